Context: an optimization exercise on an open-source flow, tuned for small area. The choices shown serve that exercise and are no tape-out recipe.
In this exercise RTL edits were held to simulation tests only and were not proved equivalent to the original.
Runs are listed by start time; runs that overlapped did not see each other's results, and the first one shown may already differ from the original design.
Some runs may be left out. An edit can pass the tests and still lose a function that they never use.
Power figures rest on the tool's default switching activity, not on a simulated workload.

==> design/flow/design.v <==
`timescale 1ns / 1ps
module bin2dec(clk,bin,dec0,dec1,dec2);
input clk;
input [7:0] bin;
output reg [3:0] dec0;
output reg [3:0] dec1;
output reg [3:0] dec2;
reg [3:0] i;
always @(posedge clk)
begin
	for(i=0;i<=9;i=i+1)
	begin
		if(100*i<=bin) dec2=i;
	end
	for(i=0;i<=9;i=i+1)
	begin
		if(10*i<=bin-dec2*100) dec1=i;
	end
	dec0=bin-dec1*10-dec2*100;
end
endmodule
`timescale 1ns / 1ps
module doRaMi(note,clk,rst,wave);
input [4:0] note;
input clk;
input rst;
output reg wave;
reg [15:0]count;
always @(posedge clk)
if(rst)
begin
	count<=0;
	wave<=0;
end
else
begin
	case (note)
		0:wave<=0;
		1: 
		begin
			if(count>=47800)
			begin
				count<=0;
				wave<=~wave;
			end
			else count<=count+1;
		end
		2: 
		begin
			if(count>=45125)
			begin
				count<=0;
				wave<=~wave;
			end
			else count<=count+1;
		end
		3: 
		begin
			if(count>=42588)
			begin
				count<=0;
				wave<=~wave;
			end
			else count<=count+1;
		end
		4: 
		begin
			if(count>=40191)
			begin
				count<=0;
				wave<=~wave;
			end
			else count<=count+1;
		end
		5: 
		begin
			if(count>=37935)
			begin
				count<=0;
				wave<=~wave;
			end
			else count<=count+1;
		end
		6: 
		begin
			if(count>=35815)
			begin
				count<=0;
				wave<=~wave;
			end
			else count<=count+1;
		end
		7: 
		begin
			if(count>=33828)
			begin
				count<=0;
				wave<=~wave;
			end
			else count<=count+1;
		end
		8: 
		begin
			if(count>=31886)
			begin
				count<=0;
				wave<=~wave;
			end
			else count<=count+1;
		end
		9: 
		begin
			if(count>=30119)
			begin
				count<=0;
				wave<=~wave;
			end
			else count<=count+1;
		end
		10: 
		begin
			if(count>=28408)
			begin
				count<=0;
				wave<=~wave;
			end
			else count<=count+1;
		end
		11: 
		begin
			if(count>=26823)
			begin
				count<=0;
				wave<=~wave;
			end
			else count<=count+1;
		end
		12: 
		begin
			if(count>=25328)
			begin
				count<=0;
				wave<=~wave;
			end
			else count<=count+1;
		end
		13: 
		begin
			if(count>=23899)
			begin
				count<=0;
				wave<=~wave;
			end
			else count<=count+1;
		end
		14: 
		begin
			if(count>=22562)
			begin
				count<=0;
				wave<=~wave;
			end
			else count<=count+1;
		end
		15: 
		begin
			if(count>=21294)
			begin
				count<=0;
				wave<=~wave;
			end
			else count<=count+1;
		end
		16: 
		begin
			if(count>=18967)
			begin
				count<=0;
				wave<=~wave;
			end
			else count<=count+1;
		end
		17: 
		begin
			if(count>=17908)
			begin
				count<=0;
				wave<=~wave;
			end
			else count<=count+1;
		end
		18: 
		begin
			if(count>=12664)
			begin
				count<=0;
				wave<=~wave;
			end
			else count<=count+1;
		end
		19: 
		begin
			if(count>=9484)
			begin
				count<=0;
				wave<=~wave;
			end
			else count<=count+1;
		end
		default:wave<=0;
	endcase
end
endmodule
`timescale 1ns / 1ps
module sound(tick,clk,rst,hit,fault,lose,squareWave);
input tick,clk,rst,hit,fault,lose;
output squareWave;
reg [1:0] play;
reg [6:0]notelength;
reg [4:0]note;
doRaMi U(note,clk,rst,squareWave);
always @(posedge clk)
if(rst)
	begin
	play<=0;
	notelength<=0;
	note<=0;
	end 
else if(tick)
begin
	if(hit)
	begin
		notelength<=0;
		play<=1;
	end
	if(fault)
	begin
		notelength<=0;
		play<=2;
	end
	if(lose)
	begin
		notelength<=0;
		play<=3;
	end
	if(play==1)
	begin
		if(notelength<9) note<=18;
		else if(notelength<49) note<=19;
		else
		begin
			note<=0;
			play<=0;
		end
		notelength<=notelength+1;
	end
	if(play==2)
	begin
		if(notelength<19) note<=1;
		else
		begin
			note<=0;
			play<=0;
		end
		notelength<=notelength+1;
	end
	if(play==3)
	begin
		if(notelength<15) note<=12;
		else if(notelength==15) note<=0;
		else if(notelength<31) note<=17;
		else if(notelength<47) note<=0;
		else if(notelength<63) note<=17;
		else if(notelength==63) note<=0;
		else if(notelength<79) note<=17;
		else if(notelength==79) note<=0;
		else if(notelength<95) note<=16;
		else if(notelength==95) note<=0;
		else if(notelength<111) note<=15;
		else if(notelength==111) note<=0;
		else if(notelength<127) note<=13;
		else
		begin
			note<=0;
			play<=0;
		end
		notelength<=notelength+1;
	end
end
endmodule
`timescale 1ns / 1ps
module bgm(situation,mission,clk,rst,tick,wave);
input [1:0] situation;
input [2:0] mission;
input clk,rst,tick;
output wave;
reg [2:0] count;
reg [3:0] note;
reg [6:0] i;
reg [3:0] j;
doRaMi U({1'b0,note},clk,rst,wave);
always @(posedge clk)
if(rst)
	begin
	note<=0;
	i=0;
	j=0;
	count<=0;
	end
else if(tick)
begin
	if((count>=3&&mission==0)||(count>=2&&mission==1)||(count>=1&&mission==2))
	begin
		count<=0;
		if(situation==0)
		begin 
			if(i<85)
			begin
				j=j+1;
				if(j>getLength(i))
				begin
					j=0;
					i=i+1;
					note<=0;
				end
				else note<=getNote(i);
			end
			else i=0;
		end
		else if(situation==3) note<=0;
		else
		begin
			i=0;
			j=0;
			note<=0;
		end
	end
	else count<=count+1;
end
function [3:0] getNote;
	input [6:0]i;
	case(i)
		0:getNote=7;
		1:getNote=2;
		2:getNote=7;
		3:getNote=7;
		4:getNote=9;
		5:getNote=10;
		6:getNote=10;
		7:getNote=7;
		8:getNote=7;
		9:getNote=7;
		10:getNote=10;
		11:getNote=9;
		12:getNote=5;
		13:getNote=5;
		14:getNote=5;
		15:getNote=9;
		16:getNote=9;
		17:getNote=7;
		18:getNote=7;
		19:getNote=7;
		20:getNote=2;
		21:getNote=7;
		22:getNote=7;
		23:getNote=9;
		24:getNote=10;
		25:getNote=10;
		26:getNote=7;
		27:getNote=7;
		28:getNote=7;
		29:getNote=10;
		30:getNote=14;
		31:getNote=14;
		32:getNote=14;
		33:getNote=12;
		34:getNote=10;
		35:getNote=10;
		36:getNote=9;
		37:getNote=9;
		38:getNote=10;
		39:getNote=7;
		40:getNote=7;
		41:getNote=7;
		42:getNote=7;
		43:getNote=10;
		44:getNote=14;
		45:getNote=14;
		46:getNote=12;
		47:getNote=10;
		48:getNote=9;
		49:getNote=5;
		50:getNote=5;
		51:getNote=5;
		52:getNote=9;
		53:getNote=12;
		54:getNote=12;
		55:getNote=12;
		56:getNote=12;
		57:getNote=10;
		58:getNote=9;
		59:getNote=10;
		60:getNote=7;
		61:getNote=7;
		62:getNote=7;
		63:getNote=0;
		64:getNote=7;
		65:getNote=14;
		66:getNote=14;
		67:getNote=12;
		68:getNote=10;
		69:getNote=9;
		70:getNote=5;
		71:getNote=5;
		72:getNote=5;
		73:getNote=9;
		74:getNote=12;
		75:getNote=12;
		76:getNote=12;
		77:getNote=12;
		78:getNote=10;
		79:getNote=9;
		80:getNote=10;
		81:getNote=7;
		82:getNote=7;
		83:getNote=7;
		84:getNote=0;
		default:getNote=0;
	endcase
endfunction
function [3:0] getLength;
	input [6:0]i;
	case(i)
		0:getLength=4;
		1:getLength=9;
		2:getLength=9;
		3:getLength=14;
		4:getLength=4;
		5:getLength=4;
		6:getLength=4;
		7:getLength=9;
		8:getLength=9;
		9:getLength=4;
		10:getLength=4;
		11:getLength=9;
		12:getLength=9;
		13:getLength=9;
		14:getLength=9;
		15:getLength=4;
		16:getLength=4;
		17:getLength=9;
		18:getLength=14;
		19:getLength=4;
		20:getLength=9;
		21:getLength=9;
		22:getLength=14;
		23:getLength=4;
		24:getLength=4;
		25:getLength=4;
		26:getLength=9;
		27:getLength=9;
		28:getLength=4;
		29:getLength=4;
		30:getLength=4;
		31:getLength=4;
		32:getLength=4;
		33:getLength=4;
		34:getLength=4;
		35:getLength=4;
		36:getLength=4;
		37:getLength=4;
		38:getLength=9;
		39:getLength=4;
		40:getLength=4;
		41:getLength=9;
		42:getLength=4;
		43:getLength=4;
		44:getLength=9;
		45:getLength=9;
		46:getLength=9;
		47:getLength=9;
		48:getLength=9;
		49:getLength=9;
		50:getLength=9;
		51:getLength=4;
		52:getLength=4;
		53:getLength=4;
		54:getLength=4;
		55:getLength=4;
		56:getLength=4;
		57:getLength=9;
		58:getLength=9;
		59:getLength=9;
		60:getLength=4;
		61:getLength=4;
		62:getLength=9;
		63:getLength=4;
		64:getLength=4;
		65:getLength=9;
		66:getLength=9;
		67:getLength=9;
		68:getLength=9;
		69:getLength=9;
		70:getLength=9;
		71:getLength=9;
		72:getLength=4;
		73:getLength=4;
		74:getLength=4;
		75:getLength=4;
		76:getLength=4;
		77:getLength=4;
		78:getLength=9;
		79:getLength=9;
		80:getLength=9;
		81:getLength=4;
		82:getLength=4;
		83:getLength=9;
		84:getLength=9;
		default:getLength=0;
	endcase
endfunction
endmodule
`timescale 1ns / 1ps
module game(clk,rst,reset,start,pause,btn,soundWave,BGM,mouseout,score2,score1,score0,countdownout,lifeout,mission,score_max0,score_max1,score_max2);
output soundWave,BGM;
input clk,rst,reset,start,pause;
input [7:0] btn;
output [7:0]mouseout;
output [4:0]lifeout;
output [5:0]countdownout;
parameter MAX_LIFE=5,MAX_TIME=40;
parameter TICK_HALF=500;  
reg clk100;
reg [17:0]clk100_count;
wire tick;
reg [7:0] old_btn;
reg old_pause;
reg hit;
reg [9:0] i,j;
reg [30:0]randNum;
reg [4:0]seed;
reg [8:0] appearCount;
reg [6:0] TimeCount;
reg [5:0] disappearCount;
reg [7:0]score; 
reg [4:0]lifebuff;
reg [5:0]countdown; 
reg [2:0]life; 
reg [7:0]score_max; 
reg [4:0]onebitlife;
reg [2:0]mouse[7:0];
reg [7:0]onebitmouse;
output reg [1:0]mission; 
reg [1:0]situation; 
reg hitSound,faultSound,loseSound;
output [3:0]score0,score1,score2;
output [3:0]score_max0,score_max1,score_max2;
bin2dec U3(clk,score_max,score_max0,score_max1,score_max2);
sound U4(tick,clk,rst,hitSound,faultSound,loseSound,soundWave);
bgm U5(situation,{1'b0,mission},clk,rst,tick,BGM);
bin2dec U6(clk,score,score0,score1,score2);
assign tick = (clk100_count==TICK_HALF-1) && !clk100;
always @(posedge clk)
begin
	if(rst)
	begin
		seed<=0;
		clk100_count<=0;
		clk100<=0;
	end
	else
	begin
		if(seed>=25)
			seed<=0;
		else seed<=seed+1;
		if(clk100_count==TICK_HALF-1)
		begin
			clk100_count<=0;
			clk100<=~clk100;
		end
		else clk100_count<=clk100_count+1;
	end
end
always @(posedge clk)
if(rst)
begin
	score_max<=0;
	score<=0;
	countdown<=MAX_TIME;
	life<=MAX_LIFE;
	mission<=0;
	lifebuff<=0;
	appearCount<=0;
	TimeCount<=0;
	disappearCount<=0;
	randNum=0;
	situation<=2;
	hit<=0;
	hitSound<=0;
	faultSound<=0;
	loseSound<=0;
	for(i=0;i<8;i=i+1) mouse[i]<=0;
	old_btn<=0;
	old_pause<=0;
end
else if(tick)
begin
	if(score>score_max) score_max<=score;
	hitSound<=0;
	faultSound<=0;
	loseSound<=0;
	if(situation==0)
	begin
		if((appearCount>=299&&mission==0)||(appearCount>=249&&mission==1)||(appearCount>=149&&mission==2)||(hit&&appearCount==49))
			begin
				hit<=0;
				appearCount<=0;
				if(mission==0)
					begin
						randNum=65539*randNum;
						mouse[randNum>>28]<=5;
					end
				else
					begin
						randNum=65539*randNum;
						mouse[randNum>>28]<=4;
					end
			end
		else appearCount<=appearCount+1'b1;
		if(disappearCount>=49)
			begin
				disappearCount<=0;
				for(i=0;i<8;i=i+1)
				begin
					if(mouse[i]>0) mouse[i]<=mouse[i]-1;
				end
			end
		else disappearCount<=disappearCount+1'b1;
		if(TimeCount==99)
			begin
				TimeCount<=0;
				if(countdown>0) countdown<=countdown-1;
				else situation<=1; 
			end
		else TimeCount<=TimeCount+1'b1;
		for(i=0;i<8;i=i+1)
		begin
			if(!old_btn[i]&&btn[i])
			begin
				if(mouse[i])
				begin
					mouse[i]<=0;
					score<=score+1;
					lifebuff<=lifebuff+1;
					hit<=1;
					appearCount<=0;
					disappearCount<=0;
					hitSound<=1;
				end
				else
				begin
					life<=life-1;
					lifebuff<=0;
					faultSound<=1;
				end
			end
		end
		if(life<MAX_LIFE&&lifebuff==10)
		begin
			life<=life+1;
			lifebuff<=0;
		end
		if((score>=20&&mission==0)||(score>=50&&mission==1))
			begin
				mission<=mission+1;
				countdown<=MAX_TIME;
			end
		if(life==0)
		begin
			situation<=1; 
			loseSound<=1;
		end
	end
	if(reset)
	begin
		score<=0;
		lifebuff<=0;
		countdown<=MAX_TIME;
		life<=MAX_LIFE;
		mission<=0;
		appearCount<=0;
		TimeCount<=0;
		situation<=2;
		disappearCount<=0;
		for(i=0;i<8;i=i+1) mouse[i]<=0;
		hit<=0;
	end
	if(!old_pause&&pause&&situation==0)situation<=3;
	else if(!old_pause&&pause&&situation==3) situation<=0;
	if(start&&situation==3) situation<=0;
	else if(start&&situation!=0)
	begin
		score<=0;
		countdown<=MAX_TIME;
		life<=MAX_LIFE;
		mission<=0;
		appearCount<=0;
		TimeCount<=0;
		disappearCount<=0;
		for(i=0;i<8;i=i+1) mouse[i]<=0;
		situation<=0;
		randNum=65539*seed;
		for(i=0;i<20;i=i+1) randNum=65539*randNum;
		hit<=1;
	end
	old_btn<=btn;
	old_pause<=pause;
end
always@(posedge clk)
if(rst)
begin
	onebitmouse=0;
	onebitlife=5'b11111;
end
else
begin
for(j=0;j<=7;j=j+1)
if (mouse[j]==0) onebitmouse[j]=0;
	else onebitmouse[j]=1;
case (life)
	0: onebitlife=5'b00000;
	1: onebitlife=5'b10000;
	2: onebitlife=5'b11000;
	3: onebitlife=5'b11100;
	4: onebitlife=5'b11110;
	5: onebitlife=5'b11111;
endcase
end
assign mouseout[7:0] = onebitmouse[7:0];
assign lifeout[4:0] = onebitlife[4:0];
assign countdownout[5:0] =countdown[5:0];
endmodule
`timescale 1ns / 1ps
module VGA_Display(ck,rst,HS,VS,outRed,outGreen,outBlue,mouse,score2,score1,score0,
                   countdown,life,score_max2,score_max1,score_max0,mission);
input ck,rst;
output reg HS,VS;
output reg outRed,outGreen,outBlue;
input [7:0] mouse;
input [3:0] score2,score1,score0;
input [5:0] countdown;
input [4:0] life;
input [3:0] score_max2,score_max1,score_max0;
input [1:0] mission;
localparam PAL=640;   
localparam LAF=480;   
localparam PLD=800;   
localparam LFD=521;   
localparam HPW=96;    
localparam HFP=16;    
localparam VPW=2;     
localparam VFP=10;    
reg ck25MHz;
reg [9:0] intHcnt;  
reg [9:0] intVcnt;  
function integer fmod;
	input integer a;
	input integer b;
	integer k;
	begin
		fmod=0;
		for(k=0;k<=16;k=k+1)
			if((a-b*k)>=b) fmod=k+1;
	end
endfunction
function pic_mouse;
	input integer r;
	input integer c;
	reg [15:0] row;
	begin
		case(r)
			0: row=16'b0000000000000000;
			1: row=16'b0000011111100000;
			2: row=16'b0000111111110000;
			3: row=16'b0001111111111000;
			4: row=16'b0001101111011000;
			5: row=16'b0001101111011000;
			6: row=16'b0001101111011000;
			7: row=16'b0001111111111000;
			8: row=16'b0001111001111000;
			9: row=16'b0001111111111000;
			10: row=16'b0001100110011000;
			11: row=16'b0001100110011000;
			12: row=16'b0001110000111000;
			13: row=16'b0111111111111110;
			14: row=16'b0111111111111110;
			15: row=16'b0000000000000000;
			default: row=16'b0;
		endcase
		if(c>=0 && c<=15) pic_mouse=row[15-c];
		else pic_mouse=1'b0;
	end
endfunction
function pic_heart;
	input integer r;
	input integer c;
	input broken;
	reg [12:0] row;
	begin
		if(!broken)
			case(r)
				0: row=13'b0001000001000;
				1: row=13'b0111100011110;
				2: row=13'b1111110111111;
				3: row=13'b1111111111111;
				4: row=13'b1111111111111;
				5: row=13'b1111111111111;
				6: row=13'b1111111111111;
				7: row=13'b0111111111110;
				8: row=13'b0011111111100;
				9: row=13'b0001111111000;
				10: row=13'b0000111110000;
				11: row=13'b0000011100000;
				12: row=13'b0000001000000;
				default: row=13'b0;
			endcase
		else
			case(r)
				0: row=13'b0001000001000;
				1: row=13'b0111100011110;
				2: row=13'b1111100111111;
				3: row=13'b1111001111111;
				4: row=13'b1110000011111;
				5: row=13'b1111000000111;
				6: row=13'b1111110000111;
				7: row=13'b0111110001110;
				8: row=13'b0011110011100;
				9: row=13'b0001100111000;
				10: row=13'b0000100110000;
				11: row=13'b0000001100000;
				12: row=13'b0000001000000;
				default: row=13'b0;
			endcase
		if(c>=0 && c<=12) pic_heart=row[12-c];
		else pic_heart=1'b0;
	end
endfunction
function pic_num;
	input [3:0] num;
	input integer r;
	input integer c;
	reg [29:0] p;
	reg [4:0] row;
	begin
		case(num)
			0: p={5'b01110,5'b10001,5'b10001,5'b10001,5'b10001,5'b01110};
			1: p={5'b00100,5'b01100,5'b00100,5'b00100,5'b00100,5'b01110};
			2: p={5'b01110,5'b10001,5'b00010,5'b00100,5'b01000,5'b11111};
			3: p={5'b11111,5'b00001,5'b00110,5'b00001,5'b00001,5'b01110};
			4: p={5'b00010,5'b00110,5'b01010,5'b10010,5'b11111,5'b00010};
			5: p={5'b11111,5'b10000,5'b11110,5'b00001,5'b00001,5'b01110};
			6: p={5'b01110,5'b10000,5'b11110,5'b10001,5'b10001,5'b01110};
			7: p={5'b11111,5'b00001,5'b00010,5'b00100,5'b00100,5'b00100};
			8: p={5'b01110,5'b10001,5'b01110,5'b10001,5'b10001,5'b01110};
			9: p={5'b01110,5'b10001,5'b10001,5'b01111,5'b00001,5'b01110};
			default: p=30'b0;
		endcase
		case(r)
			0: row=p[29:25];
			1: row=p[24:20];
			2: row=p[19:15];
			3: row=p[14:10];
			4: row=p[9:5];
			5: row=p[4:0];
			default: row=5'b0;
		endcase
		if(c>=0 && c<=4) pic_num=row[4-c];
		else pic_num=1'b0;
	end
endfunction
function [2:0] draw_mouse;
	input integer x;
	input integer y;
	input integer h;
	input integer v;
	input up;
	begin
		if(!up)
		begin
			if(h>=x+10 && h<x+150 && v>=y+130 && v<y+150) draw_mouse=3'b111;
			else draw_mouse=3'b000;
		end
		else
		begin
			if(h>=x+10 && h<x+150 && v>=y+130 && v<y+150) draw_mouse=3'b111;
			else if(h>=x+70 && h<x+90 && v>=y+80 && v<y+90) draw_mouse=3'b101;
			else if(h>=x+70 && h<x+90 && v>=y+100 && v<y+120) draw_mouse=3'b111;
			else if(pic_mouse(fmod(v-y,10),fmod(h-x,10))) draw_mouse=3'b011;
			else draw_mouse=3'b000;
		end
	end
endfunction
function [2:0] draw_heart;
	input integer x;
	input integer y;
	input integer h;
	input integer v;
	input alive;
	begin
		if(!alive)
			draw_heart = pic_heart(fmod(v-y,4),fmod(h-x,4),1'b1) ? 3'b111 : 3'b000;
		else
			draw_heart = pic_heart(fmod(v-y,4),fmod(h-x,4),1'b0) ? 3'b100 : 3'b000;
	end
endfunction
function [2:0] draw_num;
	input integer x;
	input integer y;
	input integer h;
	input integer v;
	input [3:0] num;
	begin
		draw_num = pic_num(num,fmod(v-y,10),fmod(h-x,10)) ? 3'b111 : 3'b000;
	end
endfunction
always @(posedge ck)
	if(rst) ck25MHz<=1'b0;
	else ck25MHz<=~ck25MHz;
always @(posedge ck)
	if(rst)
	begin
		intHcnt<=0;
		intVcnt<=0;
		HS<=1'b1;
		VS<=1'b1;
	end
	else if(!ck25MHz)
	begin
		if(intHcnt==PLD-1)
		begin
			intHcnt<=0;
			if(intVcnt==LFD-1) intVcnt<=0;
			else intVcnt<=intVcnt+1'b1;
		end
		else intHcnt<=intHcnt+1'b1;
		if(intHcnt==PAL-1+HFP) HS<=1'b0;
		else if(intHcnt==PAL-1+HFP+HPW) HS<=1'b1;
		if(intVcnt==LAF-1+VFP) VS<=1'b0;
		else if(intVcnt==LAF-1+VFP+VPW) VS<=1'b1;
	end
integer h,v,inttime,x,y,ti,tj;
reg [2:0] rgb,t;
always @*
begin
	h=intHcnt;
	v=intVcnt;
	inttime=countdown;
	x=0;
	y=0;
	t=3'b000;
	rgb=3'b000;
	if(h<PAL && v<LAF)
	begin
		if(v<320)
		begin
			for(ti=0;ti<4;ti=ti+1)
				for(tj=0;tj<2;tj=tj+1)
				begin
					x=ti*160;
					y=tj*160;
					if(h>=x && h<x+160 && v>=y && v<y+160)
						rgb=draw_mouse(x,y,h,v,mouse[7-ti-4*tj]);
				end
		end
		else if(h>=10 && h<=10+inttime*7 && v>=420 && v<=460) rgb=3'b010;
		else if(h>=340 && h<=390 && v>=330 && v<=390) rgb=draw_num(340,330,h,v,score2);
		else if(h>=410 && h<=460 && v>=330 && v<=390) rgb=draw_num(410,330,h,v,score1);
		else if(h>=480 && h<=530 && v>=330 && v<=390) rgb=draw_num(480,330,h,v,score0);
		else if(h>=340 && h<=390 && v>=410 && v<=470)
		begin
			t=draw_num(340,410,h,v,score_max2);
			rgb={t[2],2'b00};
		end
		else if(h>=410 && h<=460 && v>=410 && v<=470)
		begin
			t=draw_num(410,410,h,v,score_max1);
			rgb={t[2],2'b00};
		end
		else if(h>=480 && h<=530 && v>=410 && v<=470)
		begin
			t=draw_num(480,410,h,v,score_max0);
			rgb={t[2],2'b00};
		end
		else if(h>=560 && h<=620 && v>=430 && v<=460) rgb=3'b011;
		else if(h>=560 && h<=620 && v>=390 && v<=420)
			rgb = (mission==2'b01 || mission==2'b10) ? 3'b010 : 3'b000;
		else if(h>=560 && h<=620 && v>=350 && v<=380)
			rgb = (mission==2'b10) ? 3'b110 : 3'b000;
		else if(h>=14 && h<=14+52 && v>=336 && v<=336+52) rgb=draw_heart(14,336,h,v,life[4]);
		else if(h>=74 && h<=74+52 && v>=336 && v<=336+52) rgb=draw_heart(74,336,h,v,life[3]);
		else if(h>=134 && h<=134+52 && v>=336 && v<=336+52) rgb=draw_heart(134,336,h,v,life[2]);
		else if(h>=194 && h<=194+52 && v>=336 && v<=336+52) rgb=draw_heart(194,336,h,v,life[1]);
		else if(h>=254 && h<=254+52 && v>=336 && v<=336+52) rgb=draw_heart(254,336,h,v,life[0]);
		else rgb=3'b000;
	end
	outRed=rgb[2];
	outGreen=rgb[1];
	outBlue=rgb[0];
end
endmodule
`timescale 1ns / 1ps
module HitTheMouse(
	input        mclk,       
	input        rst,        
	input  [7:0] btn,        
	output [7:0] led,        
	input  [3:0] fpgabtn,    
	output       OutBlue,
	output       OutGreen,
	output       OutRed,
	output       HS,
	output       VS,
	output       soundwave,  
	output       bgm         
);
wire [7:0] mainmouse;
wire [3:0] score2,score1,score0;
wire [4:0] life;
wire [5:0] countdown;
wire [3:0] score_max2,score_max1,score_max0;
wire [1:0] mission;
VGA_Display VGAshow(
	.ck(mclk),
	.rst(rst),
	.HS(HS),
	.VS(VS),
	.outRed(OutRed),
	.outGreen(OutGreen),
	.outBlue(OutBlue),
	.mouse(mainmouse),
	.score2(score2),
	.score1(score1),
	.score0(score0),
	.countdown(countdown),
	.life(life),
	.score_max2(score_max2),
	.score_max1(score_max1),
	.score_max0(score_max0),
	.mission(mission)
);
assign led = mainmouse;
game verilogmodelGE(
	.clk(mclk),
	.rst(rst),
	.reset(fpgabtn[0]),
	.start(fpgabtn[2]),
	.pause(fpgabtn[1]),
	.btn(btn),
	.soundWave(soundwave),
	.BGM(bgm),
	.mouseout(mainmouse),
	.score2(score2),
	.score1(score1),
	.score0(score0),
	.countdownout(countdown),
	.lifeout(life),
	.mission(mission),
	.score_max0(score_max0),
	.score_max1(score_max1),
	.score_max2(score_max2)
);
endmodule
==> design/flow/run.sh <==
#!/bin/bash
# synth_recipe.tcl (not shown) runs the flow's synth.tcl, then flattens the netlist and writes it again
# the make line also repeats each setting of config.mk as NAME=value (left out here)
make -C /OpenROAD-flow-scripts/flow DESIGN_CONFIG=/design/flow/config.mk WORK_HOME=/design/flow/orfs CLKGATE_MAP_FILE= SYNTH_SCRIPT=/design/flow/synth_recipe.tcl finish
==> design/flow/config.mk <==
export PLATFORM = sky130hd
export DESIGN_NAME = HitTheMouse
export DESIGN_NICKNAME = HitTheMouse
export VERILOG_FILES = /design/flow/design.v
export SDC_FILE = /design/flow/constraint.sdc
export NUM_CORES = 8
export LEC_CHECK = 0
export CAP_MARGIN = 20
export CORE_MARGIN = 2
export CORE_UTILIZATION = 40
export SLEW_MARGIN = 20
==> design/flow/constraint.sdc <==
create_clock -name core_clock -period 60.0 [get_ports {mclk}]
set_input_delay 12.0000 -clock core_clock [delete_from_list [all_inputs] [get_ports {mclk}]]
set_output_delay 12.0000 -clock core_clock [all_outputs]
set_load 0.01 [all_outputs]
==> results by group, run 1 <==
Logic synthesis
  – Sequential fraction of the synthesis area: 4.93%
  – Synth async-reset ratio: 0%
  – Syn_area_per_cell: 7.63 um^2
  – Number of synthesized flops with an enable pin: 0
  – Synth warnings: 6
  – Yosys reg bits: 377
  – Synth Flop Type: dfxtp_1
  – Synth unique cells: 142
  – Area leader, netlist: ha_1
  – Synth top area cells: ha_1 (33%), dfxtp_1 (4.9%), nand2_1 (4.9%), xnor2_1 (4.6%), inv_1 (4.4%)
  – Mapped Area: 0.153 mm^2
  – Yosys top cell area share: 33.1%
  – Top cells by count, synth: ha_1 (4044), nand2_1 (1992), inv_1 (1783)
  – Cells after Synth: 20.1k
  – Most common cell in the netlist: ha_1

Die
  – Placement row count: 227
  – Die Footprint: 0.387 mm^2
  – Die Wd: 622 um
  – Core Region: 0.381 mm^2
  – Ports: 29
  – Initial Utilization: 40.1%
  – Die Y-Extent: 622 um

Detailed routing
  – Final wirelength: 573000 um
  – Via count: 153k
  – DR iter-0 viols: 16.0k
  – TritonRoute pass-1 iters: 9
  – Post-route antenna net violation count: 0
  – WL/cell: 23.1 um
  – DR vias/cell: 6.20
  – # DRC: 0

Clock network
  – Worst-Skew Late Latency: 0.62 ns
  – Root Driver: clkbuf_16
  – Clock transition at path regs: 0.06 ns
  – H-tree depth: 2
  – CTS tree: built
  – Hold_buf cts: 0
  – TritonCTS sink count: 377
  – Longest Clk Path Bufs: 3
  – Number of CTS-inserted buffers: 47

Timing
  – Post-layout min period: 56.31 ns
  – Pins Over Slew Limit: 0
  – Worst Tran Pin Value: 1.27 ns
  – Final TNS setup: 0 ns
  – Clock Skews: 0.0199 ns
  – Unrepaired setup endpoints after global routing: no
  – Max-Slew Margin vs Limit: 14.4%
  – Period utilization: 93.9%
  – Fmax: 17.8 MHz
  – Final-report hold violation count: 0
  – Final Setup Violations: 0

Place
  – DP HPWL: 444000 um
  – Gpl congestion: 1.06
  – Number of I/O port buffers: 27

Cells and area
  – Fill cell total of the finished layout: 39.4k
  – Storage cell area: 0.00758 mm^2
  – Proportion of layout cells with a drive suffix above 1: 5.14%
  – Area grow syn2layout: 5.21%
  – Footprint of the multi-input gates: 0.135 mm^2
  – Final-stage net count: 24.0k

Global route
  – M2 GR Usage: 44.1%
  – Vias in the first global route: 143k
  – M1 GR Usage: 37.4%
  – Grt ovf: 0
  – Initial antenna violation count: 24
  – Total track usage: 28.3%
  – First-pass GRT wire length: 870000 um
  – Largest net degree at the start of global routing: 84
  – GRT Max-Usage Layer: met2
  – Met3 GRT Util: 4.70%

Min path
  – Hold crit path type: reg2reg

Critical path
  – WP data required: 60.47 ns
  – Setup Crit Path Kind: reg2reg
  – Worst Path Arrival: 56.78 ns
  – Crit Path Max Fanout: 21
  – Critical Path End Type: flip-flop
  – CP dominant cell by count: ha_1
  – Setup crit start kind: flip-flop
  – Slowest-stage cell, CP: a2111oi_1
  – Critical Path Max Stage Delay: 0.61 ns

Outcome
  – Status: no timing/DRC/antenna violations

Run
  – Max cap viols: 0
timing repair:
action | CTS | global route
gates resized for setup | 0 | 3
buffers inserted | 0 | 0
endpoints found under the setup margin | 0 | 1
final timing paths:
kind / start / depth (start not counted) / end / slack [ns]
min: verilogmodelGE.old_btn[2]$_SDFFE_PP0P_ / 2 / verilogmodelGE.old_btn[2]$_SDFFE_PP0P_ / 0.45
min reg2reg: verilogmodelGE.old_btn[2]$_SDFFE_PP0P_ / 2 / verilogmodelGE.old_btn[2]$_SDFFE_PP0P_ / 0.45
max: verilogmodelGE.seed[0]$_SDFF_PP0_ / 227 / verilogmodelGE.randNum[30]$_SDFFE_PP0P_ / 3.69
max reg2reg: verilogmodelGE.seed[0]$_SDFF_PP0_ / 227 / verilogmodelGE.randNum[30]$_SDFFE_PP0P_ / 3.69
critical path: cells and delay by family (launching register included):
family	cells	cell delay, ns
fa+ha+maj	98	32.66
flops	1	0.31
buf+inv	28	2.11
simple gates	32	4.89
xor+xnor	27	7.01
compound gates	42	9.15
layout make-up:
type,count,area share (%)
clock inverter,19,0.189
timing repair buffer,437,2.09
sequential,377,4.71
tap,5038,3.92
antenna,18,0.0280
inverter,1844,4.32
multi-input combinational,17000,83.9
clock buffer,66,0.838
layout by cell type, fill, tap and decap left out, types with 73 or more instances in the layout:
cell,instances
o21bai_1,84
ha_1,4036
xnor2_1,783
nand3_1,744
and3_1,191
xor2_1,166
a2111oi_0,85
nor4b_1,181
inv_1,1776
nand4b_1,146
a31oi_1,211
or3_1,199
or4_1,81
a21o_1,195
or2_2,84
o211ai_1,172
and2_1,150
nand2b_1,251
nor2_1,1164
nor2b_1,172
mux2i_1,111
a211oi_1,193
o31a_1,73
dfxtp_1,362
o31ai_1,170
o22ai_1,100
o2111ai_1,109
a21boi_0,73
nand2_1,1992
a21oi_1,984
nor3_1,488
o21a_1,151
nand4_1,351
o21ai_0,930
buf_4,409
nor4_1,246
o41ai_1,83
fa_1,285
routing by layer:
layer | wire [um] | share of wire [%]
met1 | 243000 | 43
met2 | 242000 | 42
met3 | 51300 | 9.0
met4 | 35400 | 6.2
met5 | 93 | 0.016
cells by family after synthesis:
group / Yosys count / synth area share [%]
AO/OA/AOI/OAI: 4551 / 20.2
XOR/XNOR: 1033 / 6.49
adder cells (fa/ha/maj): 4334 / 36.8
buffers and inverters: 2718 / 6.99
flip-flops: 377 / 4.93
multiplexers: 160 / 1.13
other: 1 / 0.00245
AND/OR/NAND/NOR: 6882 / 23.4
metrics by stage:
step / area, um^2 / utilization [%] / hold WS (ns) / std cells / setup slack [ns]
after CTS: 161000 / 42.2 / 0.447 / 24700 / 3.01
after floorplan: 153000 / - / 0.426 / 20100 / 9.32
after detailed placement: 159000 / 41.7 / 0.440 / 24700 / 3.21
final: 161000 / 42.2 / 0.447 / 24800 / 3.69
after global placement: 159000 / 41.7 / 0.432 / 24700 / 3.46
after global routing: 161000 / 42.2 / 0.482 / 24700 / 0.0299
Power of run 1 is not shown: default switching activity piles up to over one toggle a cycle in this logic, so the estimate is an artifact.
==> inputs of run 2 (changes only) <==
==> design/flow/design.v (replaced) <==
`timescale 1ns / 1ps
module HitTheMouse(
	input        mclk,       
	input        rst,        
	input  [7:0] btn,        
	output [7:0] led,        
	input  [3:0] fpgabtn,    
	output       OutBlue,
	output       OutGreen,
	output       OutRed,
	output       HS,
	output       VS,
	output       soundwave,  
	output       bgm         
);
reg       p;
reg [3:0] hr;
reg [6:0] hq;
reg [3:0] vr;
reg [5:0] vq;
reg [2:0] lm5;
wire hend = (hq==7'd79) && (hr==4'd9);
wire vend = (vq==6'd52) && (vr==4'd0);
always @(posedge mclk)
	if(rst) begin
		p<=1'b0; hr<=4'd0; hq<=7'd0; vr<=4'd0; vq<=6'd0; lm5<=3'd0;
	end else begin
		p<=~p;
		if(!p) begin
			if(hr==4'd9) begin
				hr<=4'd0;
				hq<=hend ? 7'd0 : hq+1'b1;
			end else hr<=hr+1'b1;
			if(hend) begin
				lm5<=(lm5==3'd4) ? 3'd0 : lm5+1'b1;
				if(vend) begin
					vr<=4'd0; vq<=6'd0;
				end else if(vr==4'd9) begin
					vr<=4'd0; vq<=vq+1'b1;
				end else vr<=vr+1'b1;
			end
		end
	end
wire th = (hr==4'd0) &&
          ((lm5==3'd0 && (hq==7'd25 || hq==7'd75)) ||
           (lm5==3'd1 &&  hq==7'd45) ||
           (lm5==3'd2 && (hq==7'd15 || hq==7'd65)) ||
           (lm5==3'd3 &&  hq==7'd35) ||
           (lm5==3'd4 && (hq==7'd5  || hq==7'd55)));
wire tick  = th & p;
wire tick1 = th & ~p;
assign HS = !(((hq>7'd65) || (hq==7'd65 && hr>=4'd6)) && ((hq<7'd75) || (hq==7'd75 && hr<=4'd1)));
wire h0 = (hq==7'd0) && (hr==4'd0);
assign VS = !((vq==6'd48 && vr==4'd9 && !h0) || (vq==6'd49 && vr==4'd0) || (vq==6'd49 && vr==4'd1 && h0));
wire [7:0] up;
wire [1:0] sc2, mx2;
wire [3:0] sc1, sc0, mx1, mx0;
wire [2:0] life;
wire [5:0] cd;
wire [1:0] mission, sit;
wire hs, fs, ls;
game u_game(.clk(mclk), .rst(rst), .tick(tick), .tick1(tick1), .btn(btn),
	.reset(fpgabtn[0]), .pause(fpgabtn[1]), .start(fpgabtn[2]),
	.up(up), .sc2(sc2), .sc1(sc1), .sc0(sc0), .mx2(mx2), .mx1(mx1), .mx0(mx0),
	.life(life), .cd(cd), .mission(mission), .sit(sit), .hs(hs), .fs(fs), .ls(ls));
assign led = up;
sfx u_sfx(.clk(mclk), .rst(rst), .tick(tick), .hs(hs), .fs(fs), .ls(ls), .wave(soundwave));
music u_music(.clk(mclk), .rst(rst), .tick(tick), .sit(sit), .mission(mission), .wave(bgm));
vga u_vga(.hq(hq), .hr(hr), .vq(vq), .vr(vr), .up(up), .sc2(sc2), .sc1(sc1), .sc0(sc0),
	.mx2(mx2), .mx1(mx1), .mx0(mx0), .cd(cd), .life(life), .mission(mission),
	.rgb({OutRed, OutGreen, OutBlue}));
endmodule
module game(
	input            clk, rst, tick, tick1,
	input      [7:0] btn,
	input            reset, pause, start,
	output reg [7:0] up,
	output reg [1:0] sc2, mx2,
	output reg [3:0] sc1, sc0, mx1, mx0,
	output reg [2:0] life,
	output reg [5:0] cd,
	output reg [1:0] mission, sit,
	output reg       hs, fs, ls
);
reg [3:0] sd;
always @(posedge clk)
	if(rst) sd<=4'd2;
	else if(tick) sd<=(sd>=4'd7) ? sd-4'd7 : sd+4'd6;
reg [7:0]  old_btn;
reg        old_pause;
reg        hit;
reg [29:0] ry;           
reg [8:0]  ac;           
reg [6:0]  tc;           
reg [5:0]  dc;           
reg [4:0]  lb;           
reg [23:0] mouse;        
reg        clr_p, linc_p;
wire play = (sit==2'd0);
wire [7:0] rise = btn & ~old_btn;
wire [7:0] mup;
genvar gi;
generate for(gi=0;gi<8;gi=gi+1) begin: g_mup
	assign mup[gi] = |mouse[3*gi+2:3*gi];
end endgenerate
wire [7:0] hitv  = rise & mup;
wire anyhit  = |hitv;
wire anymiss = |(rise & ~mup);
reg lasthit;
integer k;
always @* begin
	lasthit=1'b0;
	for(k=0;k<8;k=k+1)
		if(rise[k]) lasthit=mup[k];
end
wire ge20 = (sc2!=2'd0) || (sc1>=4'd2);
wire ge50 = (sc2!=2'd0) || (sc1>=4'd5);
wire spawn = (ac==9'd299 && mission==2'd0) || (ac>=9'd249 && mission==2'd1) ||
             (ac>=9'd149 && mission==2'd2) || (hit && ac==9'd49);
wire [29:0] ry_n = ry + {ry[28:0],1'b0} + {ry[13:0],16'd0} + 30'd32769;
wire [2:0] idx = ry_n[29:27];
wire dis = (dc==6'd49);
wire tcw = (tc==7'd99);
wire mup_g = (ge20 && mission==2'd0) || (ge50 && mission==2'd1);
wire newgame = start && sit!=2'd3 && sit!=2'd0;
wire clr = reset || newgame;
wire linc = play && life<3'd5 && lb==5'd10;
wire pedge = !old_pause && pause;
wire [3:0] sd_prev = sd;
wire [3:0] ryinit_i = sd_prev;
wire [29:0] ryinit =
	({30{ryinit_i==4'd0}} & 30'h1930a959) |
	({30{ryinit_i==4'd1}} & 30'hb91fc0c) |
	({30{ryinit_i==4'd2}} & 30'h3df34ebf) |
	({30{ryinit_i==4'd3}} & 30'h3054a172) |
	({30{ryinit_i==4'd4}} & 30'h22b5f425) |
	({30{ryinit_i==4'd5}} & 30'h151746d8) |
	({30{ryinit_i==4'd6}} & 30'h778998b) |
	({30{ryinit_i==4'd7}} & 30'h39d9ec3e) |
	({30{ryinit_i==4'd8}} & 30'h2c3b3ef1) |
	({30{ryinit_i==4'd9}} & 30'h1e9c91a4) |
	({30{ryinit_i==4'd10}} & 30'h10fde457) |
	({30{ryinit_i==4'd11}} & 30'h35f370a) |
	({30{ryinit_i==4'd12}} & 30'h35c089bd);
reg [2:0] nm;
integer i;
always @(posedge clk)
if(rst) begin
	old_btn<=8'd0; old_pause<=1'b0; hit<=1'b0; ry<=30'd0;
	ac<=9'd0; tc<=7'd0; dc<=6'd0; lb<=5'd0; cd<=6'd40;
	mission<=2'd0; sit<=2'd2; hs<=1'b0; fs<=1'b0; ls<=1'b0;
	mouse<=24'd0;
end else if(tick) begin
	hs<=play && anyhit;
	fs<=play && anymiss;
	ls<=play && life==3'd0;
	if(play) begin
		if(spawn) begin
			hit<=1'b0;
			ac<=9'd0;
			ry<=ry_n;
		end else ac<=ac+1'b1;
		if(dis) dc<=6'd0; else dc<=dc+1'b1;
		if(tcw) begin
			tc<=7'd0;
			if(cd!=6'd0) cd<=cd-1'b1;
		end else tc<=tc+1'b1;
		if(|rise) lb<=lasthit ? lb+1'b1 : 5'd0;
		if(anyhit) begin
			hit<=1'b1; ac<=9'd0; dc<=6'd0;
		end
		if(linc) lb<=5'd0;
		if(mup_g) begin
			mission<=mission+1'b1;
			cd<=6'd40;
		end
	end
	for(i=0;i<8;i=i+1) begin
		nm=mouse[3*i+:3];
		if(play && spawn && idx==i) nm=(mission==2'd0) ? 3'd5 : 3'd4;
		if(play && dis && mouse[3*i+:3]!=3'd0) nm=mouse[3*i+:3]-1'b1;
		if(play && hitv[i]) nm=3'd0;
		if(clr) nm=3'd0;
		mouse[3*i+:3]<=nm;
	end
	if(reset) begin
		lb<=5'd0; cd<=6'd40; mission<=2'd0; ac<=9'd0; tc<=7'd0; dc<=6'd0; hit<=1'b0;
	end
	if(newgame) begin
		cd<=6'd40; mission<=2'd0; ac<=9'd0; tc<=7'd0; dc<=6'd0;
		ry<=ryinit;
		hit<=1'b1;
	end
	if(start && sit!=2'd0) sit<=2'd0;
	else if(pedge && sit==2'd0) sit<=2'd3;
	else if(pedge && sit==2'd3) sit<=2'd0;
	else if(reset) sit<=2'd2;
	else if(play && ((tcw && cd==6'd0) || life==3'd0)) sit<=2'd1;
	old_btn<=btn;
	old_pause<=pause;
end
always @(posedge clk)
	if(rst) begin
		clr_p<=1'b0; linc_p<=1'b0;
	end else begin
		clr_p<=tick && clr;
		linc_p<=tick && linc;
	end
always @(posedge clk)
if(rst) begin
	sc2<=2'd0; sc1<=4'd0; sc0<=4'd0;
	mx2<=2'd0; mx1<=4'd0; mx0<=4'd0;
	life<=3'd5;
	up<=8'd0;
end else begin
	up<=mup;
	if(tick1 && {sc2,sc1,sc0}>{mx2,mx1,mx0}) begin
		mx2<=sc2; mx1<=sc1; mx0<=sc0;
	end
	if(clr_p) begin
		sc2<=2'd0; sc1<=4'd0; sc0<=4'd0;
	end else if(tick1 && hs) begin
		if(sc0==4'd9) begin
			sc0<=4'd0;
			if(sc1==4'd9) begin
				sc1<=4'd0;
				sc2<=sc2+1'b1;
			end else sc1<=sc1+1'b1;
		end else sc0<=sc0+1'b1;
	end
	if(clr_p) life<=3'd5;
	else if(linc_p) life<=life+1'b1;
	else if(tick1 && fs) life<=life-1'b1;
end
endmodule
module tone(
	input         clk, rst,
	input         silent,
	input  [15:0] thr,
	output reg    wave
);
reg [15:0] cnt;
always @(posedge clk)
if(rst) begin
	cnt<=16'd0; wave<=1'b0;
end else if(silent) wave<=1'b0;
else if(cnt>=thr) begin
	cnt<=16'd0; wave<=~wave;
end else cnt<=cnt+1'b1;
endmodule
module sfx(
	input  clk, rst, tick, hs, fs, ls,
	output wave
);
reg [1:0] play, lastplay;
reg [6:0] nl;
always @(posedge clk)
if(rst) begin
	play<=2'd0; lastplay<=2'd0; nl<=7'd0;
end else if(tick) begin
	lastplay<=play;
	if(play!=2'd0) nl<=nl+1'b1;
	else if(hs|fs|ls) nl<=7'd0;
	if((play==2'd1 && nl>=7'd49) || (play==2'd2 && nl>=7'd19) || (play==2'd3 && nl==7'd127))
		play<=2'd0;
	else if(ls) play<=2'd3;
	else if(fs) play<=2'd2;
	else if(hs) play<=2'd1;
end
wire [6:0] onl = nl-1'b1;
reg [3:0] scode;
always @* begin
	scode=4'd0;
	case(lastplay)
		2'd1: if(onl<7'd9) scode=4'd7; else if(onl<7'd49) scode=4'd8;
		2'd2: if(onl<7'd19) scode=4'd1;
		2'd3: begin
			if(onl<7'd15) scode=4'd2;
			else if(onl==7'd15) scode=4'd0;
			else if(onl<7'd31) scode=4'd6;
			else if(onl<7'd47) scode=4'd0;
			else if(onl<7'd63) scode=4'd6;
			else if(onl==7'd63) scode=4'd0;
			else if(onl<7'd79) scode=4'd6;
			else if(onl==7'd79) scode=4'd0;
			else if(onl<7'd95) scode=4'd5;
			else if(onl==7'd95) scode=4'd0;
			else if(onl<7'd111) scode=4'd4;
			else if(onl==7'd111) scode=4'd0;
			else if(onl<7'd127) scode=4'd3;
		end
		default: scode=4'd0;
	endcase
end
wire [3:0] sthr_i = scode;
wire [15:0] sthr =
	({16{sthr_i==4'd1}} & 16'hbab8) |
	({16{sthr_i==4'd2}} & 16'h62f0) |
	({16{sthr_i==4'd3}} & 16'h5d5b) |
	({16{sthr_i==4'd4}} & 16'h532e) |
	({16{sthr_i==4'd5}} & 16'h4a17) |
	({16{sthr_i==4'd6}} & 16'h45f4) |
	({16{sthr_i==4'd7}} & 16'h3178) |
	({16{sthr_i==4'd8}} & 16'h250c);
tone u_tone(.clk(clk), .rst(rst), .silent(scode==4'd0), .thr(sthr), .wave(wave));
endmodule
module music(
	input       clk, rst, tick,
	input [1:0] sit, mission,
	output      wave
);
reg [1:0] bc;
reg [6:0] bi;
reg [3:0] bj;
reg       muted;
wire [6:0] song_i = bi;
wire [4:0] song =
	({5{song_i==7'd0}} & 5'h3) |
	({5{song_i==7'd1}} & 5'h9) |
	({5{song_i==7'd2}} & 5'hb) |
	({5{song_i==7'd3}} & 5'h13) |
	({5{song_i==7'd4}} & 5'h4) |
	({5{song_i==7'd5}} & 5'h5) |
	({5{song_i==7'd6}} & 5'h5) |
	({5{song_i==7'd7}} & 5'hb) |
	({5{song_i==7'd8}} & 5'hb) |
	({5{song_i==7'd9}} & 5'h3) |
	({5{song_i==7'd10}} & 5'h5) |
	({5{song_i==7'd11}} & 5'hc) |
	({5{song_i==7'd12}} & 5'ha) |
	({5{song_i==7'd13}} & 5'ha) |
	({5{song_i==7'd14}} & 5'ha) |
	({5{song_i==7'd15}} & 5'h4) |
	({5{song_i==7'd16}} & 5'h4) |
	({5{song_i==7'd17}} & 5'hb) |
	({5{song_i==7'd18}} & 5'h13) |
	({5{song_i==7'd19}} & 5'h3) |
	({5{song_i==7'd20}} & 5'h9) |
	({5{song_i==7'd21}} & 5'hb) |
	({5{song_i==7'd22}} & 5'h13) |
	({5{song_i==7'd23}} & 5'h4) |
	({5{song_i==7'd24}} & 5'h5) |
	({5{song_i==7'd25}} & 5'h5) |
	({5{song_i==7'd26}} & 5'hb) |
	({5{song_i==7'd27}} & 5'hb) |
	({5{song_i==7'd28}} & 5'h3) |
	({5{song_i==7'd29}} & 5'h5) |
	({5{song_i==7'd30}} & 5'h7) |
	({5{song_i==7'd31}} & 5'h7) |
	({5{song_i==7'd32}} & 5'h7) |
	({5{song_i==7'd33}} & 5'h6) |
	({5{song_i==7'd34}} & 5'h5) |
	({5{song_i==7'd35}} & 5'h5) |
	({5{song_i==7'd36}} & 5'h4) |
	({5{song_i==7'd37}} & 5'h4) |
	({5{song_i==7'd38}} & 5'hd) |
	({5{song_i==7'd39}} & 5'h3) |
	({5{song_i==7'd40}} & 5'h3) |
	({5{song_i==7'd41}} & 5'hb) |
	({5{song_i==7'd42}} & 5'h3) |
	({5{song_i==7'd43}} & 5'h5) |
	({5{song_i==7'd44}} & 5'hf) |
	({5{song_i==7'd45}} & 5'hf) |
	({5{song_i==7'd46}} & 5'he) |
	({5{song_i==7'd47}} & 5'hd) |
	({5{song_i==7'd48}} & 5'hc) |
	({5{song_i==7'd49}} & 5'ha) |
	({5{song_i==7'd50}} & 5'ha) |
	({5{song_i==7'd51}} & 5'h2) |
	({5{song_i==7'd52}} & 5'h4) |
	({5{song_i==7'd53}} & 5'h6) |
	({5{song_i==7'd54}} & 5'h6) |
	({5{song_i==7'd55}} & 5'h6) |
	({5{song_i==7'd56}} & 5'h6) |
	({5{song_i==7'd57}} & 5'hd) |
	({5{song_i==7'd58}} & 5'hc) |
	({5{song_i==7'd59}} & 5'hd) |
	({5{song_i==7'd60}} & 5'h3) |
	({5{song_i==7'd61}} & 5'h3) |
	({5{song_i==7'd62}} & 5'hb) |
	({5{song_i==7'd64}} & 5'h3) |
	({5{song_i==7'd65}} & 5'hf) |
	({5{song_i==7'd66}} & 5'hf) |
	({5{song_i==7'd67}} & 5'he) |
	({5{song_i==7'd68}} & 5'hd) |
	({5{song_i==7'd69}} & 5'hc) |
	({5{song_i==7'd70}} & 5'ha) |
	({5{song_i==7'd71}} & 5'ha) |
	({5{song_i==7'd72}} & 5'h2) |
	({5{song_i==7'd73}} & 5'h4) |
	({5{song_i==7'd74}} & 5'h6) |
	({5{song_i==7'd75}} & 5'h6) |
	({5{song_i==7'd76}} & 5'h6) |
	({5{song_i==7'd77}} & 5'h6) |
	({5{song_i==7'd78}} & 5'hd) |
	({5{song_i==7'd79}} & 5'hc) |
	({5{song_i==7'd80}} & 5'hd) |
	({5{song_i==7'd81}} & 5'h3) |
	({5{song_i==7'd82}} & 5'h3) |
	({5{song_i==7'd83}} & 5'hb) |
	({5{song_i==7'd84}} & 5'h8);
wire [1:0] blen = song[4:3];
wire adv = (blen==2'd0) ? (bj>=4'd4) : (blen==2'd1) ? (bj>=4'd9) : (bj>=4'd14);
wire beat = (bc>=2'd3 && mission==2'd0) || (bc>=2'd2 && mission==2'd1) || (bc>=2'd1 && mission==2'd2);
always @(posedge clk)
if(rst) begin
	bc<=2'd0; bi<=7'd0; bj<=4'd0; muted<=1'b0;
end else if(tick) begin
	if(beat) begin
		bc<=2'd0;
		if(sit==2'd0) begin
			if(bi<7'd85) begin
				muted<=1'b0;
				if(adv) begin
					bj<=4'd0; bi<=bi+1'b1;
				end else bj<=bj+1'b1;
			end else bi<=7'd0;
		end else if(sit==2'd3) muted<=1'b1;
		else begin
			bi<=7'd0; bj<=4'd0;
		end
	end else bc<=bc+1'b1;
end
wire [2:0] bcode = song[2:0];
wire [2:0] bthr_i = bcode;
wire [15:0] bthr =
	({16{bthr_i==3'd1}} & 16'hb045) |
	({16{bthr_i==3'd2}} & 16'h942f) |
	({16{bthr_i==3'd3}} & 16'h8424) |
	({16{bthr_i==3'd4}} & 16'h75a7) |
	({16{bthr_i==3'd5}} & 16'h6ef8) |
	({16{bthr_i==3'd6}} & 16'h62f0) |
	({16{bthr_i==3'd7}} & 16'h5822);
tone u_tone(.clk(clk), .rst(rst), .silent(bj==4'd0 || muted || bcode==3'd0), .thr(bthr), .wave(wave));
endmodule
module vga(
	input  [6:0] hq,
	input  [3:0] hr,
	input  [5:0] vq,
	input  [3:0] vr,
	input  [7:0] up,
	input  [1:0] sc2, mx2,
	input  [3:0] sc1, sc0, mx1, mx0,
	input  [5:0] cd,
	input  [2:0] life,
	input  [1:0] mission,
	output [2:0] rgb
);
wire act = !hq[6] && (vq<6'd48);
wire [3:0] C = hq[3:0];
wire [3:0] R = vq[3:0];
wire mu = up[~{vq[4],hq[5:4]}];
wire [3:0] mrow_i = R;
wire [15:0] mrow =
	({16{mrow_i==4'd1}} & 16'h7e0) |
	({16{mrow_i==4'd2}} & 16'hff0) |
	({16{mrow_i==4'd3}} & 16'h1ff8) |
	({16{mrow_i==4'd4}} & 16'h1bd8) |
	({16{mrow_i==4'd5}} & 16'h1bd8) |
	({16{mrow_i==4'd6}} & 16'h1bd8) |
	({16{mrow_i==4'd7}} & 16'h1ff8) |
	({16{mrow_i==4'd8}} & 16'h1e78) |
	({16{mrow_i==4'd9}} & 16'h1ff8) |
	({16{mrow_i==4'd10}} & 16'h1998) |
	({16{mrow_i==4'd11}} & 16'h1998) |
	({16{mrow_i==4'd12}} & 16'h1c38) |
	({16{mrow_i==4'd13}} & 16'h7ffe) |
	({16{mrow_i==4'd14}} & 16'h7ffe);
wire hole  = (C!=4'd0) && (C!=4'd15) && (R==4'd13 || R==4'd14);
wire mid   = (C==4'd7 || C==4'd8);
wire [2:0] mrgb = hole ? 3'b111 :
                  !mu ? 3'b000 :
                  (mid && R==4'd8) ? 3'b101 :
                  (mid && (R==4'd10 || R==4'd11)) ? 3'b111 :
                  mrow[C] ? 3'b011 : 3'b000;
wire [5:0] bar_i = cd;
wire [8:0] bar =
	({9{bar_i==6'd0}} & 9'h10) |
	({9{bar_i==6'd1}} & 9'h17) |
	({9{bar_i==6'd2}} & 9'h24) |
	({9{bar_i==6'd3}} & 9'h31) |
	({9{bar_i==6'd4}} & 9'h38) |
	({9{bar_i==6'd5}} & 9'h45) |
	({9{bar_i==6'd6}} & 9'h52) |
	({9{bar_i==6'd7}} & 9'h59) |
	({9{bar_i==6'd8}} & 9'h66) |
	({9{bar_i==6'd9}} & 9'h73) |
	({9{bar_i==6'd10}} & 9'h80) |
	({9{bar_i==6'd11}} & 9'h87) |
	({9{bar_i==6'd12}} & 9'h94) |
	({9{bar_i==6'd13}} & 9'ha1) |
	({9{bar_i==6'd14}} & 9'ha8) |
	({9{bar_i==6'd15}} & 9'hb5) |
	({9{bar_i==6'd16}} & 9'hc2) |
	({9{bar_i==6'd17}} & 9'hc9) |
	({9{bar_i==6'd18}} & 9'hd6) |
	({9{bar_i==6'd19}} & 9'he3) |
	({9{bar_i==6'd20}} & 9'hf0) |
	({9{bar_i==6'd21}} & 9'hf7) |
	({9{bar_i==6'd22}} & 9'h104) |
	({9{bar_i==6'd23}} & 9'h111) |
	({9{bar_i==6'd24}} & 9'h118) |
	({9{bar_i==6'd25}} & 9'h125) |
	({9{bar_i==6'd26}} & 9'h132) |
	({9{bar_i==6'd27}} & 9'h139) |
	({9{bar_i==6'd28}} & 9'h146) |
	({9{bar_i==6'd29}} & 9'h153) |
	({9{bar_i==6'd30}} & 9'h160) |
	({9{bar_i==6'd31}} & 9'h167) |
	({9{bar_i==6'd32}} & 9'h174) |
	({9{bar_i==6'd33}} & 9'h181) |
	({9{bar_i==6'd34}} & 9'h188) |
	({9{bar_i==6'd35}} & 9'h195) |
	({9{bar_i==6'd36}} & 9'h1a2) |
	({9{bar_i==6'd37}} & 9'h1a9) |
	({9{bar_i==6'd38}} & 9'h1b6) |
	({9{bar_i==6'd39}} & 9'h1c3) |
	({9{bar_i==6'd40}} & 9'h1d0) |
	({9{bar_i==6'd41}} & 9'h1d0) |
	({9{bar_i==6'd42}} & 9'h1d0) |
	({9{bar_i==6'd43}} & 9'h1d0) |
	({9{bar_i==6'd44}} & 9'h1d0) |
	({9{bar_i==6'd45}} & 9'h1d0) |
	({9{bar_i==6'd46}} & 9'h1d0) |
	({9{bar_i==6'd47}} & 9'h1d0) |
	({9{bar_i==6'd48}} & 9'h1d0) |
	({9{bar_i==6'd49}} & 9'h1d0) |
	({9{bar_i==6'd50}} & 9'h1d0) |
	({9{bar_i==6'd51}} & 9'h1d0) |
	({9{bar_i==6'd52}} & 9'h1d0) |
	({9{bar_i==6'd53}} & 9'h1d0) |
	({9{bar_i==6'd54}} & 9'h1d0) |
	({9{bar_i==6'd55}} & 9'h1d0) |
	({9{bar_i==6'd56}} & 9'h1d0) |
	({9{bar_i==6'd57}} & 9'h1d0) |
	({9{bar_i==6'd58}} & 9'h1d0) |
	({9{bar_i==6'd59}} & 9'h1d0) |
	({9{bar_i==6'd60}} & 9'h1d0) |
	({9{bar_i==6'd61}} & 9'h1d0) |
	({9{bar_i==6'd62}} & 9'h1d0) |
	({9{bar_i==6'd63}} & 9'h1d0);
wire [4:0] bq = bar[8:4];
wire [3:0] brm = bar[3:0];
wire vbar = (vq>=6'd42 && vq<=6'd45) || (vq==6'd46 && vr==4'd0);
wire hbar = (hq!=7'd0) && ((hq<{2'b00,bq}) || (hq=={2'b00,bq} && hr<=brm));
wire srow = (vq>=6'd33 && vq<=6'd38);
wire brow = (vq>=6'd41 && vq<=6'd46);
wire g2 = (hq>=7'd34 && hq<=7'd38);
wire g1 = (hq>=7'd41 && hq<=7'd45);
wire g0 = (hq>=7'd48 && hq<=7'd52);
wire [2:0] dr = vq[2:0]-3'd1;
wire [2:0] dc = g2 ? hq[2:0]-3'd2 : g1 ? hq[2:0]-3'd1 : hq[2:0];
wire [3:0] digit = srow ? (g2 ? {2'b00,sc2} : g1 ? sc1 : sc0) : (g2 ? {2'b00,mx2} : g1 ? mx1 : mx0);
wire [3:0] font_i = digit;
wire [29:0] font =
	({30{font_i==4'd0}} & 30'h1d18c62e) |
	({30{font_i==4'd1}} & 30'h1c4210c4) |
	({30{font_i==4'd2}} & 30'h3e22222e) |
	({30{font_i==4'd3}} & 30'h1d08321f) |
	({30{font_i==4'd4}} & 30'h11f4a988) |
	({30{font_i==4'd5}} & 30'h1d083c3f) |
	({30{font_i==4'd6}} & 30'h1d18bc2e) |
	({30{font_i==4'd7}} & 30'h842221f) |
	({30{font_i==4'd8}} & 30'h1d18ba2e) |
	({30{font_i==4'd9}} & 30'h1d0f462e);
wire [4:0] frow = (dr==3'd0) ? font[4:0] : (dr==3'd1) ? font[9:5] : (dr==3'd2) ? font[14:10] :
                  (dr==3'd3) ? font[19:15] : (dr==3'd4) ? font[24:20] : font[29:25];
wire dpix = (srow | brow) && (g2 | g1 | g0) && frow[dc];
wire hlev = (hq>=7'd56 && hq<=7'd61) || (hq==7'd62 && hr==4'd0);
wire lv1 = (vq>=6'd43 && vq<=6'd45) || (vq==6'd46 && vr==4'd0);
wire lv2 = (vq>=6'd39 && vq<=6'd41) || (vq==6'd42 && vr==4'd0);
wire lv3 = (vq>=6'd35 && vq<=6'd37) || (vq==6'd38 && vr==4'd0);
wire [6:0] hh_i = hq;
wire [5:0] hh =
	({6{hh_i==7'd0}} & 6'h3f) |
	({6{hh_i==7'd2}} & 6'h1) |
	({6{hh_i==7'd3}} & 6'h2) |
	({6{hh_i==7'd4}} & 6'h3) |
	({6{hh_i==7'd5}} & 6'h4) |
	({6{hh_i==7'd6}} & 6'h5) |
	({6{hh_i==7'd7}} & 6'h8) |
	({6{hh_i==7'd8}} & 6'h9) |
	({6{hh_i==7'd9}} & 6'ha) |
	({6{hh_i==7'd10}} & 6'hb) |
	({6{hh_i==7'd11}} & 6'hc) |
	({6{hh_i==7'd12}} & 6'hd) |
	({6{hh_i==7'd13}} & 6'h10) |
	({6{hh_i==7'd14}} & 6'h11) |
	({6{hh_i==7'd15}} & 6'h12) |
	({6{hh_i==7'd16}} & 6'h13) |
	({6{hh_i==7'd17}} & 6'h14) |
	({6{hh_i==7'd18}} & 6'h15) |
	({6{hh_i==7'd19}} & 6'h18) |
	({6{hh_i==7'd20}} & 6'h19) |
	({6{hh_i==7'd21}} & 6'h1a) |
	({6{hh_i==7'd22}} & 6'h1b) |
	({6{hh_i==7'd23}} & 6'h1c) |
	({6{hh_i==7'd24}} & 6'h1d) |
	({6{hh_i==7'd25}} & 6'h20) |
	({6{hh_i==7'd26}} & 6'h21) |
	({6{hh_i==7'd27}} & 6'h22) |
	({6{hh_i==7'd28}} & 6'h23) |
	({6{hh_i==7'd29}} & 6'h24) |
	({6{hh_i==7'd30}} & 6'h25) |
	({6{hh_i==7'd31}} & 6'h3f) |
	({6{hh_i==7'd32}} & 6'h3f) |
	({6{hh_i==7'd33}} & 6'h3f) |
	({6{hh_i==7'd34}} & 6'h3f) |
	({6{hh_i==7'd35}} & 6'h3f) |
	({6{hh_i==7'd36}} & 6'h3f) |
	({6{hh_i==7'd37}} & 6'h3f) |
	({6{hh_i==7'd38}} & 6'h3f) |
	({6{hh_i==7'd39}} & 6'h3f) |
	({6{hh_i==7'd40}} & 6'h3f) |
	({6{hh_i==7'd41}} & 6'h3f) |
	({6{hh_i==7'd42}} & 6'h3f) |
	({6{hh_i==7'd43}} & 6'h3f) |
	({6{hh_i==7'd44}} & 6'h3f) |
	({6{hh_i==7'd45}} & 6'h3f) |
	({6{hh_i==7'd46}} & 6'h3f) |
	({6{hh_i==7'd47}} & 6'h3f) |
	({6{hh_i==7'd48}} & 6'h3f) |
	({6{hh_i==7'd49}} & 6'h3f) |
	({6{hh_i==7'd50}} & 6'h3f) |
	({6{hh_i==7'd51}} & 6'h3f) |
	({6{hh_i==7'd52}} & 6'h3f) |
	({6{hh_i==7'd53}} & 6'h3f) |
	({6{hh_i==7'd54}} & 6'h3f) |
	({6{hh_i==7'd55}} & 6'h3f) |
	({6{hh_i==7'd56}} & 6'h3f) |
	({6{hh_i==7'd57}} & 6'h3f) |
	({6{hh_i==7'd58}} & 6'h3f) |
	({6{hh_i==7'd59}} & 6'h3f) |
	({6{hh_i==7'd60}} & 6'h3f) |
	({6{hh_i==7'd61}} & 6'h3f) |
	({6{hh_i==7'd62}} & 6'h3f) |
	({6{hh_i==7'd63}} & 6'h3f) |
	({6{hh_i==7'd64}} & 6'h3f) |
	({6{hh_i==7'd65}} & 6'h3f) |
	({6{hh_i==7'd66}} & 6'h3f) |
	({6{hh_i==7'd67}} & 6'h3f) |
	({6{hh_i==7'd68}} & 6'h3f) |
	({6{hh_i==7'd69}} & 6'h3f) |
	({6{hh_i==7'd70}} & 6'h3f) |
	({6{hh_i==7'd71}} & 6'h3f) |
	({6{hh_i==7'd72}} & 6'h3f) |
	({6{hh_i==7'd73}} & 6'h3f) |
	({6{hh_i==7'd74}} & 6'h3f) |
	({6{hh_i==7'd75}} & 6'h3f) |
	({6{hh_i==7'd76}} & 6'h3f) |
	({6{hh_i==7'd77}} & 6'h3f) |
	({6{hh_i==7'd78}} & 6'h3f) |
	({6{hh_i==7'd79}} & 6'h3f) |
	({6{hh_i==7'd80}} & 6'h3f) |
	({6{hh_i==7'd81}} & 6'h3f) |
	({6{hh_i==7'd82}} & 6'h3f) |
	({6{hh_i==7'd83}} & 6'h3f) |
	({6{hh_i==7'd84}} & 6'h3f) |
	({6{hh_i==7'd85}} & 6'h3f) |
	({6{hh_i==7'd86}} & 6'h3f) |
	({6{hh_i==7'd87}} & 6'h3f) |
	({6{hh_i==7'd88}} & 6'h3f) |
	({6{hh_i==7'd89}} & 6'h3f) |
	({6{hh_i==7'd90}} & 6'h3f) |
	({6{hh_i==7'd91}} & 6'h3f) |
	({6{hh_i==7'd92}} & 6'h3f) |
	({6{hh_i==7'd93}} & 6'h3f) |
	({6{hh_i==7'd94}} & 6'h3f) |
	({6{hh_i==7'd95}} & 6'h3f) |
	({6{hh_i==7'd96}} & 6'h3f) |
	({6{hh_i==7'd97}} & 6'h3f) |
	({6{hh_i==7'd98}} & 6'h3f) |
	({6{hh_i==7'd99}} & 6'h3f) |
	({6{hh_i==7'd100}} & 6'h3f) |
	({6{hh_i==7'd101}} & 6'h3f) |
	({6{hh_i==7'd102}} & 6'h3f) |
	({6{hh_i==7'd103}} & 6'h3f) |
	({6{hh_i==7'd104}} & 6'h3f) |
	({6{hh_i==7'd105}} & 6'h3f) |
	({6{hh_i==7'd106}} & 6'h3f) |
	({6{hh_i==7'd107}} & 6'h3f) |
	({6{hh_i==7'd108}} & 6'h3f) |
	({6{hh_i==7'd109}} & 6'h3f) |
	({6{hh_i==7'd110}} & 6'h3f) |
	({6{hh_i==7'd111}} & 6'h3f) |
	({6{hh_i==7'd112}} & 6'h3f) |
	({6{hh_i==7'd113}} & 6'h3f) |
	({6{hh_i==7'd114}} & 6'h3f) |
	({6{hh_i==7'd115}} & 6'h3f) |
	({6{hh_i==7'd116}} & 6'h3f) |
	({6{hh_i==7'd117}} & 6'h3f) |
	({6{hh_i==7'd118}} & 6'h3f) |
	({6{hh_i==7'd119}} & 6'h3f) |
	({6{hh_i==7'd120}} & 6'h3f) |
	({6{hh_i==7'd121}} & 6'h3f) |
	({6{hh_i==7'd122}} & 6'h3f) |
	({6{hh_i==7'd123}} & 6'h3f) |
	({6{hh_i==7'd124}} & 6'h3f) |
	({6{hh_i==7'd125}} & 6'h3f) |
	({6{hh_i==7'd126}} & 6'h3f) |
	({6{hh_i==7'd127}} & 6'h3f);
wire [2:0] hi = hh[5:3];
wire [2:0] hj = hh[2:0];
wire [6:0] hc_i = {hj,hr};
wire [4:0] hc =
	({5{hc_i==7'd4}} & 5'h10) |
	({5{hc_i==7'd5}} & 5'h10) |
	({5{hc_i==7'd6}} & 5'h10) |
	({5{hc_i==7'd7}} & 5'h10) |
	({5{hc_i==7'd8}} & 5'h11) |
	({5{hc_i==7'd9}} & 5'h11) |
	({5{hc_i==7'd16}} & 5'h11) |
	({5{hc_i==7'd17}} & 5'h11) |
	({5{hc_i==7'd18}} & 5'h12) |
	({5{hc_i==7'd19}} & 5'h12) |
	({5{hc_i==7'd20}} & 5'h12) |
	({5{hc_i==7'd21}} & 5'h12) |
	({5{hc_i==7'd22}} & 5'h13) |
	({5{hc_i==7'd23}} & 5'h13) |
	({5{hc_i==7'd24}} & 5'h13) |
	({5{hc_i==7'd25}} & 5'h13) |
	({5{hc_i==7'd32}} & 5'h14) |
	({5{hc_i==7'd33}} & 5'h14) |
	({5{hc_i==7'd34}} & 5'h14) |
	({5{hc_i==7'd35}} & 5'h14) |
	({5{hc_i==7'd36}} & 5'h15) |
	({5{hc_i==7'd37}} & 5'h15) |
	({5{hc_i==7'd38}} & 5'h15) |
	({5{hc_i==7'd39}} & 5'h15) |
	({5{hc_i==7'd40}} & 5'h16) |
	({5{hc_i==7'd41}} & 5'h16) |
	({5{hc_i==7'd48}} & 5'h16) |
	({5{hc_i==7'd49}} & 5'h16) |
	({5{hc_i==7'd50}} & 5'h17) |
	({5{hc_i==7'd51}} & 5'h17) |
	({5{hc_i==7'd52}} & 5'h17) |
	({5{hc_i==7'd53}} & 5'h17) |
	({5{hc_i==7'd54}} & 5'h18) |
	({5{hc_i==7'd55}} & 5'h18) |
	({5{hc_i==7'd56}} & 5'h18) |
	({5{hc_i==7'd57}} & 5'h18) |
	({5{hc_i==7'd64}} & 5'h19) |
	({5{hc_i==7'd65}} & 5'h19) |
	({5{hc_i==7'd66}} & 5'h19) |
	({5{hc_i==7'd67}} & 5'h19) |
	({5{hc_i==7'd68}} & 5'h1a) |
	({5{hc_i==7'd69}} & 5'h1a) |
	({5{hc_i==7'd70}} & 5'h1a) |
	({5{hc_i==7'd71}} & 5'h1a) |
	({5{hc_i==7'd72}} & 5'h1b) |
	({5{hc_i==7'd73}} & 5'h1b) |
	({5{hc_i==7'd80}} & 5'h1b) |
	({5{hc_i==7'd81}} & 5'h1b) |
	({5{hc_i==7'd82}} & 5'h1c) |
	({5{hc_i==7'd83}} & 5'h1c) |
	({5{hc_i==7'd84}} & 5'h1c) |
	({5{hc_i==7'd85}} & 5'h1c);
wire [9:0] hv_i = {vq,vr};
wire [4:0] hv =
	({5{hv_i==10'd534}} & 5'h10) |
	({5{hv_i==10'd535}} & 5'h10) |
	({5{hv_i==10'd536}} & 5'h10) |
	({5{hv_i==10'd537}} & 5'h10) |
	({5{hv_i==10'd544}} & 5'h11) |
	({5{hv_i==10'd545}} & 5'h11) |
	({5{hv_i==10'd546}} & 5'h11) |
	({5{hv_i==10'd547}} & 5'h11) |
	({5{hv_i==10'd548}} & 5'h12) |
	({5{hv_i==10'd549}} & 5'h12) |
	({5{hv_i==10'd550}} & 5'h12) |
	({5{hv_i==10'd551}} & 5'h12) |
	({5{hv_i==10'd552}} & 5'h13) |
	({5{hv_i==10'd553}} & 5'h13) |
	({5{hv_i==10'd560}} & 5'h13) |
	({5{hv_i==10'd561}} & 5'h13) |
	({5{hv_i==10'd562}} & 5'h14) |
	({5{hv_i==10'd563}} & 5'h14) |
	({5{hv_i==10'd564}} & 5'h14) |
	({5{hv_i==10'd565}} & 5'h14) |
	({5{hv_i==10'd566}} & 5'h15) |
	({5{hv_i==10'd567}} & 5'h15) |
	({5{hv_i==10'd568}} & 5'h15) |
	({5{hv_i==10'd569}} & 5'h15) |
	({5{hv_i==10'd576}} & 5'h16) |
	({5{hv_i==10'd577}} & 5'h16) |
	({5{hv_i==10'd578}} & 5'h16) |
	({5{hv_i==10'd579}} & 5'h16) |
	({5{hv_i==10'd580}} & 5'h17) |
	({5{hv_i==10'd581}} & 5'h17) |
	({5{hv_i==10'd582}} & 5'h17) |
	({5{hv_i==10'd583}} & 5'h17) |
	({5{hv_i==10'd584}} & 5'h18) |
	({5{hv_i==10'd585}} & 5'h18) |
	({5{hv_i==10'd592}} & 5'h18) |
	({5{hv_i==10'd593}} & 5'h18) |
	({5{hv_i==10'd594}} & 5'h19) |
	({5{hv_i==10'd595}} & 5'h19) |
	({5{hv_i==10'd596}} & 5'h19) |
	({5{hv_i==10'd597}} & 5'h19) |
	({5{hv_i==10'd598}} & 5'h1a) |
	({5{hv_i==10'd599}} & 5'h1a) |
	({5{hv_i==10'd600}} & 5'h1a) |
	({5{hv_i==10'd601}} & 5'h1a) |
	({5{hv_i==10'd608}} & 5'h1b) |
	({5{hv_i==10'd609}} & 5'h1b) |
	({5{hv_i==10'd610}} & 5'h1b) |
	({5{hv_i==10'd611}} & 5'h1b) |
	({5{hv_i==10'd612}} & 5'h1c) |
	({5{hv_i==10'd613}} & 5'h1c) |
	({5{hv_i==10'd614}} & 5'h1c) |
	({5{hv_i==10'd615}} & 5'h1c);
wire [3:0] hrow = hv[3:0];
wire [3:0] hcol = hc[3:0];
wire [3:0] hrowa_i = hrow;
wire [12:0] hrowa =
	({13{hrowa_i==4'd0}} & 13'h208) |
	({13{hrowa_i==4'd1}} & 13'hf1e) |
	({13{hrowa_i==4'd2}} & 13'h1fbf) |
	({13{hrowa_i==4'd3}} & 13'h1fff) |
	({13{hrowa_i==4'd4}} & 13'h1fff) |
	({13{hrowa_i==4'd5}} & 13'h1fff) |
	({13{hrowa_i==4'd6}} & 13'h1fff) |
	({13{hrowa_i==4'd7}} & 13'hffe) |
	({13{hrowa_i==4'd8}} & 13'h7fc) |
	({13{hrowa_i==4'd9}} & 13'h3f8) |
	({13{hrowa_i==4'd10}} & 13'h1f0) |
	({13{hrowa_i==4'd11}} & 13'he0) |
	({13{hrowa_i==4'd12}} & 13'h40);
wire [3:0] hrowb_i = hrow;
wire [12:0] hrowb =
	({13{hrowb_i==4'd0}} & 13'h208) |
	({13{hrowb_i==4'd1}} & 13'hf1e) |
	({13{hrowb_i==4'd2}} & 13'h1f9f) |
	({13{hrowb_i==4'd3}} & 13'h1fcf) |
	({13{hrowb_i==4'd4}} & 13'h1f07) |
	({13{hrowb_i==4'd5}} & 13'h1c0f) |
	({13{hrowb_i==4'd6}} & 13'h1c3f) |
	({13{hrowb_i==4'd7}} & 13'he3e) |
	({13{hrowb_i==4'd8}} & 13'h73c) |
	({13{hrowb_i==4'd9}} & 13'h398) |
	({13{hrowb_i==4'd10}} & 13'h190) |
	({13{hrowb_i==4'd11}} & 13'hc0) |
	({13{hrowb_i==4'd12}} & 13'h40);
wire alive = (life<=3'd5) && (life>hi);
wire hpix = hv[4] && hc[4] && (alive ? hrowa[hcol] : hrowb[hcol]);
wire [2:0] lower = (vbar && hbar) ? 3'b010 :
                   dpix ? (srow ? 3'b111 : 3'b100) :
                   (hlev && lv1) ? 3'b011 :
                   (hlev && lv2 && (mission==2'd1 || mission==2'd2)) ? 3'b010 :
                   (hlev && lv3 && mission==2'd2) ? 3'b110 :
                   hpix ? (alive ? 3'b100 : 3'b111) : 3'b000;
assign rgb = !act ? 3'b000 : !vq[5] ? mrgb : lower;
endmodule
==> results by group, run 2 <==
Outcome
  – Status: no timing/DRC/antenna violations

Logic synthesis
  – Syn_area_per_cell: 7.25 um^2
  – Top cells by count, synth: nor2_1 (361), nand2_1 (272), a21oi_1 (240)
  – Mapped Area: 0.0209 mm^2
  – Yosys top cell area share: 21.5%
  – Area leader, netlist: dfxtp_1
  – Adder-cell share of the synthesized area: 11.7%
  – Synth top area cells: dfxtp_1 (22%), ha_1 (10%), nor2_1 (6.5%), a21oi_1 (5.7%), nand2_1 (4.9%)
  – Largest family of logic cells by synthesized area: simple AND/OR/NAND/NOR gates
  – Compound-Gate Fraction of Synth Area: 26.9%
  – Number of synthesized flops with an enable pin: 0
  – Synth unique cells: 109
  – Simple-gate share of the synthesized area: 26.9%
  – Sequential fraction of the synthesis area: 21.5%
  – Cells after Synth: 2885
  – Yosys reg bits: 225
  – Synth warnings: 5
  – Synth async-reset ratio: 0%
  – Xor-xnor portion of the synthesized cell area: 5.11%
  – Mux contribution to synthesized area: 2.23%
  – Most common cell in the netlist: nor2_1
  – Synth Flop Type: dfxtp_1

Critical path
  – WP data required: 48.00 ns
  – Critical Path Max Stage Delay: 0.79 ns
  – Reg2Reg Setup Slack: 53.96 ns
  – Worst Path Arrival: 6.97 ns
  – Buf+Inv Stages, Crit Path: 2
  – FF-to-FF path depth: 22
  – Worst R2R End: u_sfx.u_tone.cnt[1]$_SDFFE_PP0N_
  – Setup crit start kind: flip-flop
  – Critical Path End Type: primary output
  – Setup Crit Path Kind: reg2out
  – Cell Chain, Critical Path: inv_1 -> ha_1 -> or3_1 -> nor3_1 -> o221a_2 -> o21a_1 -> o21ai_0 -> nor4_1 -> ha_1 -> a32oi_1 -> o21ai_1 -> maj3_1 -> a21oi_1 -> a2111oi_0 -> nor4_2 -> nand3_1 -> a311oi_1 -> clkdlybuf4s50_1
  – Reg2reg start: u_sfx.nl[0]$_SDFFE_PP0P_
  – Slowest-stage cell, CP: dfxtp_1
  – CP dominant cell by count: ha_1
  – CP top delay family: compound AO/OA/AOI/OAI gates
  – Crit Path Max Fanout: 19

Run
  – Max cap viols: 0

Cells and area
  – Final core utilization: 43.9%
  – Antenna Diode Count: 0
  – Final-stage net count: 2988
  – Commonest cells after routing, fill and taps aside: nor2_1 (360), nand2_1 (271), a21oi_1 (239)
  – Area grow syn2layout: 8.02%
  – Most flop-heavy register: u_game.ry
  – Proportion of layout cells with a drive suffix above 1: 5.41%
  – Number of flip-flops in the largest register: 30
  – Final design area excluding fillers: 0.0226 mm^2
  – Most common cell after layout, fill and taps aside: nor2_1
  – Top flop regs: u_game.ry x30, u_game.mouse x24

Place
  – Gpl congestion: 0.925
  – DP HPWL: 42600 um
  – Number of I/O port buffers: 27
  – Dpl cell area: 0.0215 mm^2

Power
  – Combinational share of power: 3.1%
  – Switching part of the total: 23.3%
  – Internal Power: 0.271 mW
  – Worst VDD drop: 0.0252 mV
  – Register share of total power: 42.4%
  – Static leakage: 8.55 nW
  – Clock share of power: 54.5%
  – Power Density: 15.7 mW/mm^2
  – P_sw: 0.0825 mW

Die
  – Die Footprint: 0.0542 mm^2
  – Die Y-Extent: 233 um
  – Placement row count: 83
  – Initial Utilization: 40.6%
  – Die Wd: 233 um
  – Ports: 29
  – Core Region: 0.0515 mm^2

Global route
  – First-pass GRT wire length: 99800 um
  – Vias in the first global route: 19.6k
  – Total track usage: 21.8%
  – Grt ovf: 0
  – Initial antenna violation count: 0
  – Largest net degree at the start of global routing: 67

Clock network
  – H-tree depth: 1
  – Clock transition at path regs: 0.06 ns
  – Root Driver: clkbuf_16
  – Hold_buf cts: 0
  – TritonCTS sink count: 225
  – Setup bufs post-CTS: 0
  – Worst-Skew Late Latency: 0.59 ns
  – Longest Clk Path Bufs: 3
  – CTS tree: built
  – Number of CTS-inserted buffers: 29
  – Post-CTS sizing: 0

Detailed routing
  – Final wirelength: 60300 um
  – TritonRoute pass-1 iters: 6
  – Post-route antenna net violation count: 0
  – DR iter-0 viols: 1994
  – WL/cell: 17.3 um
  – DR vias/cell: 5.99
  – # DRC: 0
  – Via count: 20.9k

Timing
  – Fmax: 52.7 MHz
  – Pins Over Slew Limit: 0
  – Final TNS setup: 0 ns
  – Final-report hold violation count: 0
  – Unrepaired setup endpoints after global routing: no
  – Post-layout min period: 18.97 ns
  – Clock Skews: 0.0243 ns
  – Hold_ws: 0.452 ns
  – Max-Slew Margin vs Limit: 25.5%
  – Worst Tran Pin Value: 1.10 ns
  – Final Setup Violations: 0
  – Period utilization: 31.6%

Min path
  – HP Start: u_game.old_pause$_SDFFE_PP0P_
  – Hold crit path type: reg2reg
  – Hold Crit Depth: 2
  – Hold Path Sink: u_game.old_pause$_SDFFE_PP0P_
==> run 2: worst max-delay path by stage <==
| stage | endpoint | from | slack, ns | cells after the start |
|---|---|---|---|---|
| after floorplan | OutRed | hq[0]$_SDFFE_PP0P_ | 43.39 | 21 |
| after CTS | OutRed | hq[0]$_SDFFE_PP0P_ | 41.11 | 19 |
| after detailed placement | OutRed | hq[1]$_SDFFE_PP0P_ | 41.72 | 19 |
| after global routing | OutGreen | hq[1]$_SDFFE_PP0P_ | 40.54 | 18 |
| after global placement | OutRed | hq[0]$_SDFFE_PP0P_ | 41.75 | 19 |
| final | OutGreen | hq[0]$_SDFFE_PP0P_ | 41.03 | 18 |
==> run 2: tightest hold or removal path, delay by kind of cell, from the launching register on <==
family	cells	cell delay, ns
simple gates	1	0.05
flops	1	0.30
compound gates	1	0.05
==> run 2: layout make-up <==
| cell class | instances | area (um^2) |
|---|---|---|
| Clock buffer | 34 | 774 |
| Clock inverter | 20 | 284 |
| Fill cell | 5318 | 28900 |
| Inverter | 124 | 465 |
| Multi-Input combinational cell | 2362 | 15300 |
| Sequential cell | 225 | 4500 |
| Tap cell | 680 | 851 |
| Timing Repair Buffer | 46 | 430 |
==> run 2: kinds of logic after synthesis <==
family                   Yosys count
AND/OR/NAND/NOR                 1156
AO/OA/AOI/OAI                    857
buffers and inverters            298
flip-flops                       225
adder cells (fa/ha/maj)          187
XOR/XNOR                         122
multiplexers                      40
==> run 2: through the flow <==
step	setup slack (ns)	cells	power, mW
floorplan	43.39	2885	0.160
global placement	41.75	3436	0.164
detailed placement	41.72	3436	0.164
CTS	41.11	3490	0.358
global route	40.54	3491	0.365
finish	41.03	3491	0.354
==> run 2: power by group through the flow <==
stage               clock network [mW]  registers [mW]  logic (mW)
floorplan                            0           0.153     0.00713
global placement                     0           0.153      0.0108
detailed placement                   0           0.153      0.0109
CTS                              0.197           0.150      0.0110
global route                     0.203           0.150      0.0121
finish                           0.193           0.150      0.0111
==> run 2: routing by layer <==
layer | wire length (um) | share of wire [%] | global-route usage, %
met3 | 3480 | 5.8 | 2.88
met1 | 28100 | 46 | 29.6
met2 | 27600 | 46 | 36.4
met4 | 1190 | 2.0 | 5.04
met5 | 0 | 0 | 0
--- run 3: outline of the changes from run 2 ---
design/flow/design.v: 853 -> 5043 lines; modules unchanged: 0
  HitTheMouse: edited, 71 -> 5043 lines, shown in part
  removed: game, tone, sfx, music, vga
  code outside the modules changed too, not shown
==> module HitTheMouse as of run 3, first 112 of 5043 lines <==
module HitTheMouse(mclk, rst, btn, led, fpgabtn, OutBlue, OutGreen, OutRed, HS, VS, soundwave, bgm);
  input mclk;
  wire mclk;
  input rst;
  wire rst;
  input [7:0] btn;
  wire [7:0] btn;
  output [7:0] led;
  reg [7:0] led;
  input [3:0] fpgabtn;
  wire [3:0] fpgabtn;
  output OutBlue;
  wire OutBlue;
  output OutGreen;
  wire OutGreen;
  output OutRed;
  wire OutRed;
  output HS;
  wire HS;
  output VS;
  wire VS;
  output soundwave;
  reg soundwave;
  output bgm;
  reg bgm;
  wire _0000_;
  wire _0001_;
  wire _0002_;
  wire _0003_;
  wire _0004_;
  wire _0005_;
  wire _0006_;
  wire _0007_;
  wire _0008_;
  wire _0009_;
  wire _0010_;
  wire _0011_;
  wire _0012_;
  wire _0013_;
  wire _0014_;
  wire _0015_;
  wire _0016_;
  wire _0017_;
  wire _0018_;
  wire _0019_;
  wire _0020_;
  wire _0021_;
  wire _0022_;
  wire _0023_;
  wire _0024_;
  wire _0025_;
  wire _0026_;
  wire _0027_;
  wire _0028_;
  wire _0029_;
  wire _0030_;
  wire _0031_;
  wire _0032_;
  wire _0033_;
  wire _0034_;
  wire _0035_;
  wire _0036_;
  wire _0037_;
  wire _0038_;
  wire _0039_;
  wire _0040_;
  wire _0041_;
  wire _0042_;
  wire _0043_;
  wire _0044_;
  wire _0045_;
  wire _0046_;
  wire _0047_;
  wire _0048_;
  wire _0049_;
  wire _0050_;
  wire _0051_;
  wire _0052_;
  wire _0053_;
  wire _0054_;
  wire _0055_;
  wire _0056_;
  wire _0057_;
  wire _0058_;
  wire _0059_;
  wire _0060_;
  wire _0061_;
  wire _0062_;
  wire _0063_;
  wire _0064_;
  wire _0065_;
  wire _0066_;
  wire _0067_;
  wire _0068_;
  wire _0069_;
  wire _0070_;
  wire _0071_;
  wire _0072_;
  wire _0073_;
  wire _0074_;
  wire _0075_;
  wire _0076_;
  wire _0077_;
  wire _0078_;
  wire _0079_;
  wire _0080_;
  wire _0081_;
  wire _0082_;
  wire _0083_;
  wire _0084_;
  wire _0085_;
  wire _0086_;
--- a/design/flow/config.mk
+++ b/design/flow/config.mk
@@ -5,7 +5,8 @@
 export SDC_FILE = /design/flow/constraint.sdc
 export NUM_CORES = 8
 export LEC_CHECK = 0
+export ABC_AREA = 1
 export CAP_MARGIN = 20
 export CORE_MARGIN = 2
-export CORE_UTILIZATION = 40
+export CORE_UTILIZATION = 60
 export SLEW_MARGIN = 20
==> results by group, run 3 <==
Timing
  – Final-report hold violation count: 0
  – Period utilization: 27.7%
  – Worst Tran Pin Value: 0.903 ns
  – Clock Skews: 0.0142 ns
  – Final Setup Violations: 0
  – Max-Slew Margin vs Limit: 39.8%
  – Pins Over Slew Limit: 0
  – Post-layout min period: 16.62 ns
  – Fmax: 60.2 MHz
  – Unrepaired setup endpoints after global routing: no
  – Final TNS setup: 0 ns

Cells and area
  – Top flop regs: u_game_mouse x24, u_music_u_tone_cnt x16, u_sfx_u_tone_cnt x16
  – Proportion of layout cells with a drive suffix above 1: 6.30%
  – Final design area excluding fillers: 0.0157 mm^2
  – Fill cell total of the finished layout: 2120
  – Most common cell after layout, fill and taps aside: nand2_1
  – Storage cell area: 0.00498 mm^2
  – Most flop-heavy register: u_game_mouse
  – Final core utilization: 67.3%
  – Commonest cells after routing, fill and taps aside: nand2_1 (362), inv_1 (321), nor2_1 (266)
  – Area grow syn2layout: 10.9%
  – Final-stage net count: 2135
  – Number of flip-flops in the largest register: 24
  – Antenna Diode Count: 0
  – Footprint of the multi-input gates: 0.00769 mm^2

Logic synthesis
  – Syn_area_per_cell: 7.06 um^2
  – Synth async-reset ratio: 0%
  – Sequential fraction of the synthesis area: 35.3%
  – Mapped Area: 0.0141 mm^2
  – Area leader, netlist: dfxtp_1
  – Most common cell in the netlist: nand2_1
  – Synth unique cells: 71
  – Yosys top cell area share: 31.5%
  – Synth warnings: 1
  – Synth top area cells: dfxtp_1 (31%), nand2_1 (9.6%), inv_1 (8.6%), ha_1 (8.0%), nor2_1 (7.1%)
  – Top cells by count, synth: nand2_1 (362), inv_1 (322), nor2_1 (266)
  – Synth Flop Type: dfxtp_1
  – Number of synthesized flops with an enable pin: 18
  – Cells after Synth: 1999
  – Yosys reg bits: 240

Clock network
  – CTS tree: built
  – Worst-Skew Late Latency: 0.55 ns
  – H-tree depth: 1
  – Hold_buf cts: 0
  – Clock transition at path regs: 0.06 ns
  – Post-CTS sizing: 0
  – Number of CTS-inserted buffers: 27
  – Setup bufs post-CTS: 0
  – Longest Clk Path Bufs: 3
  – TritonCTS sink count: 240
  – Root Driver: clkbuf_16

Die
  – Die Footprint: 0.0248 mm^2
  – Die Wd: 157 um
  – Die Y-Extent: 157 um
  – Placement row count: 56
  – Core Region: 0.0233 mm^2
  – Initial Utilization: 60.7%
  – Ports: 29

Critical path
  – Reg2Reg Setup Slack: 53.48 ns
  – Worst Path Arrival: 4.62 ns
  – Setup Crit Path Kind: reg2out
  – Crit Path Max Fanout: 14
  – Critical Path End Type: primary output
  – Reg2reg start: u_music_bi[3]$_DFF_P_
  – Setup crit start kind: flip-flop
  – WP data required: 48.00 ns
  – FF-to-FF path depth: 34
  – Worst Setup EP: OutBlue
  – Worst R2R End: u_music_u_tone_cnt[14]$_DFF_P_
  – Worst Setup SP: hq[3]$_DFF_P_

Global route
  – Vias in the first global route: 12.4k
  – Largest net degree at the start of global routing: 52
  – Grt ovf: 0
  – First-pass GRT wire length: 59300 um
  – Met3 GRT Util: 5.04%
  – M1 GR Usage: 38.9%
  – Initial antenna violation count: 0
  – GRT Max-Usage Layer: met2
  – M2 GR Usage: 48.5%
  – Total track usage: 29.2%

Place
  – Dpl cell area: 0.0147 mm^2
  – Gpl congestion: 0.945
  – DP HPWL: 26800 um
  – Number of I/O port buffers: 27

Detailed routing
  – DR iter-0 viols: 1117
  – Via count: 13.2k
  – Post-route antenna net violation count: 0
  – Final wirelength: 35900 um
  – DR vias/cell: 5.60
  – TritonRoute pass-1 iters: 6
  – # DRC: 0
  – WL/cell: 15.2 um

Min path
  – Hold crit path type: reg2reg

Power
  – Worst VDD drop: 0.0247 mV
  – Power Density: 23.1 mW/mm^2
  – Static leakage: 7.05 nW

Run
  – Max cap viols: 0

Outcome
  – Status: no timing/DRC/antenna violations
[run 3: cell count changes after synthesis, sizes merged, moves of 38 or more]
cell and change:
a211oi -38, a21oi -129, clkbuf -110, ha -81, inv +214, nand2 +108
nand2b -53, nor2 -71, nor2b -51, nor3 -70, o21ai -43, xnor2 -59
xor2 -49
[run 3: through the flow]
stage	setup WS (ns)	cells	power [mW]	hold slack [ns]
5_1_grt	42.83	2366	0.372	0.334
2_1_floorplan	45.27	1999	0.176	0.310
3_5_place_dp	44.03	2318	0.181	0.313
6_report	43.38	2366	0.361	0.326
3_3_place_gp	44.07	2318	0.181	0.311
4_1_cts	43.45	2366	0.364	0.327
[run 3: per-layer routing]
layer	vias up	wire length [um]
met5	-	0
met4	0	763
met3	62	2480
met2	389	16500
met1	6100	16100
li1	6690	-
[run 3: worst min path at each step]
stage,startpoint,to,slack [ns],cells after the start
after floorplan,u_game_rg_reg_12_$_DFF_P_,u_game_rg_reg_11_$_DFF_P_,0.31,0
after global placement,u_game_rg_reg_12_$_DFF_P_,u_game_rg_reg_11_$_DFF_P_,0.31,0
after detailed placement,u_game_rg_reg_21_$_DFF_P_,u_game_rg_reg_20_$_DFF_P_,0.31,0
after CTS,u_game_rg_reg_14_$_DFF_P_,u_game_rg_reg_13_$_DFF_P_,0.33,0
after global routing,u_game_rg_reg_21_$_DFF_P_,u_game_rg_reg_20_$_DFF_P_,0.33,0
final,u_game_rg_reg_15_$_DFF_P_,u_game_rg_reg_14_$_DFF_P_,0.33,0
[run 3: cell families (layout without fill, tap and decap cells)]
kind of cell | after synthesis | in the layout | synth area share, %
AOI/OAI and AO/OA | 400 | 400 | 17.3
adders and majority gates | 93 | 93 | 8.40
buffers and inverters | 371 | 419 | 10.2
xor gates and xnor gates | 14 | 14 | 0.869
DFF | 240 | 240 | 35.3
and+or+nand+nor | 881 | 881 | 27.9
[run 3: where the power goes]
group	internal, mW	switching [mW]
combinational	0.00439	0.00843
sequential	0.163	0.00194
clock	0.115	0.0686
[run 3: final cells by class]
cell class,count,area share (%)
inverters,341,8.19
multi-input cells,1388,49.1
clock inverters,10,1.13
repair buffers,30,1.87
clock buffers,38,5.32
well taps,319,2.55
flip-flops and latches,240,31.8
[run 3: critical path, stage by stage, from the launching register on]
cell and delay, ns:
dfxtp_1 0.67, clkinv_1 0.40, ha_1 0.37, inv_1 0.15, o211ai_1 0.12, o21ai_1 0.22, inv_1 0.10, o21ai_1 0.24
nand3_1 0.10, nand2_1 0.16, inv_1 0.09, nand3_1 0.09, nand2_1 0.06, o21ai_0 0.14, nand2_1 0.06, o21ai_0 0.07
nand2_1 0.11, nand3_1 0.09, nand2_1 0.06, nand2_1 0.07, nand3_1 0.08, nand2_1 0.07, nand2_1 0.06, clkdlybuf4s50_1 0.48
==> inputs of run 4 (changes only) <==
--- a/design/flow/config.mk
+++ b/design/flow/config.mk
@@ -8,5 +8,8 @@
 export ABC_AREA = 1
 export CAP_MARGIN = 20
 export CORE_MARGIN = 2
-export CORE_UTILIZATION = 60
+export CORE_UTILIZATION = 70
+export CTS_BUF_LIST = sky130_fd_sc_hd__clkbuf_16 sky130_fd_sc_hd__clkbuf_8 sky130_fd_sc_hd__clkbuf_4
+export CTS_CLUSTER_DIAMETER = 100
+export CTS_CLUSTER_SIZE = 30
 export SLEW_MARGIN = 20
==> results by group, run 4 <==
Timing
  – Worst Tran Pin Value: 0.898 ns
  – Pins Over Slew Limit: 0
  – Post-layout min period: 16.55 ns
  – Final TNS setup: 0 ns
  – Max-Slew Margin vs Limit: 39.3%
  – Period utilization: 27.6%
  – Unrepaired setup endpoints after global routing: no
  – Final Setup Violations: 0
  – Final-report hold violation count: 0
  – Final worst slack: 43.45 ns
  – Clock Skews: 0.0175 ns
  – Fmax: 60.4 MHz

Critical path
  – CP dominant cell by count: nand2_1
  – Setup crit start kind: flip-flop
  – Worst Setup EP: OutBlue
  – Reg2reg start: u_music_bi[3]$_DFF_P_
  – Critical Path Max Stage Delay: 0.52 ns
  – Worst R2R End: u_music_u_tone_cnt[14]$_DFF_P_
  – Worst Setup SP: u_vga_hv_i_reg_9_$_DFF_P_
  – Critical Path End Type: primary output
  – Crit Path Max Fanout: 13
  – WP data required: 48.00 ns
  – Reg2Reg Setup Slack: 53.46 ns
  – Setup Crit Path Kind: reg2out
  – Slowest-stage cell, CP: dfxtp_1
  – FF-to-FF path depth: 35
  – Worst Path Arrival: 4.55 ns

Outcome
  – Status: no timing/DRC/antenna violations

Logic synthesis
  – Top cells by count, synth: nand2_1 (362), inv_1 (322), nor2_1 (266)
  – Cells after Synth: 1999
  – Synth Flop Type: dfxtp_1
  – Synth async-reset ratio: 0%
  – Yosys reg bits: 240
  – Sequential fraction of the synthesis area: 35.3%
  – Most common cell in the netlist: nand2_1
  – Number of synthesized flops with an enable pin: 18
  – Mapped Area: 0.0141 mm^2
  – Area leader, netlist: dfxtp_1
  – Syn_area_per_cell: 7.06 um^2
  – Yosys top cell area share: 31.5%
  – Synth top area cells: dfxtp_1 (31%), nand2_1 (9.6%), inv_1 (8.6%), ha_1 (8.0%), nor2_1 (7.1%)
  – Synth unique cells: 71
  – Synth warnings: 1

Cells and area
  – Number of flip-flops in the largest register: 24
  – Commonest cells after routing, fill and taps aside: nand2_1 (362), inv_1 (321), nor2_1 (266)
  – Final std cells w/o fill: 2284
  – Top flop regs: u_game_mouse x24, u_music_u_tone_cnt x16, u_sfx_u_tone_cnt x16
  – Area grow syn2layout: 6.09%
  – Final-stage net count: 2120
  – Most common cell after layout, fill and taps aside: nand2_1
  – Most flop-heavy register: u_game_mouse
  – Antenna Diode Count: 0
  – Proportion of layout cells with a drive suffix above 1: 5.25%

Die
  – Initial Utilization: 71.8%
  – Die Footprint: 0.0213 mm^2
  – Placement row count: 51
  – Die Y-Extent: 146 um
  – Die Wd: 146 um
  – Ports: 29
  – Core Region: 0.0197 mm^2

Detailed routing
  – Post-route antenna net violation count: 0
  – DR iter-0 viols: 1333
  – Final wirelength: 35200 um
  – Via count: 13.5k
  – WL/cell: 15.4 um
  – TritonRoute pass-1 iters: 6
  – # DRC: 0
  – DR vias/cell: 5.89

Min path
  – Hold crit path type: reg2reg

Global route
  – Initial antenna violation count: 0
  – Total track usage: 32.8%
  – Largest net degree at the start of global routing: 53
  – First-pass GRT wire length: 59500 um
  – Vias in the first global route: 12.7k
  – Grt ovf: 0

Clock network
  – CTS tree: built
  – Setup bufs post-CTS: 0
  – H-tree depth: 1
  – Post-CTS sizing: 0
  – Hold_buf cts: 0
  – Worst-Skew Late Latency: 0.49 ns
  – Number of CTS-inserted buffers: 12
  – Longest Clk Path Bufs: 3
  – TritonCTS sink count: 240
  – Clock transition at path regs: 0.10 ns
  – Root Driver: clkbuf_16

Place
  – Placed insts: 2264
  – Number of I/O port buffers: 27
  – DP HPWL: 26900 um
  – Setup WS pre-CTS: 44.03 ns
  – Gpl congestion: 0.961

Power
  – Worst VDD drop: 0.0290 mV
  – Static leakage: 6.76 nW
  – Power Density: 18.3 mW/mm^2

Run
  – Max cap viols: 0
## run 4: how the worst min path moves through the flow
stage,cells past startpoint,to,slack [ns],from
floorplan,0,u_game_rg_reg_11_$_DFF_P_,0.31,u_game_rg_reg_12_$_DFF_P_
global placement,0,u_game_rg_reg_12_$_DFF_P_,0.31,u_game_rg_reg_13_$_DFF_P_
detailed placement,0,u_game_rg_reg_20_$_DFF_P_,0.31,u_game_rg_reg_21_$_DFF_P_
CTS,0,u_game_rg_reg_12_$_DFF_P_,0.34,u_game_rg_reg_13_$_DFF_P_
global route,0,u_game_rg_reg_23_$_DFF_P_,0.34,u_game_rg_reg_24_$_DFF_P_
finish,0,u_game_rg_reg_12_$_DFF_P_,0.34,u_game_rg_reg_13_$_DFF_P_
## run 4: metrics by stage
step	hold slack [ns]	util (%)	power (mW)	cell area (um^2)
6_report	0.337	76.2	0.274	15000
5_1_grt	0.344	76.2	0.283	15000
4_1_cts	0.341	76.2	0.275	15000
3_5_place_dp	0.315	74.2	0.181	14600
3_3_place_gp	0.312	74.2	0.181	14600
2_1_floorplan	0.310	-	0.176	14100
## run 4: cell families after synthesis
kind of cell	Yosys count	synth area share, %
flops	240	35.3
fa+ha+maj	93	8.40
simple gates	881	27.9
buf+inv	371	10.2
compound gates	400	17.3
xor+xnor	14	0.869
## run 4: worst max-delay path: cells and delay by family (launching register included)
kind            cells  cell delay (ns)
buf+inv             4             0.90
fa+ha+maj           1             0.27
compound gates      4             0.61
simple gates       20             1.77
flops               1             0.52
## run 4: final cells by class
cell class / instances / area (um^2)
Tap cell: 265 / 332
Sequential cell: 240 / 4980
Inverter: 341 / 1280
Fill cell: 1576 / 4680
Multi-Input combinational cell: 1388 / 7690
Clock inverter: 3 / 36.3
Clock buffer: 17 / 355
Timing Repair Buffer: 30 / 293
## run 4: report_power, final
part           switching (mW)  total [mW]  leakage [nW]  internal (mW)
registers             0.00192       0.165          1.97          0.163
clock network          0.0526      0.0959         0.196         0.0433
logic                 0.00840      0.0129          4.60        0.00447
total                  0.0630       0.274          6.76          0.211
## run 4: metal layers
layer,track usage (%),share of wire [%],vias to the layer above
li1,-,-,6658
met2,56.8,48,597
met4,9.42,2.7,0
met5,0,0,-
met1,43.4,42,6116
met3,3.97,7.8,86
==> inputs of run 5 (changes only) <==
==> design/flow/flow/run.sh (new file) <==
#!/bin/bash
# Own layout flow: the standard synthesis; then the logic between its registers is
# mapped again for area (ABC: deepsyn, then the area-oriented mapper amap), keeping every
# register as the standard synthesis made it; then the standard layout steps.
set -euo pipefail
R=orfs/results/${FLOW_PLATFORM}/HitTheMouse/base
bash standard.sh synth > synth.log 2>&1
cp $R/1_2_yosys.v $R/1_2_yosys_standard.v
export REMAP_LIB=${FLOW_HOME}/platforms/${FLOW_PLATFORM}/lib/sky130_fd_sc_hd__tt_025C_1v80.lib
export REMAP_MAPLIB=$PWD/remap.lib
export REMAP_SCRIPT=$PWD/flow/remap.abc
export REMAP_IN=$PWD/$R/1_2_yosys_standard.v
export REMAP_OUT=$PWD/$R/1_2_yosys.v
python3 flow/filterlib.py $REMAP_LIB $REMAP_MAPLIB > filterlib.log 2>&1
${FLOW_HOME}/../tools/install/yosys/bin/yosys -c flow/remap.tcl > remap.log 2>&1
bash standard.sh BUFFER_PORTS_ARGS="-buffer_cell sky130_fd_sc_hd__buf_1" finish > layout.log 2>&1
==> design/flow/flow/filterlib.py (new file) <==
# Writes a copy of a Liberty file that keeps only plain logic cells, for the remapping step:
# usage: python3 filterlib.py IN.lib OUT.lib
import re, sys
KEEP = re.compile(r'sky130_fd_sc_hd__(a\d|o\d|and\d|or\d|nand\d|nor\d|xor\d|xnor\d|inv_|mux2|mux4|maj3|buf_1$)')
DROP = re.compile(r'lpflow|probe|clk|dly')
src = open(sys.argv[1]).read()
out = []
pos = 0
kept = dropped = 0
for m in re.finditer(r'\n\s*cell\s*\(\s*"?([\w]+)"?\s*\)\s*\{', src):
    if m.start() < pos:
        continue
    # find the end of this cell group
    depth = 0
    i = m.end() - 1
    while True:
        c = src[i]
        if c == '{':
            depth += 1
        elif c == '}':
            depth -= 1
            if depth == 0:
                break
        i += 1
    name = m.group(1)
    out.append(src[pos:m.start()])
    if KEEP.match(name) and not DROP.search(name):
        out.append(src[m.start():i + 1])
        kept += 1
    else:
        dropped += 1
    pos = i + 1
out.append(src[pos:])
open(sys.argv[2], 'w').write(''.join(out))
print('kept %d cells, dropped %d' % (kept, dropped))
==> design/flow/flow/remap.abc (new file) <==
strash
&get -n
&deepsyn -T 120 -S 1
&put
dch
amap
==> design/flow/flow/remap.tcl (new file) <==
# Maps the logic between the registers of the standard synthesis again, for area.
# The registers (their cells, instance names and output nets) are kept as they are.
# Environment: REMAP_IN, REMAP_OUT (netlists), REMAP_LIB (the platform's Liberty file),
# REMAP_MAPLIB (the cells to map to), REMAP_SCRIPT (ABC script), FLOW_TOP.
set f [open $::env(REMAP_IN)]
set text [read $f]
close $f
# sequential cell types used in the netlist
set seq {}
foreach {m t} [regexp -all -inline {(sky130_fd_sc_hd__(?:e?s?df|dl|sedf)[a-z0-9_]*)\s} $text] {
  if {[lsearch $seq $t] < 0} { lappend seq $t }
}
puts "sequential cells: $seq"
yosys read_liberty -ignore_miss_func -ignore_miss_dir $::env(REMAP_LIB)
yosys read_verilog $::env(REMAP_IN)
yosys hierarchy -top $::env(FLOW_TOP)
set sel {}
foreach t $seq {
  yosys setattr -mod -set blackbox 1 $t
  lappend sel t:$t %d
}
# hidden names for the cells that are flattened, so that nets keep their original names
yosys rename -hide t:sky130_fd_sc_hd__* {*}$sel
yosys flatten
yosys hierarchy -top $::env(FLOW_TOP)
# the platform's cells as black boxes, so that the mapped cells have known ports
yosys read_liberty -lib -ignore_redef -ignore_miss_func -ignore_miss_dir $::env(REMAP_LIB)
yosys opt_clean
yosys stat
yosys abc -liberty $::env(REMAP_MAPLIB) -script $::env(REMAP_SCRIPT)
yosys setundef -zero
yosys splitnets
yosys opt_clean -purge
yosys hilomap -singleton -hicell sky130_fd_sc_hd__conb_1 HI -locell sky130_fd_sc_hd__conb_1 LO
yosys insbuf -buf sky130_fd_sc_hd__buf_4 A X
yosys opt_clean -purge
yosys check -assert
yosys stat -liberty $::env(REMAP_LIB)
yosys write_verilog -noattr -noexpr -nohex -nodec $::env(REMAP_OUT)
==> design/flow/standard.sh (new file) <==
#!/bin/bash
# synth_recipe.tcl (not shown) runs the flow's synth.tcl, then flattens the netlist and writes it again
# the make line also repeats each setting of config.mk as NAME=value (left out here)
make -C /OpenROAD-flow-scripts/flow DESIGN_CONFIG=/design/flow/config.mk WORK_HOME=/design/flow/orfs CLKGATE_MAP_FILE= SYNTH_SCRIPT=/design/flow/synth_recipe.tcl "${@:-finish}"
removed: design/flow/run.sh
==> results by group, run 5 <==
Outcome
  – Status: no timing/DRC/antenna violations

Clock network
  – Hold_buf cts: 0
  – Longest Clk Path Bufs: 3
  – CTS tree: built
  – Post-CTS sizing: 0
  – Root Driver: clkbuf_16
  – Clock transition at path regs: 0.11 ns
  – TritonCTS sink count: 240
  – Setup bufs post-CTS: 0
  – H-tree depth: 1
  – Worst-Skew Late Latency: 0.49 ns
  – Number of CTS-inserted buffers: 12

Detailed routing
  – # DRC: 0
  – Post-route antenna net violation count: 0
  – Final wirelength: 34700 um
  – WL/cell: 17.0 um
  – DR vias/cell: 6.44
  – TritonRoute pass-1 iters: 7
  – DR iter-0 viols: 1406
  – Via count: 13.1k

Die
  – Die Wd: 138 um
  – Core Region: 0.0174 mm^2
  – Die Footprint: 0.0190 mm^2
  – Die Y-Extent: 138 um
  – Initial Utilization: 72.1%
  – Placement row count: 48
  – Ports: 29

Logic synthesis
  – Cells after Synth: 1761
  – Syn_area_per_cell: 7.10 um^2
  – Mapped Area: 0.0125 mm^2
  – Synth warnings: 1

Cells and area
  – Final std cells w/o fill: 2039
  – Final-stage net count: 1822
  – Area grow syn2layout: 6.51%
  – Most common cell after layout, fill and taps aside: nor2_1
  – Proportion of layout cells with a drive suffix above 1: 1.54%
  – Storage cell area: 0.00498 mm^2
  – Top flop regs: u_game_mouse x24, u_music_u_tone_cnt x16, u_sfx_u_tone_cnt x16
  – Most flop-heavy register: u_game_mouse
  – Final design area excluding fillers: 0.0133 mm^2
  – Antenna Diode Count: 0
  – Commonest cells after routing, fill and taps aside: nor2_1 (412), inv_1 (270), dfxtp_1 (222)
  – Number of flip-flops in the largest register: 24
  – Footprint of the multi-input gates: 0.00651 mm^2
  – Final core utilization: 76.8%
  – Fill cell total of the finished layout: 1333

Timing
  – Period utilization: 29.2%
  – Post-layout min period: 17.55 ns
  – Final-report hold violation count: 0
  – Pins Over Slew Limit: 0
  – Unrepaired setup endpoints after global routing: no
  – Final worst slack: 42.45 ns
  – Clock Skews: 0.0214 ns
  – Fmax: 57.0 MHz
  – Worst Tran Pin Value: 0.965 ns
  – Hold_ws: 0.336 ns
  – Final Setup Violations: 0
  – Final TNS setup: 0 ns
  – Max-Slew Margin vs Limit: 35.0%

Global route
  – Largest net degree at the start of global routing: 37
  – Total track usage: 36.5%
  – First-pass GRT wire length: 56400 um
  – Initial antenna violation count: 1
  – Vias in the first global route: 12.1k
  – Grt ovf: 0

Place
  – Gpl congestion: 0.977
  – DP HPWL: 25600 um
  – Placed insts: 2019
  – Dpl cell area: 0.0129 mm^2
  – Setup WS pre-CTS: 43.08 ns
  – Number of I/O port buffers: 27

Critical path
  – Critical Path Max Stage Delay: 0.59 ns
  – Setup crit start kind: flip-flop
  – WP data required: 48.00 ns
  – Cell Chain, Critical Path: inv_1 -> nor2_1 -> nand2_1 -> o22ai_1 -> nor2_1 -> o21ai_0 -> nor2_1 -> o311ai_0 -> inv_1 -> a21oi_1 -> nor2_1 -> nor2_1 -> o21ai_0 -> a21oi_1 -> a31oi_1 -> nor4_1 -> nor3_1 -> o21ai_0 -> nand2_1 -> o21a_1 -> o22ai_1 -> nor2_1 -> o21ai_0 -> buf_1
  – Critical Path End Type: primary output
  – Slowest-stage cell, CP: o311ai_0
  – Worst Setup SP: u_vga_hv_i_reg_9_$_DFF_P_
  – CP dominant cell by count: nor2_1
  – Crit Path Max Fanout: 8
  – Worst Path Arrival: 5.55 ns
  – Setup Crit Path Kind: reg2out
  – Reg2reg start: u_music_bi[3]$_DFF_P_
  – Reg2Reg Setup Slack: 53.11 ns

Power
  – Worst VDD drop: 0.0312 mV
  – Power Density: 20.9 mW/mm^2
  – Static leakage: 4.89 nW
  – Design Power: 0.278 mW

Run
  – Max cap viols: 0

Min path
  – HP Start: u_game_rg_reg_13_$_DFF_P_
  – Hold crit path type: reg2reg
==> run 5: report_power, final <==
part,leakage (nW),switching (mW),internal [mW]
clock network,0.192,0.0527,0.0426
registers,1.97,0.00204,0.164
logic,2.73,0.0114,0.00546
==> run 5: worst paths after layout <==
| check | endpoint | cells after the start |
|---|---|---|
| max | OutBlue | 24 |
| min | u_game_rg_reg_12_$_DFF_P_ | 0 |
| max reg2reg | u_music_u_tone_cnt[14]$_DFF_P_ | 35 |
| min reg2reg | u_game_rg_reg_12_$_DFF_P_ | 0 |
==> run 5: per-layer routing <==
metal,global-route usage (%),wire length (um),vias up
li1,-,-,6303
met1,47.8,14300,5992
met2,60.2,15700,688
met3,4.71,3120,141
met4,16.9,1580,0
met5,0,0,-
==> run 5: layout make-up <==
| cell class | instances | area share [%] |
|---|---|---|
| clock buffers | 16 | 2.61 |
| clock inverters | 4 | 0.263 |
| inverters | 270 | 7.61 |
| multi-input cells | 1251 | 48.9 |
| flip-flops and latches | 240 | 37.4 |
| well taps | 225 | 2.11 |
| repair buffers | 33 | 1.11 |
==> run 5: worst max-delay path: cells and delay by family, from the launching register on <==
kind,cells,cell delay (ns)
buffers and inverters,3,0.49
AO/OA/AOI/OAI,11,2.52
AND/OR/NAND/NOR,10,1.61
flip-flops,1,0.41
==> inputs of run 6 (changes only) <==
==> design/flow/design.v (replaced) <==
`timescale 1ns / 1ps
module HitTheMouse(
	input        mclk,       
	input        rst,        
	input  [7:0] btn,        
	output [7:0] led,        
	input  [3:0] fpgabtn,    
	output       OutBlue,
	output       OutGreen,
	output       OutRed,
	output       HS,
	output       VS,
	output       soundwave,  
	output       bgm         
);
reg       p;
reg [3:0] hr;
reg [6:0] hq;
reg [3:0] vr;
reg [5:0] vq;
reg [2:0] lm5;
wire hend = (hq==7'd79) && (hr==4'd9);
wire vend = (vq==6'd52) && (vr==4'd0);
always @(posedge mclk)
	if(rst) begin
		p<=1'b0; hr<=4'd0; hq<=7'd0; vr<=4'd0; vq<=6'd0; lm5<=3'd0;
	end else begin
		p<=~p;
		if(!p) begin
			if(hr==4'd9) begin
				hr<=4'd0;
				hq<=hend ? 7'd0 : hq+1'b1;
			end else hr<=hr+1'b1;
			if(hend) begin
				lm5<=(lm5==3'd4) ? 3'd0 : lm5+1'b1;
				if(vend) begin
					vr<=4'd0; vq<=6'd0;
				end else if(vr==4'd9) begin
					vr<=4'd0; vq<=vq+1'b1;
				end else vr<=vr+1'b1;
			end
		end
	end
wire th = (hr==4'd0) &&
          ((lm5==3'd0 && (hq==7'd25 || hq==7'd75)) ||
           (lm5==3'd1 &&  hq==7'd45) ||
           (lm5==3'd2 && (hq==7'd15 || hq==7'd65)) ||
           (lm5==3'd3 &&  hq==7'd35) ||
           (lm5==3'd4 && (hq==7'd5  || hq==7'd55)));
wire tick  = th & p;
wire tick1 = th & ~p;
assign HS = !(((hq>7'd65) || (hq==7'd65 && hr>=4'd6)) && ((hq<7'd75) || (hq==7'd75 && hr<=4'd1)));
wire h0 = (hq==7'd0) && (hr==4'd0);
assign VS = !((vq==6'd48 && vr==4'd9 && !h0) || (vq==6'd49 && vr==4'd0) || (vq==6'd49 && vr==4'd1 && h0));
wire [7:0] up;
wire [1:0] sc2, mx2;
wire [3:0] sc1, sc0, mx1, mx0;
wire [2:0] life;
wire [4:0] bq;
wire [3:0] brm;
wire [1:0] mission, sit;
wire hs, fs, ls;
game u_game(.clk(mclk), .rst(rst), .tick(tick), .tick1(tick1), .p(p), .btn(btn),
	.reset(fpgabtn[0]), .pause(fpgabtn[1]), .start(fpgabtn[2]),
	.up(up), .sc2(sc2), .sc1(sc1), .sc0(sc0), .mx2(mx2), .mx1(mx1), .mx0(mx0),
	.life(life), .bq(bq), .brm(brm), .mission(mission), .sit(sit), .hs(hs), .fs(fs), .ls(ls));
assign led = up;
sfx u_sfx(.clk(mclk), .rst(rst), .tick(tick), .hs(hs), .fs(fs), .ls(ls), .wave(soundwave));
music u_music(.clk(mclk), .rst(rst), .tick(tick), .sit(sit), .mission(mission), .wave(bgm));
vga u_vga(.hq(hq), .hr(hr), .vq(vq), .vr(vr), .up(up), .sc2(sc2), .sc1(sc1), .sc0(sc0),
	.mx2(mx2), .mx1(mx1), .mx0(mx0), .bq(bq), .brm(brm), .life(life), .mission(mission),
	.rgb({OutRed, OutGreen, OutBlue}));
endmodule
module game(
	input            clk, rst, tick, tick1,
	input            p,
	input      [7:0] btn,
	input            reset, pause, start,
	output reg [7:0] up,
	output reg [1:0] sc2, mx2,
	output reg [3:0] sc1, sc0, mx1, mx0,
	output reg [2:0] life,
	output reg [4:0] bq,      
	output reg [3:0] brm,
	output reg [1:0] mission, sit,
	output reg       hs, fs, ls
);
reg [3:0] sd;
always @(posedge clk)
	if(rst) sd<=4'd2;
	else if(tick) sd<=(sd>=4'd7) ? sd-4'd7 : sd+4'd6;
reg [3:0] ph;
always @(posedge clk)
	if(rst) ph<=4'd0;
	else if(p) ph<=ph+1'b1;
wire [4:0] phase = {ph,p};
wire last = (phase==5'd31);
reg [31:0] rg;
reg        rq, act, ld, init;
reg        d1, c1, e1, r1, c2;
wire [3:0] sdp = (sd>=4'd6) ? sd-4'd6 : sd+4'd7;
wire a = rg[0];
wire w = a ^ d1 ^ c1;                          
wire xr = rg[16] ^ e1 ^ r1;                    
wire u = ph[3] & xr;                           
wire y = w ^ u ^ c2;                           
wire sbit = (phase==5'd0) | ((phase>=5'd1 && phase<=5'd4) & sdp[phase[1:0]-2'd1]);
always @(posedge clk) begin
	rg<={ (act ? (ld ? sbit : y) : a), rg[31:1] };
	d1<=!last & a;
	c1<=!last & ((a&d1)|(a&c1)|(d1&c1));
	e1<=(phase!=5'd15) & xr;
	r1<=(phase!=5'd15) & ((xr&e1)|(xr&r1)|(e1&r1));
	c2<=!last & ((w&u)|(w&c2)|(u&c2));
end
reg [7:0]  old_btn;
reg        old_pause;
reg        hit;
reg [8:0]  ac;           
reg [6:0]  tc;           
reg [5:0]  dc;           
reg [4:0]  lb;           
reg [23:0] mouse;        
reg        clr_p, linc_p;
wire play = (sit==2'd0);
wire [7:0] rise = btn & ~old_btn;
wire [7:0] mup;
genvar gi;
generate for(gi=0;gi<8;gi=gi+1) begin: g_mup
	assign mup[gi] = |mouse[3*gi+2:3*gi];
end endgenerate
wire [7:0] hitv  = rise & up;       
wire anyhit  = |hitv;
wire anymiss = |(rise & ~up);
reg lasthit;
integer k;
always @* begin
	lasthit=1'b0;
	for(k=0;k<8;k=k+1)
		if(rise[k]) lasthit=up[k];
end
wire ge20 = (sc2!=2'd0) || (sc1>=4'd2);
wire ge50 = (sc2!=2'd0) || (sc1>=4'd5);
wire spawn = (ac==9'd299 && mission==2'd0) || (ac>=9'd249 && mission==2'd1) ||
             (ac>=9'd149 && mission==2'd2) || (hit && ac==9'd49);
wire [2:0] idx = (ph[3:2]==2'd0) ? rg[27:25] : (ph[3:2]==2'd1) ? rg[19:17] :
                 (ph[3:2]==2'd2) ? rg[11:9] : rg[3:1];
wire dis = (dc==6'd49);
wire tcw = (tc==7'd99);
wire cd0 = (bq==5'd1) && (brm==4'd0);    
wire mup_g = (ge20 && mission==2'd0) || (ge50 && mission==2'd1);
wire newgame = start && sit!=2'd3 && sit!=2'd0;
wire clr = reset || newgame;
wire linc = play && life<3'd5 && lb==5'd10;
wire pedge = !old_pause && pause;
always @(posedge clk) begin
	if(last) begin
		act<=rq;
		rq<=1'b0;
		if(act) ld<=1'b0;
	end
	if(tick) begin
		if(newgame) begin
			rq<=1'b1; ld<=1'b1; init<=1'b1;
		end else if(play && (spawn || (init && tc<7'd22))) begin
			rq<=1'b1;
			if(tc==7'd21) init<=1'b0;
		end
	end
end
reg [2:0] nm;
integer i;
always @(posedge clk) begin
	if(tick) begin
		if(play) begin
			if(spawn) begin
				hit<=1'b0;
				ac<=9'd0;
			end else ac<=ac+1'b1;
			if(dis) dc<=6'd0; else dc<=dc+1'b1;
			if(tcw) tc<=7'd0;
			else tc<=tc+1'b1;
			if(anyhit) begin
				hit<=1'b1; ac<=9'd0; dc<=6'd0;
			end
		end
		if(reset) begin
			ac<=9'd0; tc<=7'd0; dc<=6'd0; hit<=1'b0;
		end
		if(newgame) begin
			ac<=9'd0; tc<=7'd0; dc<=6'd0;
			hit<=1'b1;
		end
		old_btn<=btn;
		old_pause<=pause;
	end
	clr_p<=tick && clr;
	linc_p<=tick && linc;
	up<=mup;
end
always @(posedge clk)
if(rst) begin
	lb<=5'd0; bq<=5'd29; brm<=4'd0;
	mission<=2'd0; sit<=2'd2; hs<=1'b0; fs<=1'b0; ls<=1'b0;
	mouse<=24'd0;
end else if(tick) begin
	hs<=play && anyhit;
	fs<=play && anymiss;
	ls<=play && life==3'd0;
	if(play) begin
		if(tcw && !cd0) begin
			if(brm>=4'd7) brm<=brm-4'd7;
			else begin
				brm<=brm+4'd3; bq<=bq-1'b1;
			end
		end
		if(|rise) lb<=lasthit ? lb+1'b1 : 5'd0;
		if(linc) lb<=5'd0;
		if(mup_g) begin
			mission<=mission+1'b1;
			bq<=5'd29; brm<=4'd0;
		end
	end
	for(i=0;i<8;i=i+1) begin
		nm=mouse[3*i+:3];
		if(play && spawn && idx==i) nm=(mission==2'd0) ? 3'b101 : 3'b011;
		if(play && dis && up[i]) nm={mouse[3*i+:2], mouse[3*i]&~(mouse[3*i+1]&mouse[3*i+2])};
		if(play && hitv[i]) nm=3'd0;
		if(clr) nm=3'd0;
		mouse[3*i+:3]<=nm;
	end
	if(reset) begin
		lb<=5'd0; bq<=5'd29; brm<=4'd0; mission<=2'd0;
	end
	if(newgame) begin
		bq<=5'd29; brm<=4'd0; mission<=2'd0;
	end
	if(start && sit!=2'd0) sit<=2'd0;
	else if(pedge && sit==2'd0) sit<=2'd3;
	else if(pedge && sit==2'd3) sit<=2'd0;
	else if(reset) sit<=2'd2;
	else if(play && ((tcw && cd0) || life==3'd0)) sit<=2'd1;
end
always @(posedge clk)
if(rst) begin
	sc2<=2'd0; sc1<=4'd0; sc0<=4'd0;
	mx2<=2'd0; mx1<=4'd0; mx0<=4'd0;
	life<=3'd5;
end else begin
	if(tick1 && {sc2,sc1,sc0}>{mx2,mx1,mx0}) begin
		mx2<=sc2; mx1<=sc1; mx0<=sc0;
	end
	if(clr_p) begin
		sc2<=2'd0; sc1<=4'd0; sc0<=4'd0;
	end else if(tick1 && hs) begin
		if(sc0==4'd9) begin
			sc0<=4'd0;
			if(sc1==4'd9) begin
				sc1<=4'd0;
				sc2<=sc2+1'b1;
			end else sc1<=sc1+1'b1;
		end else sc0<=sc0+1'b1;
	end
	if(clr_p) life<=3'd5;
	else if(linc_p) life<=life+1'b1;
	else if(tick1 && fs) life<=life-1'b1;
end
endmodule
module tone(
	input         clk, rst,
	input         silent,
	input  [15:0] thr,
	output reg    wave
);
reg [15:0] cnt;
always @(posedge clk)
if(rst) begin
	cnt<=16'd0; wave<=1'b0;
end else if(silent) wave<=1'b0;
else if(cnt>=thr) begin
	cnt<=16'd0; wave<=~wave;
end else cnt<=cnt+1'b1;
endmodule
module sfx(
	input  clk, rst, tick, hs, fs, ls,
	output wave
);
reg [1:0] play, lastplay;
reg [6:0] nl;
always @(posedge clk)
	if(tick) begin
		if(play!=2'd0) nl<=nl+1'b1;
		else if(hs|fs|ls) nl<=7'd0;
	end
always @(posedge clk)
if(rst) begin
	play<=2'd0; lastplay<=2'd0;
end else if(tick) begin
	lastplay<=play;
	if((play==2'd1 && nl>=7'd49) || (play==2'd2 && nl>=7'd19) || (play==2'd3 && nl==7'd127))
		play<=2'd0;
	else if(ls) play<=2'd3;
	else if(fs) play<=2'd2;
	else if(hs) play<=2'd1;
end
wire [6:0] onl = nl-1'b1;
reg [3:0] scode;
always @* begin
	scode=4'd0;
	case(lastplay)
		2'd1: if(onl<7'd9) scode=4'd7; else if(onl<7'd49) scode=4'd8;
		2'd2: if(onl<7'd19) scode=4'd1;
		2'd3: begin
			if(onl<7'd15) scode=4'd2;
			else if(onl==7'd15) scode=4'd0;
			else if(onl<7'd31) scode=4'd6;
			else if(onl<7'd47) scode=4'd0;
			else if(onl<7'd63) scode=4'd6;
			else if(onl==7'd63) scode=4'd0;
			else if(onl<7'd79) scode=4'd6;
			else if(onl==7'd79) scode=4'd0;
			else if(onl<7'd95) scode=4'd5;
			else if(onl==7'd95) scode=4'd0;
			else if(onl<7'd111) scode=4'd4;
			else if(onl==7'd111) scode=4'd0;
			else if(onl<7'd127) scode=4'd3;
		end
		default: scode=4'd0;
	endcase
end
wire [3:0] sthr_i = scode;
wire [15:0] sthr =
	({16{sthr_i==4'd1}} & 16'hbab8) |
	({16{sthr_i==4'd2}} & 16'h62f0) |
	({16{sthr_i==4'd3}} & 16'h5d5b) |
	({16{sthr_i==4'd4}} & 16'h532e) |
	({16{sthr_i==4'd5}} & 16'h4a17) |
	({16{sthr_i==4'd6}} & 16'h45f4) |
	({16{sthr_i==4'd7}} & 16'h3178) |
	({16{sthr_i==4'd8}} & 16'h250c);
tone u_tone(.clk(clk), .rst(rst), .silent(scode==4'd0), .thr(sthr), .wave(wave));
endmodule
module music(
	input       clk, rst, tick,
	input [1:0] sit, mission,
	output      wave
);
reg [1:0] bc;
reg [6:0] bi;
reg [3:0] bj;
reg       muted;
wire [6:0] song_i = bi;
wire [4:0] song =
	({5{song_i==7'd0}} & 5'h3) |
	({5{song_i==7'd1}} & 5'h9) |
	({5{song_i==7'd2}} & 5'hb) |
	({5{song_i==7'd3}} & 5'h13) |
	({5{song_i==7'd4}} & 5'h4) |
	({5{song_i==7'd5}} & 5'h5) |
	({5{song_i==7'd6}} & 5'h5) |
	({5{song_i==7'd7}} & 5'hb) |
	({5{song_i==7'd8}} & 5'hb) |
	({5{song_i==7'd9}} & 5'h3) |
	({5{song_i==7'd10}} & 5'h5) |
	({5{song_i==7'd11}} & 5'hc) |
	({5{song_i==7'd12}} & 5'ha) |
	({5{song_i==7'd13}} & 5'ha) |
	({5{song_i==7'd14}} & 5'ha) |
	({5{song_i==7'd15}} & 5'h4) |
	({5{song_i==7'd16}} & 5'h4) |
	({5{song_i==7'd17}} & 5'hb) |
	({5{song_i==7'd18}} & 5'h13) |
	({5{song_i==7'd19}} & 5'h3) |
	({5{song_i==7'd20}} & 5'h9) |
	({5{song_i==7'd21}} & 5'hb) |
	({5{song_i==7'd22}} & 5'h13) |
	({5{song_i==7'd23}} & 5'h4) |
	({5{song_i==7'd24}} & 5'h5) |
	({5{song_i==7'd25}} & 5'h5) |
	({5{song_i==7'd26}} & 5'hb) |
	({5{song_i==7'd27}} & 5'hb) |
	({5{song_i==7'd28}} & 5'h3) |
	({5{song_i==7'd29}} & 5'h5) |
	({5{song_i==7'd30}} & 5'h7) |
	({5{song_i==7'd31}} & 5'h7) |
	({5{song_i==7'd32}} & 5'h7) |
	({5{song_i==7'd33}} & 5'h6) |
	({5{song_i==7'd34}} & 5'h5) |
	({5{song_i==7'd35}} & 5'h5) |
	({5{song_i==7'd36}} & 5'h4) |
	({5{song_i==7'd37}} & 5'h4) |
	({5{song_i==7'd38}} & 5'hd) |
	({5{song_i==7'd39}} & 5'h3) |
	({5{song_i==7'd40}} & 5'h3) |
	({5{song_i==7'd41}} & 5'hb) |
	({5{song_i==7'd42}} & 5'h3) |
	({5{song_i==7'd43}} & 5'h5) |
	({5{song_i==7'd44}} & 5'hf) |
	({5{song_i==7'd45}} & 5'hf) |
	({5{song_i==7'd46}} & 5'he) |
	({5{song_i==7'd47}} & 5'hd) |
	({5{song_i==7'd48}} & 5'hc) |
	({5{song_i==7'd49}} & 5'ha) |
	({5{song_i==7'd50}} & 5'ha) |
	({5{song_i==7'd51}} & 5'h2) |
	({5{song_i==7'd52}} & 5'h4) |
	({5{song_i==7'd53}} & 5'h6) |
	({5{song_i==7'd54}} & 5'h6) |
	({5{song_i==7'd55}} & 5'h6) |
	({5{song_i==7'd56}} & 5'h6) |
	({5{song_i==7'd57}} & 5'hd) |
	({5{song_i==7'd58}} & 5'hc) |
	({5{song_i==7'd59}} & 5'hd) |
	({5{song_i==7'd60}} & 5'h3) |
	({5{song_i==7'd61}} & 5'h3) |
	({5{song_i==7'd62}} & 5'hb) |
	({5{song_i==7'd64}} & 5'h3) |
	({5{song_i==7'd65}} & 5'hf) |
	({5{song_i==7'd66}} & 5'hf) |
	({5{song_i==7'd67}} & 5'he) |
	({5{song_i==7'd68}} & 5'hd) |
	({5{song_i==7'd69}} & 5'hc) |
	({5{song_i==7'd70}} & 5'ha) |
	({5{song_i==7'd71}} & 5'ha) |
	({5{song_i==7'd72}} & 5'h2) |
	({5{song_i==7'd73}} & 5'h4) |
	({5{song_i==7'd74}} & 5'h6) |
	({5{song_i==7'd75}} & 5'h6) |
	({5{song_i==7'd76}} & 5'h6) |
	({5{song_i==7'd77}} & 5'h6) |
	({5{song_i==7'd78}} & 5'hd) |
	({5{song_i==7'd79}} & 5'hc) |
	({5{song_i==7'd80}} & 5'hd) |
	({5{song_i==7'd81}} & 5'h3) |
	({5{song_i==7'd82}} & 5'h3) |
	({5{song_i==7'd83}} & 5'hb) |
	({5{song_i==7'd84}} & 5'h8);
wire [1:0] blen = song[4:3];
wire adv = (blen==2'd0) ? (bj>=4'd4) : (blen==2'd1) ? (bj>=4'd9) : (bj>=4'd14);
wire beat = (bc>=2'd3 && mission==2'd0) || (bc>=2'd2 && mission==2'd1) || (bc>=2'd1 && mission==2'd2);
always @(posedge clk)
	if(tick && beat && sit==2'd0 && bi<7'd85) muted<=1'b0;
	else if(tick && beat && sit==2'd3) muted<=1'b1;
always @(posedge clk)
if(rst) begin
	bc<=2'd0; bi<=7'd0; bj<=4'd0;
end else if(tick) begin
	if(beat) begin
		bc<=2'd0;
		if(sit==2'd0) begin
			if(bi<7'd85) begin
				if(adv) begin
					bj<=4'd0; bi<=bi+1'b1;
				end else bj<=bj+1'b1;
			end else bi<=7'd0;
		end else if(sit!=2'd3) begin
			bi<=7'd0; bj<=4'd0;
		end
	end else bc<=bc+1'b1;
end
wire [2:0] bcode = song[2:0];
wire [2:0] bthr_i = bcode;
wire [15:0] bthr =
	({16{bthr_i==3'd1}} & 16'hb045) |
	({16{bthr_i==3'd2}} & 16'h942f) |
	({16{bthr_i==3'd3}} & 16'h8424) |
	({16{bthr_i==3'd4}} & 16'h75a7) |
	({16{bthr_i==3'd5}} & 16'h6ef8) |
	({16{bthr_i==3'd6}} & 16'h62f0) |
	({16{bthr_i==3'd7}} & 16'h5822);
tone u_tone(.clk(clk), .rst(rst), .silent(bj==4'd0 || muted || bcode==3'd0), .thr(bthr), .wave(wave));
endmodule
module vga(
	input  [6:0] hq,
	input  [3:0] hr,
	input  [5:0] vq,
	input  [3:0] vr,
	input  [7:0] up,
	input  [1:0] sc2, mx2,
	input  [3:0] sc1, sc0, mx1, mx0,
	input  [4:0] bq,
	input  [3:0] brm,
	input  [2:0] life,
	input  [1:0] mission,
	output [2:0] rgb
);
wire act = !hq[6] && (vq<6'd48);
wire [3:0] C = hq[3:0];
wire [3:0] R = vq[3:0];
wire mu = up[~{vq[4],hq[5:4]}];
wire [3:0] mrow_i = R;
wire [15:0] mrow =
	({16{mrow_i==4'd1}} & 16'h7e0) |
	({16{mrow_i==4'd2}} & 16'hff0) |
	({16{mrow_i==4'd3}} & 16'h1ff8) |
	({16{mrow_i==4'd4}} & 16'h1bd8) |
	({16{mrow_i==4'd5}} & 16'h1bd8) |
	({16{mrow_i==4'd6}} & 16'h1bd8) |
	({16{mrow_i==4'd7}} & 16'h1ff8) |
	({16{mrow_i==4'd8}} & 16'h1e78) |
	({16{mrow_i==4'd9}} & 16'h1ff8) |
	({16{mrow_i==4'd10}} & 16'h1998) |
	({16{mrow_i==4'd11}} & 16'h1998) |
	({16{mrow_i==4'd12}} & 16'h1c38) |
	({16{mrow_i==4'd13}} & 16'h7ffe) |
	({16{mrow_i==4'd14}} & 16'h7ffe);
wire hole  = (C!=4'd0) && (C!=4'd15) && (R==4'd13 || R==4'd14);
wire mid   = (C==4'd7 || C==4'd8);
wire [2:0] mrgb = hole ? 3'b111 :
                  !mu ? 3'b000 :
                  (mid && R==4'd8) ? 3'b101 :
                  (mid && (R==4'd10 || R==4'd11)) ? 3'b111 :
                  mrow[C] ? 3'b011 : 3'b000;
wire vbar = (vq>=6'd42 && vq<=6'd45) || (vq==6'd46 && vr==4'd0);
wire hbar = (hq!=7'd0) && ((hq<{2'b00,bq}) || (hq=={2'b00,bq} && hr<=brm));
wire srow = (vq>=6'd33 && vq<=6'd38);
wire brow = (vq>=6'd41 && vq<=6'd46);
wire g2 = (hq>=7'd34 && hq<=7'd38);
wire g1 = (hq>=7'd41 && hq<=7'd45);
wire g0 = (hq>=7'd48 && hq<=7'd52);
wire [2:0] dr = vq[2:0]-3'd1;
wire [2:0] dc = g2 ? hq[2:0]-3'd2 : g1 ? hq[2:0]-3'd1 : hq[2:0];
wire [3:0] digit = srow ? (g2 ? {2'b00,sc2} : g1 ? sc1 : sc0) : (g2 ? {2'b00,mx2} : g1 ? mx1 : mx0);
wire [3:0] font_i = digit;
wire [29:0] font =
	({30{font_i==4'd0}} & 30'h1d18c62e) |
	({30{font_i==4'd1}} & 30'h1c4210c4) |
	({30{font_i==4'd2}} & 30'h3e22222e) |
	({30{font_i==4'd3}} & 30'h1d08321f) |
	({30{font_i==4'd4}} & 30'h11f4a988) |
	({30{font_i==4'd5}} & 30'h1d083c3f) |
	({30{font_i==4'd6}} & 30'h1d18bc2e) |
	({30{font_i==4'd7}} & 30'h842221f) |
	({30{font_i==4'd8}} & 30'h1d18ba2e) |
	({30{font_i==4'd9}} & 30'h1d0f462e);
wire [4:0] frow = (dr==3'd0) ? font[4:0] : (dr==3'd1) ? font[9:5] : (dr==3'd2) ? font[14:10] :
                  (dr==3'd3) ? font[19:15] : (dr==3'd4) ? font[24:20] : font[29:25];
wire dpix = (srow | brow) && (g2 | g1 | g0) && frow[dc];
wire hlev = (hq>=7'd56 && hq<=7'd61) || (hq==7'd62 && hr==4'd0);
wire lv1 = (vq>=6'd43 && vq<=6'd45) || (vq==6'd46 && vr==4'd0);
wire lv2 = (vq>=6'd39 && vq<=6'd41) || (vq==6'd42 && vr==4'd0);
wire lv3 = (vq>=6'd35 && vq<=6'd37) || (vq==6'd38 && vr==4'd0);
wire [6:0] hh_i = hq;
wire [5:0] hh =
	({6{hh_i==7'd0}} & 6'h3f) |
	({6{hh_i==7'd2}} & 6'h1) |
	({6{hh_i==7'd3}} & 6'h2) |
	({6{hh_i==7'd4}} & 6'h3) |
	({6{hh_i==7'd5}} & 6'h4) |
	({6{hh_i==7'd6}} & 6'h5) |
	({6{hh_i==7'd7}} & 6'h8) |
	({6{hh_i==7'd8}} & 6'h9) |
	({6{hh_i==7'd9}} & 6'ha) |
	({6{hh_i==7'd10}} & 6'hb) |
	({6{hh_i==7'd11}} & 6'hc) |
	({6{hh_i==7'd12}} & 6'hd) |
	({6{hh_i==7'd13}} & 6'h10) |
	({6{hh_i==7'd14}} & 6'h11) |
	({6{hh_i==7'd15}} & 6'h12) |
	({6{hh_i==7'd16}} & 6'h13) |
	({6{hh_i==7'd17}} & 6'h14) |
	({6{hh_i==7'd18}} & 6'h15) |
	({6{hh_i==7'd19}} & 6'h18) |
	({6{hh_i==7'd20}} & 6'h19) |
	({6{hh_i==7'd21}} & 6'h1a) |
	({6{hh_i==7'd22}} & 6'h1b) |
	({6{hh_i==7'd23}} & 6'h1c) |
	({6{hh_i==7'd24}} & 6'h1d) |
	({6{hh_i==7'd25}} & 6'h20) |
	({6{hh_i==7'd26}} & 6'h21) |
	({6{hh_i==7'd27}} & 6'h22) |
	({6{hh_i==7'd28}} & 6'h23) |
	({6{hh_i==7'd29}} & 6'h24) |
	({6{hh_i==7'd30}} & 6'h25) |
	({6{hh_i==7'd31}} & 6'h3f) |
	({6{hh_i==7'd32}} & 6'h3f) |
	({6{hh_i==7'd33}} & 6'h3f) |
	({6{hh_i==7'd34}} & 6'h3f) |
	({6{hh_i==7'd35}} & 6'h3f) |
	({6{hh_i==7'd36}} & 6'h3f) |
	({6{hh_i==7'd37}} & 6'h3f) |
	({6{hh_i==7'd38}} & 6'h3f) |
	({6{hh_i==7'd39}} & 6'h3f) |
	({6{hh_i==7'd40}} & 6'h3f) |
	({6{hh_i==7'd41}} & 6'h3f) |
	({6{hh_i==7'd42}} & 6'h3f) |
	({6{hh_i==7'd43}} & 6'h3f) |
	({6{hh_i==7'd44}} & 6'h3f) |
	({6{hh_i==7'd45}} & 6'h3f) |
	({6{hh_i==7'd46}} & 6'h3f) |
	({6{hh_i==7'd47}} & 6'h3f) |
	({6{hh_i==7'd48}} & 6'h3f) |
	({6{hh_i==7'd49}} & 6'h3f) |
	({6{hh_i==7'd50}} & 6'h3f) |
	({6{hh_i==7'd51}} & 6'h3f) |
	({6{hh_i==7'd52}} & 6'h3f) |
	({6{hh_i==7'd53}} & 6'h3f) |
	({6{hh_i==7'd54}} & 6'h3f) |
	({6{hh_i==7'd55}} & 6'h3f) |
	({6{hh_i==7'd56}} & 6'h3f) |
	({6{hh_i==7'd57}} & 6'h3f) |
	({6{hh_i==7'd58}} & 6'h3f) |
	({6{hh_i==7'd59}} & 6'h3f) |
	({6{hh_i==7'd60}} & 6'h3f) |
	({6{hh_i==7'd61}} & 6'h3f) |
	({6{hh_i==7'd62}} & 6'h3f) |
	({6{hh_i==7'd63}} & 6'h3f) |
	({6{hh_i==7'd64}} & 6'h3f) |
	({6{hh_i==7'd65}} & 6'h3f) |
	({6{hh_i==7'd66}} & 6'h3f) |
	({6{hh_i==7'd67}} & 6'h3f) |
	({6{hh_i==7'd68}} & 6'h3f) |
	({6{hh_i==7'd69}} & 6'h3f) |
	({6{hh_i==7'd70}} & 6'h3f) |
	({6{hh_i==7'd71}} & 6'h3f) |
	({6{hh_i==7'd72}} & 6'h3f) |
	({6{hh_i==7'd73}} & 6'h3f) |
	({6{hh_i==7'd74}} & 6'h3f) |
	({6{hh_i==7'd75}} & 6'h3f) |
	({6{hh_i==7'd76}} & 6'h3f) |
	({6{hh_i==7'd77}} & 6'h3f) |
	({6{hh_i==7'd78}} & 6'h3f) |
	({6{hh_i==7'd79}} & 6'h3f) |
	({6{hh_i==7'd80}} & 6'h3f) |
	({6{hh_i==7'd81}} & 6'h3f) |
	({6{hh_i==7'd82}} & 6'h3f) |
	({6{hh_i==7'd83}} & 6'h3f) |
	({6{hh_i==7'd84}} & 6'h3f) |
	({6{hh_i==7'd85}} & 6'h3f) |
	({6{hh_i==7'd86}} & 6'h3f) |
	({6{hh_i==7'd87}} & 6'h3f) |
	({6{hh_i==7'd88}} & 6'h3f) |
	({6{hh_i==7'd89}} & 6'h3f) |
	({6{hh_i==7'd90}} & 6'h3f) |
	({6{hh_i==7'd91}} & 6'h3f) |
	({6{hh_i==7'd92}} & 6'h3f) |
	({6{hh_i==7'd93}} & 6'h3f) |
	({6{hh_i==7'd94}} & 6'h3f) |
	({6{hh_i==7'd95}} & 6'h3f) |
	({6{hh_i==7'd96}} & 6'h3f) |
	({6{hh_i==7'd97}} & 6'h3f) |
	({6{hh_i==7'd98}} & 6'h3f) |
	({6{hh_i==7'd99}} & 6'h3f) |
	({6{hh_i==7'd100}} & 6'h3f) |
	({6{hh_i==7'd101}} & 6'h3f) |
	({6{hh_i==7'd102}} & 6'h3f) |
	({6{hh_i==7'd103}} & 6'h3f) |
	({6{hh_i==7'd104}} & 6'h3f) |
	({6{hh_i==7'd105}} & 6'h3f) |
	({6{hh_i==7'd106}} & 6'h3f) |
	({6{hh_i==7'd107}} & 6'h3f) |
	({6{hh_i==7'd108}} & 6'h3f) |
	({6{hh_i==7'd109}} & 6'h3f) |
	({6{hh_i==7'd110}} & 6'h3f) |
	({6{hh_i==7'd111}} & 6'h3f) |
	({6{hh_i==7'd112}} & 6'h3f) |
	({6{hh_i==7'd113}} & 6'h3f) |
	({6{hh_i==7'd114}} & 6'h3f) |
	({6{hh_i==7'd115}} & 6'h3f) |
	({6{hh_i==7'd116}} & 6'h3f) |
	({6{hh_i==7'd117}} & 6'h3f) |
	({6{hh_i==7'd118}} & 6'h3f) |
	({6{hh_i==7'd119}} & 6'h3f) |
	({6{hh_i==7'd120}} & 6'h3f) |
	({6{hh_i==7'd121}} & 6'h3f) |
	({6{hh_i==7'd122}} & 6'h3f) |
	({6{hh_i==7'd123}} & 6'h3f) |
	({6{hh_i==7'd124}} & 6'h3f) |
	({6{hh_i==7'd125}} & 6'h3f) |
	({6{hh_i==7'd126}} & 6'h3f) |
	({6{hh_i==7'd127}} & 6'h3f);
wire [2:0] hi = hh[5:3];
wire [2:0] hj = hh[2:0];
wire [6:0] hc_i = {hj,hr};
wire [4:0] hc =
	({5{hc_i==7'd4}} & 5'h10) |
	({5{hc_i==7'd5}} & 5'h10) |
	({5{hc_i==7'd6}} & 5'h10) |
	({5{hc_i==7'd7}} & 5'h10) |
	({5{hc_i==7'd8}} & 5'h11) |
	({5{hc_i==7'd9}} & 5'h11) |
	({5{hc_i==7'd16}} & 5'h11) |
	({5{hc_i==7'd17}} & 5'h11) |
	({5{hc_i==7'd18}} & 5'h12) |
	({5{hc_i==7'd19}} & 5'h12) |
	({5{hc_i==7'd20}} & 5'h12) |
	({5{hc_i==7'd21}} & 5'h12) |
	({5{hc_i==7'd22}} & 5'h13) |
	({5{hc_i==7'd23}} & 5'h13) |
	({5{hc_i==7'd24}} & 5'h13) |
	({5{hc_i==7'd25}} & 5'h13) |
	({5{hc_i==7'd32}} & 5'h14) |
	({5{hc_i==7'd33}} & 5'h14) |
	({5{hc_i==7'd34}} & 5'h14) |
	({5{hc_i==7'd35}} & 5'h14) |
	({5{hc_i==7'd36}} & 5'h15) |
	({5{hc_i==7'd37}} & 5'h15) |
	({5{hc_i==7'd38}} & 5'h15) |
	({5{hc_i==7'd39}} & 5'h15) |
	({5{hc_i==7'd40}} & 5'h16) |
	({5{hc_i==7'd41}} & 5'h16) |
	({5{hc_i==7'd48}} & 5'h16) |
	({5{hc_i==7'd49}} & 5'h16) |
	({5{hc_i==7'd50}} & 5'h17) |
	({5{hc_i==7'd51}} & 5'h17) |
	({5{hc_i==7'd52}} & 5'h17) |
	({5{hc_i==7'd53}} & 5'h17) |
	({5{hc_i==7'd54}} & 5'h18) |
	({5{hc_i==7'd55}} & 5'h18) |
	({5{hc_i==7'd56}} & 5'h18) |
	({5{hc_i==7'd57}} & 5'h18) |
	({5{hc_i==7'd64}} & 5'h19) |
	({5{hc_i==7'd65}} & 5'h19) |
	({5{hc_i==7'd66}} & 5'h19) |
	({5{hc_i==7'd67}} & 5'h19) |
	({5{hc_i==7'd68}} & 5'h1a) |
	({5{hc_i==7'd69}} & 5'h1a) |
	({5{hc_i==7'd70}} & 5'h1a) |
	({5{hc_i==7'd71}} & 5'h1a) |
	({5{hc_i==7'd72}} & 5'h1b) |
	({5{hc_i==7'd73}} & 5'h1b) |
	({5{hc_i==7'd80}} & 5'h1b) |
	({5{hc_i==7'd81}} & 5'h1b) |
	({5{hc_i==7'd82}} & 5'h1c) |
	({5{hc_i==7'd83}} & 5'h1c) |
	({5{hc_i==7'd84}} & 5'h1c) |
	({5{hc_i==7'd85}} & 5'h1c);
wire [9:0] hv_i = {vq,vr};
wire [4:0] hv =
	({5{hv_i==10'd534}} & 5'h10) |
	({5{hv_i==10'd535}} & 5'h10) |
	({5{hv_i==10'd536}} & 5'h10) |
	({5{hv_i==10'd537}} & 5'h10) |
	({5{hv_i==10'd544}} & 5'h11) |
	({5{hv_i==10'd545}} & 5'h11) |
	({5{hv_i==10'd546}} & 5'h11) |
	({5{hv_i==10'd547}} & 5'h11) |
	({5{hv_i==10'd548}} & 5'h12) |
	({5{hv_i==10'd549}} & 5'h12) |
	({5{hv_i==10'd550}} & 5'h12) |
	({5{hv_i==10'd551}} & 5'h12) |
	({5{hv_i==10'd552}} & 5'h13) |
	({5{hv_i==10'd553}} & 5'h13) |
	({5{hv_i==10'd560}} & 5'h13) |
	({5{hv_i==10'd561}} & 5'h13) |
	({5{hv_i==10'd562}} & 5'h14) |
	({5{hv_i==10'd563}} & 5'h14) |
	({5{hv_i==10'd564}} & 5'h14) |
	({5{hv_i==10'd565}} & 5'h14) |
	({5{hv_i==10'd566}} & 5'h15) |
	({5{hv_i==10'd567}} & 5'h15) |
	({5{hv_i==10'd568}} & 5'h15) |
	({5{hv_i==10'd569}} & 5'h15) |
	({5{hv_i==10'd576}} & 5'h16) |
	({5{hv_i==10'd577}} & 5'h16) |
	({5{hv_i==10'd578}} & 5'h16) |
	({5{hv_i==10'd579}} & 5'h16) |
	({5{hv_i==10'd580}} & 5'h17) |
	({5{hv_i==10'd581}} & 5'h17) |
	({5{hv_i==10'd582}} & 5'h17) |
	({5{hv_i==10'd583}} & 5'h17) |
	({5{hv_i==10'd584}} & 5'h18) |
	({5{hv_i==10'd585}} & 5'h18) |
	({5{hv_i==10'd592}} & 5'h18) |
	({5{hv_i==10'd593}} & 5'h18) |
	({5{hv_i==10'd594}} & 5'h19) |
	({5{hv_i==10'd595}} & 5'h19) |
	({5{hv_i==10'd596}} & 5'h19) |
	({5{hv_i==10'd597}} & 5'h19) |
	({5{hv_i==10'd598}} & 5'h1a) |
	({5{hv_i==10'd599}} & 5'h1a) |
	({5{hv_i==10'd600}} & 5'h1a) |
	({5{hv_i==10'd601}} & 5'h1a) |
	({5{hv_i==10'd608}} & 5'h1b) |
	({5{hv_i==10'd609}} & 5'h1b) |
	({5{hv_i==10'd610}} & 5'h1b) |
	({5{hv_i==10'd611}} & 5'h1b) |
	({5{hv_i==10'd612}} & 5'h1c) |
	({5{hv_i==10'd613}} & 5'h1c) |
	({5{hv_i==10'd614}} & 5'h1c) |
	({5{hv_i==10'd615}} & 5'h1c);
wire [3:0] hrow = hv[3:0];
wire [3:0] hcol = hc[3:0];
wire [3:0] hrowa_i = hrow;
wire [12:0] hrowa =
	({13{hrowa_i==4'd0}} & 13'h208) |
	({13{hrowa_i==4'd1}} & 13'hf1e) |
	({13{hrowa_i==4'd2}} & 13'h1fbf) |
	({13{hrowa_i==4'd3}} & 13'h1fff) |
	({13{hrowa_i==4'd4}} & 13'h1fff) |
	({13{hrowa_i==4'd5}} & 13'h1fff) |
	({13{hrowa_i==4'd6}} & 13'h1fff) |
	({13{hrowa_i==4'd7}} & 13'hffe) |
	({13{hrowa_i==4'd8}} & 13'h7fc) |
	({13{hrowa_i==4'd9}} & 13'h3f8) |
	({13{hrowa_i==4'd10}} & 13'h1f0) |
	({13{hrowa_i==4'd11}} & 13'he0) |
	({13{hrowa_i==4'd12}} & 13'h40);
wire [3:0] hrowb_i = hrow;
wire [12:0] hrowb =
	({13{hrowb_i==4'd0}} & 13'h208) |
	({13{hrowb_i==4'd1}} & 13'hf1e) |
	({13{hrowb_i==4'd2}} & 13'h1f9f) |
	({13{hrowb_i==4'd3}} & 13'h1fcf) |
	({13{hrowb_i==4'd4}} & 13'h1f07) |
	({13{hrowb_i==4'd5}} & 13'h1c0f) |
	({13{hrowb_i==4'd6}} & 13'h1c3f) |
	({13{hrowb_i==4'd7}} & 13'he3e) |
	({13{hrowb_i==4'd8}} & 13'h73c) |
	({13{hrowb_i==4'd9}} & 13'h398) |
	({13{hrowb_i==4'd10}} & 13'h190) |
	({13{hrowb_i==4'd11}} & 13'hc0) |
	({13{hrowb_i==4'd12}} & 13'h40);
wire alive = (life<=3'd5) && (life>hi);
wire hpix = hv[4] && hc[4] && (alive ? hrowa[hcol] : hrowb[hcol]);
wire [2:0] lower = (vbar && hbar) ? 3'b010 :
                   dpix ? (srow ? 3'b111 : 3'b100) :
                   (hlev && lv1) ? 3'b011 :
                   (hlev && lv2 && (mission==2'd1 || mission==2'd2)) ? 3'b010 :
                   (hlev && lv3 && mission==2'd2) ? 3'b110 :
                   hpix ? (alive ? 3'b100 : 3'b111) : 3'b000;
assign rgb = !act ? 3'b000 : !vq[5] ? mrgb : lower;
endmodule
==> design/flow/flow/run.sh (replaced) <==
#!/bin/bash
# Own layout flow: the standard synthesis; then the logic between its registers is
# mapped again for area (ABC: deepsyn, the area-oriented mapper amap, then stochastic remapping
# of overlapping parts with amap), keeping every
# register as the standard synthesis made it; then the standard layout steps.
set -euo pipefail
R=orfs/results/${FLOW_PLATFORM}/HitTheMouse/base
bash standard.sh synth > synth.log 2>&1
cp $R/1_2_yosys.v $R/1_2_yosys_standard.v
export REMAP_LIB=${FLOW_HOME}/platforms/${FLOW_PLATFORM}/lib/sky130_fd_sc_hd__tt_025C_1v80.lib
export REMAP_MAPLIB=$PWD/remap.lib
export REMAP_SCRIPT=$PWD/flow/remap.abc
export REMAP_IN=$PWD/$R/1_2_yosys_standard.v
export REMAP_OUT=$PWD/$R/1_2_yosys.v
python3 flow/filterlib.py $REMAP_LIB $REMAP_MAPLIB > filterlib.log 2>&1
${FLOW_HOME}/../tools/install/yosys/bin/yosys -c flow/remap.tcl > remap.log 2>&1
# ports buffered with the smallest buffer; a clock tree of clkbuf_16 leaves for at most 25 registers
# each (clkbuf_8 above them), without dummy loads
bash standard.sh BUFFER_PORTS_ARGS="-buffer_cell sky130_fd_sc_hd__buf_1" \
  CTS_ARGS="-sink_clustering_enable -repair_clock_nets -sink_clustering_size 25 -sink_clustering_max_diameter 80 -buf_list sky130_fd_sc_hd__clkbuf_8 -sink_clustering_buffer sky130_fd_sc_hd__clkbuf_16 -dont_use_dummy_load" \
  finish > layout.log 2>&1
==> design/flow/flow/remap.abc (replaced) <==
strash
&get -n
&deepsyn -T 400 -S 1
&put
dch
amap
stochmap -N 14 -T 300 -I 1000000 -S 1 -o "strash; dch; amap"
--- a/design/flow/config.mk
+++ b/design/flow/config.mk
@@ -9,7 +9,4 @@
 export CAP_MARGIN = 20
 export CORE_MARGIN = 2
 export CORE_UTILIZATION = 70
-export CTS_BUF_LIST = sky130_fd_sc_hd__clkbuf_16 sky130_fd_sc_hd__clkbuf_8 sky130_fd_sc_hd__clkbuf_4
-export CTS_CLUSTER_DIAMETER = 100
-export CTS_CLUSTER_SIZE = 30
 export SLEW_MARGIN = 20
==> results by group, run 6 <==
Global route
  – First-pass GRT wire length: 51900 um
  – Grt ovf: 0
  – Total track usage: 34.8%
  – Largest net degree at the start of global routing: 33
  – Vias in the first global route: 11.0k
  – Initial antenna violation count: 0

Clock network
  – Hold_buf cts: 0
  – Number of CTS-inserted buffers: 14
  – Setup bufs post-CTS: 0
  – Post-CTS sizing: 0
  – Worst-Skew Late Latency: 0.55 ns
  – CTS tree: built
  – H-tree depth: 1
  – Clock transition at path regs: 0.10 ns
  – Root Driver: clkbuf_8
  – TritonCTS sink count: 243
  – Longest Clk Path Bufs: 3

Die
  – Die Y-Extent: 134 um
  – Placement row count: 47
  – Ports: 29
  – Die Footprint: 0.0179 mm^2
  – Core Region: 0.0165 mm^2
  – Die Wd: 134 um
  – Initial Utilization: 71.5%

Cells and area
  – Fill cell total of the finished layout: 1263
  – Most common cell after layout, fill and taps aside: nor2_1
  – Final-stage net count: 1603
  – Final std cells w/o fill: 1807
  – Most flop-heavy register: u_game.rg
  – Area grow syn2layout: 6.39%
  – Final core utilization: 76.0%
  – Antenna Diode Count: 0
  – Proportion of layout cells with a drive suffix above 1: 1.45%
  – Commonest cells after routing, fill and taps aside: nor2_1 (299), dfxtp_1 (202), inv_1 (179)
  – Top flop regs: u_game.rg x32, u_game.mouse x24
  – Final design area excluding fillers: 0.0126 mm^2
  – Number of flip-flops in the largest register: 32

Place
  – Setup WS pre-CTS: 43.84 ns
  – Number of I/O port buffers: 27
  – DP HPWL: 22700 um
  – Dpl cell area: 0.0122 mm^2
  – Placed insts: 1793
  – Gpl congestion: 0.973

Logic synthesis
  – Syn_area_per_cell: 7.68 um^2
  – Cells after Synth: 1538
  – Synth warnings: 5
  – Mapped Area: 0.0118 mm^2

Detailed routing
  – TritonRoute pass-1 iters: 7
  – Routed wl met3: 2590 um
  – # DRC: 0
  – Post-route antenna net violation count: 0
  – DR iter-0 viols: 1051
  – Met2 wire length: 14800 um
  – Top layer in use: met4
  – DR vias/cell: 6.48
  – Via count: 11.7k
  – Final wirelength: 31600 um
  – Post-Route M1 WL: 13100 um
  – WL/cell: 17.5 um

Timing
  – Final TNS setup: 0 ns
  – Final-report hold violation count: 0
  – Fmax: 59.5 MHz
  – Max-Slew Margin vs Limit: 36.5%
  – Hold_ws: 0.334 ns
  – Clock Skews: 0.0707 ns
  – Final worst slack: 43.20 ns
  – Pins Over Slew Limit: 0
  – Worst Tran Pin Value: 0.944 ns
  – Final Setup Violations: 0
  – Post-layout min period: 16.80 ns
  – Unrepaired setup endpoints after global routing: no
  – Period utilization: 28.0%

Power
  – Clock share of power: 32.1%
  – Static leakage: 4.26 nW
  – Register share of total power: 62.5%
  – Power Density: 21.8 mW/mm^2
  – Switching part of the total: 23.1%
  – Combinational share of power: 5.4%
  – P_sw: 0.0631 mW
  – Design Power: 0.274 mW
  – Worst VDD drop: 0.0262 mV
  – Internal Power: 0.210 mW

Critical path
  – Setup crit start kind: flip-flop
  – Buf+Inv Stages, Crit Path: 3
  – Crit Path Max Fanout: 14
  – Cell Chain, Critical Path: inv_1 -> nand2_1 -> a221oi_1 -> nor3_1 -> inv_1 -> nor2_1 -> o21ai_0 -> a31oi_1 -> o21ai_0 -> a31oi_1 -> o21ai_0 -> a21oi_1 -> nor2_1 -> a211oi_1 -> a221o_1 -> nor2_1 -> a21boi_0 -> buf_1
  – Worst Path Arrival: 4.80 ns
  – CP top delay family: compound AO/OA/AOI/OAI gates
  – Critical Path Stages: 18
  – FF-to-FF path depth: 33
  – Setup Crit Path Kind: reg2out
  – Slowest-stage cell, CP: dfxtp_1
  – WP data required: 48.00 ns
  – Critical Path Max Stage Delay: 0.60 ns
  – Critical Path End Type: primary output

Min path
  – Hold Crit Depth: 0
  – Hold crit path type: reg2reg

Outcome
  – Status: no timing/DRC/antenna violations

Run
  – Max cap viols: 0
==> run 6: layer usage <==
layer | vias up | global-route usage (%)
li1 | 5682 | -
met1 | 5350 | 45.3
met2 | 585 | 58.3
met3 | 100 | 5.48
met4 | 0 | 14.0
met5 | - | 0
==> run 6: layout make-up <==
type	instances	area, um^2	area share [%]
Sequential cell	243	5280	42.0
Clock buffer	14	317	2.52
Tap cell	220	275	2.19
Timing Repair Buffer	35	163	1.29
Inverter	179	672	5.35
Multi-Input combinational cell	1116	5860	46.7
==> run 6: path summary, 6_finish.rpt <==
path	slack (ns)	to	from
worst max-delay path	43.20	OutGreen	hq[3]$_SDFFE_PP0P_
worst min-delay path	0.33	u_game.rg[23]$_DFF_P_	u_game.rg[24]$_DFF_P_
worst max register to register	53.18	u_music.u_tone.cnt[14]$_SDFFE_PP0N_	u_music.bi[1]$_SDFFE_PP0P_
worst min register to register	0.33	u_game.rg[23]$_DFF_P_	u_game.rg[24]$_DFF_P_
==> run 6: worst register-to-register path: cells and delay by family (launching register included) <==
family / cells / cell delay, ns
and+or+nand+nor: 22 / 3.29
buffers and inverters: 2 / 0.45
DFF: 1 / 0.43
AOI/OAI and AO/OA: 9 / 2.47
==> run 6: power groups by stage <==
stage	logic (mW)	clock network (mW)	registers [mW]
6_report	0.0148	0.0878	0.171
5_1_grt	0.0164	0.0943	0.171
4_1_cts	0.0145	0.0878	0.171
3_5_place_dp	0.0142	0	0.174
3_3_place_gp	0.0135	0	0.174
2_1_floorplan	0.00923	0	0.174
==> inputs of run 7 (changes only) <==
--- a/design/flow/design.v
+++ b/design/flow/design.v
@@ -53,7 +53,7 @@
 wire h0 = (hq==7'd0) && (hr==4'd0);
 assign VS = !((vq==6'd48 && vr==4'd9 && !h0) || (vq==6'd49 && vr==4'd0) || (vq==6'd49 && vr==4'd1 && h0));
 wire [7:0] up;
-wire [1:0] sc2, mx2;
+wire sc2, mx2;
 wire [3:0] sc1, sc0, mx1, mx0;
 wire [2:0] life;
 wire [4:0] bq;
@@ -77,7 +77,7 @@
 	input      [7:0] btn,
 	input            reset, pause, start,
 	output reg [7:0] up,
-	output reg [1:0] sc2, mx2,
+	output reg       sc2, mx2,    
 	output reg [3:0] sc1, sc0, mx1, mx0,
 	output reg [2:0] life,
 	output reg [4:0] bq,      
@@ -92,25 +92,25 @@
 reg [3:0] ph;
 always @(posedge clk)
 	if(rst) ph<=4'd0;
-	else if(p) ph<=ph+1'b1;
-wire [4:0] phase = {ph,p};
-wire last = (phase==5'd31);
-reg [31:0] rg;
+	else if(p) ph<=(ph==4'd14) ? 4'd0 : ph+1'b1;
+wire last = (ph==4'd14) & p;                   
+wire ph15 = (ph==4'd7) & p;                    
+reg [29:0] rg;
 reg        rq, act, ld, init;
 reg        d1, c1, e1, r1, c2;
 wire [3:0] sdp = (sd>=4'd6) ? sd-4'd6 : sd+4'd7;
-wire a = rg[0];
+wire a = rg[0];                                
 wire w = a ^ d1 ^ c1;                          
-wire xr = rg[16] ^ e1 ^ r1;                    
-wire u = ph[3] & xr;                           
+wire xr = rg[14] ^ e1 ^ r1;                    
+wire u = ph15 | (ph[3] & xr);                  
 wire y = w ^ u ^ c2;                           
-wire sbit = (phase==5'd0) | ((phase>=5'd1 && phase<=5'd4) & sdp[phase[1:0]-2'd1]);
+wire sbit = (ph==4'd0) ? (p ? sdp[1] : sdp[0]) : (ph==4'd1) ? (p ? sdp[3] : sdp[2]) : 1'b0;
 always @(posedge clk) begin
-	rg<={ (act ? (ld ? sbit : y) : a), rg[31:1] };
-	d1<=!last & a;
+	rg<={ (act ? (ld ? sbit : y) : a), rg[29:1] };
+	d1<=last | a;
 	c1<=!last & ((a&d1)|(a&c1)|(d1&c1));
-	e1<=(phase!=5'd15) & xr;
-	r1<=(phase!=5'd15) & ((xr&e1)|(xr&r1)|(e1&r1));
+	e1<=ph15 | xr;
+	r1<=!ph15 & ((xr&e1)|(xr&r1)|(e1&r1));
 	c2<=!last & ((w&u)|(w&c2)|(u&c2));
 end
 reg [7:0]  old_btn;
@@ -139,12 +139,11 @@
 	for(k=0;k<8;k=k+1)
 		if(rise[k]) lasthit=up[k];
 end
-wire ge20 = (sc2!=2'd0) || (sc1>=4'd2);
-wire ge50 = (sc2!=2'd0) || (sc1>=4'd5);
+wire ge20 = sc2 || (sc1>=4'd2);
+wire ge50 = sc2 || (sc1>=4'd5);
 wire spawn = (ac==9'd299 && mission==2'd0) || (ac>=9'd249 && mission==2'd1) ||
              (ac>=9'd149 && mission==2'd2) || (hit && ac==9'd49);
-wire [2:0] idx = (ph[3:2]==2'd0) ? rg[27:25] : (ph[3:2]==2'd1) ? rg[19:17] :
-                 (ph[3:2]==2'd2) ? rg[11:9] : rg[3:1];
+wire [2:0] idx = (ph==4'd9) ? rg[10:8] : (ph==4'd14) ? {rg[0],rg[29:28]} : rg[20:18];
 wire dis = (dc==6'd49);
 wire tcw = (tc==7'd99);
 wire cd0 = (bq==5'd1) && (brm==4'd0);    
@@ -243,21 +242,21 @@
 end
 always @(posedge clk)
 if(rst) begin
-	sc2<=2'd0; sc1<=4'd0; sc0<=4'd0;
-	mx2<=2'd0; mx1<=4'd0; mx0<=4'd0;
+	sc2<=1'b0; sc1<=4'd0; sc0<=4'd0;
+	mx2<=1'b0; mx1<=4'd0; mx0<=4'd0;
 	life<=3'd5;
 end else begin
 	if(tick1 && {sc2,sc1,sc0}>{mx2,mx1,mx0}) begin
 		mx2<=sc2; mx1<=sc1; mx0<=sc0;
 	end
 	if(clr_p) begin
-		sc2<=2'd0; sc1<=4'd0; sc0<=4'd0;
+		sc2<=1'b0; sc1<=4'd0; sc0<=4'd0;
 	end else if(tick1 && hs) begin
 		if(sc0==4'd9) begin
 			sc0<=4'd0;
 			if(sc1==4'd9) begin
 				sc1<=4'd0;
-				sc2<=sc2+1'b1;
+				sc2<=1'b1;
 			end else sc1<=sc1+1'b1;
 		end else sc0<=sc0+1'b1;
 	end
@@ -303,31 +302,14 @@
 	else if(fs) play<=2'd2;
 	else if(hs) play<=2'd1;
 end
-wire [6:0] onl = nl-1'b1;
-reg [3:0] scode;
-always @* begin
-	scode=4'd0;
-	case(lastplay)
-		2'd1: if(onl<7'd9) scode=4'd7; else if(onl<7'd49) scode=4'd8;
-		2'd2: if(onl<7'd19) scode=4'd1;
-		2'd3: begin
-			if(onl<7'd15) scode=4'd2;
-			else if(onl==7'd15) scode=4'd0;
-			else if(onl<7'd31) scode=4'd6;
-			else if(onl<7'd47) scode=4'd0;
-			else if(onl<7'd63) scode=4'd6;
-			else if(onl==7'd63) scode=4'd0;
-			else if(onl<7'd79) scode=4'd6;
-			else if(onl==7'd79) scode=4'd0;
-			else if(onl<7'd95) scode=4'd5;
-			else if(onl==7'd95) scode=4'd0;
-			else if(onl<7'd111) scode=4'd4;
-			else if(onl==7'd111) scode=4'd0;
-			else if(onl<7'd127) scode=4'd3;
-		end
-		default: scode=4'd0;
-	endcase
-end
+wire [2:0] blk = nl[6:4];
+wire nl0 = (nl==7'd0);
+wire [3:0] tune3 = (blk==3'd0) ? 4'd2 : (blk==3'd2) ? 4'd0 : (blk==3'd5) ? 4'd5 :
+                   (blk==3'd6) ? 4'd4 : (blk==3'd7) ? 4'd3 : 4'd6;
+wire [3:0] scode = nl0 ? 4'd0 :
+                   (lastplay==2'd1) ? ((nl<=7'd9) ? 4'd7 : (nl<=7'd49) ? 4'd8 : 4'd0) :
+                   (lastplay==2'd2) ? ((nl<=7'd19) ? 4'd1 : 4'd0) :
+                   (lastplay==2'd3 && (nl[3:0]!=4'd0 || blk==3'd3)) ? tune3 : 4'd0;
 wire [3:0] sthr_i = scode;
 wire [15:0] sthr =
 	({16{sthr_i==4'd1}} & 16'hbab8) |
@@ -476,7 +458,7 @@
 	input  [5:0] vq,
 	input  [3:0] vr,
 	input  [7:0] up,
-	input  [1:0] sc2, mx2,
+	input        sc2, mx2,
 	input  [3:0] sc1, sc0, mx1, mx0,
 	input  [4:0] bq,
 	input  [3:0] brm,
@@ -520,7 +502,7 @@
 wire g0 = (hq>=7'd48 && hq<=7'd52);
 wire [2:0] dr = vq[2:0]-3'd1;
 wire [2:0] dc = g2 ? hq[2:0]-3'd2 : g1 ? hq[2:0]-3'd1 : hq[2:0];
-wire [3:0] digit = srow ? (g2 ? {2'b00,sc2} : g1 ? sc1 : sc0) : (g2 ? {2'b00,mx2} : g1 ? mx1 : mx0);
+wire [3:0] digit = srow ? (g2 ? {3'b000,sc2} : g1 ? sc1 : sc0) : (g2 ? {3'b000,mx2} : g1 ? mx1 : mx0);
 wire [3:0] font_i = digit;
 wire [29:0] font =
 	({30{font_i==4'd0}} & 30'h1d18c62e) |
==> results by group, run 7 <==
Cells and area
  – Commonest cells after routing, fill and taps aside: nor2_1 (311), dfxtp_1 (198), inv_1 (180)
  – Final-stage net count: 1613
  – Final design area excluding fillers: 0.0125 mm^2
  – Proportion of layout cells with a drive suffix above 1: 1.19%
  – Number of flip-flops in the largest register: 30
  – Area grow syn2layout: 6.22%
  – Final std cells w/o fill: 1817
  – Most common cell after layout, fill and taps aside: nor2_1
  – Antenna Diode Count: 0
  – Top flop regs: u_game.rg x30, u_game.mouse x24
  – Most flop-heavy register: u_game.rg

Global route
  – First-pass GRT wire length: 49200 um
  – Largest net degree at the start of global routing: 30
  – Initial antenna violation count: 0
  – Met3 GRT Util: 3.73%
  – GRT Max-Usage Layer: met2
  – M1 GR Usage: 44.3%
  – Vias in the first global route: 10.6k
  – M2 GR Usage: 55.4%
  – Total track usage: 32.6%
  – Grt ovf: 0

Detailed routing
  – DR iter-0 viols: 1186
  – TritonRoute pass-1 iters: 5
  – Post-route antenna net violation count: 0
  – Final wirelength: 29500 um
  – # DRC: 0
  – Via count: 11.7k
  – WL/cell: 16.3 um
  – DR vias/cell: 6.42

Place
  – Dpl cell area: 0.0122 mm^2
  – DP HPWL: 21900 um
  – Gpl congestion: 0.962
  – Placed insts: 1803
  – Setup WS pre-CTS: 43.66 ns
  – Number of I/O port buffers: 27

Die
  – Die Wd: 134 um
  – Die Y-Extent: 134 um
  – Initial Utilization: 71.4%
  – Placement row count: 47
  – Die Footprint: 0.0178 mm^2
  – Ports: 29
  – Core Region: 0.0165 mm^2

Run
  – Max cap viols: 0

Clock network
  – Hold_buf cts: 0
  – Longest Clk Path Bufs: 3
  – H-tree depth: 1
  – TritonCTS sink count: 239
  – Number of CTS-inserted buffers: 14
  – CTS tree: built
  – Setup bufs post-CTS: 0
  – Root Driver: clkbuf_8
  – Clock transition at path regs: 0.09 ns
  – Post-CTS sizing: 0
  – Worst-Skew Late Latency: 0.56 ns

Timing
  – Unrepaired setup endpoints after global routing: no
  – Worst Tran Pin Value: 0.948 ns
  – Final worst slack: 43.07 ns
  – Clock Skews: 0.103 ns
  – Final Setup Violations: 0
  – Fmax: 59.1 MHz
  – Final TNS setup: 0 ns
  – Post-layout min period: 16.93 ns
  – Max-Slew Margin vs Limit: 36.3%
  – Pins Over Slew Limit: 0
  – Final-report hold violation count: 0
  – Period utilization: 28.2%

Logic synthesis
  – Mapped Area: 0.0117 mm^2
  – Synth warnings: 5
  – Syn_area_per_cell: 7.57 um^2
  – Cells after Synth: 1551

Min path
  – Hold Crit Depth: 0
  – Hold crit path type: reg2reg

Critical path
  – WP data required: 48.00 ns
  – Critical Path End Type: primary output
  – Setup crit start kind: flip-flop
  – Crit Path Max Fanout: 15
  – Worst Path Arrival: 4.93 ns
  – Setup Crit Path Kind: reg2out
  – FF-to-FF path depth: 29

Power
  – Power Density: 21.4 mW/mm^2
  – Worst VDD drop: 0.0229 mV
  – Static leakage: 4.37 nW

Outcome
  – Status: no timing/DRC/antenna violations
run 7: cell type report:
type	instances	area [um^2]
Multi-Input combinational cell	1132	5880
Fill cell	1305	3990
Tap cell	220	275
Inverter	180	676
Timing Repair Buffer	32	139
Clock buffer	14	317
Sequential cell	239	5190
run 7: report_power, final:
group / internal (mW) / switching [mW] / total, mW / leakage, nW
combinational: 0.00424 / 0.00904 / 0.0133 / 2.23
clock: 0.0373 / 0.0495 / 0.0868 / 0.157
sequential: 0.165 / 0.00173 / 0.167 / 1.98
run 7: worst max-delay path, cell delays in order (launching register included):
cell      delay, ns
dfxtp_1        0.49
inv_1          0.30
o21ai_0        0.23
a21oi_1        0.07
nor3_1         0.39
inv_1          0.20
a21oi_1        0.31
nor2_1         0.11
a21oi_1        0.18
nand2_1        0.11
o311ai_0       0.27
o21ai_0        0.30
o21ai_0        0.22
a21oi_1        0.06
a221oi_1       0.31
nor4_1         0.07
nor2_1         0.10
nor4_1         0.07
a221oi_1       0.39
a21boi_0       0.14
buf_1          0.14
run 7: stage by stage:
stage          hold slack [ns]  power [mW]  util [%]
2_1_floorplan            0.310       0.179         -
3_3_place_gp             0.310       0.183      73.9
3_5_place_dp             0.312       0.183      73.9
4_1_cts                  0.334       0.267      75.8
5_1_grt                  0.340       0.274      75.8
6_report                 0.334       0.267      75.8
run 7: path summary, 6_finish.rpt:
check / startpoint / to / slack (ns)
min reg2reg: u_game.rg[6]$_DFF_P_ / u_game.rg[5]$_DFF_P_ / 0.33
max: vq[3]$_SDFFE_PP0P_ / OutGreen / 43.07
max reg2reg: u_music.bi[2]$_SDFFE_PP0P_ / u_music.u_tone.cnt[3]$_SDFFE_PP0N_ / 53.21
min: u_game.rg[6]$_DFF_P_ / u_game.rg[5]$_DFF_P_ / 0.33
run 7: routing by layer:
layer,vias up,wire length [um],part of all wire [%]
li1,5712,-,-
met1,5347,12800,43
met2,531,14000,47
met3,70,2180,7.4
met4,0,605,2.0
met5,-,0,0
==> inputs of run 8 (changes only) <==
--- a/design/flow/design.v
+++ b/design/flow/design.v
@@ -85,10 +85,10 @@
 	output reg [1:0] mission, sit,
 	output reg       hs, fs, ls
 );
-reg [3:0] sd;
+reg [3:0] sdp;
 always @(posedge clk)
-	if(rst) sd<=4'd2;
-	else if(tick) sd<=(sd>=4'd7) ? sd-4'd7 : sd+4'd6;
+	if(rst) sdp<=4'd9;
+	else if(tick) sdp<=(sdp>=4'd7) ? sdp-4'd7 : sdp+4'd6;
 reg [3:0] ph;
 always @(posedge clk)
 	if(rst) ph<=4'd0;
@@ -98,7 +98,6 @@
 reg [29:0] rg;
 reg        rq, act, ld, init;
 reg        d1, c1, e1, r1, c2;
-wire [3:0] sdp = (sd>=4'd6) ? sd-4'd6 : sd+4'd7;
 wire a = rg[0];                                
 wire w = a ^ d1 ^ c1;                          
 wire xr = rg[14] ^ e1 ^ r1;                    
@@ -169,27 +168,19 @@
 end
 reg [2:0] nm;
 integer i;
+wire tplay = tick & play;
+wire tclr = tick & (reset | newgame);
 always @(posedge clk) begin
+	ac<=(tclr | (tplay & (spawn | anyhit))) ? 9'd0 : ac+{8'd0,tplay};
+	dc<=(tclr | (tplay & (dis | anyhit))) ? 6'd0 : dc+{5'd0,tplay};
+	tc<=(tclr | (tplay & tcw)) ? 7'd0 : tc+{6'd0,tplay};
 	if(tick) begin
 		if(play) begin
-			if(spawn) begin
-				hit<=1'b0;
-				ac<=9'd0;
-			end else ac<=ac+1'b1;
-			if(dis) dc<=6'd0; else dc<=dc+1'b1;
-			if(tcw) tc<=7'd0;
-			else tc<=tc+1'b1;
-			if(anyhit) begin
-				hit<=1'b1; ac<=9'd0; dc<=6'd0;
-			end
-		end
-		if(reset) begin
-			ac<=9'd0; tc<=7'd0; dc<=6'd0; hit<=1'b0;
-		end
-		if(newgame) begin
-			ac<=9'd0; tc<=7'd0; dc<=6'd0;
-			hit<=1'b1;
+			if(spawn) hit<=1'b0;
+			if(anyhit) hit<=1'b1;
 		end
+		if(reset) hit<=1'b0;
+		if(newgame) hit<=1'b1;
 		old_btn<=btn;
 		old_pause<=pause;
 	end
@@ -287,10 +278,7 @@
 reg [1:0] play, lastplay;
 reg [6:0] nl;
 always @(posedge clk)
-	if(tick) begin
-		if(play!=2'd0) nl<=nl+1'b1;
-		else if(hs|fs|ls) nl<=7'd0;
-	end
+	nl<=(tick && play==2'd0 && (hs|fs|ls)) ? 7'd0 : nl+{6'd0,tick && play!=2'd0};
 always @(posedge clk)
 if(rst) begin
 	play<=2'd0; lastplay<=2'd0;
==> results by group, run 8 <==
Cells and area
  – Proportion of layout cells with a drive suffix above 1: 1.31%
  – Final-stage net count: 1623
  – Top flop regs: u_game.rg x30, u_game.mouse x24
  – Most flop-heavy register: u_game.rg
  – Number of flip-flops in the largest register: 30
  – Fill cell total of the finished layout: 1252
  – Storage cell area: 0.00490 mm^2
  – Commonest cells after routing, fill and taps aside: nor2_1 (306), dfxtp_1 (227), inv_1 (187)
  – Antenna Diode Count: 0
  – Footprint of the multi-input gates: 0.00594 mm^2
  – Final std cells w/o fill: 1823
  – Area grow syn2layout: 6.36%
  – Most common cell after layout, fill and taps aside: nor2_1

Critical path
  – CP dominant cell by count: a21oi_1
  – Setup crit start kind: flip-flop
  – Critical Path Max Stage Delay: 0.59 ns
  – Slowest-stage cell, CP: a311oi_1
  – Critical Path End Type: primary output
  – Cell Chain, Critical Path: inv_1 -> nor2_1 -> nor2_1 -> nand2_1 -> a311oi_1 -> nor2_1 -> a21oi_1 -> a21oi_1 -> a21oi_1 -> a21oi_1 -> nor3_1 -> o21ai_0 -> o32ai_1 -> o221ai_1 -> nor4_1 -> a221oi_1 -> a21oi_1 -> buf_1
  – FF-to-FF path depth: 25
  – Crit Path Max Fanout: 12
  – Setup Crit Path Kind: reg2out
  – Worst Path Arrival: 5.21 ns
  – WP data required: 48.00 ns

Timing
  – Post-layout min period: 17.21 ns
  – Final-report hold violation count: 0
  – Unrepaired setup endpoints after global routing: no
  – Clock Skews: 0.0472 ns
  – Worst Tran Pin Value: 1.01 ns
  – Final worst slack: 42.79 ns
  – Final Setup Violations: 0
  – Final TNS setup: 0 ns
  – Fmax: 58.1 MHz
  – Max-Slew Margin vs Limit: 32.4%
  – Period utilization: 28.7%
  – Pins Over Slew Limit: 0

Place
  – Setup WS pre-CTS: 43.53 ns
  – Number of I/O port buffers: 27
  – DP HPWL: 22100 um
  – Placed insts: 1809
  – Gpl congestion: 0.995

Global route
  – Largest net degree at the start of global routing: 31
  – Initial antenna violation count: 0
  – Grt ovf: 0
  – Total track usage: 33.4%
  – First-pass GRT wire length: 49700 um
  – Vias in the first global route: 10.6k

Clock network
  – CTS tree: built
  – Root Driver: clkbuf_8
  – Post-CTS sizing: 0
  – Longest Clk Path Bufs: 3
  – Clock transition at path regs: 0.10 ns
  – H-tree depth: 1
  – Worst-Skew Late Latency: 0.53 ns
  – Setup bufs post-CTS: 0
  – Number of CTS-inserted buffers: 14
  – Hold_buf cts: 0
  – TritonCTS sink count: 239

Detailed routing
  – DR vias/cell: 6.43
  – DR iter-0 viols: 1269
  – Final wirelength: 30300 um
  – # DRC: 0
  – TritonRoute pass-1 iters: 6
  – Post-route antenna net violation count: 0
  – Via count: 11.7k
  – WL/cell: 16.6 um

Logic synthesis
  – Synth warnings: 5
  – Cells after Synth: 1561
  – Mapped Area: 0.0115 mm^2
  – Syn_area_per_cell: 7.39 um^2

Power
  – Power Density: 21.2 mW/mm^2
  – Design Power: 0.260 mW
  – Worst VDD drop: 0.0297 mV
  – Static leakage: 4.21 nW

Min path
  – Hold crit path type: reg2reg
  – Hold Crit Depth: 0

Die
  – Ports: 29
  – Initial Utilization: 72.1%
  – Placement row count: 46
  – Die Wd: 132 um
  – Core Region: 0.0160 mm^2
  – Die Y-Extent: 132 um
  – Die Footprint: 0.0175 mm^2

Outcome
  – Status: no timing/DRC/antenna violations

Run
  – Max cap viols: 0
-- run 8: routing by layer --
layer  vias to the layer above  track usage, %  wire [um]
li1                       5718               -          -
met1                      5310            45.3      12900
met2                       615            54.7      13700
met3                        83            4.67       2600
met4                         0            12.2       1000
met5                         -               0          0
-- run 8: area by class of cell --
class	instances	share of cell area [%]
repair buffers	32	1.13
multi-input cells	1135	48.4
well taps	216	2.20
clock buffers	14	2.58
flip-flops and latches	239	40.0
inverters	187	5.72
-- run 8: metrics by stage --
stage          hold slack (ns)  cell area (um^2)  utilization, %
2_1_floorplan            0.310             11500               -
3_3_place_gp             0.310             12000            74.7
3_5_place_dp             0.313             12000            74.7
4_1_cts                  0.330             12300            76.7
5_1_grt                  0.333             12300            76.7
6_report                 0.330             12300            76.7
-- run 8: worst paths after layout --
check,slack (ns),to,from
hold reg to reg,0.33,u_game.rg[15]$_DFF_P_,u_game.rg[16]$_DFF_P_
setup reg to reg,53.65,u_game.bq[4]$_SDFFE_PP1P_,hq[2]$_SDFFE_PP0P_
hold / removal,0.33,u_game.rg[15]$_DFF_P_,u_game.rg[16]$_DFF_P_
setup / recovery,42.79,OutGreen,hq[2]$_SDFFE_PP0P_
-- run 8: worst max-delay path, delay by kind of cell (launching register included) --
family          cells  cell delay (ns)
compound gates     10             2.21
buf+inv             2             0.56
flops               1             0.44
simple gates        6             1.48
-- run 8: where the power goes --
group          internal, mW  leakage [nW]  switching, mW
Combinational       0.00347          2.11        0.00726
Clock                0.0373         0.157         0.0487
Sequential            0.161          1.94        0.00148
==> inputs of run 9 (changes only) <==
--- a/design/flow/design.v
+++ b/design/flow/design.v
@@ -143,13 +143,13 @@
 wire spawn = (ac==9'd299 && mission==2'd0) || (ac>=9'd249 && mission==2'd1) ||
              (ac>=9'd149 && mission==2'd2) || (hit && ac==9'd49);
 wire [2:0] idx = (ph==4'd9) ? rg[10:8] : (ph==4'd14) ? {rg[0],rg[29:28]} : rg[20:18];
-wire dis = (dc==6'd49);
-wire tcw = (tc==7'd99);
+wire dis = (dc==6'd26);                     
+wire tcw = (tc==7'd93);                     
 wire cd0 = (bq==5'd1) && (brm==4'd0);    
 wire mup_g = (ge20 && mission==2'd0) || (ge50 && mission==2'd1);
 wire newgame = start && sit!=2'd3 && sit!=2'd0;
 wire clr = reset || newgame;
-wire linc = play && life<3'd5 && lb==5'd10;
+wire linc = play && life<3'd5 && lb==5'd25;       
 wire pedge = !old_pause && pause;
 always @(posedge clk) begin
 	if(last) begin
@@ -160,9 +160,9 @@
 	if(tick) begin
 		if(newgame) begin
 			rq<=1'b1; ld<=1'b1; init<=1'b1;
-		end else if(play && (spawn || (init && tc<7'd22))) begin
+		end else if(play && (spawn || init)) begin
 			rq<=1'b1;
-			if(tc==7'd21) init<=1'b0;
+			if(tc==7'd15) init<=1'b0;             
 		end
 	end
 end
@@ -172,8 +172,8 @@
 wire tclr = tick & (reset | newgame);
 always @(posedge clk) begin
 	ac<=(tclr | (tplay & (spawn | anyhit))) ? 9'd0 : ac+{8'd0,tplay};
-	dc<=(tclr | (tplay & (dis | anyhit))) ? 6'd0 : dc+{5'd0,tplay};
-	tc<=(tclr | (tplay & tcw)) ? 7'd0 : tc+{6'd0,tplay};
+	dc<=(tclr | (tplay & (dis | anyhit))) ? 6'd1 : tplay ? {dc[4:0],dc[5]^dc[4]} : dc;
+	tc<=(tclr | (tplay & tcw)) ? 7'd1 : tplay ? {tc[5:0],tc[6]^tc[5]} : tc;
 	if(tick) begin
 		if(play) begin
 			if(spawn) hit<=1'b0;
@@ -204,7 +204,7 @@
 				brm<=brm+4'd3; bq<=bq-1'b1;
 			end
 		end
-		if(|rise) lb<=lasthit ? lb+1'b1 : 5'd0;
+		if(|rise) lb<=lasthit ? {lb[3:0],lb[4]^lb[2]^(lb[3:0]==4'd0)} : 5'd0;
 		if(linc) lb<=5'd0;
 		if(mup_g) begin
 			mission<=mission+1'b1;
@@ -317,7 +317,7 @@
 );
 reg [1:0] bc;
 reg [6:0] bi;
-reg [3:0] bj;
+reg [3:0] bj;       
 reg       muted;
 wire [6:0] song_i = bi;
 wire [4:0] song =
@@ -406,25 +406,25 @@
 	({5{song_i==7'd83}} & 5'hb) |
 	({5{song_i==7'd84}} & 5'h8);
 wire [1:0] blen = song[4:3];
-wire adv = (blen==2'd0) ? (bj>=4'd4) : (blen==2'd1) ? (bj>=4'd9) : (bj>=4'd14);
+wire adv = (blen==2'd0) ? (bj==4'd3) : (blen==2'd1) ? (bj==4'd11) : (bj==4'd8);
 wire beat = (bc>=2'd3 && mission==2'd0) || (bc>=2'd2 && mission==2'd1) || (bc>=2'd1 && mission==2'd2);
 always @(posedge clk)
 	if(tick && beat && sit==2'd0 && bi<7'd85) muted<=1'b0;
 	else if(tick && beat && sit==2'd3) muted<=1'b1;
 always @(posedge clk)
 if(rst) begin
-	bc<=2'd0; bi<=7'd0; bj<=4'd0;
+	bc<=2'd0; bi<=7'd0; bj<=4'd1;
 end else if(tick) begin
 	if(beat) begin
 		bc<=2'd0;
 		if(sit==2'd0) begin
 			if(bi<7'd85) begin
 				if(adv) begin
-					bj<=4'd0; bi<=bi+1'b1;
-				end else bj<=bj+1'b1;
+					bj<=4'd1; bi<=bi+1'b1;
+				end else bj<={bj[2:0],bj[3]^bj[2]};
 			end else bi<=7'd0;
 		end else if(sit!=2'd3) begin
-			bi<=7'd0; bj<=4'd0;
+			bi<=7'd0; bj<=4'd1;
 		end
 	end else bc<=bc+1'b1;
 end
@@ -438,7 +438,7 @@
 	({16{bthr_i==3'd5}} & 16'h6ef8) |
 	({16{bthr_i==3'd6}} & 16'h62f0) |
 	({16{bthr_i==3'd7}} & 16'h5822);
-tone u_tone(.clk(clk), .rst(rst), .silent(bj==4'd0 || muted || bcode==3'd0), .thr(bthr), .wave(wave));
+tone u_tone(.clk(clk), .rst(rst), .silent(bj==4'd1 || muted || bcode==3'd0), .thr(bthr), .wave(wave));
 endmodule
 module vga(
 	input  [6:0] hq,
==> results by group, run 9 <==
Clock network
  – Setup bufs post-CTS: 0
  – Post-CTS sizing: 0
  – TritonCTS sink count: 239
  – CTS tree: built
  – Longest Clk Path Bufs: 3
  – H-tree depth: 1
  – Clock transition at path regs: 0.09 ns
  – Root Driver: clkbuf_8
  – Number of CTS-inserted buffers: 14
  – Hold_buf cts: 0
  – Worst-Skew Late Latency: 0.53 ns

Detailed routing
  – TritonRoute pass-1 iters: 8
  – WL/cell: 17.0 um
  – Via count: 12.0k
  – Post-route antenna net violation count: 0
  – DR vias/cell: 6.49
  – Final wirelength: 31400 um
  – Met2 wire length: 14300 um
  – DR iter-0 viols: 1384
  – # DRC: 0
  – Top layer in use: met5
  – Routed wl met3: 2870 um
  – Post-Route M1 WL: 13200 um

Timing
  – Fmax: 57.9 MHz
  – Pins Over Slew Limit: 0
  – Unrepaired setup endpoints after global routing: no
  – Period utilization: 28.8%
  – Final-report hold violation count: 0
  – Final TNS setup: 0 ns
  – Clock Skews: 0.0299 ns
  – Final worst slack: 42.73 ns
  – Worst Tran Pin Value: 1.09 ns
  – Hold_ws: 0.328 ns
  – Final Setup Violations: 0
  – Post-layout min period: 17.27 ns
  – Max-Slew Margin vs Limit: 26.6%

Power
  – Clock share of power: 33.1%
  – Internal Power: 0.203 mW
  – Worst VDD drop: 0.0288 mV
  – Combinational share of power: 4.6%
  – Design Power: 0.262 mW
  – Register share of total power: 62.4%
  – Power Density: 21.2 mW/mm^2
  – P_sw: 0.0592 mW
  – Static leakage: 4.47 nW
  – Switching part of the total: 22.6%

Critical path
  – CP dominant cell by count: inv_1
  – Crit Path Max Fanout: 15
  – Cell Chain, Critical Path: inv_1 -> nor2_1 -> inv_1 -> a21oi_1 -> o22ai_1 -> inv_1 -> o22ai_1 -> a211oi_1 -> nor2_1 -> a21oi_1 -> a211oi_1 -> a31oi_1 -> inv_1 -> nand2_1 -> o21ai_0 -> o221ai_1 -> a31oi_1 -> nor4_1 -> o21ai_0 -> o21bai_1 -> nor2_1 -> o41ai_1 -> buf_1
  – CP top delay family: compound AO/OA/AOI/OAI gates
  – Buf+Inv Stages, Crit Path: 5
  – Worst Path Arrival: 5.27 ns
  – Setup crit start kind: flip-flop
  – Reg2Reg Setup Slack: 53.83 ns
  – WP data required: 48.00 ns
  – Setup Crit Path Kind: reg2out
  – Critical Path End Type: primary output
  – Slowest-stage cell, CP: dfxtp_1
  – Critical Path Max Stage Delay: 0.65 ns

Logic synthesis
  – Syn_area_per_cell: 7.39 um^2
  – Mapped Area: 0.0116 mm^2
  – Cells after Synth: 1574
  – Synth warnings: 5

Global route
  – Largest net degree at the start of global routing: 38
  – Vias in the first global route: 11.0k
  – First-pass GRT wire length: 51200 um
  – Total track usage: 34.5%
  – Initial antenna violation count: 1
  – Grt ovf: 0

Cells and area
  – Antenna Diode Count: 0
  – Fill cell total of the finished layout: 1285
  – Area grow syn2layout: 6.52%
  – Footprint of the multi-input gates: 0.00587 mm^2
  – Storage cell area: 0.00490 mm^2
  – Final core utilization: 75.5%
  – Commonest cells after routing, fill and taps aside: nor2_1 (301), dfxtp_1 (227), inv_1 (225)
  – Top flop regs: u_game.rg x30, u_game.mouse x24
  – Most flop-heavy register: u_game.rg
  – Number of flip-flops in the largest register: 30
  – Final-stage net count: 1639
  – Final design area excluding fillers: 0.0124 mm^2
  – Proportion of layout cells with a drive suffix above 1: 1.48%
  – Most common cell after layout, fill and taps aside: nor2_1
  – Final std cells w/o fill: 1843

Die
  – Die Wd: 133 um
  – Die Footprint: 0.0177 mm^2
  – Die Y-Extent: 133 um
  – Core Region: 0.0164 mm^2
  – Initial Utilization: 70.9%
  – Ports: 29
  – Placement row count: 47

Outcome
  – Status: no timing/DRC/antenna violations

Place
  – Number of I/O port buffers: 27
  – Placed insts: 1829
  – Gpl congestion: 0.976
  – Setup WS pre-CTS: 43.58 ns
  – Dpl cell area: 0.0121 mm^2
  – DP HPWL: 22900 um

Run
  – Max cap viols: 0

Min path
  – Hold crit path type: reg2reg
[run 9: final timing paths]
| kind | start | to | cells past startpoint |
|---|---|---|---|
| worst max-delay path | hq[4]$_SDFFE_PP0P_ | OutGreen | 23 |
| worst min-delay path | u_game.rg[13]$_DFF_P_ | u_game.rg[12]$_DFF_P_ | 0 |
| worst max register to register | u_music.bi[1]$_SDFFE_PP0P_ | u_music.u_tone.cnt[0]$_SDFFE_PP0N_ | 28 |
| worst min register to register | u_game.rg[13]$_DFF_P_ | u_game.rg[12]$_DFF_P_ | 0 |
[run 9: cell type report]
type,instances,share of cell area [%]
sequential,239,39.6
clock buffer,14,2.56
tap,220,2.22
timing repair buffer,36,1.37
inverter,225,6.82
multi-input combinational,1109,47.4
[run 9: power by group through the flow]
stage | Combinational (mW) | Clock (mW) | Sequential [mW]
2_1_floorplan | 0.00771 | 0 | 0.167
3_3_place_gp | 0.0111 | 0 | 0.167
3_5_place_dp | 0.0116 | 0 | 0.167
4_1_cts | 0.0117 | 0.0873 | 0.163
5_1_grt | 0.0133 | 0.0933 | 0.164
6_report | 0.0120 | 0.0867 | 0.164
[run 9: layer usage]
metal  up-vias  GRT usage, %
li1       5776             -
met1      5442          46.6
met2       632          56.4
met3       118          5.59
met4         2          12.2
met5         -             0
[run 9: worst register-to-register path, delay by kind of cell, from the launching register on]
family,cells,cell delay (ns)
AOI/OAI and AO/OA,18,3.71
buffers and inverters,4,0.72
DFF,1,0.54
and+or+nand+nor,6,1.07
==> inputs of run 10 (changes only) <==
--- a/design/flow/design.v
+++ b/design/flow/design.v
@@ -32,7 +32,7 @@
 				hq<=hend ? 7'd0 : hq+1'b1;
 			end else hr<=hr+1'b1;
 			if(hend) begin
-				lm5<=(lm5==3'd4) ? 3'd0 : lm5+1'b1;
+				lm5<={lm5[1:0], ~(lm5[2]|lm5[1])};
 				if(vend) begin
 					vr<=4'd0; vq<=6'd0;
 				end else if(vr==4'd9) begin
@@ -42,11 +42,11 @@
 		end
 	end
 wire th = (hr==4'd0) &&
-          ((lm5==3'd0 && (hq==7'd25 || hq==7'd75)) ||
-           (lm5==3'd1 &&  hq==7'd45) ||
-           (lm5==3'd2 && (hq==7'd15 || hq==7'd65)) ||
-           (lm5==3'd3 &&  hq==7'd35) ||
-           (lm5==3'd4 && (hq==7'd5  || hq==7'd55)));
+          ((lm5==3'b000 && (hq==7'd25 || hq==7'd75)) ||
+           (lm5==3'b001 &&  hq==7'd45) ||
+           (lm5==3'b011 && (hq==7'd15 || hq==7'd65)) ||
+           (lm5==3'b110 &&  hq==7'd35) ||
+           (lm5==3'b100 && (hq==7'd5  || hq==7'd55)));
 wire tick  = th & p;
 wire tick1 = th & ~p;
 assign HS = !(((hq>7'd65) || (hq==7'd65 && hr>=4'd6)) && ((hq<7'd75) || (hq==7'd75 && hr<=4'd1)));
@@ -85,10 +85,25 @@
 	output reg [1:0] mission, sit,
 	output reg       hs, fs, ls
 );
-reg [3:0] sdp;
+reg [3:0] sz;
 always @(posedge clk)
-	if(rst) sdp<=4'd9;
-	else if(tick) sdp<=(sdp>=4'd7) ? sdp-4'd7 : sdp+4'd6;
+	if(rst) sz<=4'd0;
+	else if(tick) sz<={sz[2:0], sz[1]^sz[3]^(~sz[0]&~sz[1])};
+wire [3:0] seedtab_i = sz;
+wire [3:0] seedtab =
+	({4{seedtab_i==4'd0}} & 4'h9) |
+	({4{seedtab_i==4'd1}} & 4'h2) |
+	({4{seedtab_i==4'd2}} & 4'h8) |
+	({4{seedtab_i==4'd3}} & 4'hc) |
+	({4{seedtab_i==4'd5}} & 4'h1) |
+	({4{seedtab_i==4'd7}} & 4'h5) |
+	({4{seedtab_i==4'd8}} & 4'h3) |
+	({4{seedtab_i==4'd9}} & 4'h6) |
+	({4{seedtab_i==4'd10}} & 4'h7) |
+	({4{seedtab_i==4'd12}} & 4'ha) |
+	({4{seedtab_i==4'd14}} & 4'h4) |
+	({4{seedtab_i==4'd15}} & 4'hb);
+wire [3:0] sdp = seedtab;
 reg [3:0] ph;
 always @(posedge clk)
 	if(rst) ph<=4'd0;
@@ -213,8 +228,8 @@
 	end
 	for(i=0;i<8;i=i+1) begin
 		nm=mouse[3*i+:3];
-		if(play && spawn && idx==i) nm=(mission==2'd0) ? 3'b101 : 3'b011;
-		if(play && dis && up[i]) nm={mouse[3*i+:2], mouse[3*i]&~(mouse[3*i+1]&mouse[3*i+2])};
+		if(play && spawn && idx==i) nm=(mission==2'd0) ? 3'b111 : 3'b110;
+		if(play && dis && up[i]) nm={mouse[3*i+:2], mouse[3*i+2]&mouse[3*i+1]&~mouse[3*i]};
 		if(play && hitv[i]) nm=3'd0;
 		if(clr) nm=3'd0;
 		mouse[3*i+:3]<=nm;
==> results by group, run 10 <==
Outcome
  – Status: no timing/DRC/antenna violations

Cells and area
  – Storage cell area: 0.00490 mm^2
  – Footprint of the multi-input gates: 0.00574 mm^2
  – Number of flip-flops in the largest register: 30
  – Top flop regs: u_game.rg x30, u_game.mouse x24
  – Most flop-heavy register: u_game.rg
  – Proportion of layout cells with a drive suffix above 1: 1.46%
  – Commonest cells after routing, fill and taps aside: nor2_1 (296), dfxtp_1 (227), inv_1 (202)
  – Fill cell total of the finished layout: 1225
  – Most common cell after layout, fill and taps aside: nor2_1
  – Antenna Diode Count: 0
  – Final-stage net count: 1594
  – Area grow syn2layout: 6.63%

Detailed routing
  – Final wirelength: 30800 um
  – WL/cell: 17.1 um
  – Post-route antenna net violation count: 0
  – TritonRoute pass-1 iters: 7
  – DR vias/cell: 6.55
  – # DRC: 0
  – DR iter-0 viols: 1293
  – Via count: 11.8k

Critical path
  – Critical Path End Type: primary output
  – Setup Crit Path Kind: reg2out
  – Crit Path Max Fanout: 15
  – Worst Path Arrival: 5.04 ns
  – Setup crit start kind: flip-flop
  – WP data required: 48.00 ns
  – Reg2Reg Setup Slack: 52.04 ns

Clock network
  – Clock transition at path regs: 0.09 ns
  – H-tree depth: 1
  – Root Driver: clkbuf_8
  – TritonCTS sink count: 239
  – Setup bufs post-CTS: 0
  – Post-CTS sizing: 0
  – Number of CTS-inserted buffers: 14
  – Longest Clk Path Bufs: 3
  – CTS tree: built
  – Hold_buf cts: 0
  – Worst-Skew Late Latency: 0.56 ns

Logic synthesis
  – Synth warnings: 5
  – Cells after Synth: 1529
  – Mapped Area: 0.0114 mm^2
  – Syn_area_per_cell: 7.45 um^2

Power
  – Power Density: 21.5 mW/mm^2
  – Static leakage: 4.29 nW
  – Design Power: 0.261 mW
  – Worst VDD drop: 0.0296 mV

Die
  – Die Y-Extent: 132 um
  – Die Footprint: 0.0173 mm^2
  – Initial Utilization: 71.8%
  – Die Wd: 132 um
  – Core Region: 0.0159 mm^2
  – Placement row count: 46
  – Ports: 29

Timing
  – Pins Over Slew Limit: 0
  – Hold_ws: 0.331 ns
  – Final TNS setup: 0 ns
  – Post-layout min period: 17.04 ns
  – Clock Skews: 0.0535 ns
  – Max-Slew Margin vs Limit: 21.3%
  – Period utilization: 28.4%
  – Final-report hold violation count: 0
  – Fmax: 58.7 MHz
  – Worst Tran Pin Value: 1.18 ns
  – Unrepaired setup endpoints after global routing: no
  – Final Setup Violations: 0

Run
  – Max cap viols: 0

Global route
  – M1 GR Usage: 43.7%
  – Met3 GRT Util: 5.40%
  – Initial antenna violation count: 1
  – Total track usage: 34.5%
  – GRT Max-Usage Layer: met2
  – M2 GR Usage: 57.4%
  – Vias in the first global route: 10.9k
  – Grt ovf: 0
  – Largest net degree at the start of global routing: 26
  – First-pass GRT wire length: 50600 um

Place
  – Number of I/O port buffers: 27
  – DP HPWL: 22300 um
  – Gpl congestion: 0.958

Min path
  – Hold crit path type: reg2reg
-- run 10: critical path: stages (launching register included) --
cell and delay (ns):
dfxtp_1 0.63, inv_1 0.37, a221oi_1 0.40, a31oi_1 0.13
nor2_1 0.37, a21oi_1 0.09, nor2_1 0.16, a22oi_1 0.15
a211oi_1 0.28, nand2_1 0.10, o21ai_0 0.07, o21ai_0 0.11
o21ai_0 0.11, a31oi_1 0.10, a21oi_1 0.15, a21oi_1 0.06
nor3_1 0.20, a31oi_1 0.07, nor4_1 0.37, a222oi_1 0.22
a22oi_1 0.22, buf_1 0.17
-- run 10: area by class of cell --
class,count,share of cell area (%)
inverter,202,6.24
tap,216,2.22
sequential,239,40.4
timing repair buffer,35,1.33
multi-input combinational,1088,47.3
clock buffer,14,2.60
-- run 10: through the flow --
step	cells	util, %	setup WS (ns)	cell area, um^2
detailed placement	1780	74.5	43.70	11800
finish	1794	76.5	42.96	12200
global route	1794	76.5	42.43	12200
CTS	1794	76.5	43.15	12200
floorplan	1529	-	44.56	11400
global placement	1780	74.5	43.58	11800
-- run 10: path summary, 6_finish.rpt --
kind                         startpoint                            endpoint  cells after the start
max                  vq[3]$_SDFFE_PP0P_                             OutBlue                     21
min               u_game.rg[22]$_DFF_P_               u_game.rg[21]$_DFF_P_                      0
max reg2reg  u_music.bi[5]$_SDFFE_PP0P_  u_music.u_tone.cnt[9]$_SDFFE_PP0N_                     35
min reg2reg       u_game.rg[22]$_DFF_P_               u_game.rg[21]$_DFF_P_                      0
-- run 10: per-layer routing --
metal / share of wire (%) / wire (um) / vias to the layer above
met5: 0 / 0 / -
met4: 4.9 / 1510 / 0
met3: 8.7 / 2670 / 138
met2: 46 / 14100 / 649
met1: 40 / 12400 / 5345
li1: - / - / 5624
-- run 10: report_power, final --
part           leakage [nW]  internal, mW  switching [mW]  total, mW
Sequential             1.95         0.162         0.00146      0.163
Clock                 0.157        0.0373          0.0506     0.0878
Combinational          2.19       0.00333         0.00715     0.0105
==> inputs of run 11 (changes only) <==
--- a/design/flow/design.v
+++ b/design/flow/design.v
@@ -331,115 +331,93 @@
 	output      wave
 );
 reg [1:0] bc;
-reg [6:0] bi;
+reg [2:0] bs;
+reg [4:0] bo;
+wire bend = (bs==3'd6);    
 reg [3:0] bj;       
 reg       muted;
-wire [6:0] song_i = bi;
-wire [4:0] song =
-	({5{song_i==7'd0}} & 5'h3) |
-	({5{song_i==7'd1}} & 5'h9) |
-	({5{song_i==7'd2}} & 5'hb) |
-	({5{song_i==7'd3}} & 5'h13) |
-	({5{song_i==7'd4}} & 5'h4) |
-	({5{song_i==7'd5}} & 5'h5) |
-	({5{song_i==7'd6}} & 5'h5) |
-	({5{song_i==7'd7}} & 5'hb) |
-	({5{song_i==7'd8}} & 5'hb) |
-	({5{song_i==7'd9}} & 5'h3) |
-	({5{song_i==7'd10}} & 5'h5) |
-	({5{song_i==7'd11}} & 5'hc) |
-	({5{song_i==7'd12}} & 5'ha) |
-	({5{song_i==7'd13}} & 5'ha) |
-	({5{song_i==7'd14}} & 5'ha) |
-	({5{song_i==7'd15}} & 5'h4) |
-	({5{song_i==7'd16}} & 5'h4) |
-	({5{song_i==7'd17}} & 5'hb) |
-	({5{song_i==7'd18}} & 5'h13) |
-	({5{song_i==7'd19}} & 5'h3) |
-	({5{song_i==7'd20}} & 5'h9) |
-	({5{song_i==7'd21}} & 5'hb) |
-	({5{song_i==7'd22}} & 5'h13) |
-	({5{song_i==7'd23}} & 5'h4) |
-	({5{song_i==7'd24}} & 5'h5) |
-	({5{song_i==7'd25}} & 5'h5) |
-	({5{song_i==7'd26}} & 5'hb) |
-	({5{song_i==7'd27}} & 5'hb) |
-	({5{song_i==7'd28}} & 5'h3) |
-	({5{song_i==7'd29}} & 5'h5) |
-	({5{song_i==7'd30}} & 5'h7) |
-	({5{song_i==7'd31}} & 5'h7) |
-	({5{song_i==7'd32}} & 5'h7) |
-	({5{song_i==7'd33}} & 5'h6) |
-	({5{song_i==7'd34}} & 5'h5) |
-	({5{song_i==7'd35}} & 5'h5) |
-	({5{song_i==7'd36}} & 5'h4) |
-	({5{song_i==7'd37}} & 5'h4) |
-	({5{song_i==7'd38}} & 5'hd) |
-	({5{song_i==7'd39}} & 5'h3) |
-	({5{song_i==7'd40}} & 5'h3) |
-	({5{song_i==7'd41}} & 5'hb) |
-	({5{song_i==7'd42}} & 5'h3) |
-	({5{song_i==7'd43}} & 5'h5) |
-	({5{song_i==7'd44}} & 5'hf) |
-	({5{song_i==7'd45}} & 5'hf) |
-	({5{song_i==7'd46}} & 5'he) |
-	({5{song_i==7'd47}} & 5'hd) |
-	({5{song_i==7'd48}} & 5'hc) |
-	({5{song_i==7'd49}} & 5'ha) |
-	({5{song_i==7'd50}} & 5'ha) |
-	({5{song_i==7'd51}} & 5'h2) |
-	({5{song_i==7'd52}} & 5'h4) |
-	({5{song_i==7'd53}} & 5'h6) |
-	({5{song_i==7'd54}} & 5'h6) |
-	({5{song_i==7'd55}} & 5'h6) |
-	({5{song_i==7'd56}} & 5'h6) |
-	({5{song_i==7'd57}} & 5'hd) |
-	({5{song_i==7'd58}} & 5'hc) |
-	({5{song_i==7'd59}} & 5'hd) |
-	({5{song_i==7'd60}} & 5'h3) |
-	({5{song_i==7'd61}} & 5'h3) |
-	({5{song_i==7'd62}} & 5'hb) |
-	({5{song_i==7'd64}} & 5'h3) |
-	({5{song_i==7'd65}} & 5'hf) |
-	({5{song_i==7'd66}} & 5'hf) |
-	({5{song_i==7'd67}} & 5'he) |
-	({5{song_i==7'd68}} & 5'hd) |
-	({5{song_i==7'd69}} & 5'hc) |
-	({5{song_i==7'd70}} & 5'ha) |
-	({5{song_i==7'd71}} & 5'ha) |
-	({5{song_i==7'd72}} & 5'h2) |
-	({5{song_i==7'd73}} & 5'h4) |
-	({5{song_i==7'd74}} & 5'h6) |
-	({5{song_i==7'd75}} & 5'h6) |
-	({5{song_i==7'd76}} & 5'h6) |
-	({5{song_i==7'd77}} & 5'h6) |
-	({5{song_i==7'd78}} & 5'hd) |
-	({5{song_i==7'd79}} & 5'hc) |
-	({5{song_i==7'd80}} & 5'hd) |
-	({5{song_i==7'd81}} & 5'h3) |
-	({5{song_i==7'd82}} & 5'h3) |
-	({5{song_i==7'd83}} & 5'hb) |
-	({5{song_i==7'd84}} & 5'h8);
+wire [1:0] part = (bs==3'd1) ? 2'd1 : (bs==3'd3) ? 2'd2 : (bs[2]) ? 2'd3 : 2'd0;
+wire [6:0] songrom_i = {part,bo};
+wire [4:0] songrom =
+	({5{songrom_i==7'd0}} & 5'h3) |
+	({5{songrom_i==7'd1}} & 5'h9) |
+	({5{songrom_i==7'd2}} & 5'hb) |
+	({5{songrom_i==7'd3}} & 5'h13) |
+	({5{songrom_i==7'd4}} & 5'h4) |
+	({5{songrom_i==7'd5}} & 5'h5) |
+	({5{songrom_i==7'd6}} & 5'h5) |
+	({5{songrom_i==7'd7}} & 5'hb) |
+	({5{songrom_i==7'd8}} & 5'hb) |
+	({5{songrom_i==7'd9}} & 5'h3) |
+	({5{songrom_i==7'd10}} & 5'h5) |
+	({5{songrom_i==7'd32}} & 5'hc) |
+	({5{songrom_i==7'd33}} & 5'ha) |
+	({5{songrom_i==7'd34}} & 5'ha) |
+	({5{songrom_i==7'd35}} & 5'ha) |
+	({5{songrom_i==7'd36}} & 5'h4) |
+	({5{songrom_i==7'd37}} & 5'h4) |
+	({5{songrom_i==7'd38}} & 5'hb) |
+	({5{songrom_i==7'd39}} & 5'h13) |
+	({5{songrom_i==7'd64}} & 5'h7) |
+	({5{songrom_i==7'd65}} & 5'h7) |
+	({5{songrom_i==7'd66}} & 5'h7) |
+	({5{songrom_i==7'd67}} & 5'h6) |
+	({5{songrom_i==7'd68}} & 5'h5) |
+	({5{songrom_i==7'd69}} & 5'h5) |
+	({5{songrom_i==7'd70}} & 5'h4) |
+	({5{songrom_i==7'd71}} & 5'h4) |
+	({5{songrom_i==7'd72}} & 5'hd) |
+	({5{songrom_i==7'd73}} & 5'h3) |
+	({5{songrom_i==7'd74}} & 5'h3) |
+	({5{songrom_i==7'd75}} & 5'hb) |
+	({5{songrom_i==7'd76}} & 5'h3) |
+	({5{songrom_i==7'd96}} & 5'h5) |
+	({5{songrom_i==7'd97}} & 5'hf) |
+	({5{songrom_i==7'd98}} & 5'hf) |
+	({5{songrom_i==7'd99}} & 5'he) |
+	({5{songrom_i==7'd100}} & 5'hd) |
+	({5{songrom_i==7'd101}} & 5'hc) |
+	({5{songrom_i==7'd102}} & 5'ha) |
+	({5{songrom_i==7'd103}} & 5'ha) |
+	({5{songrom_i==7'd104}} & 5'h2) |
+	({5{songrom_i==7'd105}} & 5'h4) |
+	({5{songrom_i==7'd106}} & 5'h6) |
+	({5{songrom_i==7'd107}} & 5'h6) |
+	({5{songrom_i==7'd108}} & 5'h6) |
+	({5{songrom_i==7'd109}} & 5'h6) |
+	({5{songrom_i==7'd110}} & 5'hd) |
+	({5{songrom_i==7'd111}} & 5'hc) |
+	({5{songrom_i==7'd112}} & 5'hd) |
+	({5{songrom_i==7'd113}} & 5'h3) |
+	({5{songrom_i==7'd114}} & 5'h3) |
+	({5{songrom_i==7'd115}} & 5'hb);
+wire [4:0] song = (bs==3'd5 && bo==5'd0) ? 5'd3 : (bs==3'd5 && bo==5'd20) ? 5'd8 : songrom;
+wire plast = (bs==3'd0 || bs==3'd2) ? (bo==5'd10) : (bs==3'd1) ? (bo==5'd7) : (bs==3'd3) ? (bo==5'd12) : (bo==5'd20);
 wire [1:0] blen = song[4:3];
 wire adv = (blen==2'd0) ? (bj==4'd3) : (blen==2'd1) ? (bj==4'd11) : (bj==4'd8);
 wire beat = (bc>=2'd3 && mission==2'd0) || (bc>=2'd2 && mission==2'd1) || (bc>=2'd1 && mission==2'd2);
 always @(posedge clk)
-	if(tick && beat && sit==2'd0 && bi<7'd85) muted<=1'b0;
+	if(tick && beat && sit==2'd0 && !bend) muted<=1'b0;
 	else if(tick && beat && sit==2'd3) muted<=1'b1;
 always @(posedge clk)
 if(rst) begin
-	bc<=2'd0; bi<=7'd0; bj<=4'd1;
+	bc<=2'd0; bs<=3'd0; bo<=5'd0; bj<=4'd1;
 end else if(tick) begin
 	if(beat) begin
 		bc<=2'd0;
 		if(sit==2'd0) begin
-			if(bi<7'd85) begin
+			if(!bend) begin
 				if(adv) begin
-					bj<=4'd1; bi<=bi+1'b1;
+					bj<=4'd1;
+					if(plast) begin
+						bs<=bs+1'b1; bo<=5'd0;
+					end else bo<=bo+1'b1;
 				end else bj<={bj[2:0],bj[3]^bj[2]};
-			end else bi<=7'd0;
+			end else begin
+				bs<=3'd0; bo<=5'd0;
+			end
 		end else if(sit!=2'd3) begin
-			bi<=7'd0; bj<=4'd1;
+			bs<=3'd0; bo<=5'd0; bj<=4'd1;
 		end
 	end else bc<=bc+1'b1;
 end
==> results by group, run 11 <==
Place
  – Dpl cell area: 0.0118 mm^2
  – Setup WS pre-CTS: 43.34 ns
  – Gpl congestion: 0.996
  – Number of I/O port buffers: 27
  – DP HPWL: 21800 um

Critical path
  – WP data required: 48.00 ns
  – Setup Crit Path Kind: reg2out
  – Crit Path Max Fanout: 13
  – Worst Setup SP: vq[3]$_SDFFE_PP0P_
  – CP dominant cell by count: nor2_1
  – Worst Path Arrival: 5.39 ns
  – Slowest-stage cell, CP: a2111oi_0
  – Reg2reg start: u_music.bo[3]$_SDFFE_PP0P_
  – Setup crit start kind: flip-flop
  – Cell Chain, Critical Path: inv_1 -> nand2_1 -> o22ai_1 -> nor2_1 -> inv_1 -> nor2_1 -> a21oi_1 -> a21oi_1 -> nor2_1 -> a222oi_1 -> o21ai_0 -> nor2_1 -> a21oi_1 -> o21ai_0 -> o31ai_1 -> o21ai_0 -> nand2_1 -> a2111oi_0 -> a221o_1 -> o21a_1 -> buf_1
  – Reg2Reg Setup Slack: 54.65 ns
  – Critical Path End Type: primary output
  – Critical Path Max Stage Delay: 0.64 ns

Detailed routing
  – Via count: 11.6k
  – Post-route antenna net violation count: 0
  – WL/cell: 16.5 um
  – # DRC: 0
  – DR vias/cell: 6.44
  – Final wirelength: 29600 um
  – TritonRoute pass-1 iters: 6
  – DR iter-0 viols: 1213

Clock network
  – Clock transition at path regs: 0.09 ns
  – Root Driver: clkbuf_8
  – Hold_buf cts: 0
  – H-tree depth: 1
  – CTS tree: built
  – Longest Clk Path Bufs: 3
  – Post-CTS sizing: 0
  – Worst-Skew Late Latency: 0.55 ns
  – TritonCTS sink count: 240
  – Setup bufs post-CTS: 0
  – Number of CTS-inserted buffers: 14

Global route
  – Initial antenna violation count: 0
  – Total track usage: 33.5%
  – Vias in the first global route: 10.5k
  – First-pass GRT wire length: 49400 um
  – Grt ovf: 0
  – Largest net degree at the start of global routing: 27

Timing
  – Worst Tran Pin Value: 1.05 ns
  – Period utilization: 29.0%
  – Final worst slack: 42.61 ns
  – Max-Slew Margin vs Limit: 30.0%
  – Pins Over Slew Limit: 0
  – Final-report hold violation count: 0
  – Final Setup Violations: 0
  – Unrepaired setup endpoints after global routing: no
  – Final TNS setup: 0 ns
  – Fmax: 57.5 MHz
  – Post-layout min period: 17.39 ns
  – Clock Skews: 0.0493 ns

Logic synthesis
  – Synth warnings: 5
  – Syn_area_per_cell: 7.46 um^2
  – Cells after Synth: 1531
  – Mapped Area: 0.0114 mm^2

Outcome
  – Status: no timing/DRC/antenna violations

Cells and area
  – Area grow syn2layout: 6.52%
  – Final design area excluding fillers: 0.0122 mm^2
  – Most common cell after layout, fill and taps aside: nor2_1
  – Antenna Diode Count: 0
  – Commonest cells after routing, fill and taps aside: nor2_1 (270), dfxtp_1 (228), inv_1 (224)
  – Top flop regs: u_game.rg x30, u_game.mouse x24
  – Proportion of layout cells with a drive suffix above 1: 1.39%
  – Most flop-heavy register: u_game.rg
  – Final core utilization: 76.3%
  – Number of flip-flops in the largest register: 30
  – Final-stage net count: 1595
  – Fill cell total of the finished layout: 1240

Power
  – Design Power: 0.268 mW
  – Worst VDD drop: 0.0290 mV
  – Power Density: 22.0 mW/mm^2
  – Static leakage: 4.38 nW

Die
  – Ports: 29
  – Die Y-Extent: 132 um
  – Placement row count: 46
  – Initial Utilization: 71.6%
  – Die Footprint: 0.0174 mm^2
  – Die Wd: 132 um
  – Core Region: 0.0159 mm^2

Min path
  – HP Start: u_game.rg[25]$_DFF_P_
  – Hold crit path type: reg2reg

Run
  – Max cap viols: 0
## run 11: metal layers
metal	track usage [%]	routed length [um]	up-vias
li1	-	-	5604
met1	46.7	12900	5265
met2	54.0	13200	589
met3	4.15	2340	94
met4	12.1	1070	0
met5	0	0	-
## run 11: worst max-delay path: cells and delay by family (launching register included)
family,cells,cell delay (ns)
buffers and inverters,3,0.64
DFF,1,0.50
and+or+nand+nor,6,1.15
AOI/OAI and AO/OA,12,2.60
## run 11: worst paths after layout
kind	endpoint	cells past startpoint
hold reg to reg	u_game.rg[24]$_DFF_P_	0
hold / removal	u_game.rg[24]$_DFF_P_	0
setup / recovery	OutBlue	21
setup reg to reg	u_music.u_tone.cnt[15]$_SDFFE_PP0N_	31
## run 11: layout make-up
cell class | instances | area [um^2] | area share (%)
Multi-Input combinational cell | 1067 | 5660 | 46.5
Sequential cell | 240 | 4920 | 40.5
Inverter | 224 | 841 | 6.91
Clock buffer | 14 | 317 | 2.60
Tap cell | 216 | 270 | 2.22
Timing Repair Buffer | 34 | 154 | 1.26
## run 11: power breakdown
| group | switching, mW | internal [mW] | total, mW |
|---|---|---|---|
| clock | 0.0482 | 0.0372 | 0.0854 |
| sequential | 0.00228 | 0.164 | 0.166 |
| combinational | 0.0113 | 0.00547 | 0.0167 |
| total | 0.0617 | 0.206 | 0.268 |
## run 11: stage by stage
stage,instances,hold WS (ns)
global placement,1781,0.310
CTS,1795,0.333
finish,1795,0.332
floorplan,1531,0.310
global route,1795,0.334
detailed placement,1781,0.312
==> inputs of run 12 (changes only) <==
--- a/design/flow/flow/run.sh
+++ b/design/flow/flow/run.sh
@@ -14,8 +14,8 @@
 export REMAP_OUT=$PWD/$R/1_2_yosys.v
 python3 flow/filterlib.py $REMAP_LIB $REMAP_MAPLIB > filterlib.log 2>&1
 ${FLOW_HOME}/../tools/install/yosys/bin/yosys -c flow/remap.tcl > remap.log 2>&1
-# ports buffered with the smallest buffer; a clock tree of clkbuf_16 leaves for at most 25 registers
-# each (clkbuf_8 above them), without dummy loads
+# ports buffered with the smallest buffer; a clock tree of clkbuf_16 leaves for at most 28 registers
+# each (clkbuf_4 above them), without dummy loads
 bash standard.sh BUFFER_PORTS_ARGS="-buffer_cell sky130_fd_sc_hd__buf_1" \
-  CTS_ARGS="-sink_clustering_enable -repair_clock_nets -sink_clustering_size 25 -sink_clustering_max_diameter 80 -buf_list sky130_fd_sc_hd__clkbuf_8 -sink_clustering_buffer sky130_fd_sc_hd__clkbuf_16 -dont_use_dummy_load" \
+  CTS_ARGS="-sink_clustering_enable -repair_clock_nets -sink_clustering_size 28 -sink_clustering_max_diameter 80 -buf_list sky130_fd_sc_hd__clkbuf_4 -sink_clustering_buffer sky130_fd_sc_hd__clkbuf_16 -dont_use_dummy_load" \
   finish > layout.log 2>&1
==> results by group, run 12 <==
Timing
  – Fmax: 56.6 MHz
  – Unrepaired setup endpoints after global routing: no
  – Worst Tran Pin Value: 1.20 ns
  – Pins Over Slew Limit: 0
  – Post-layout min period: 17.68 ns
  – Max-Slew Margin vs Limit: 19.2%
  – Clock Skews: 0.0551 ns
  – Final-report hold violation count: 0
  – Final TNS setup: 0 ns
  – Final Setup Violations: 0
  – Period utilization: 29.5%

Logic synthesis
  – Synth warnings: 5
  – Mapped Area: 0.0114 mm^2
  – Cells after Synth: 1521
  – Syn_area_per_cell: 7.47 um^2

Place
  – Dpl cell area: 0.0118 mm^2
  – Number of I/O port buffers: 27
  – Gpl congestion: 0.929
  – Placed insts: 1770
  – DP HPWL: 21500 um

Cells and area
  – Final std cells w/o fill: 1784
  – Final core utilization: 75.9%
  – Area grow syn2layout: 6.09%
  – Proportion of layout cells with a drive suffix above 1: 1.21%
  – Fill cell total of the finished layout: 1279
  – Most flop-heavy register: u_game.rg
  – Commonest cells after routing, fill and taps aside: nor2_1 (278), dfxtp_1 (228), inv_1 (222)
  – Final design area excluding fillers: 0.0121 mm^2
  – Number of flip-flops in the largest register: 30
  – Footprint of the multi-input gates: 0.00560 mm^2
  – Top flop regs: u_game.rg x30, u_game.mouse x24
  – Most common cell after layout, fill and taps aside: nor2_1
  – Final-stage net count: 1583
  – Storage cell area: 0.00492 mm^2

Detailed routing
  – DR vias/cell: 6.38
  – Final wirelength: 29300 um
  – DR iter-0 viols: 1137
  – Post-route antenna net violation count: 0
  – TritonRoute pass-1 iters: 8
  – # DRC: 0
  – Via count: 11.4k
  – WL/cell: 16.4 um

Die
  – Core Region: 0.0159 mm^2
  – Die Footprint: 0.0173 mm^2
  – Ports: 29
  – Initial Utilization: 71.5%
  – Placement row count: 46
  – Die Y-Extent: 131 um
  – Die Wd: 131 um

Power
  – Worst VDD drop: 0.0250 mV
  – Design Power: 0.261 mW
  – Power Density: 21.6 mW/mm^2
  – Static leakage: 4.46 nW

Critical path
  – FF-to-FF path depth: 25
  – Reg2reg start: u_music.bo[1]$_SDFFE_PP0P_
  – Reg2Reg Setup Slack: 54.06 ns
  – Worst Path Arrival: 5.68 ns
  – CP dominant cell by count: o21ai_0
  – WP data required: 48.00 ns
  – Worst R2R End: u_music.u_tone.cnt[0]$_SDFFE_PP0N_
  – Setup Crit Path Kind: reg2out
  – Critical Path End Type: primary output
  – Critical Path Max Stage Delay: 0.76 ns
  – Worst Setup SP: hq[3]$_SDFFE_PP0P_
  – Crit Path Max Fanout: 11
  – Cell Chain, Critical Path: inv_1 -> o21ai_0 -> o21ai_0 -> nor2_1 -> o22ai_1 -> a221oi_1 -> o21ai_0 -> o21ai_0 -> inv_1 -> a2111oi_0 -> a21oi_1 -> a21oi_1 -> o22a_1 -> o22ai_1 -> a2111oi_0 -> a221o_1 -> o21a_1 -> buf_1
  – Slowest-stage cell, CP: a2111oi_0
  – Worst Setup EP: OutBlue
  – Setup crit start kind: flip-flop

Clock network
  – Hold_buf cts: 0
  – Root Driver: clkbuf_4
  – Number of CTS-inserted buffers: 13
  – Setup bufs post-CTS: 0
  – Longest Clk Path Bufs: 3
  – Worst-Skew Late Latency: 0.66 ns
  – TritonCTS sink count: 240
  – Post-CTS sizing: 0
  – H-tree depth: 1
  – Clock transition at path regs: 0.11 ns
  – CTS tree: built

Run
  – Max cap viols: 0

Global route
  – First-pass GRT wire length: 47300 um
  – Grt ovf: 0
  – Initial antenna violation count: 1
  – Total track usage: 32.3%
  – Vias in the first global route: 10.2k
  – Largest net degree at the start of global routing: 30

Min path
  – Hold crit path type: reg2reg
  – HP Start: u_game.rg[5]$_DFF_P_

Outcome
  – Status: no timing/DRC/antenna violations
run 12: critical path, delay by kind of cell (launching register included):
kind / cells / cell delay (ns)
and+or+nand+nor: 1 / 0.21
AOI/OAI and AO/OA: 14 / 3.68
buffers and inverters: 3 / 0.51
DFF: 1 / 0.60
run 12: final cells by class:
class	instances	area share (%)
Multi-Input combinational cell	1059	46.5
Clock buffer	13	2.26
Inverter	222	6.92
Antenna cell	1	0.0208
Timing Repair Buffer	33	1.21
Tap cell	216	2.24
Sequential cell	240	40.9
run 12: how the worst min path moves through the flow:
stage,end,cells after the start
3_3_place_gp,u_game.rg[16]$_DFF_P_,0
6_report,u_game.rg[4]$_DFF_P_,0
2_1_floorplan,u_game.rg[0]$_DFF_P_,0
5_1_grt,u_game.rg[14]$_DFF_P_,0
3_5_place_dp,u_game.rg[4]$_DFF_P_,0
4_1_cts,u_game.rg[4]$_DFF_P_,0
run 12: report_power, final:
part	leakage [nW]	switching (mW)	internal, mW
Clock	0.137	0.0485	0.0319
Combinational	2.37	0.00993	0.00516
Sequential	1.96	0.00237	0.163
Total	4.46	0.0608	0.200
run 12: stage by stage:
step                      setup WS [ns]  hold WS, ns
after floorplan                   44.37        0.310
after global placement            43.25        0.310
after detailed placement          43.22        0.312
after CTS                         42.50        0.330
after global routing              41.87        0.342
final                             42.32        0.329
run 12: metal layers:
metal / up-vias / share of wire, % / track usage, %
li1: 5555 / - / -
met1: 5177 / 43 / 44.4
met2: 562 / 45 / 52.5
met3: 92 / 8.6 / 3.90
met4: 0 / 3.5 / 12.6
met5: - / 0 / 0
==> inputs of run 13 (changes only) <==
--- a/design/flow/design.v
+++ b/design/flow/design.v
@@ -452,28 +452,28 @@
 wire [3:0] R = vq[3:0];
 wire mu = up[~{vq[4],hq[5:4]}];
 wire [3:0] mrow_i = R;
-wire [15:0] mrow =
-	({16{mrow_i==4'd1}} & 16'h7e0) |
-	({16{mrow_i==4'd2}} & 16'hff0) |
-	({16{mrow_i==4'd3}} & 16'h1ff8) |
-	({16{mrow_i==4'd4}} & 16'h1bd8) |
-	({16{mrow_i==4'd5}} & 16'h1bd8) |
-	({16{mrow_i==4'd6}} & 16'h1bd8) |
-	({16{mrow_i==4'd7}} & 16'h1ff8) |
-	({16{mrow_i==4'd8}} & 16'h1e78) |
-	({16{mrow_i==4'd9}} & 16'h1ff8) |
-	({16{mrow_i==4'd10}} & 16'h1998) |
-	({16{mrow_i==4'd11}} & 16'h1998) |
-	({16{mrow_i==4'd12}} & 16'h1c38) |
-	({16{mrow_i==4'd13}} & 16'h7ffe) |
-	({16{mrow_i==4'd14}} & 16'h7ffe);
+wire [7:0] mrow =
+	({8{mrow_i==4'd1}} & 8'he0) |
+	({8{mrow_i==4'd2}} & 8'hf0) |
+	({8{mrow_i==4'd3}} & 8'hf8) |
+	({8{mrow_i==4'd4}} & 8'hd8) |
+	({8{mrow_i==4'd5}} & 8'hd8) |
+	({8{mrow_i==4'd6}} & 8'hd8) |
+	({8{mrow_i==4'd7}} & 8'hf8) |
+	({8{mrow_i==4'd8}} & 8'h78) |
+	({8{mrow_i==4'd9}} & 8'hf8) |
+	({8{mrow_i==4'd10}} & 8'h98) |
+	({8{mrow_i==4'd11}} & 8'h98) |
+	({8{mrow_i==4'd12}} & 8'h38) |
+	({8{mrow_i==4'd13}} & 8'hfe) |
+	({8{mrow_i==4'd14}} & 8'hfe);
 wire hole  = (C!=4'd0) && (C!=4'd15) && (R==4'd13 || R==4'd14);
 wire mid   = (C==4'd7 || C==4'd8);
 wire [2:0] mrgb = hole ? 3'b111 :
                   !mu ? 3'b000 :
                   (mid && R==4'd8) ? 3'b101 :
                   (mid && (R==4'd10 || R==4'd11)) ? 3'b111 :
-                  mrow[C] ? 3'b011 : 3'b000;
+                  mrow[C[3] ? ~C[2:0] : C[2:0]] ? 3'b011 : 3'b000;
 wire vbar = (vq>=6'd42 && vq<=6'd45) || (vq==6'd46 && vr==4'd0);
 wire hbar = (hq!=7'd0) && ((hq<{2'b00,bq}) || (hq=={2'b00,bq} && hr<=brm));
 wire srow = (vq>=6'd33 && vq<=6'd38);
==> results by group, run 13 <==
Critical path
  – Worst R2R End: u_music.u_tone.cnt[14]$_SDFFE_PP0N_
  – Setup Crit Path Kind: reg2out
  – Critical Path End Type: primary output
  – FF-to-FF path depth: 33
  – Buf+Inv Stages, Crit Path: 2
  – Slowest-stage cell, CP: dfxtp_1
  – Worst Path Arrival: 4.90 ns
  – CP dominant cell by count: nor2_1
  – Cell Chain, Critical Path: nor2_1 -> o21ai_0 -> a21oi_1 -> nor3_1 -> inv_1 -> nor2_1 -> nor2_1 -> a21oi_1 -> nor2_1 -> o32ai_1 -> nor3_1 -> a222oi_1 -> nor4_1 -> a221oi_1 -> nor4_1 -> or4_1 -> o21a_1 -> buf_1
  – Crit Path Max Fanout: 12
  – WP data required: 48.00 ns
  – Critical Path Max Stage Delay: 0.62 ns
  – CP top delay family: simple AND/OR/NAND/NOR gates
  – Reg2reg start: u_music.bs[0]$_SDFFE_PP0P_
  – Setup crit start kind: flip-flop
  – Reg2Reg Setup Slack: 53.90 ns

Power
  – Worst VDD drop: 0.0328 mV
  – Power Density: 21.5 mW/mm^2
  – Internal Power: 0.199 mW
  – Design Power: 0.259 mW
  – Static leakage: 4.42 nW
  – Switching part of the total: 23.1%
  – Clock share of power: 31.0%
  – Combinational share of power: 5.4%
  – P_sw: 0.0598 mW
  – Register share of total power: 63.6%

Die
  – Initial Utilization: 71.5%
  – Die Footprint: 0.0173 mm^2
  – Ports: 29
  – Die Wd: 131 um
  – Core Region: 0.0159 mm^2
  – Placement row count: 46
  – Die Y-Extent: 131 um

Cells and area
  – Commonest cells after routing, fill and taps aside: nor2_1 (300), dfxtp_1 (228), inv_1 (204)
  – Number of flip-flops in the largest register: 30
  – Most flop-heavy register: u_game.rg
  – Most common cell after layout, fill and taps aside: nor2_1
  – Area grow syn2layout: 6.29%
  – Top flop regs: u_game.rg x30, u_game.mouse x24
  – Final-stage net count: 1586
  – Fill cell total of the finished layout: 1248
  – Proportion of layout cells with a drive suffix above 1: 1.40%

Timing
  – Final worst slack: 43.10 ns
  – Clock Skews: 0.115 ns
  – Unrepaired setup endpoints after global routing: no
  – Final-report hold violation count: 0
  – Fmax: 59.2 MHz
  – Worst Tran Pin Value: 1.03 ns
  – Max-Slew Margin vs Limit: 31.2%
  – Final Setup Violations: 0
  – Final TNS setup: 0 ns
  – Post-layout min period: 16.90 ns
  – Pins Over Slew Limit: 0
  – Period utilization: 28.2%

Place
  – Number of I/O port buffers: 27
  – Setup WS pre-CTS: 43.92 ns
  – DP HPWL: 21800 um
  – Gpl congestion: 0.984

Global route
  – Total track usage: 33.4%
  – Vias in the first global route: 10.6k
  – Grt ovf: 0
  – Initial antenna violation count: 1
  – Largest net degree at the start of global routing: 29
  – First-pass GRT wire length: 49000 um

Detailed routing
  – WL/cell: 16.7 um
  – Final wirelength: 29800 um
  – TritonRoute pass-1 iters: 7
  – Via count: 11.6k
  – DR vias/cell: 6.47
  – DR iter-0 viols: 1121
  – # DRC: 0
  – Post-route antenna net violation count: 0

Clock network
  – Post-CTS sizing: 0
  – Clock transition at path regs: 0.10 ns
  – CTS tree: built
  – H-tree depth: 1
  – Longest Clk Path Bufs: 3
  – Worst-Skew Late Latency: 0.67 ns
  – Setup bufs post-CTS: 0
  – Root Driver: clkbuf_4
  – TritonCTS sink count: 240
  – Number of CTS-inserted buffers: 13
  – Hold_buf cts: 0

Logic synthesis
  – Synth warnings: 5
  – Syn_area_per_cell: 7.47 um^2
  – Cells after Synth: 1521
  – Mapped Area: 0.0114 mm^2

Run
  – Max cap viols: 0

Min path
  – Hold Crit Depth: 0
  – HP Start: u_game.rg[11]$_DFF_P_
  – Hold Path Sink: u_game.rg[10]$_DFF_P_
  – Hold crit path type: reg2reg

Outcome
  – Status: no timing/DRC/antenna violations
## run 13: worst max-delay path by stage
stage,startpoint,endpoint,cells after the start
2_1_floorplan,vq[3]$_SDFFE_PP0P_,OutGreen,17
3_3_place_gp,vq[3]$_SDFFE_PP0P_,OutGreen,18
3_5_place_dp,vq[3]$_SDFFE_PP0P_,OutRed,18
4_1_cts,hq[4]$_SDFFE_PP0P_,OutRed,18
5_1_grt,vq[3]$_SDFFE_PP0P_,OutBlue,19
6_report,hq[4]$_SDFFE_PP0P_,OutRed,18
## run 13: stage by stage
stage          hold WS (ns)  util, %  std cells  cell area (um^2)
3_3_place_gp          0.311     74.3       1773             11800
5_1_grt               0.338     76.0       1787             12100
2_1_floorplan         0.310        -       1521             11400
3_5_place_dp          0.312     74.3       1773             11800
4_1_cts               0.335     76.0       1786             12100
6_report              0.336     76.0       1787             12100
## run 13: area by class of cell
type | instances | area (um^2) | share of cell area, %
Timing Repair Buffer | 36 | 169 | 1.40
Clock buffer | 13 | 273 | 2.26
Antenna cell | 1 | 2.50 | 0.0207
Multi-Input combinational cell | 1077 | 5670 | 47.0
Sequential cell | 240 | 4920 | 40.8
Inverter | 204 | 766 | 6.34
Tap cell | 216 | 270 | 2.24
## run 13: per-layer routing
metal	routed length (um)	global-route usage [%]	part of all wire [%]
met2	13700	55.6	46
met4	1350	15.6	4.5
met3	2240	4.67	7.5
met5	0	0	0
met1	12500	43.2	42
## run 13: power groups by stage
| stage | clock network (mW) | registers [mW] | logic [mW] |
|---|---|---|---|
| after floorplan | 0 | 0.168 | 0.00929 |
| after global placement | 0 | 0.168 | 0.0131 |
| after detailed placement | 0 | 0.168 | 0.0137 |
| after CTS | 0.0811 | 0.165 | 0.0138 |
| after global routing | 0.0859 | 0.165 | 0.0155 |
| final | 0.0802 | 0.165 | 0.0141 |
==> inputs of run 14 (changes only) <==
--- a/design/flow/design.v
+++ b/design/flow/design.v
@@ -141,7 +141,7 @@
 wire [7:0] mup;
 genvar gi;
 generate for(gi=0;gi<8;gi=gi+1) begin: g_mup
-	assign mup[gi] = |mouse[3*gi+2:3*gi];
+	assign mup[gi] = mouse[3*gi+2] | mouse[3*gi+1];    
 end endgenerate
 wire [7:0] hitv  = rise & up;       
 wire anyhit  = |hitv;
==> design/flow/flow/run.sh (replaced) <==
#!/bin/bash
# Own layout flow: the standard synthesis; then the logic between its registers is
# mapped again for area (ABC: deepsyn, the area-oriented mapper amap, then stochastic remapping
# of overlapping parts with amap), four times with different random seeds in parallel, keeping
# the smallest; every register stays as the standard synthesis made it; then the standard
# layout steps.
set -euo pipefail
R=orfs/results/${FLOW_PLATFORM}/HitTheMouse/base
bash standard.sh synth > synth.log 2>&1
cp $R/1_2_yosys.v $R/1_2_yosys_standard.v
export REMAP_LIB=${FLOW_HOME}/platforms/${FLOW_PLATFORM}/lib/sky130_fd_sc_hd__tt_025C_1v80.lib
export REMAP_MAPLIB=$PWD/remap.lib
export REMAP_IN=$PWD/$R/1_2_yosys_standard.v
python3 flow/filterlib.py $REMAP_LIB $REMAP_MAPLIB > filterlib.log 2>&1
for s in 1 2 3 4; do
  sed "s/@S@/$s/g" flow/remap.abc > remap_$s.abc
  REMAP_SCRIPT=$PWD/remap_$s.abc REMAP_OUT=$PWD/remap_$s.v \
    ${FLOW_HOME}/../tools/install/yosys/bin/yosys -c flow/remap.tcl > remap_$s.log 2>&1 &
done
wait
best=$(for s in 1 2 3 4; do
  a=$(grep "Chip area for module" remap_$s.log | tail -1 | awk '{print $NF}')
  [ -n "$a" ] && [ -s remap_$s.v ] && echo "$a $s"
done | sort -g | head -1 | awk '{print $2}')
echo "remap areas:" > remap.log
grep -H "Chip area for module" remap_*.log >> remap.log
echo "kept seed $best" >> remap.log
cp remap_$best.v $R/1_2_yosys.v
# ports buffered with the smallest buffer; a clock tree of clkbuf_16 leaves for at most 28 registers
# each (clkbuf_4 above them), without dummy loads
bash standard.sh BUFFER_PORTS_ARGS="-buffer_cell sky130_fd_sc_hd__buf_1" \
  CTS_ARGS="-sink_clustering_enable -repair_clock_nets -sink_clustering_size 28 -sink_clustering_max_diameter 80 -buf_list sky130_fd_sc_hd__clkbuf_4 -sink_clustering_buffer sky130_fd_sc_hd__clkbuf_16 -dont_use_dummy_load" \
  finish > layout.log 2>&1
==> design/flow/flow/remap.abc (replaced) <==
strash
&get -n
&deepsyn -T 400 -S @S@
&put
dch
amap
stochmap -N 14 -T 300 -I 1000000 -S @S@ -o "strash; dch; amap"
==> results by group, run 14 <==
Cells and area
  – Most common cell after layout, fill and taps aside: nor2_1
  – Storage cell area: 0.00492 mm^2
  – Final core utilization: 75.6%
  – Proportion of layout cells with a drive suffix above 1: 1.23%
  – Commonest cells after routing, fill and taps aside: nor2_1 (253), dfxtp_1 (228), inv_1 (195)
  – Most flop-heavy register: u_game.rg
  – Area grow syn2layout: 6.26%
  – Final std cells w/o fill: 1760
  – Final-stage net count: 1560
  – Top flop regs: u_game.rg x30, u_game.mouse x24
  – Antenna Diode Count: 0
  – Fill cell total of the finished layout: 1235
  – Footprint of the multi-input gates: 0.00561 mm^2
  – Number of flip-flops in the largest register: 30

Min path
  – HP Start: u_game.rg[22]$_DFF_P_
  – Hold crit path type: reg2reg
  – Hold Path Sink: u_game.rg[21]$_DFF_P_
  – Hold Crit Depth: 0

Logic synthesis
  – Synth warnings: 5
  – Mapped Area: 0.0113 mm^2
  – Syn_area_per_cell: 7.51 um^2
  – Cells after Synth: 1499

Critical path
  – Reg2Reg Setup Slack: 54.14 ns
  – Critical Path End Type: primary output
  – Crit Path Max Fanout: 11
  – Worst R2R End: u_game.ac[8]$_SDFF_PP0_
  – Worst Path Arrival: 4.62 ns
  – WP data required: 48.00 ns
  – Setup Crit Path Kind: reg2out
  – Setup crit start kind: flip-flop
  – FF-to-FF path depth: 25
  – Reg2reg start: hq[1]$_SDFFE_PP0P_

Die
  – Initial Utilization: 71.1%
  – Ports: 29
  – Die Y-Extent: 131 um
  – Die Wd: 131 um
  – Core Region: 0.0158 mm^2
  – Placement row count: 46
  – Die Footprint: 0.0171 mm^2

Timing
  – Clock Skews: 0.0720 ns
  – Final Setup Violations: 0
  – Final-report hold violation count: 0
  – Period utilization: 27.7%
  – Post-layout min period: 16.62 ns
  – Fmax: 60.2 MHz
  – Unrepaired setup endpoints after global routing: no
  – Worst Tran Pin Value: 0.924 ns
  – Hold_ws: 0.337 ns
  – Pins Over Slew Limit: 0
  – Max-Slew Margin vs Limit: 37.6%
  – Final TNS setup: 0 ns

Detailed routing
  – TritonRoute pass-1 iters: 6
  – DR iter-0 viols: 1321
  – Via count: 11.4k
  – WL/cell: 17.1 um
  – DR vias/cell: 6.50
  – Final wirelength: 30000 um
  – # DRC: 0
  – Post-route antenna net violation count: 0

Global route
  – Initial antenna violation count: 1
  – First-pass GRT wire length: 47500 um
  – Largest net degree at the start of global routing: 29
  – Grt ovf: 0
  – Total track usage: 33.7%
  – Vias in the first global route: 10.2k

Run
  – Max cap viols: 0

Power
  – Internal Power: 0.202 mW
  – P_sw: 0.0620 mW
  – Power Density: 22.0 mW/mm^2
  – Clock share of power: 32.3%
  – Combinational share of power: 5.4%
  – Switching part of the total: 23.5%
  – Worst VDD drop: 0.0223 mV
  – Register share of total power: 62.3%
  – Static leakage: 4.20 nW

Clock network
  – Post-CTS sizing: 0
  – Root Driver: clkbuf_4
  – Longest Clk Path Bufs: 3
  – Hold_buf cts: 0
  – CTS tree: built
  – Clock transition at path regs: 0.10 ns
  – Number of CTS-inserted buffers: 14
  – TritonCTS sink count: 240
  – H-tree depth: 1
  – Worst-Skew Late Latency: 0.67 ns
  – Setup bufs post-CTS: 0

Place
  – DP HPWL: 21800 um
  – Gpl congestion: 0.989
  – Number of I/O port buffers: 27
  – Placed insts: 1746

Outcome
  – Status: no timing/DRC/antenna violations
run 14: final cells by class:
| class | instances | share of cell area [%] |
|---|---|---|
| multi-input combinational | 1064 | 46.9 |
| timing repair buffer | 31 | 1.10 |
| tap | 216 | 2.26 |
| inverter | 195 | 6.12 |
| clock buffer | 14 | 2.49 |
| sequential | 240 | 41.2 |
run 14: worst max-delay path by stage:
stage                        from       to  slack [ns]  cells after the start
6_report       hq[1]$_SDFFE_PP0P_  OutBlue       43.38                     16
5_1_grt        hq[3]$_SDFFE_PP0P_  OutBlue       43.02                     18
4_1_cts        hq[3]$_SDFFE_PP0P_  OutBlue       43.49                     18
3_5_place_dp   hq[1]$_SDFFE_PP0P_  OutBlue       44.20                     16
3_3_place_gp   hq[1]$_SDFFE_PP0P_  OutBlue       44.15                     16
2_1_floorplan  hq[3]$_SDFFE_PP0P_  OutBlue       45.00                     17
run 14: critical path, cell delays in order, from the launching register on:
cell	delay (ns)
dfxtp_1	0.57
inv_1	0.27
o22ai_1	0.41
nor2_1	0.10
a21oi_1	0.26
o22a_1	0.20
nand2_1	0.14
o221ai_1	0.29
o221a_1	0.22
nor3_1	0.05
a2111oi_0	0.47
a31oi_1	0.08
a211oi_1	0.34
a21oi_1	0.12
o221ai_1	0.12
o21a_1	0.18
buf_1	0.18
run 14: stage by stage:
| step | total power [mW] | setup slack [ns] | area, um^2 |
|---|---|---|---|
| CTS | 0.263 | 43.49 | 12000 |
| global placement | 0.181 | 44.15 | 11700 |
| global route | 0.270 | 43.02 | 12000 |
| detailed placement | 0.182 | 44.20 | 11700 |
| finish | 0.264 | 43.38 | 12000 |
| floorplan | 0.177 | 45.00 | 11300 |
run 14: routing by layer:
layer  global-route usage [%]  wire (um)
met2                     56.8      13900
met4                     11.2        880
met5                        0         10
met3                     4.80       2550
met1                     44.9      12600
run 14: power by group through the flow:
| stage | Clock (mW) | Combinational, mW | Sequential (mW) |
|---|---|---|---|
| after global routing | 0.0893 | 0.0157 | 0.165 |
| after floorplan | 0 | 0.00998 | 0.167 |
| final | 0.0851 | 0.0142 | 0.164 |
| after detailed placement | 0 | 0.0137 | 0.168 |
| after CTS | 0.0847 | 0.0139 | 0.164 |
| after global placement | 0 | 0.0132 | 0.168 |
==> inputs of run 15 (changes only) <==
--- a/design/flow/flow/run.sh
+++ b/design/flow/flow/run.sh
@@ -1,7 +1,7 @@
 #!/bin/bash
 # Own layout flow: the standard synthesis; then the logic between its registers is
 # mapped again for area (ABC: deepsyn, the area-oriented mapper amap, then stochastic remapping
-# of overlapping parts with amap), four times with different random seeds in parallel, keeping
+# of overlapping parts with amap), six times with different random seeds in parallel, keeping
 # the smallest; every register stays as the standard synthesis made it; then the standard
 # layout steps.
 set -euo pipefail
@@ -12,13 +12,13 @@
 export REMAP_MAPLIB=$PWD/remap.lib
 export REMAP_IN=$PWD/$R/1_2_yosys_standard.v
 python3 flow/filterlib.py $REMAP_LIB $REMAP_MAPLIB > filterlib.log 2>&1
-for s in 1 2 3 4; do
+for s in 1 2 3 4 5 6; do
   sed "s/@S@/$s/g" flow/remap.abc > remap_$s.abc
   REMAP_SCRIPT=$PWD/remap_$s.abc REMAP_OUT=$PWD/remap_$s.v \
     ${FLOW_HOME}/../tools/install/yosys/bin/yosys -c flow/remap.tcl > remap_$s.log 2>&1 &
 done
 wait
-best=$(for s in 1 2 3 4; do
+best=$(for s in 1 2 3 4 5 6; do
   a=$(grep "Chip area for module" remap_$s.log | tail -1 | awk '{print $NF}')
   [ -n "$a" ] && [ -s remap_$s.v ] && echo "$a $s"
 done | sort -g | head -1 | awk '{print $2}')
--- a/design/flow/config.mk
+++ b/design/flow/config.mk
@@ -9,4 +9,5 @@
 export CAP_MARGIN = 20
 export CORE_MARGIN = 2
 export CORE_UTILIZATION = 70
+export GPL_TIMING_DRIVEN = 0
 export SLEW_MARGIN = 20
==> results by group, run 15 <==
Clock network
  – H-tree depth: 1
  – Post-CTS sizing: 0
  – Worst-Skew Late Latency: 0.64 ns
  – Longest Clk Path Bufs: 3
  – Root Driver: clkbuf_4
  – Number of CTS-inserted buffers: 13
  – Setup bufs post-CTS: 0
  – Clock transition at path regs: 0.10 ns
  – CTS tree: built
  – TritonCTS sink count: 240
  – Hold_buf cts: 0

Global route
  – Vias in the first global route: 9932
  – Total track usage: 33.3%
  – Largest net degree at the start of global routing: 29
  – First-pass GRT wire length: 46800 um
  – Initial antenna violation count: 1
  – Grt ovf: 0

Logic synthesis
  – Synth warnings: 5
  – Cells after Synth: 1500
  – Mapped Area: 0.0113 mm^2
  – Syn_area_per_cell: 7.51 um^2

Place
  – DP HPWL: 21300 um
  – Number of I/O port buffers: 27
  – Gpl congestion: 0.953

Critical path
  – Reg2reg start: hq[3]$_SDFFE_PP0P_
  – Reg2Reg Setup Slack: 53.62 ns
  – FF-to-FF path depth: 25
  – Worst Path Arrival: 4.62 ns
  – WP data required: 48.00 ns
  – Setup Crit Path Kind: reg2out
  – Setup crit start kind: flip-flop
  – Worst Setup EP: OutBlue
  – Worst Setup SP: hq[3]$_SDFFE_PP0P_
  – Critical Path End Type: primary output
  – Crit Path Max Fanout: 10
  – Worst R2R End: u_game.ac[8]$_SDFF_PP0_

Die
  – Die Wd: 131 um
  – Initial Utilization: 71.2%
  – Core Region: 0.0158 mm^2
  – Die Y-Extent: 131 um
  – Placement row count: 46
  – Die Footprint: 0.0171 mm^2
  – Ports: 29

Cells and area
  – Commonest cells after routing, fill and taps aside: nor2_1 (250), dfxtp_1 (228), inv_1 (196)
  – Final-stage net count: 1557
  – Area grow syn2layout: 5.89%
  – Most common cell after layout, fill and taps aside: nor2_1
  – Number of flip-flops in the largest register: 30
  – Storage cell area: 0.00492 mm^2
  – Most flop-heavy register: u_game.rg
  – Fill cell total of the finished layout: 1256
  – Footprint of the multi-input gates: 0.00561 mm^2
  – Final core utilization: 75.4%
  – Top flop regs: u_game.rg x30, u_game.mouse x24
  – Proportion of layout cells with a drive suffix above 1: 1.10%

Timing
  – Unrepaired setup endpoints after global routing: no
  – Hold_ws: 0.336 ns
  – Fmax: 60.2 MHz
  – Pins Over Slew Limit: 0
  – Worst Tran Pin Value: 0.976 ns
  – Final-report hold violation count: 0
  – Final TNS setup: 0 ns
  – Period utilization: 27.7%
  – Final Setup Violations: 0
  – Clock Skews: 0.0407 ns
  – Max-Slew Margin vs Limit: 34.9%
  – Post-layout min period: 16.62 ns

Detailed routing
  – DR vias/cell: 6.35
  – Post-route antenna net violation count: 0
  – TritonRoute pass-1 iters: 6
  – Final wirelength: 28800 um
  – WL/cell: 16.4 um
  – DR iter-0 viols: 1234
  – # DRC: 0
  – Via count: 11.2k

Power
  – Static leakage: 4.17 nW
  – Power Density: 21.7 mW/mm^2
  – Worst VDD drop: 0.0298 mV

Outcome
  – Status: no timing/DRC/antenna violations

Min path
  – Hold crit path type: reg2reg

Run
  – Max cap viols: 0
run 15: worst max-delay path, cell delays in order, from the launching register on:
cell	delay (ns)
dfxtp_1	0.57
inv_1	0.22
nor2_1	0.25
a21oi_1	0.15
a21oi_1	0.16
nor2_1	0.05
a21oi_1	0.19
o22a_1	0.18
nand2_1	0.14
o221ai_1	0.28
o221a_1	0.21
nor3_1	0.05
a2111oi_0	0.43
a31oi_1	0.07
a211oi_1	0.44
a21oi_1	0.13
o221ai_1	0.12
o21a_1	0.18
buf_1	0.15
run 15: final cells by class:
class                   count  area share, %
well taps                 216           2.27
clock buffers              13           2.29
flip-flops and latches    240           41.3
multi-input cells        1064           47.1
inverters                 196           6.17
repair buffers             28          0.923
diodes                      1         0.0210
run 15: worst min-delay path by stage:
stage / from / end / slack, ns / depth (start not counted)
2_1_floorplan: u_game.rg[1]$_DFF_P_ / u_game.rg[0]$_DFF_P_ / 0.31 / 0
3_3_place_gp: u_game.rg[1]$_DFF_P_ / u_game.rg[0]$_DFF_P_ / 0.31 / 0
3_5_place_dp: u_game.rg[4]$_DFF_P_ / u_game.rg[3]$_DFF_P_ / 0.31 / 0
4_1_cts: u_game.rg[4]$_DFF_P_ / u_game.rg[3]$_DFF_P_ / 0.34 / 0
5_1_grt: u_game.rg[4]$_DFF_P_ / u_game.rg[3]$_DFF_P_ / 0.34 / 0
6_report: u_game.rg[24]$_DFF_P_ / u_game.rg[23]$_DFF_P_ / 0.34 / 0
run 15: routing by layer:
metal  part of all wire, %  global-route usage, %  vias up  routed length, um
met5                     0                      0        -                  0
met4                   2.8                   9.20        0                808
met3                   7.8                   4.44       80               2250
met2                    46                   55.0      502              13200
met1                    44                   46.1     5070              12500
li1                      -                      -     5507                  -
run 15: power by group:
part	total [mW]	internal, mW	leakage, nW	switching (mW)
combinational	0.0144	0.00444	2.07	0.00998
clock	0.0799	0.0319	0.137	0.0480
sequential	0.164	0.163	1.96	0.00185
total	0.259	0.199	4.17	0.0598
run 15: metrics by stage:
step / setup WS (ns) / power (mW) / instance area (um^2) / cells
finish: 43.38 / 0.259 / 11900 / 1758
global route: 42.89 / 0.266 / 11900 / 1758
CTS: 43.50 / 0.259 / 11900 / 1757
detailed placement: 44.20 / 0.182 / 11700 / 1744
global placement: 44.17 / 0.181 / 11600 / 1743
floorplan: 45.04 / 0.177 / 11300 / 1500
==> inputs of run 16 (changes only) <==
--- a/design/flow/flow/run.sh
+++ b/design/flow/flow/run.sh
@@ -1,7 +1,7 @@
 #!/bin/bash
 # Own layout flow: the standard synthesis; then the logic between its registers is
 # mapped again for area (ABC: deepsyn, the area-oriented mapper amap, then stochastic remapping
-# of overlapping parts with amap), six times with different random seeds in parallel, keeping
+# of overlapping parts with amap), eight times with different random seeds in parallel, keeping
 # the smallest; every register stays as the standard synthesis made it; then the standard
 # layout steps.
 set -euo pipefail
@@ -12,13 +12,13 @@
 export REMAP_MAPLIB=$PWD/remap.lib
 export REMAP_IN=$PWD/$R/1_2_yosys_standard.v
 python3 flow/filterlib.py $REMAP_LIB $REMAP_MAPLIB > filterlib.log 2>&1
-for s in 1 2 3 4 5 6; do
+for s in 1 2 3 4 5 6 7 8; do
   sed "s/@S@/$s/g" flow/remap.abc > remap_$s.abc
   REMAP_SCRIPT=$PWD/remap_$s.abc REMAP_OUT=$PWD/remap_$s.v \
     ${FLOW_HOME}/../tools/install/yosys/bin/yosys -c flow/remap.tcl > remap_$s.log 2>&1 &
 done
 wait
-best=$(for s in 1 2 3 4 5 6; do
+best=$(for s in 1 2 3 4 5 6 7 8; do
   a=$(grep "Chip area for module" remap_$s.log | tail -1 | awk '{print $NF}')
   [ -n "$a" ] && [ -s remap_$s.v ] && echo "$a $s"
 done | sort -g | head -1 | awk '{print $2}')
==> design/flow/flow/remap.abc (replaced) <==
strash
&get -n
&deepsyn -T 900 -S @S@
&put
dch
amap
stochmap -N 14 -T 400 -I 1000000 -S @S@ -o "strash; dch; amap"
==> results by group, run 16 <==
Outcome
  – Status: no timing/DRC/antenna violations

Logic synthesis
  – Synth warnings: 5
  – Syn_area_per_cell: 7.47 um^2
  – Cells after Synth: 1507
  – Mapped Area: 0.0113 mm^2

Global route
  – First-pass GRT wire length: 45500 um
  – Largest net degree at the start of global routing: 29
  – Grt ovf: 0
  – Initial antenna violation count: 1
  – Total track usage: 32.4%
  – Vias in the first global route: 9868

Detailed routing
  – DR vias/cell: 6.29
  – Final wirelength: 28600 um
  – DR iter-0 viols: 995
  – # DRC: 0
  – TritonRoute pass-1 iters: 8
  – Via count: 11.1k
  – WL/cell: 16.2 um
  – Post-route antenna net violation count: 0

Timing
  – Final TNS setup: 0 ns
  – Fmax: 59.7 MHz
  – Final-report hold violation count: 0
  – Hold_ws: 0.262 ns
  – Post-layout min period: 16.76 ns
  – Final worst slack: 43.24 ns
  – Pins Over Slew Limit: 0
  – Final Setup Violations: 0
  – Period utilization: 27.9%
  – Unrepaired setup endpoints after global routing: no
  – Max-Slew Margin vs Limit: 30.8%
  – Clock Skews: 0.0914 ns
  – Worst Tran Pin Value: 1.03 ns

Die
  – Die Wd: 131 um
  – Ports: 29
  – Placement row count: 46
  – Die Y-Extent: 131 um
  – Die Footprint: 0.0171 mm^2
  – Core Region: 0.0158 mm^2
  – Initial Utilization: 71.1%

Cells and area
  – Top flop regs: u_game.rg x30, u_game.mouse x24
  – Number of flip-flops in the largest register: 30
  – Commonest cells after routing, fill and taps aside: nor2_1 (265), dfxtp_1 (228), inv_1 (201)
  – Most common cell after layout, fill and taps aside: nor2_1
  – Final std cells w/o fill: 1767
  – Area grow syn2layout: 5.97%
  – Final design area excluding fillers: 0.0119 mm^2
  – Proportion of layout cells with a drive suffix above 1: 1.16%
  – Most flop-heavy register: u_game.rg
  – Final-stage net count: 1565
  – Final core utilization: 75.4%

Clock network
  – Post-CTS sizing: 0
  – Setup bufs post-CTS: 0
  – Longest Clk Path Bufs: 3
  – Number of CTS-inserted buffers: 13
  – Hold_buf cts: 0
  – H-tree depth: 1
  – Root Driver: clkbuf_4
  – Worst-Skew Late Latency: 0.67 ns
  – TritonCTS sink count: 240
  – CTS tree: built
  – Clock transition at path regs: 0.10 ns

Power
  – Design Power: 0.253 mW
  – Clock share of power: 31.8%
  – Static leakage: 4.11 nW
  – Worst VDD drop: 0.0343 mV
  – Combinational share of power: 3.8%
  – Register share of total power: 64.4%
  – Switching part of the total: 22.3%
  – Internal Power: 0.197 mW
  – Power Density: 21.2 mW/mm^2
  – P_sw: 0.0565 mW

Critical path
  – Worst Path Arrival: 4.76 ns
  – Setup crit start kind: flip-flop
  – Crit Path Max Fanout: 11
  – Critical Path End Type: primary output
  – WP data required: 48.00 ns
  – Setup Crit Path Kind: reg2out

Min path
  – Hold crit path type: reg2reg

Place
  – Placed insts: 1751
  – DP HPWL: 21100 um
  – Setup WS pre-CTS: 43.98 ns
  – Dpl cell area: 0.0116 mm^2
  – Number of I/O port buffers: 27
  – Gpl congestion: 1.01

Run
  – Max cap viols: 0
-- run 16: cell types whose count changed in the layout (fill, tap and decap cells not counted), sizes merged, moves of 5 or more --
cell	before	now
inv	196	201
nand2b	12	5
nand3	30	42
nand4	11	4
nor2	251	266
nor2b	6	11
o21ai	143	131
or3	8	3
-- run 16: cell type report --
| cell class | instances | area (um^2) |
|---|---|---|
| Antenna cell | 2 | 5.00 |
| Sequential cell | 240 | 4920 |
| Tap cell | 216 | 270 |
| Timing Repair Buffer | 29 | 115 |
| Inverter | 201 | 754 |
| Multi-Input combinational cell | 1066 | 5590 |
| Clock buffer | 13 | 273 |
| Fill cell | 1211 | 3900 |
-- run 16: power by group through the flow --
stage | registers, mW | logic [mW] | clock network [mW]
after floorplan | 0.166 | 0.00631 | 0
after global placement | 0.167 | 0.00886 | 0
after detailed placement | 0.167 | 0.00931 | 0
after CTS | 0.163 | 0.00938 | 0.0817
after global routing | 0.163 | 0.0105 | 0.0860
final | 0.163 | 0.00952 | 0.0805
-- run 16: final timing paths --
path | cells past startpoint | endpoint | from | slack (ns)
worst min register to register | 0 | u_game.rg[4]$_DFF_P_ | u_game.rg[5]$_DFF_P_ | 0.26
worst max-delay path | 18 | OutBlue | vq[3]$_SDFFE_PP0P_ | 43.24
worst min-delay path | 0 | u_game.rg[4]$_DFF_P_ | u_game.rg[5]$_DFF_P_ | 0.26
worst max register to register | 21 | u_music.bo[4]$_SDFFE_PP0P_ | hq[4]$_SDFFE_PP0P_ | 53.99
-- run 16: critical path, stage by stage (launching register included) --
cell and delay (ns):
dfxtp_1 0.59, inv_1 0.30, nand2_1 0.22, o22ai_1 0.09, nor2_1 0.24, inv_1 0.15, nor2_1 0.29, nor2_1 0.11
inv_1 0.11, o21ai_0 0.14, a222oi_1 0.37, o21ai_0 0.13, a222oi_1 0.36, o221ai_1 0.17, a211oi_1 0.36, nand2_1 0.10
o2111ai_1 0.12, o21a_1 0.18, buf_1 0.15
-- run 16: per-layer routing --
metal  up-vias  GRT usage (%)  part of all wire, %
met4         0           11.8                  3.2
met1      5063           40.5                   42
li1       5492              -                    -
met5         -              0                    0
met3        88           5.29                  7.2
met2       470           56.7                   48

[static timing again, ports no longer ideal]
In the flow no input, the clock included, has a driving cell. The finished layouts below were timed again as built, in two steps. Step 1: set_driving_cell puts a clkbuf_16 on mclk and a buf_2 on each other input, an assumption about the parent block. Step 2 also shifts input and output timing later by t, the mid clock arrival at the registers, as if the neighbouring blocks saw the same clock. Three values: ideal, step 1, step 2; two values: the first two.
run | shift t [ns] | setup slack, ns | worst hold slack (ns) | clock arrival spread, ns
run 1 | 0.671 | 3.688 / 3.688 / 3.688 | 0.447 / 0.447 / 0.447 | 0.023 / 0.023
run 2 | 0.639 | 41.032 / 40.971 / 41.610 | 0.452 / 0.452 / 0.452 | 0.029 / 0.029
run 3 | 0.592 | 43.384 / 43.335 / 43.927 | 0.326 / 0.326 / 0.326 | 0.016 / 0.016
run 4 | 0.522 | 43.451 / 43.405 / 43.927 | 0.337 / 0.337 / 0.337 | 0.021 / 0.020
run 5 | 0.528 | 42.450 / 42.405 / 42.933 | 0.336 / 0.336 / 0.336 | 0.022 / 0.022
run 6 | 0.558 | 43.199 / 43.155 / 43.713 | 0.334 / 0.334 / 0.334 | 0.071 / 0.071
run 7 | 0.551 | 43.072 / 43.031 / 43.582 | 0.334 / 0.334 / 0.334 | 0.104 / 0.104
run 8 | 0.545 | 42.793 / 42.754 / 43.299 | 0.330 / 0.330 / 0.330 | 0.048 / 0.048
run 9 | 0.556 | 42.731 / 42.690 / 43.246 | 0.328 / 0.328 / 0.328 | 0.030 / 0.030
run 10 | 0.571 | 42.956 / 42.914 / 43.485 | 0.331 / 0.331 / 0.331 | 0.054 / 0.054
run 11 | 0.561 | 42.607 / 42.569 / 43.130 | 0.332 / 0.332 / 0.332 | 0.050 / 0.050
run 12 | 0.668 | 42.320 / 42.280 / 42.948 | 0.329 / 0.329 / 0.329 | 0.055 / 0.056
run 13 | 0.648 | 43.103 / 43.063 / 43.711 | 0.336 / 0.336 / 0.336 | 0.116 / 0.116
run 14 | 0.669 | 43.379 / 43.340 / 44.009 | 0.337 / 0.337 / 0.337 | 0.073 / 0.073
run 15 | 0.659 | 43.383 / 43.345 / 44.004 | 0.336 / 0.336 / 0.336 | 0.042 / 0.041
run 16 | 0.665 | 43.240 / 43.196 / 43.861 | 0.262 / 0.262 / 0.262 | 0.092 / 0.092
After both steps every run listed still meets setup and hold.
